Context: an optimization exercise on an open-source flow, tuned for small area and a short achievable clock period. The choices shown serve that exercise and are no tape-out recipe.
RTL that was checked went through simulation tests only; none was proved equivalent to the original.
The runs stand in the order in which they began. Some may have run side by side, so a run need not build on the results above it, and the first need not be the original design.
Not every run is shown, and edits may drop behaviour that the tests do not exercise.
The RTL of run 2 was laid out without a check of its function.
Power is estimated from default activity; no workload was simulated.

--- flow/design.v ---
module InstDeco(
  input  [31:0] io_instruc,
  output [4:0]  io_rd,
  output [4:0]  io_rs1,
  output [4:0]  io_rs2,
  output [31:0] io_imm
);
  wire [6:0] opcode = io_instruc[6:0];  
  wire [2:0] funct3 = io_instruc[14:12];  
  wire [6:0] funct7 = io_instruc[31:25];  
  wire  _T_7 = 7'h37 == opcode;  
  wire [31:0] _T_10 = {io_instruc[31:12],12'h0};  
  wire  _T_11 = 7'h17 == opcode;  
  wire  _T_15 = 7'h6f == opcode;  
  wire [20:0] _T_24 = {io_instruc[31],io_instruc[19:12],io_instruc[20],io_instruc[30:21],1'h0};  
  wire  _T_25 = 7'h67 == opcode;  
  wire [11:0] _T_27 = io_instruc[31:20];  
  wire  _T_28 = 7'h63 == opcode;  
  wire [12:0] _T_37 = {io_instruc[31],io_instruc[7],io_instruc[30:25],io_instruc[11:8],1'h0};  
  wire  _T_38 = 3'h0 == funct3;  
  wire  _T_39 = 3'h1 == funct3;  
  wire  _T_40 = 3'h4 == funct3;  
  wire  _T_41 = 3'h5 == funct3;  
  wire  _T_42 = 3'h6 == funct3;  
  wire  _T_43 = 3'h7 == funct3;  
  wire  _T_44 = 7'h3 == opcode;  
  wire  _T_49 = 3'h2 == funct3;  
  wire  _T_52 = 7'h23 == opcode;  
  wire [11:0] _T_56 = {funct7,io_instruc[11:7]};  
  wire  _T_60 = 7'h13 == opcode;  
  wire  _T_65 = 3'h3 == funct3;  
  wire [4:0] _T_71 = io_instruc[24:20];  
  wire [11:0] _GEN_16 = _T_41 ? $signed({{7{_T_71[4]}},_T_71}) : $signed(_T_27);  
  wire [11:0] _GEN_18 = _T_39 ? $signed({{7{_T_71[4]}},_T_71}) : $signed(_GEN_16);  
  wire [11:0] _GEN_21 = _T_43 ? $signed(_T_27) : $signed(_GEN_18);  
  wire [11:0] _GEN_23 = _T_42 ? $signed(_T_27) : $signed(_GEN_21);  
  wire [11:0] _GEN_25 = _T_40 ? $signed(_T_27) : $signed(_GEN_23);  
  wire [11:0] _GEN_27 = _T_65 ? $signed(_T_27) : $signed(_GEN_25);  
  wire [11:0] _GEN_29 = _T_49 ? $signed(_T_27) : $signed(_GEN_27);  
  wire [11:0] _GEN_31 = _T_38 ? $signed(_T_27) : $signed(_GEN_29);  
  wire  _T_77 = 7'h33 == opcode;  
  wire  _T_104 = 7'h73 == opcode;  
  wire [31:0] _T_107 = {20'h0,io_instruc[31:20]};  
  wire [31:0] _GEN_65 = _T_104 ? $signed(_T_107) : $signed(32'sh0);  
  wire [31:0] _GEN_68 = _T_77 ? $signed(32'sh0) : $signed(_GEN_65);  
  wire [31:0] _GEN_69 = _T_60 ? $signed({{20{_GEN_31[11]}},_GEN_31}) : $signed(_GEN_68);  
  wire [31:0] _GEN_71 = _T_52 ? $signed({{20{_T_56[11]}},_T_56}) : $signed(_GEN_69);  
  wire [31:0] _GEN_73 = _T_44 ? $signed({{20{_T_27[11]}},_T_27}) : $signed(_GEN_71);  
  wire [31:0] _GEN_75 = _T_28 ? $signed({{19{_T_37[12]}},_T_37}) : $signed(_GEN_73);  
  wire [31:0] _GEN_78 = _T_25 ? $signed({{20{_T_27[11]}},_T_27}) : $signed(_GEN_75);  
  wire [31:0] _GEN_80 = _T_15 ? $signed({{11{_T_24[20]}},_T_24}) : $signed(_GEN_78);  
  wire [31:0] _GEN_82 = _T_11 ? $signed(_T_10) : $signed(_GEN_80);  
  assign io_rd = io_instruc[11:7];  
  assign io_rs1 = io_instruc[19:15];  
  assign io_rs2 = io_instruc[24:20];  
  assign io_imm = _T_7 ? $signed(_T_10) : $signed(_GEN_82);  
endmodule
module ALU(
  input  [31:0] io_instruc,
  input  [31:0] io_in1,
  input  [31:0] io_in2,
  output [31:0] io_out
);
  wire [6:0] opcode = io_instruc[6:0];  
  wire [2:0] funct3 = io_instruc[14:12];  
  wire [6:0] funct7 = io_instruc[31:25];  
  wire  _T_3 = opcode == 7'h37;  
  wire  _T_4 = opcode == 7'h17;  
  wire  _T_5 = opcode == 7'h13;  
  wire  _T_6 = funct3 == 3'h0;  
  wire [31:0] _T_8 = io_in1 + io_in2;  
  wire  _T_9 = funct3 == 3'h2;  
  wire  _T_12 = $signed(io_in1) < $signed(io_in2);  
  wire  _T_13 = funct3 == 3'h3;  
  wire  _T_14 = io_in1 < io_in2;  
  wire  _T_16 = funct3 == 3'h4;  
  wire [31:0] _T_17 = io_in1 ^ io_in2;  
  wire  _T_18 = funct3 == 3'h6;  
  wire [31:0] _T_19 = io_in1 | io_in2;  
  wire  _T_20 = funct3 == 3'h7;  
  wire [31:0] _T_21 = io_in1 & io_in2;  
  wire  _T_22 = funct3 == 3'h1;  
  wire [62:0] _GEN_34 = {{31'd0}, io_in1};  
  wire [62:0] _T_24 = _GEN_34 << io_in2[4:0];  
  wire  _T_25 = funct3 == 3'h5;  
  wire  _T_26 = funct7 == 7'h0;  
  wire [31:0] _T_28 = io_in1 >> io_in2[4:0];  
  wire  _T_29 = funct7 == 7'h20;  
  wire  _T_31 = ~io_in1[31];  
  wire [5:0] _GEN_35 = {{1'd0}, io_in2[4:0]};  
  wire [5:0] _T_38 = 6'h20 - _GEN_35;  
  wire [94:0] _T_39 = 95'hffffffff << _T_38;  
  wire [94:0] _GEN_36 = {{63'd0}, _T_28};  
  wire [94:0] _T_40 = _GEN_36 | _T_39;  
  wire [94:0] _GEN_0 = _T_31 ? {{63'd0}, _T_28} : _T_40;  
  wire [94:0] _GEN_1 = _T_29 ? _GEN_0 : 95'h0;  
  wire [94:0] _GEN_2 = _T_26 ? {{63'd0}, _T_28} : _GEN_1;  
  wire [94:0] _GEN_3 = _T_25 ? _GEN_2 : 95'h0;  
  wire [94:0] _GEN_4 = _T_22 ? {{32'd0}, _T_24} : _GEN_3;  
  wire [94:0] _GEN_5 = _T_20 ? {{63'd0}, _T_21} : _GEN_4;  
  wire [94:0] _GEN_6 = _T_18 ? {{63'd0}, _T_19} : _GEN_5;  
  wire [94:0] _GEN_7 = _T_16 ? {{63'd0}, _T_17} : _GEN_6;  
  wire [94:0] _GEN_8 = _T_13 ? {{94'd0}, _T_14} : _GEN_7;  
  wire [94:0] _GEN_9 = _T_9 ? {{94'd0}, _T_12} : _GEN_8;  
  wire [94:0] _GEN_10 = _T_6 ? {{63'd0}, _T_8} : _GEN_9;  
  wire  _T_41 = opcode == 7'h33;  
  wire [31:0] _T_48 = io_in1 - io_in2;  
  wire [31:0] _GEN_11 = _T_29 ? _T_48 : 32'h0;  
  wire [31:0] _GEN_12 = _T_26 ? _T_8 : _GEN_11;  
  wire [62:0] _GEN_13 = _T_26 ? _T_24 : 63'h0;  
  wire  _GEN_14 = _T_26 & _T_12;  
  wire  _GEN_15 = _T_26 & _T_14;  
  wire [31:0] _GEN_16 = _T_26 ? _T_17 : 32'h0;  
  wire [31:0] _GEN_20 = _T_26 ? _T_19 : 32'h0;  
  wire [31:0] _GEN_21 = _T_26 ? _T_21 : 32'h0;  
  wire [31:0] _GEN_22 = _T_20 ? _GEN_21 : 32'h0;  
  wire [31:0] _GEN_23 = _T_18 ? _GEN_20 : _GEN_22;  
  wire [94:0] _GEN_24 = _T_25 ? _GEN_2 : {{63'd0}, _GEN_23};  
  wire [94:0] _GEN_25 = _T_16 ? {{63'd0}, _GEN_16} : _GEN_24;  
  wire [94:0] _GEN_26 = _T_13 ? {{94'd0}, _GEN_15} : _GEN_25;  
  wire [94:0] _GEN_27 = _T_9 ? {{94'd0}, _GEN_14} : _GEN_26;  
  wire [94:0] _GEN_28 = _T_22 ? {{32'd0}, _GEN_13} : _GEN_27;  
  wire [94:0] _GEN_29 = _T_6 ? {{63'd0}, _GEN_12} : _GEN_28;  
  wire [94:0] _GEN_30 = _T_41 ? _GEN_29 : 95'h0;  
  wire [94:0] _GEN_31 = _T_5 ? _GEN_10 : _GEN_30;  
  wire [94:0] _GEN_32 = _T_4 ? 95'h0 : _GEN_31;  
  wire [94:0] _GEN_33 = _T_3 ? 95'h0 : _GEN_32;  
  assign io_out = _GEN_33[31:0];  
endmodule
module mary_top(
  input         clock,
  input         reset,
  input         io_reset,
  input  [31:0] io_instr,
  output [4:0]  io_addr,
  output [31:0] io_out
);
  wire [31:0] InstDeco_io_instruc;  
  wire [4:0] InstDeco_io_rd;  
  wire [4:0] InstDeco_io_rs1;  
  wire [4:0] InstDeco_io_rs2;  
  wire [31:0] InstDeco_io_imm;  
  wire [31:0] ALU_io_instruc;  
  wire [31:0] ALU_io_in1;  
  wire [31:0] ALU_io_in2;  
  wire [31:0] ALU_io_out;  
  reg [6:0] opcode;  
  reg [31:0] RegOfVec_0;  
  reg [31:0] RegOfVec_1;  
  reg [31:0] RegOfVec_2;  
  reg [31:0] RegOfVec_3;  
  reg [31:0] RegOfVec_4;  
  reg [31:0] RegOfVec_5;  
  reg [31:0] RegOfVec_6;  
  reg [31:0] RegOfVec_7;  
  reg [31:0] RegOfVec_8;  
  reg [31:0] RegOfVec_9;  
  reg [31:0] RegOfVec_10;  
  reg [31:0] RegOfVec_11;  
  reg [31:0] RegOfVec_12;  
  reg [31:0] RegOfVec_13;  
  reg [31:0] RegOfVec_14;  
  reg [31:0] RegOfVec_15;  
  reg [31:0] RegOfVec_16;  
  reg [31:0] RegOfVec_17;  
  reg [31:0] RegOfVec_18;  
  reg [31:0] RegOfVec_19;  
  reg [31:0] RegOfVec_20;  
  reg [31:0] RegOfVec_21;  
  reg [31:0] RegOfVec_22;  
  reg [31:0] RegOfVec_23;  
  reg [31:0] RegOfVec_24;  
  reg [31:0] RegOfVec_25;  
  reg [31:0] RegOfVec_26;  
  reg [31:0] RegOfVec_27;  
  reg [31:0] RegOfVec_28;  
  reg [31:0] RegOfVec_29;  
  reg [31:0] RegOfVec_30;  
  reg [31:0] RegOfVec_31;  
  reg [31:0] instruc;  
  reg [4:0] addrI;  
  reg [31:0] pc;  
  reg [31:0] reg_out;  
  wire [31:0] _GEN_1 = 5'h1 == InstDeco_io_rs1 ? RegOfVec_1 : RegOfVec_0;  
  wire [31:0] _GEN_2 = 5'h2 == InstDeco_io_rs1 ? RegOfVec_2 : _GEN_1;  
  wire [31:0] _GEN_3 = 5'h3 == InstDeco_io_rs1 ? RegOfVec_3 : _GEN_2;  
  wire [31:0] _GEN_4 = 5'h4 == InstDeco_io_rs1 ? RegOfVec_4 : _GEN_3;  
  wire [31:0] _GEN_5 = 5'h5 == InstDeco_io_rs1 ? RegOfVec_5 : _GEN_4;  
  wire [31:0] _GEN_6 = 5'h6 == InstDeco_io_rs1 ? RegOfVec_6 : _GEN_5;  
  wire [31:0] _GEN_7 = 5'h7 == InstDeco_io_rs1 ? RegOfVec_7 : _GEN_6;  
  wire [31:0] _GEN_8 = 5'h8 == InstDeco_io_rs1 ? RegOfVec_8 : _GEN_7;  
  wire [31:0] _GEN_9 = 5'h9 == InstDeco_io_rs1 ? RegOfVec_9 : _GEN_8;  
  wire [31:0] _GEN_10 = 5'ha == InstDeco_io_rs1 ? RegOfVec_10 : _GEN_9;  
  wire [31:0] _GEN_11 = 5'hb == InstDeco_io_rs1 ? RegOfVec_11 : _GEN_10;  
  wire [31:0] _GEN_12 = 5'hc == InstDeco_io_rs1 ? RegOfVec_12 : _GEN_11;  
  wire [31:0] _GEN_13 = 5'hd == InstDeco_io_rs1 ? RegOfVec_13 : _GEN_12;  
  wire [31:0] _GEN_14 = 5'he == InstDeco_io_rs1 ? RegOfVec_14 : _GEN_13;  
  wire [31:0] _GEN_15 = 5'hf == InstDeco_io_rs1 ? RegOfVec_15 : _GEN_14;  
  wire [31:0] _GEN_16 = 5'h10 == InstDeco_io_rs1 ? RegOfVec_16 : _GEN_15;  
  wire [31:0] _GEN_17 = 5'h11 == InstDeco_io_rs1 ? RegOfVec_17 : _GEN_16;  
  wire [31:0] _GEN_18 = 5'h12 == InstDeco_io_rs1 ? RegOfVec_18 : _GEN_17;  
  wire [31:0] _GEN_19 = 5'h13 == InstDeco_io_rs1 ? RegOfVec_19 : _GEN_18;  
  wire [31:0] _GEN_20 = 5'h14 == InstDeco_io_rs1 ? RegOfVec_20 : _GEN_19;  
  wire [31:0] _GEN_21 = 5'h15 == InstDeco_io_rs1 ? RegOfVec_21 : _GEN_20;  
  wire [31:0] _GEN_22 = 5'h16 == InstDeco_io_rs1 ? RegOfVec_22 : _GEN_21;  
  wire [31:0] _GEN_23 = 5'h17 == InstDeco_io_rs1 ? RegOfVec_23 : _GEN_22;  
  wire [31:0] _GEN_24 = 5'h18 == InstDeco_io_rs1 ? RegOfVec_24 : _GEN_23;  
  wire [31:0] _GEN_25 = 5'h19 == InstDeco_io_rs1 ? RegOfVec_25 : _GEN_24;  
  wire [31:0] _GEN_26 = 5'h1a == InstDeco_io_rs1 ? RegOfVec_26 : _GEN_25;  
  wire [31:0] _GEN_27 = 5'h1b == InstDeco_io_rs1 ? RegOfVec_27 : _GEN_26;  
  wire [31:0] _GEN_28 = 5'h1c == InstDeco_io_rs1 ? RegOfVec_28 : _GEN_27;  
  wire [31:0] _GEN_29 = 5'h1d == InstDeco_io_rs1 ? RegOfVec_29 : _GEN_28;  
  wire [31:0] _GEN_30 = 5'h1e == InstDeco_io_rs1 ? RegOfVec_30 : _GEN_29;  
  wire [31:0] _GEN_33 = 5'h1 == InstDeco_io_rs2 ? RegOfVec_1 : RegOfVec_0;  
  wire [31:0] _GEN_34 = 5'h2 == InstDeco_io_rs2 ? RegOfVec_2 : _GEN_33;  
  wire [31:0] _GEN_35 = 5'h3 == InstDeco_io_rs2 ? RegOfVec_3 : _GEN_34;  
  wire [31:0] _GEN_36 = 5'h4 == InstDeco_io_rs2 ? RegOfVec_4 : _GEN_35;  
  wire [31:0] _GEN_37 = 5'h5 == InstDeco_io_rs2 ? RegOfVec_5 : _GEN_36;  
  wire [31:0] _GEN_38 = 5'h6 == InstDeco_io_rs2 ? RegOfVec_6 : _GEN_37;  
  wire [31:0] _GEN_39 = 5'h7 == InstDeco_io_rs2 ? RegOfVec_7 : _GEN_38;  
  wire [31:0] _GEN_40 = 5'h8 == InstDeco_io_rs2 ? RegOfVec_8 : _GEN_39;  
  wire [31:0] _GEN_41 = 5'h9 == InstDeco_io_rs2 ? RegOfVec_9 : _GEN_40;  
  wire [31:0] _GEN_42 = 5'ha == InstDeco_io_rs2 ? RegOfVec_10 : _GEN_41;  
  wire [31:0] _GEN_43 = 5'hb == InstDeco_io_rs2 ? RegOfVec_11 : _GEN_42;  
  wire [31:0] _GEN_44 = 5'hc == InstDeco_io_rs2 ? RegOfVec_12 : _GEN_43;  
  wire [31:0] _GEN_45 = 5'hd == InstDeco_io_rs2 ? RegOfVec_13 : _GEN_44;  
  wire [31:0] _GEN_46 = 5'he == InstDeco_io_rs2 ? RegOfVec_14 : _GEN_45;  
  wire [31:0] _GEN_47 = 5'hf == InstDeco_io_rs2 ? RegOfVec_15 : _GEN_46;  
  wire [31:0] _GEN_48 = 5'h10 == InstDeco_io_rs2 ? RegOfVec_16 : _GEN_47;  
  wire [31:0] _GEN_49 = 5'h11 == InstDeco_io_rs2 ? RegOfVec_17 : _GEN_48;  
  wire [31:0] _GEN_50 = 5'h12 == InstDeco_io_rs2 ? RegOfVec_18 : _GEN_49;  
  wire [31:0] _GEN_51 = 5'h13 == InstDeco_io_rs2 ? RegOfVec_19 : _GEN_50;  
  wire [31:0] _GEN_52 = 5'h14 == InstDeco_io_rs2 ? RegOfVec_20 : _GEN_51;  
  wire [31:0] _GEN_53 = 5'h15 == InstDeco_io_rs2 ? RegOfVec_21 : _GEN_52;  
  wire [31:0] _GEN_54 = 5'h16 == InstDeco_io_rs2 ? RegOfVec_22 : _GEN_53;  
  wire [31:0] _GEN_55 = 5'h17 == InstDeco_io_rs2 ? RegOfVec_23 : _GEN_54;  
  wire [31:0] _GEN_56 = 5'h18 == InstDeco_io_rs2 ? RegOfVec_24 : _GEN_55;  
  wire [31:0] _GEN_57 = 5'h19 == InstDeco_io_rs2 ? RegOfVec_25 : _GEN_56;  
  wire [31:0] _GEN_58 = 5'h1a == InstDeco_io_rs2 ? RegOfVec_26 : _GEN_57;  
  wire [31:0] _GEN_59 = 5'h1b == InstDeco_io_rs2 ? RegOfVec_27 : _GEN_58;  
  wire [31:0] _GEN_60 = 5'h1c == InstDeco_io_rs2 ? RegOfVec_28 : _GEN_59;  
  wire [31:0] _GEN_61 = 5'h1d == InstDeco_io_rs2 ? RegOfVec_29 : _GEN_60;  
  wire [31:0] _GEN_62 = 5'h1e == InstDeco_io_rs2 ? RegOfVec_30 : _GEN_61;  
  wire [31:0] _GEN_63 = 5'h1f == InstDeco_io_rs2 ? RegOfVec_31 : _GEN_62;  
  wire  _T_7 = ~io_reset;  
  wire  _T_8 = pc != 32'h3;  
  wire  _T_9 = _T_7 & _T_8;  
  wire [31:0] _T_11 = pc + 32'h1;  
  wire [4:0] _T_13 = addrI + 5'h1;  
  wire  _T_14 = pc == 32'h3;  
  InstDeco InstDeco (  
    .io_instruc(InstDeco_io_instruc),
    .io_rd(InstDeco_io_rd),
    .io_rs1(InstDeco_io_rs1),
    .io_rs2(InstDeco_io_rs2),
    .io_imm(InstDeco_io_imm)
  );
  ALU ALU (  
    .io_instruc(ALU_io_instruc),
    .io_in1(ALU_io_in1),
    .io_in2(ALU_io_in2),
    .io_out(ALU_io_out)
  );
  assign io_out = reg_out;  
  assign io_addr = addrI;
  assign InstDeco_io_instruc = instruc;  
  assign ALU_io_instruc = instruc;  
  assign ALU_io_in1 = 5'h1f == InstDeco_io_rs1 ? RegOfVec_31 : _GEN_30;  
  assign ALU_io_in2 = opcode[5] ? _GEN_63 : InstDeco_io_imm;  
  always @(posedge clock) begin
    if (reset) begin
      opcode <= 7'h0;
    end else begin
      opcode <= instruc[6:0];
    end
    if (reset) begin
      RegOfVec_0 <= 32'h0;
    end else if (_T_14) begin
      if (5'h0 == InstDeco_io_rd) begin
        RegOfVec_0 <= reg_out;
      end
    end
    if (reset) begin
      RegOfVec_1 <= 32'h0;
    end else if (_T_14) begin
      if (5'h1 == InstDeco_io_rd) begin
        RegOfVec_1 <= reg_out;
      end
    end
    if (reset) begin
      RegOfVec_2 <= 32'h0;
    end else if (_T_14) begin
      if (5'h2 == InstDeco_io_rd) begin
        RegOfVec_2 <= reg_out;
      end
    end
    if (reset) begin
      RegOfVec_3 <= 32'h0;
    end else if (_T_14) begin
      if (5'h3 == InstDeco_io_rd) begin
        RegOfVec_3 <= reg_out;
      end
    end
    if (reset) begin
      RegOfVec_4 <= 32'h0;
    end else if (_T_14) begin
      if (5'h4 == InstDeco_io_rd) begin
        RegOfVec_4 <= reg_out;
      end
    end
    if (reset) begin
      RegOfVec_5 <= 32'h0;
    end else if (_T_14) begin
      if (5'h5 == InstDeco_io_rd) begin
        RegOfVec_5 <= reg_out;
      end
    end
    if (reset) begin
      RegOfVec_6 <= 32'h0;
    end else if (_T_14) begin
      if (5'h6 == InstDeco_io_rd) begin
        RegOfVec_6 <= reg_out;
      end
    end
    if (reset) begin
      RegOfVec_7 <= 32'h0;
    end else if (_T_14) begin
      if (5'h7 == InstDeco_io_rd) begin
        RegOfVec_7 <= reg_out;
      end
    end
    if (reset) begin
      RegOfVec_8 <= 32'h0;
    end else if (_T_14) begin
      if (5'h8 == InstDeco_io_rd) begin
        RegOfVec_8 <= reg_out;
      end
    end
    if (reset) begin
      RegOfVec_9 <= 32'h0;
    end else if (_T_14) begin
      if (5'h9 == InstDeco_io_rd) begin
        RegOfVec_9 <= reg_out;
      end
    end
    if (reset) begin
      RegOfVec_10 <= 32'h0;
    end else if (_T_14) begin
      if (5'ha == InstDeco_io_rd) begin
        RegOfVec_10 <= reg_out;
      end
    end
    if (reset) begin
      RegOfVec_11 <= 32'h0;
    end else if (_T_14) begin
      if (5'hb == InstDeco_io_rd) begin
        RegOfVec_11 <= reg_out;
      end
    end
    if (reset) begin
      RegOfVec_12 <= 32'h0;
    end else if (_T_14) begin
      if (5'hc == InstDeco_io_rd) begin
        RegOfVec_12 <= reg_out;
      end
    end
    if (reset) begin
      RegOfVec_13 <= 32'h0;
    end else if (_T_14) begin
      if (5'hd == InstDeco_io_rd) begin
        RegOfVec_13 <= reg_out;
      end
    end
    if (reset) begin
      RegOfVec_14 <= 32'h0;
    end else if (_T_14) begin
      if (5'he == InstDeco_io_rd) begin
        RegOfVec_14 <= reg_out;
      end
    end
    if (reset) begin
      RegOfVec_15 <= 32'h0;
    end else if (_T_14) begin
      if (5'hf == InstDeco_io_rd) begin
        RegOfVec_15 <= reg_out;
      end
    end
    if (reset) begin
      RegOfVec_16 <= 32'h0;
    end else if (_T_14) begin
      if (5'h10 == InstDeco_io_rd) begin
        RegOfVec_16 <= reg_out;
      end
    end
    if (reset) begin
      RegOfVec_17 <= 32'h0;
    end else if (_T_14) begin
      if (5'h11 == InstDeco_io_rd) begin
        RegOfVec_17 <= reg_out;
      end
    end
    if (reset) begin
      RegOfVec_18 <= 32'h0;
    end else if (_T_14) begin
      if (5'h12 == InstDeco_io_rd) begin
        RegOfVec_18 <= reg_out;
      end
    end
    if (reset) begin
      RegOfVec_19 <= 32'h0;
    end else if (_T_14) begin
      if (5'h13 == InstDeco_io_rd) begin
        RegOfVec_19 <= reg_out;
      end
    end
    if (reset) begin
      RegOfVec_20 <= 32'h0;
    end else if (_T_14) begin
      if (5'h14 == InstDeco_io_rd) begin
        RegOfVec_20 <= reg_out;
      end
    end
    if (reset) begin
      RegOfVec_21 <= 32'h0;
    end else if (_T_14) begin
      if (5'h15 == InstDeco_io_rd) begin
        RegOfVec_21 <= reg_out;
      end
    end
    if (reset) begin
      RegOfVec_22 <= 32'h0;
    end else if (_T_14) begin
      if (5'h16 == InstDeco_io_rd) begin
        RegOfVec_22 <= reg_out;
      end
    end
    if (reset) begin
      RegOfVec_23 <= 32'h0;
    end else if (_T_14) begin
      if (5'h17 == InstDeco_io_rd) begin
        RegOfVec_23 <= reg_out;
      end
    end
    if (reset) begin
      RegOfVec_24 <= 32'h0;
    end else if (_T_14) begin
      if (5'h18 == InstDeco_io_rd) begin
        RegOfVec_24 <= reg_out;
      end
    end
    if (reset) begin
      RegOfVec_25 <= 32'h0;
    end else if (_T_14) begin
      if (5'h19 == InstDeco_io_rd) begin
        RegOfVec_25 <= reg_out;
      end
    end
    if (reset) begin
      RegOfVec_26 <= 32'h0;
    end else if (_T_14) begin
      if (5'h1a == InstDeco_io_rd) begin
        RegOfVec_26 <= reg_out;
      end
    end
    if (reset) begin
      RegOfVec_27 <= 32'h0;
    end else if (_T_14) begin
      if (5'h1b == InstDeco_io_rd) begin
        RegOfVec_27 <= reg_out;
      end
    end
    if (reset) begin
      RegOfVec_28 <= 32'h0;
    end else if (_T_14) begin
      if (5'h1c == InstDeco_io_rd) begin
        RegOfVec_28 <= reg_out;
      end
    end
    if (reset) begin
      RegOfVec_29 <= 32'h0;
    end else if (_T_14) begin
      if (5'h1d == InstDeco_io_rd) begin
        RegOfVec_29 <= reg_out;
      end
    end
    if (reset) begin
      RegOfVec_30 <= 32'h0;
    end else if (_T_14) begin
      if (5'h1e == InstDeco_io_rd) begin
        RegOfVec_30 <= reg_out;
      end
    end
    if (reset) begin
      RegOfVec_31 <= 32'h0;
    end else if (_T_14) begin
      if (5'h1f == InstDeco_io_rd) begin
        RegOfVec_31 <= reg_out;
      end
    end
    if (reset) begin
      instruc <= 32'h0;
    end else begin
      instruc <= io_instr;
    end
    if (reset) begin
      addrI <= 5'h0;
    end else if (!(_T_9)) begin
      addrI <= _T_13;
    end
    if (reset) begin
      pc <= 32'h0;
    end else if (_T_9) begin
      pc <= _T_11;
    end else begin
      pc <= 32'h0;
    end
    if (reset) begin
      reg_out <= 32'h0;
    end else begin
      reg_out <= ALU_io_out;
    end
  end
endmodule
--- flow/run.sh ---
#!/bin/bash
# synth_recipe.tcl (not shown) runs the flow's synth.tcl, then flattens the netlist and writes it again
# the make line also repeats each setting of config.mk as NAME=value (left out here)
make -C /OpenROAD-flow-scripts/flow DESIGN_CONFIG=/design/flow/config.mk WORK_HOME=/design/flow/orfs CLKGATE_MAP_FILE= SYNTH_SCRIPT=/design/flow/synth_recipe.tcl finish
--- flow/config.mk ---
export PLATFORM = sky130hd
export DESIGN_NAME = mary_top
export DESIGN_NICKNAME = mary_top
export VERILOG_FILES = /design/flow/design.v
export SDC_FILE = /design/flow/constraint.sdc
export NUM_CORES = 4
export LEC_CHECK = 0
export CAP_MARGIN = 40
export CORE_MARGIN = 2
export CORE_UTILIZATION = 30
export SLEW_MARGIN = 40
--- flow/constraint.sdc ---
create_clock -name core_clock -period 12.0 [get_ports {clock}]
set_input_delay 2.4000 -clock core_clock [delete_from_list [all_inputs] [get_ports {clock}]]
set_output_delay 2.4000 -clock core_clock [all_outputs]
set_load 0.01 [all_outputs]
==> run summary, run 1 <==
final hold violations=0; Worst EP arrival=around 11 ns; pin count of the biggest net entering global routing=97; Power Density=126 nW/um^2; Leak Pwr=27.3 nW; Synth Area in Simple Gates=0.242; DR vias/cell=roughly 6.6; DRC=0; cell area after synthesis=70,400 sq um; register area share after synthesis=0.320; Final Setup Violations=0; max incr delay on CP=around 0.85 ns; Final period util=0.860; clk sinks=1,126; first-iteration detailed-routing DRC count=16,723; async set-reset flop share out of synthesis=0; status=no timing/DRC/antenna violations; Total GRT Usage=0.377; yosys warns=1; mux cell area share after synthesis=0.0368; Finished Layout Cells=13,084; FMAX=96.9 MHz; antenna violations before repair=63; io pins=72; DRT Pass-1 Iters=10; RSZ-0062 raised after global routing=no; Final Skew=0.0654 ns; CTS resizes=0; Critical Path Source Type=flop; crit path buf inv count=1; PnR worst setup slack=around 1.7 ns; VDD IR max=around 0.12 mV; setup TNS=0 ns; syn avg cell area=~7 sq um; GR Overflow Total=0; Synth Area in XOR/XNOR=0.0116; clock latency on the worst-skew pair=roughly 0.87 ns; Post-Route WL=between 400,000 and 500,000 microns; slowest library cell on the worst path=dfxtp_2; Max Slew Vio Count=0; Compound-Gate Fraction of Synth Area=0.308; Slew @ Worst Pin=between 1 and 1.5 ns; most frequent cells in the layout=nand2_1, a21oi_1, dfxtp_1; Yosys top cell by area=dfxtp_1; Placeable Area=around 230,000 sq um; Tmin final=10.32 ns; max cap viols=0; Die X=~490 microns; Root Buffer=clkbuf_16; Synth cell types=about 120; DP HPWL=roughly 330,000 microns; Area contributors post-synth=dfxtp_1, nand2_1, a21oi_1; Setup CP Type=flop to flop; Seq cells post-synth=1,126; Worst Path Required=~13 ns; Site Rows=177; cells after synthesis=about 10,000; Reg clk slew, reported paths=roughly 0.070 ns; IO Port Bufs=71; hold buffers post-CTS=0; Synth-to-Final Area Change=13.7%; routed len/inst=35.8 microns; CP top delay family=compound AO/OA/AOI/OAI gates; Synth top area share=0.320; placed cells=about 13,000; Slew HR=0.259; crit end category=flop; starting density of the core=0.302; commonest non-fill, non-tap cell in the layout=nand2_1; CP Max Fanout=34; Worst Hold Class=flop to flop; CTS buffer count=~130; dominant combinational cell family by area after synthesis=compound AO/OA/AOI/OAI gates; Final GP Congestion=1.09; DR vias=86,750; NumNets Final=9,917; Post-synth EDFFs=0; adder-cell share of the synthesized area=0.0191; share of layout cells above drive strength 1=0.101; DIE AREA=between 200,000 and 250,000 sq um; pre-CTS setup slack=2.39 ns; vias in the first global route=75,785; # Post-CTS Setup Buffers=0; first-pass GRT wire length=636,000 microns; Die H=between 400 and 500 microns; worst-case clock buffer depth=3; Post-synth top flop=dfxtp_1; DRT antenna net count=0; Net Count, Synth=just over 10,000; TritonCTS clock tree=yes; CTS H-tree depth=4
final cells by class:
class	count	area [sq um]
fillers	25322	153000
diodes	72	180
well taps	3132	3920
clock buffers	194	3900
multi-input cells	7893	44200
clock inverters	46	628
flip-flops and latches	1126	22600
inverters	111	420
repair buffers	510	4100
through the flow:
step / util / hold slack, ns / power, mW / area (sq um)
after floorplan: - / 0.436 / 4.80 / 70400
after global placement: 0.320 / 0.444 / 5.58 / 74600
after detailed placement: 0.322 / 0.450 / 5.59 / 75000
after CTS: 0.341 / 0.458 / 9.84 / 79600
after global routing: 0.343 / 0.470 / 10.2 / 79800
final: 0.343 / 0.459 / 10.1 / 80000
tightest hold or removal path: stages (launching register included):
cell and delay, ns:
dfxtp_1 0.31, nand2_1 0.05, a21oi_1 0.05
power breakdown:
part | internal, mW | total [mW] | leakage [nW] | switching (mW)
clock network | 2.42 | 4.36 | 2.20 | 1.94
logic | 0.510 | 1.92 | 16.0 | 1.41
registers | 3.74 | 3.78 | 9.09 | 0.0348
total | 6.67 | 10.1 | 27.3 | 3.38
cell families (layout without fill, tap and decap cells):
| group | after synthesis | after routing |
|---|---|---|
| AND/OR/NAND/NOR | 3979 | 3979 |
| AO/OA/AOI/OAI | 3471 | 3471 |
| flip-flops | 1126 | 1126 |
| buffers and inverters | 1043 | 861 |
| multiplexers | 248 | 248 |
| adder cells (fa/ha/maj) | 106 | 106 |
| XOR/XNOR | 89 | 89 |
| other | 0 | 72 |
cell usage after synthesis, drive strengths merged (33+ instances only):
master	instances
nand2b	53
a31oi	57
clkbuf	689
ha	104
a22o	54
dfxtp	1126
nor2b	76
o21ai	470
o21a	36
o211ai	80
and3	47
a21o	57
xnor2	52
mux2i	194
a21oi	1549
buf	243
mux2	51
inv	106
nor2	629
a211o	38
o221ai	61
xor2	37
nor3	166
o31ai	48
a221oi	84
nor4	33
a211oi	159
a221o	49
o22ai	246
nand2	2561
or3	42
a22oi	150
and2	42
nand3	149
o22a	38
final timing paths:
path / start / end / slack [ns] / depth (start not counted)
worst max-delay path: instruc[20]$_SDFF_PP0_ / reg_out[0]$_SDFF_PP0_ / 1.68 / 30
worst min-delay path: RegOfVec_21[6]$_SDFFE_PP0P_ / RegOfVec_21[6]$_SDFFE_PP0P_ / 0.46 / 2
worst max register to register: instruc[20]$_SDFF_PP0_ / reg_out[0]$_SDFF_PP0_ / 1.68 / 30
worst min register to register: RegOfVec_21[6]$_SDFFE_PP0P_ / RegOfVec_21[6]$_SDFFE_PP0P_ / 0.46 / 2
per-layer routing:
layer,global-route usage,wire length [microns],vias to the layer above
li1,-,-,35276
met1,0.463,169000,41314
met2,0.500,177000,8074
met3,0.179,77500,2038
met4,0.280,44000,48
met5,0.0284,737,-
==> run 2, diff against run 1 <==
==> flow/design.v (replaced) <==
module mary_top(
  input         clock,
  input         reset,
  input         io_reset,
  input  [31:0] io_instr,
  output [4:0]  io_addr,
  output [31:0] io_out
);
  reg  [1:0]    ph;
  reg  [4:0]    addr;
  reg  [4:0]    t;
  reg  [1023:0] ring;
  reg  [31:0]   vld;
  reg  [31:0]   opa;
  reg  [31:0]   opb;
  reg  [31:0]   res;
  reg  [4:0]    prd;
  reg           pend;
  reg           c_add, c_sll, c_slt, c_sltu, c_xor, c_srl, c_or, c_and;
  reg           c_cin, c_sra, c_left;
  assign io_addr = addr;
  assign io_out  = res;
  wire [6:0] opcode = io_instr[6:0];
  wire [2:0] f3     = io_instr[14:12];
  wire [6:0] f7     = io_instr[31:25];
  wire [4:0] rs1    = io_instr[19:15];
  wire [4:0] rs2    = io_instr[24:20];
  wire last = (ph == 2'd3) | io_reset;
  wire rd_ph = ~ph[1];                       
  wire [4:0] sa = rs1 + t;
  wire [4:0] sb = rs2 + t;
  wire byp_a = pend & (rs1 == prd);
  wire byp_b = pend & (rs2 == prd);
  reg  [31:0] tap_a, tap_b;
  integer j;
  always @* begin
    tap_a = {32{byp_a}} & res;
    tap_b = {32{byp_b}} & res;
    for (j = 0; j < 16; j = j + 1) begin
      tap_a = tap_a | ({32{~byp_a & (sa[4:1] == j) & vld[2*j]}} & ring[64*j +: 32]);
      tap_b = tap_b | ({32{~byp_b & (sb[4:1] == j) & vld[2*j]}} & ring[64*j +: 32]);
    end
  end
  wire use_imm = ~opcode[5];
  wire cap_a = rd_ph & ~sa[0];
  wire cap_b = (rd_ph & ~sb[0]) | (ph == 2'd1 & use_imm);
  wire [31:0] imm = {{20{io_instr[31]}}, io_instr[31:20]};
  wire [4:0] ws = prd + t + 5'd1;
  wire do_wr = pend & (ws[1:0] == 2'b00);
  integer s;
  always @(posedge clock) begin
    for (s = 0; s < 32; s = s + 1) begin
      if ((s % 4) == 0 && do_wr && ws[4:2] == s / 4) begin
        ring[32*s +: 32] <= res;
        vld[s] <= ~reset;
      end else begin
        ring[32*s +: 32] <= ring[32*((s + 31) % 32) +: 32];
        vld[s] <= ~reset & vld[(s + 31) % 32];
      end
    end
  end
  wire [31:0] bx  = opb ^ {32{c_cin}};
  wire [32:0] sum = {1'b0, opa} + {1'b0, bx} + {32'd0, c_cin};
  wire ltu = ~sum[32];
  wire lt  = (opa[31] ^ opb[31]) ? opa[31] : sum[31];
  reg  [31:0] sh_in, sh_rev;
  integer k;
  always @* begin
    for (k = 0; k < 32; k = k + 1) sh_in[k] = c_left ? opa[31 - k] : opa[k];
  end
  wire [31:0] shr = $signed({c_sra & opa[31], sh_in}) >>> opb[4:0];
  always @* begin
    for (k = 0; k < 32; k = k + 1) sh_rev[k] = shr[31 - k];
  end
  wire [31:0] alu = ({32{c_add}}  & sum[31:0])
                  | ({32{c_sll}}  & sh_rev)
                  | ({31'd0, c_slt  & lt})
                  | ({31'd0, c_sltu & ltu})
                  | ({32{c_xor}}  & (opa ^ opb))
                  | ({32{c_srl}}  & shr)
                  | ({32{c_or}}   & (opa | opb))
                  | ({32{c_and}}  & (opa & opb));
  wire is_opi = opcode == 7'h13;
  wire is_op  = opcode == 7'h33;
  wire f7z    = f7 == 7'h00;
  wire f7s    = f7 == 7'h20;
  wire opz    = is_op & f7z;
  wire oki    = is_opi | opz;
  always @(posedge clock) begin
    c_add  <= f3 == 3'd0 & (oki | (is_op & f7s));
    c_sll  <= f3 == 3'd1 & oki;
    c_slt  <= f3 == 3'd2 & oki;
    c_sltu <= f3 == 3'd3 & oki;
    c_xor  <= f3 == 3'd4 & oki;
    c_srl  <= f3 == 3'd5 & ((is_opi | is_op) & (f7z | f7s));
    c_or   <= f3 == 3'd6 & oki;
    c_and  <= f3 == 3'd7 & oki;
    c_cin  <= (f3 == 3'd0 & is_op & f7s) | f3 == 3'd2 | f3 == 3'd3;
    c_sra  <= f7s & f3 == 3'd5;
    c_left <= f3 == 3'd1;
    if (cap_a) opa <= tap_a;
    if (cap_b) opb <= use_imm ? imm : tap_b;
    if (ph == 2'd2) begin
      res <= alu;
      prd <= io_instr[11:7];
    end
    if (reset) begin
      ph   <= 2'd0;
      addr <= 5'd0;
      t    <= 5'd0;
      pend <= 1'b0;
    end else begin
      ph   <= last ? 2'd0 : ph + 2'd1;
      if (last) addr <= addr + 5'd1;
      t    <= t + 5'd1;
      pend <= (ph == 2'd2 & ~io_reset) | (pend & ~do_wr);
    end
  end
endmodule
==> run 2 against run 1 <==
Net effect:
- design area down 38%
- via count down 63%
- synthesized cell count down 65%
- worst setup slack better by 4.3 ns
- clock skew up 0.0038 ns
- critical endpoint is now opb[9]$_DFFE_PP_
- highest routed layer unchanged
==> run summary, run 2 <==
Total GRT Usage=0.216 (was 0.377); Power Density=171 nW/um^2 (was 126 nW/um^2); status=no timing/DRC/antenna violations (unchanged); Net Count, Synth=3,706 (was 10,203); Worst Hold Launch=ring[575]$_DFF_P_ (was RegOfVec_21[6]$_SDFFE_PP0P_); register area share after synthesis=0.581 (was 0.320); async set-reset flop share out of synthesis=0 (unchanged); DR vias=32,070 (was 86,750); Reg clk slew, reported paths=0.06 ns (was 0.07 ns); Synth Area in Simple Gates=0.0721 (was 0.242); DR vias/cell=5.75 (was 6.63); crit end category=flop (unchanged); VDD IR max=0.133 mV (was 0.122 mV); Site Rows=138 (was 177); antenna violations before repair=9 (was 63); Slew @ Worst Pin=0.992 ns (was 1.10 ns); dominant combinational cell family by area after synthesis=compound AO/OA/AOI/OAI gates (unchanged); WHS Path Cells=0 (was 2); gr busiest metal=met2 (unchanged); Final Skew=0.0692 ns (was 0.0654 ns); internal power=6.28 mW (was 6.67 mW); CTS H-tree depth=3 (was 4); NumNets Final=3,740 (was 9,917); DIE AREA=145,000 sq um (was 238,000 sq um); Logic pwr share=0.084 (was 0.191); pin count of the biggest net entering global routing=46 (was 97); Area contributors post-synth=dfxtp_1, mux2_2, edfxtp_1 (was dfxtp_1, nand2_1, a21oi_1); Die H=380 microns (was 488 microns); CP top delay family=simple AND/OR/NAND/NOR gates (was compound AO/OA/AOI/OAI gates); CP endpoint=opb[9]$_DFFE_PP_ (was reg_out[0]$_SDFF_PP0_); GR Util met2=0.310 (was 0.500); Placeable Area=141,000 sq um (was 233,000 sq um); DRT antenna net count=0 (unchanged); cells after synthesis=3,556 (was 10,062); Max Slew Vio Count=0 (unchanged); Reg power frac=0.493 (was 0.376); FF-to-FF setup slack=7.58 ns (was 1.68 ns); Yosys top cell by area=dfxtp_1 (unchanged); Final GP Congestion=0.939 (was 1.09); IO Port Bufs=71 (unchanged); most frequent cell after synthesis=dfxtp_1 (was nand2_1); Synth top area share=0.509 (was 0.320); Worst Path Required=12.50 ns (was 12.76 ns); max cap viols=0 (unchanged); CTS buffer count=109 (was 134); Worst path depth=13 (was 30); Critical path origin=io_instr[20] (was instruc[20]$_SDFF_PP0_); Leak Pwr=18.5 nW (was 27.3 nW); Biggest register=ring; final core occ=0.350 (was 0.343); io pins=72 (unchanged); share of layout cells above drive strength 1=0.178 (was 0.101); routed len/inst=29.0 microns (was 35.8 microns); Synth Area in XOR/XNOR=0.0179 (was 0.0116); Worst Hold Class=flop to flop (unchanged); clock share of power=0.422 (was 0.433); PnR worst setup slack=5.94 ns (was 1.68 ns); yosys warns=1 (unchanged); adder-cell share of the synthesized area=0.0344 (was 0.0191); most instantiated cells after synthesis=dfxtp_1, mux2_2, a22oi_1 (was nand2_1, a21oi_1, dfxtp_1); Post-synth top flop=dfxtp_1 (unchanged); mux cell area share after synthesis=0.0988 (was 0.0368); first-pass GRT wire length=227,000 microns (was 636,000 microns); DRC=0 (unchanged); setup TNS=0 ns (unchanged); syn avg cell area=11.9 sq um (was 6.99 sq um); cell area after synthesis=42,500 sq um (was 70,400 sq um); max reg flops=slightly above 1,000; # Post-CTS Setup Buffers=0 (unchanged); FMAX=165 MHz (was 96.9 MHz); hold buffers post-CTS=0 (unchanged); worst path cell trace=clkdlybuf4s50_1, ha_1, inv_1, fa_1, nor2b_1, o21a_1, or3_1, a21oi_1, and3_2, buf_4, a221oi_1, nand4_1, o32a_1; crit path buf inv count=3 (was 1); Root Buffer=clkbuf_16 (unchanged); DRT Pass-1 Iters=14 (was 10); Worst EP arrival=6.56 ns (was 11.07 ns); final hold violations=0 (unchanged); vias in the first global route=30,783 (was 75,785); most frequent cells in the layout=dfxtp_1, mux2_2, a22oi_1 (was nand2_1, a21oi_1, dfxtp_1); placed cell areas=45,500 sq um (was 75,000 sq um); Synth-to-Final Area Change=16.1% (was 13.7%); Final period util=0.505 (was 0.860); M1 GR Usage=0.291 (was 0.463); Compound-Gate Fraction of Synth Area=0.162 (was 0.308); Tmin final=6.06 ns (was 10.32 ns); first-iteration detailed-routing DRC count=6,146 (was 16,723); GR Overflow Total=0 (unchanged); max incr delay on CP=0.55 ns (was 0.85 ns); Post-synth EDFFs=101 (was 0); Multi-input gate area=16,700 sq um (was 44,200 sq um); Final Setup Violations=0 (unchanged); clock latency on the worst-skew pair=0.76 ns (was 0.87 ns); Seq cells post-synth=1,181 (was 1,126); Synth cell types=94 (was 122); worst r2r dst=res[28]$_DFFE_PN_ (was reg_out[0]$_SDFF_PP0_); Fillers=13,779 (was 25,322); Post-Route WL=162,000 microns (was 468,000 microns); DP HPWL=101,000 microns (was 329,000 microns); pre-CTS setup slack=5.25 ns (was 2.39 ns); worst-case clock buffer depth=3 (unchanged); worst r2r path cells=11 (was 30); switching power total=2.15 mW (was 3.38 mW); clk sinks=1,181 (was 1,126); Critical Path Source Type=primary input (was flop); switching part of the total=0.255 (was 0.337); commonest non-fill, non-tap cell in the layout=dfxtp_1 (was nand2_1); Die X=380 microns (was 488 microns); fin area=49,300 sq um (was 80,000 sq um); CTS resizes=0 (unchanged); CP Max Fanout=20 (was 34); starting density of the core=0.301 (was 0.302); RSZ-0062 raised after global routing=no (unchanged); TritonCTS clock tree=yes (unchanged); sequential cell area=24,700 sq um (was 22,600 sq um); Setup CP Type=primary input to flop (was flop to flop); routing usage on met3=0.0724 (was 0.179); RR Startpoint=opb[0]$_DFFE_PP_ (was instruc[20]$_SDFF_PP0_); Slew HR=0.334 (was 0.259); slowest library cell on the worst path=or3_1 (was dfxtp_2)
## run 2: changes by cell type after synthesis, moves of 149 or more
cell,change
o22ai_1,-245
mux2i_1,-160
nand2_1,-2362
o21ai_0,-345
a211oi_1,-149
mux2_2,+222
nor2_1,-506
clkbuf_1,-560
a21oi_1,-1445
## run 2: kinds of logic (layout without fill, tap and decap cells)
group | Yosys count | count (layout)
multiplexers | 340 | 340
AO/OA/AOI/OAI | 890 | 890
XOR/XNOR | 85 | 85
AND/OR/NAND/NOR | 606 | 606
adder cells (fa/ha/maj) | 115 | 115
buffers and inverters | 339 | 466
other | 0 | 2
flip-flops | 1181 | 1181
## run 2: final cells by class
type | count | share of cell area
flip-flops and latches | 1181 | 0.500
multi-input cells | 2036 | 0.339
clock buffers | 169 | 0.0684
well taps | 1890 | 0.0479
repair buffers | 159 | 0.0292
clock inverters | 35 | 0.00799
inverters | 103 | 0.00784
diodes | 2 | 0.000101
## run 2: stage by stage
step                cells  hold WS [ns]  total power, mW
floorplan            3556         0.310             4.64
global placement     5359         0.310             4.92
detailed placement   5366         0.312             4.93
CTS                  5570         0.285             8.43
global route         5573         0.298             8.68
finish               5575         0.296             8.43
## run 2: worst min-delay path by stage
stage,to,slack [ns]
3_3_place_gp,ring[67]$_DFF_P_,0.31
6_report,ring[607]$_DFF_P_,0.30
3_5_place_dp,ring[478]$_DFF_P_,0.31
4_1_cts,ring[607]$_DFF_P_,0.28
5_1_grt,ring[607]$_DFF_P_,0.30
2_1_floorplan,ring[192]$_DFF_P_,0.31
## run 2: routing by layer
metal  wire length (microns)  vias to the layer above
li1                        -                    13364
met1                   65500                    15557
met2                   66000                     2513
met3                   21700                      630
met4                    8530                        6
met5                      60                        -
## run 2: worst register-to-register path, cell delays in order (launching register included)
cell and delay, ns:
edfxtp_1 0.32, buf_4 0.45, mux2i_1 0.43, fa_1 0.28
nor2b_1 0.08, o2111ai_1 0.23, a21oi_1 0.16, a21boi_1 0.54
o221ai_1 0.33, a31oi_1 0.60, mux2i_1 0.20, a211o_1 0.50
## run 2: power by group through the flow
stage	clock [mW]	combinational, mW	sequential, mW
floorplan	0	0.463	4.17
global placement	0	0.682	4.24
detailed placement	0	0.688	4.24
CTS	3.59	0.691	4.15
global route	3.76	0.760	4.16
finish	3.56	0.712	4.16
==> run 3, diff against run 2 <==
--- a/flow/design.v
+++ b/flow/design.v
@@ -11,2 +11,6 @@
   reg  [4:0]    t;
+  reg  [1:0]    ta1;
+  reg  [3:0]    ta2;
+  reg  [7:0]    ta3;
+  reg  [15:0]   ta4;
   reg  [1023:0] ring;
@@ -15,3 +19,4 @@
   reg  [31:0]   opb;
-  reg  [31:0]   res;
+  reg  [31:0]   res;         
+  reg  [31:0]   out;         
   reg  [4:0]    prd;
@@ -21,3 +26,3 @@
   assign io_addr = addr;
-  assign io_out  = res;
+  assign io_out  = out;
   wire [6:0] opcode = io_instr[6:0];
@@ -27,22 +32,47 @@
   wire [4:0] rs2    = io_instr[24:20];
-  wire last = (ph == 2'd3) | io_reset;
+  wire last  = (ph == 2'd3) | io_reset;
   wire rd_ph = ~ph[1];                       
-  wire [4:0] sa = rs1 + t;
-  wire [4:0] sb = rs2 + t;
-  wire byp_a = pend & (rs1 == prd);
-  wire byp_b = pend & (rs2 == prd);
-  reg  [31:0] tap_a, tap_b;
+  wire use_imm = ~opcode[5];
+  reg  [4:0]  tr [0:15];
+  reg  [15:0] ok, hit_a, hit_b;
   integer j;
   always @* begin
-    tap_a = {32{byp_a}} & res;
-    tap_b = {32{byp_b}} & res;
     for (j = 0; j < 16; j = j + 1) begin
-      tap_a = tap_a | ({32{~byp_a & (sa[4:1] == j) & vld[2*j]}} & ring[64*j +: 32]);
-      tap_b = tap_b | ({32{~byp_b & (sb[4:1] == j) & vld[2*j]}} & ring[64*j +: 32]);
+      tr[j] = {ta4[j], ta3[j % 8], ta2[j % 4], ta1[j % 2], t[0]};
+      ok[j] = rd_ph & vld[2*j] & ~(pend & (prd == tr[j]));
+      hit_a[j] = (rs1 == tr[j]) & ok[j];
+      hit_b[j] = (rs2 == tr[j]) & ~use_imm & ok[j];
     end
   end
-  wire use_imm = ~opcode[5];
-  wire cap_a = rd_ph & ~sa[0];
-  wire cap_b = (rd_ph & ~sb[0]) | (ph == 2'd1 & use_imm);
+  wire [4:0] t_nx = reset ? 5'd0 : t + 5'd1;
+  reg  [1:0]  ta1_nx;
+  reg  [3:0]  ta2_nx;
+  reg  [7:0]  ta3_nx;
+  reg  [15:0] ta4_nx;
+  reg  [4:0]  r_nx;
+  always @* begin
+    for (j = 0; j < 16; j = j + 1) begin
+      r_nx = {j[3:0], 1'b0} - t_nx;
+      if (j < 2) ta1_nx[j] = r_nx[1];
+      if (j < 4) ta2_nx[j] = r_nx[2];
+      if (j < 8) ta3_nx[j] = r_nx[3];
+      ta4_nx[j] = r_nx[4];
+    end
+  end
+  wire byp_a   = pend & (rs1 == prd);
+  wire byp_b   = pend & (rs2 == prd);
+  wire cap_a   = rd_ph & (rs1[0] == t[0]);    
+  wire cap_b   = rd_ph & (rs2[0] == t[0]) & ~use_imm;
+  wire imm_b   = (ph == 2'd1) & use_imm;
   wire [31:0] imm = {{20{io_instr[31]}}, io_instr[31:20]};
+  reg  [31:0] nxt_a, nxt_b;
+  always @* begin
+    nxt_a = ({32{cap_a & byp_a}} & res) | ({32{~cap_a}} & opa);
+    nxt_b = ({32{cap_b & byp_b}} & res) | ({32{~cap_b & ~imm_b}} & opb)
+          | ({32{imm_b}} & imm);
+    for (j = 0; j < 16; j = j + 1) begin
+      nxt_a = nxt_a | ({32{hit_a[j]}} & ring[64*j +: 32]);
+      nxt_b = nxt_b | ({32{hit_b[j]}} & ring[64*j +: 32]);
+    end
+  end
   wire [4:0] ws = prd + t + 5'd1;
@@ -100,4 +130,10 @@
     c_left <= f3 == 3'd1;
-    if (cap_a) opa <= tap_a;
-    if (cap_b) opb <= use_imm ? imm : tap_b;
+    opa <= nxt_a;
+    opb <= nxt_b;
+    out <= alu;                
+    t   <= t_nx;
+    ta1 <= ta1_nx;
+    ta2 <= ta2_nx;
+    ta3 <= ta3_nx;
+    ta4 <= ta4_nx;
     if (ph == 2'd2) begin
@@ -109,3 +145,2 @@
       addr <= 5'd0;
-      t    <= 5'd0;
       pend <= 1'b0;
@@ -114,3 +149,2 @@
       if (last) addr <= addr + 5'd1;
-      t    <= t + 5'd1;
       pend <= (ph == 2'd2 & ~io_reset) | (pend & ~do_wr);
==> flow/flow/run.sh (new file) <==
#!/bin/bash
set -euo pipefail
bash standard.sh \
  CORE_UTILIZATION=40 \
  SLEW_MARGIN=20 CAP_MARGIN=20 \
  SETUP_SLACK_MARGIN=8.2 \
  CTS_ARGS="-sink_clustering_enable -repair_clock_nets -dont_use_dummy_load" \
  finish > standard.log 2>&1
==> flow/standard.sh (new file) <==
#!/bin/bash
# synth_recipe.tcl (not shown) runs the flow's synth.tcl, then flattens the netlist and writes it again
# the make line also repeats each setting of config.mk as NAME=value (left out here)
make -C /OpenROAD-flow-scripts/flow DESIGN_CONFIG=/design/flow/config.mk WORK_HOME=/design/flow/orfs CLKGATE_MAP_FILE= SYNTH_SCRIPT=/design/flow/synth_recipe.tcl "${@:-finish}"
removed: flow/run.sh
==> run 3 against run 2 <==
Net effect:
- power decreased by 6.8%
- non-clock buffer count increased by 125
- first-iteration DRC count decreased by 13%
- critical path depth unchanged
- critical endpoint is now opa[15]$_DFF_P_
- largest power group unchanged
==> run summary, run 3 <==
status=no timing/DRC/antenna violations (unchanged); IO Port Bufs=71 (unchanged); syn avg cell area=11.6 sq um (was 11.9 sq um); share of layout cells above drive strength 1=0.216 (was 0.178); Synth top area share=0.554 (was 0.509); Critical Path Source Type=primary input (unchanged); Reg power frac=0.544 (was 0.493); max cap viols=0 (unchanged); clock latency on the worst-skew pair=0.72 ns (was 0.76 ns); Total GRT Usage=0.291 (was 0.216); max reg flops=1,024 (unchanged); Biggest register=ring (unchanged); routed len/inst=33.5 microns (was 29.0 microns); commonest non-fill, non-tap cell in the layout=dfxtp_1 (unchanged); Post-synth top flop=dfxtp_1 (unchanged); Die X=334 microns (was 380 microns); async set-reset flop share out of synthesis=0 (unchanged); RSZ-0062 raised after global routing=yes (was no); clock share of power=0.400 (was 0.422); Seq cells post-synth=1,243 (was 1,181); Final period util=0.332 (was 0.505); CP Max Fanout=7 (was 20); Slew HR=0.230 (was 0.334); Reg clk slew, reported paths=0.06 ns (about the same); Yosys top cell by area=dfxtp_1 (unchanged); Max Slew Vio Count=0 (unchanged); DR vias=34,023 (was 32,070); switching power total=1.79 mW (was 2.15 mW); Worst Path Required=12.65 ns (was 12.50 ns); Synth-to-Final Area Change=20.5% (was 16.1%); DP HPWL=88,300 microns (was 101,000 microns); Final Skew=0.0457 ns (was 0.0692 ns); first-iteration detailed-routing DRC count=5,371 (was 6,146); Worst EP arrival=4.63 ns (was 6.56 ns); Final Setup Violations=0 (unchanged); internal power=6.07 mW (was 6.28 mW); DRT antenna net count=0 (unchanged); Synth cell types=81 (was 94); FMAX=251 MHz (was 165 MHz); PnR worst setup slack=8.02 ns (was 5.94 ns); Setup CP Type=primary input to flop (unchanged); FF-to-FF setup slack=8.07 ns (was 7.58 ns); io pins=72 (unchanged); Worst Hold Class=flop to flop (unchanged); Post-synth EDFFs=37 (was 101); crit end category=flop (unchanged); cells after synthesis=3,767 (was 3,556); Logic pwr share=0.056 (was 0.084); CTS H-tree depth=3 (unchanged); first-pass GRT wire length=235,000 microns (was 227,000 microns); most frequent cell after synthesis=dfxtp_1 (unchanged); Site Rows=121 (was 138); pin count of the biggest net entering global routing=46 (unchanged); GR Overflow Total=0 (unchanged); Power Density=150 nW/um^2 (was 171 nW/um^2); CTS buffer count=117 (was 109); DRT Pass-1 Iters=9 (was 14); worst-case clock buffer depth=3 (unchanged); switching part of the total=0.228 (was 0.255); Net Count, Synth=3,909 (was 3,706); Pwr Total=7.86 mW (was 8.43 mW); register area share after synthesis=0.579 (was 0.581); Leak Pwr=20.6 nW (was 18.5 nW); pre-CTS setup slack=6.23 ns (was 5.25 ns); NumNets Final=4,059 (was 3,740); placed cell areas=46,100 sq um (was 45,500 sq um); setup TNS=0 ns (unchanged); antenna violations before repair=17 (was 9); Die H=334 microns (was 380 microns); yosys warns=2 (was 1); TritonCTS clock tree=yes (unchanged); starting density of the core=0.402 (was 0.301); DIE AREA=112,000 sq um (was 145,000 sq um); DR vias/cell=6.38 (was 5.75); Root Buffer=clkbuf_16 (unchanged); clk sinks=1,243 (was 1,181); Post-Route WL=179,000 microns (was 162,000 microns); hold buffers post-CTS=0 (unchanged); VDD IR max=0.107 mV (was 0.133 mV); Slew @ Worst Pin=1.15 ns (was 0.992 ns); Area contributors post-synth=dfxtp_1, mux2_2, a22oi_1 (was dfxtp_1, mux2_2, edfxtp_1); DRC=0 (unchanged); Tmin final=3.98 ns (was 6.06 ns); Placeable Area=108,000 sq um (was 141,000 sq um); final hold violations=0 (unchanged); fin area=52,500 sq um (was 49,300 sq um); final core occ=0.485 (was 0.350); Final GP Congestion=0.997 (was 0.939); cell area after synthesis=43,600 sq um (was 42,500 sq um); most instantiated cells after synthesis=dfxtp_1, a22oi_1, mux2_2 (was dfxtp_1, mux2_2, a22oi_1); most frequent cells in the layout=dfxtp_1, mux2_2, a22oi_1 (unchanged); vias in the first global route=32,003 (was 30,783)
run 3: path summary, 6_finish.rpt:
check	from	to	depth (start not counted)
setup / recovery	io_instr[16]	opa[15]$_DFF_P_	13
hold / removal	ring[816]$_DFF_P_	ring[848]$_DFF_P_	0
setup reg to reg	prd[1]$_DFFE_PN_	ring[277]$_DFF_P_	7
hold reg to reg	ring[816]$_DFF_P_	ring[848]$_DFF_P_	0
run 3: routing by layer:
metal	global-route usage	wire length (microns)	up-vias
li1	-	-	14070
met1	0.375	67300	16626
met2	0.439	76100	2589
met3	0.0754	22200	718
met4	0.175	13000	20
met5	0	216	-
run 3: area by class of cell:
| type | count | area, sq um |
|---|---|---|
| well taps | 1414 | 1770 |
| fillers | 9522 | 55900 |
| clock buffers | 117 | 2930 |
| repair buffers | 284 | 3830 |
| multi-input cells | 2158 | 18300 |
| inverters | 113 | 433 |
| flip-flops and latches | 1243 | 25300 |
| diodes | 6 | 15.0 |
run 3: logic make-up after synthesis:
| family | count (synthesis) | synth area share |
|---|---|---|
| flops | 1243 | 0.579 |
| fa+ha+maj | 107 | 0.0309 |
| buf+inv | 368 | 0.0346 |
| xor+xnor | 181 | 0.0364 |
| simple gates | 670 | 0.0751 |
| mux | 356 | 0.0965 |
| compound gates | 842 | 0.147 |
run 3: metrics by stage:
step | hold WS, ns | std cells
2_1_floorplan | 0.310 | 3767
3_3_place_gp | 0.310 | 5058
3_5_place_dp | 0.312 | 5058
4_1_cts | 0.289 | 5233
5_1_grt | 0.292 | 5329
6_report | 0.291 | 5335
run 3: power by group through the flow:
stage	combinational, mW	sequential (mW)	clock, mW
finish	0.438	4.27	3.15
global route	0.463	4.28	3.33
detailed placement	0.361	4.35	0
CTS	0.392	4.27	3.17
floorplan	0.265	4.33	0
global placement	0.359	4.35	0
run 3: what timing repair did:
item                       in CTS  in global routing
buffers inserted               44                 78
setup endpoints to repair     202                200
gates cloned                   14                 18
gates resized for setup       243                180
pin swaps                      28                 70
run 3: worst max-delay path, stage by stage:
cell	delay (ns)
clkbuf_4	0.17
xor2_4	0.17
buf_4	0.16
nor3_4	0.21
nand2_2	0.09
buf_4	0.16
nor3_4	0.24
buf_6	0.21
clkbuf_16	0.24
a22o_1	0.23
a221oi_2	0.04
and3_1	0.20
nand3_1	0.08
==> run 4, diff against run 3 <==
--- a/flow/design.v
+++ b/flow/design.v
@@ -11,6 +11,2 @@
   reg  [4:0]    t;
-  reg  [1:0]    ta1;
-  reg  [3:0]    ta2;
-  reg  [7:0]    ta3;
-  reg  [15:0]   ta4;
   reg  [1023:0] ring;
@@ -19,4 +15,3 @@
   reg  [31:0]   opb;
-  reg  [31:0]   res;         
-  reg  [31:0]   out;         
+  reg  [31:0]   res;
   reg  [4:0]    prd;
@@ -26,3 +21,3 @@
   assign io_addr = addr;
-  assign io_out  = out;
+  assign io_out  = res;
   wire [6:0] opcode = io_instr[6:0];
@@ -34,5 +29,4 @@
   wire rd_ph = ~ph[1];                       
-  wire use_imm = ~opcode[5];
-  reg  [4:0]  tr [0:15];
-  reg  [15:0] ok, hit_a, hit_b;
+  wire [3:0] hc = t[4:1] + {3'd0, t[0]};
+  reg  [15:0] hit_a, hit_b;
   integer j;
@@ -40,21 +34,4 @@
     for (j = 0; j < 16; j = j + 1) begin
-      tr[j] = {ta4[j], ta3[j % 8], ta2[j % 4], ta1[j % 2], t[0]};
-      ok[j] = rd_ph & vld[2*j] & ~(pend & (prd == tr[j]));
-      hit_a[j] = (rs1 == tr[j]) & ok[j];
-      hit_b[j] = (rs2 == tr[j]) & ~use_imm & ok[j];
-    end
-  end
-  wire [4:0] t_nx = reset ? 5'd0 : t + 5'd1;
-  reg  [1:0]  ta1_nx;
-  reg  [3:0]  ta2_nx;
-  reg  [7:0]  ta3_nx;
-  reg  [15:0] ta4_nx;
-  reg  [4:0]  r_nx;
-  always @* begin
-    for (j = 0; j < 16; j = j + 1) begin
-      r_nx = {j[3:0], 1'b0} - t_nx;
-      if (j < 2) ta1_nx[j] = r_nx[1];
-      if (j < 4) ta2_nx[j] = r_nx[2];
-      if (j < 8) ta3_nx[j] = r_nx[3];
-      ta4_nx[j] = r_nx[4];
+      hit_a[j] = (rs1[4:1] == j[3:0] - hc) & vld[2*j];
+      hit_b[j] = (rs2[4:1] == j[3:0] - hc) & vld[2*j];
     end
@@ -63,3 +40,4 @@
   wire byp_b   = pend & (rs2 == prd);
-  wire cap_a   = rd_ph & (rs1[0] == t[0]);    
+  wire use_imm = ~opcode[5];
+  wire cap_a   = rd_ph & (rs1[0] == t[0]);
   wire cap_b   = rd_ph & (rs2[0] == t[0]) & ~use_imm;
@@ -73,4 +51,4 @@
     for (j = 0; j < 16; j = j + 1) begin
-      nxt_a = nxt_a | ({32{hit_a[j]}} & ring[64*j +: 32]);
-      nxt_b = nxt_b | ({32{hit_b[j]}} & ring[64*j +: 32]);
+      nxt_a = nxt_a | ({32{cap_a & ~byp_a & hit_a[j]}} & ring[64*j +: 32]);
+      nxt_b = nxt_b | ({32{cap_b & ~byp_b & hit_b[j]}} & ring[64*j +: 32]);
     end
@@ -132,8 +110,2 @@
     opb <= nxt_b;
-    out <= alu;                
-    t   <= t_nx;
-    ta1 <= ta1_nx;
-    ta2 <= ta2_nx;
-    ta3 <= ta3_nx;
-    ta4 <= ta4_nx;
     if (ph == 2'd2) begin
@@ -145,2 +117,3 @@
       addr <= 5'd0;
+      t    <= 5'd0;
       pend <= 1'b0;
@@ -149,2 +122,3 @@
       if (last) addr <= addr + 5'd1;
+      t    <= t + 5'd1;
       pend <= (ph == 2'd2 & ~io_reset) | (pend & ~do_wr);
--- a/flow/flow/run.sh
+++ b/flow/flow/run.sh
@@ -5,3 +5,3 @@
   SLEW_MARGIN=20 CAP_MARGIN=20 \
-  SETUP_SLACK_MARGIN=8.2 \
+  SETUP_SLACK_MARGIN=8.3 \
   CTS_ARGS="-sink_clustering_enable -repair_clock_nets -dont_use_dummy_load" \
==> run 4 against run 3 <==
Net effect:
- critical path type unchanged
- largest cell class unchanged
- non-clock buffer count increased by 129
- critical endpoint is now opb[1]$_DFF_P_
- worst setup slack got worse by 0.23 ns
- design area fell by 1.8%
- clock skew rose by 0.027 ns
- final cell count down 2.4%
- global-route usage is 1.5 points higher
==> run summary, run 4 <==
Final GP Congestion=0.993 (was 0.997); Post-Route WL=172,000 microns (was 179,000 microns); Slew HR=0.182 (was 0.230); crit end category=flop (unchanged); async set-reset flop share out of synthesis=0 (unchanged); WHS Path Cells=0 (unchanged); Worst Path Required=12.56 ns (was 12.65 ns); Seq cells post-synth=1,181 (was 1,243); Synth cell types=83 (was 81); share of layout cells above drive strength 1=0.275 (was 0.216); placed cells=4,810 (was 5,058); hold buffers post-CTS=0 (unchanged); Total GRT Usage=0.307 (was 0.291); DR vias=33,270 (was 34,023); cells after synthesis=3,545 (was 3,767); NumNets Final=3,984 (was 4,059); register area share after synthesis=0.581 (was 0.579); Post-synth EDFFs=37 (unchanged); Worst EP arrival=4.77 ns (was 4.63 ns); io pins=72 (unchanged); first-iteration detailed-routing DRC count=5,927 (was 5,371); Site Rows=117 (was 121); syn avg cell area=11.7 sq um (was 11.6 sq um); Biggest register=ring (unchanged); Synth-to-Final Area Change=24.9% (was 20.5%); Yosys top cell by area=dfxtp_1 (unchanged); most frequent cell after synthesis=dfxtp_1 (unchanged); CP Max Fanout=4 (was 7); Fillers=8,743 (was 9,522); vias in the first global route=31,350 (was 32,003); most frequent cells in the layout=dfxtp_1, nand2_1, mux2_2 (was dfxtp_1, mux2_2, a22oi_1); Worst Hold Class=flop to flop (unchanged); RR Startpoint=t[0]$_SDFF_PP0_ (was prd[1]$_DFFE_PN_); DRT antenna net count=0 (unchanged); status=no timing/DRC/antenna violations (unchanged); final hold violations=0 (unchanged); cell area after synthesis=41,300 sq um (was 43,600 sq um); Final Skew=0.0732 ns (was 0.0457 ns); Multi-input gate area=17,500 sq um (was 18,300 sq um); DR vias/cell=6.39 (was 6.38); GR Overflow Total=0 (unchanged); Root Buffer=clkbuf_16 (unchanged); Worst Hold Launch=ring[939]$_DFF_P_ (was ring[816]$_DFF_P_); Placeable Area=102,000 sq um (was 108,000 sq um); IO Port Bufs=71 (unchanged); Reg clk slew, reported paths=0.06 ns (about the same); Pwr Total=7.58 mW (was 7.86 mW); Final Setup Violations=0 (unchanged); VDD IR max=0.109 mV (was 0.107 mV); Die X=325 microns (was 334 microns); Critical Path Source Type=primary input (unchanged); clk sinks=1,181 (was 1,243); CTS buffer count=114 (was 117); Synth top area share=0.554 (about the same); Die H=325 microns (was 334 microns); worst-case clock buffer depth=3 (unchanged); routed len/inst=33.1 microns (was 33.5 microns); Post-synth top flop=dfxtp_1 (unchanged); antenna violations before repair=5 (was 17); worst r2r path cells=8 (was 7); first-pass GRT wire length=233,000 microns (was 235,000 microns); Finished Layout Cells=5,207 (was 5,335); max cap viols=0 (unchanged); Slew @ Worst Pin=1.22 ns (was 1.15 ns); Max Slew Vio Count=0 (unchanged); yosys warns=1 (was 2); FF-to-FF setup slack=8.03 ns (was 8.07 ns); setup TNS=0 ns (unchanged); FMAX=238 MHz (was 251 MHz); clock latency on the worst-skew pair=0.71 ns (was 0.72 ns); Setup CP Type=primary input to flop (unchanged); starting density of the core=0.405 (was 0.402); worst r2r dst=ring[524]$_DFF_P_ (was ring[277]$_DFF_P_); DIE AREA=106,000 sq um (was 112,000 sq um); most instantiated cells after synthesis=dfxtp_1, nand2_1, mux2_2 (was dfxtp_1, a22oi_1, mux2_2); max reg flops=1,024 (unchanged); DRT Pass-1 Iters=10 (was 9); Worst Hold End=ring[971]$_DFF_P_ (was ring[848]$_DFF_P_); TritonCTS clock tree=yes (unchanged); DP HPWL=89,200 microns (was 88,300 microns); Leak Pwr=20.4 nW (was 20.6 nW); commonest non-fill, non-tap cell in the layout=dfxtp_1 (unchanged); CTS H-tree depth=3 (unchanged); Final period util=0.350 (was 0.332); pin count of the biggest net entering global routing=46 (unchanged); Area contributors post-synth=dfxtp_1, mux2_2, ha_1 (was dfxtp_1, mux2_2, a22oi_1); Tmin final=4.20 ns (was 3.98 ns); Power Density=147 nW/um^2 (was 150 nW/um^2); sequential cell area=24,000 sq um (was 25,300 sq um); DRC=0 (unchanged); RSZ-0062 raised after global routing=yes (unchanged); Net Count, Synth=3,693 (was 3,909)
run 4: how the worst max path moves through the flow:
stage	from	to	slack, ns
after global placement	io_instr[23]	opb[24]$_DFF_P_	6.00
after CTS	io_instr[22]	opb[20]$_DFF_P_	8.07
after global routing	io_instr[20]	opb[22]$_DFF_P_	7.87
final	io_instr[20]	opb[1]$_DFF_P_	7.80
after detailed placement	io_instr[23]	opb[20]$_DFF_P_	5.92
after floorplan	io_instr[23]	opb[27]$_DFF_P_	7.66
run 4: layer usage:
| metal | part of all wire | GRT usage | up-vias |
|---|---|---|---|
| li1 | - | - | 13656 |
| met1 | 0.37 | 0.389 | 16030 |
| met2 | 0.42 | 0.447 | 2781 |
| met3 | 0.13 | 0.0990 | 797 |
| met4 | 0.077 | 0.197 | 6 |
| met5 | 0.00037 | 0 | - |
run 4: cell type report:
| type | instances | share of cell area |
|---|---|---|
| diodes | 5 | 0.000243 |
| flip-flops and latches | 1181 | 0.466 |
| repair buffers | 413 | 0.0993 |
| multi-input cells | 2027 | 0.339 |
| inverters | 99 | 0.00720 |
| clock buffers | 114 | 0.0553 |
| well taps | 1368 | 0.0332 |
run 4: stage by stage:
step	cell area (sq um)	worst slack, ns	hold WS, ns	utilization
floorplan	41800	7.66	0.310	-
global placement	43700	6.00	0.310	0.429
detailed placement	43800	5.92	0.312	0.429
CTS	50200	8.07	0.264	0.492
global route	51600	7.87	0.270	0.505
finish	51600	7.80	0.260	0.506
run 4: cells by family after synthesis:
kind of cell    count (synthesis)  synth area share
buf+inv                       339            0.0338
flops                        1181             0.581
xor+xnor                      107            0.0242
compound gates                795             0.148
fa+ha+maj                     113            0.0344
simple gates                  676            0.0789
mux                           334            0.0990
run 4: report_power, final:
group	switching, mW	internal [mW]
registers	0.0511	3.99
logic	0.298	0.205
clock network	1.38	1.65
total	1.73	5.84
run 4: critical path, stage by stage:
cell      delay, ns
buf_12         0.11
xnor2_2        0.12
nand4_1        0.13
buf_6          0.14
nor2_4         0.04
and2_4         0.15
buf_12         0.13
a222oi_1       1.01
nand2_1        0.11
a21oi_1        0.15
and4_1         0.19
nand3_1        0.08
run 4: timing repair:
action | CTS | global route
gates cloned | 20 | 8
gates resized for setup | 531 | 115
pin swaps | 147 | 107
setup buffers | 189 | 61
setup endpoints to repair | 111 | 193
==> run 5, diff against run 4 <==
==> flow/design.v (replaced) <==
module mary_top(
  input         clock,
  input         reset,
  input         io_reset,
  input  [31:0] io_instr,
  output [4:0]  io_addr,
  output [31:0] io_out
);
  reg  [1:0]    ph;
  reg  [4:0]    addr;
  reg  [4:0]    t;
  reg  [1:0]    ta1;
  reg  [3:0]    ta2;
  reg  [7:0]    ta3;
  reg  [15:0]   ta4;
  reg  [1023:0] ring;
  reg  [31:0]   vld;
  reg  [31:0]   opa;
  reg  [31:0]   opb;
  reg  [31:0]   res;         
  reg  [31:0]   out;         
  reg  [4:0]    prd;
  reg           pend;
  reg  [7:0]    wen;         
  reg           c_add, c_sll, c_slt, c_sltu, c_x, c_g, c_srl;
  reg           c_cin, c_sra, c_left;
  assign io_addr = addr;
  assign io_out  = out;
  wire [6:0] opcode = io_instr[6:0];
  wire [2:0] f3     = io_instr[14:12];
  wire [6:0] f7     = io_instr[31:25];
  wire [4:0] rs1    = io_instr[19:15];
  wire [4:0] rs2    = io_instr[24:20];
  wire last  = (ph == 2'd3) | io_reset;
  wire rd_ph = ~ph[1];                       
  wire use_imm = ~opcode[5];
  reg  [4:0]  tr [0:15];
  reg  [15:0] ok, hit_a, hit_b;
  integer j;
  always @* begin
    for (j = 0; j < 16; j = j + 1) begin
      tr[j] = {ta4[j], ta3[j % 8], ta2[j % 4], ta1[j % 2], t[0]};
      ok[j] = rd_ph & vld[2*j] & ~(pend & (prd == tr[j]));
      hit_a[j] = (rs1 == tr[j]) & ok[j];
      hit_b[j] = (rs2 == tr[j]) & ~use_imm & ok[j];
    end
  end
  wire [4:0] t_nx = reset ? 5'd0 : t + 5'd1;
  reg  [1:0]  ta1_nx;
  reg  [3:0]  ta2_nx;
  reg  [7:0]  ta3_nx;
  reg  [15:0] ta4_nx;
  reg  [4:0]  r_nx;
  always @* begin
    for (j = 0; j < 16; j = j + 1) begin
      r_nx = {j[3:0], 1'b0} - t_nx;
      if (j < 2) ta1_nx[j] = r_nx[1];
      if (j < 4) ta2_nx[j] = r_nx[2];
      if (j < 8) ta3_nx[j] = r_nx[3];
      ta4_nx[j] = r_nx[4];
    end
  end
  wire byp_a   = pend & (rs1 == prd);
  wire byp_b   = pend & (rs2 == prd);
  wire cap_a   = rd_ph & (rs1[0] == t[0]);    
  wire cap_b   = rd_ph & (rs2[0] == t[0]) & ~use_imm;
  wire imm_b   = (ph == 2'd1) & use_imm;
  wire [31:0] imm = {{20{io_instr[31]}}, io_instr[31:20]};
  reg  [31:0] nxt_a, nxt_b;
  always @* begin
    nxt_a = ({32{cap_a & byp_a}} & res) | ({32{~cap_a}} & opa);
    nxt_b = ({32{cap_b & byp_b}} & res) | ({32{~cap_b & ~imm_b}} & opb)
          | ({32{imm_b}} & imm);
    for (j = 0; j < 16; j = j + 1) begin
      nxt_a = nxt_a | ({32{hit_a[j]}} & ring[64*j +: 32]);
      nxt_b = nxt_b | ({32{hit_b[j]}} & ring[64*j +: 32]);
    end
  end
  wire       wr_now  = |wen;
  wire       pend_nx = ~reset & ((ph == 2'd2 & ~io_reset) | (pend & ~wr_now));
  wire [4:0] prd_nx  = (ph == 2'd2) ? io_instr[11:7] : prd;
  wire [4:0] ws_nx   = prd_nx + t_nx + 5'd1;
  reg  [7:0] wen_nx;
  always @* begin
    for (j = 0; j < 8; j = j + 1)
      wen_nx[j] = pend_nx & (ws_nx == 4 * j);
  end
  integer s;
  always @(posedge clock) begin
    for (s = 0; s < 32; s = s + 1) begin
      if ((s % 4) == 0 && wen[s / 4]) begin
        ring[32*s +: 32] <= res;
        vld[s] <= ~reset;
      end else begin
        ring[32*s +: 32] <= ring[32*((s + 31) % 32) +: 32];
        vld[s] <= ~reset & vld[(s + 31) % 32];
      end
    end
  end
  wire [31:0] bx = opb ^ {32{c_cin}};
  wire [31:0] p  = opa ^ bx;
  wire [31:0] g  = opa & bx;
  wire [32:0] sum = {1'b0, opa} + {1'b0, bx} + {32'd0, c_cin};
  wire ltu = ~sum[32];
  wire lt  = (opa[31] ^ opb[31]) ? opa[31] : sum[31];
  wire [4:0]  sh  = opb[4:0];
  wire [4:0]  amt = c_left ? (~sh + 5'd1) : sh;
  wire [31:0] r0  = amt[0] ? {opa[0],     opa[31:1]} : opa;
  wire [31:0] r1  = amt[1] ? {r0[1:0],    r0[31:2]}  : r0;
  wire [31:0] r2  = amt[2] ? {r1[3:0],    r1[31:4]}  : r1;
  wire [31:0] r3  = amt[3] ? {r2[7:0],    r2[31:8]}  : r2;
  wire [31:0] r4  = amt[4] ? {r3[15:0],   r3[31:16]} : r3;
  reg  [31:0] th, shv;                   
  integer k;
  always @* begin
    for (k = 0; k < 32; k = k + 1) th[k] = (sh <= k);
    for (k = 0; k < 32; k = k + 1)
      shv[k] = (c_sll & th[k] & r4[k]) | (c_srl & th[31 - k] & r4[k])
             | (c_sra & ~th[31 - k] & opa[31]);
  end
  wire [31:0] alu = ({32{c_add}} & sum[31:0])
                  | shv
                  | {31'd0, (c_slt & lt) | (c_sltu & ltu)}
                  | ({32{c_x}} & p)
                  | ({32{c_g}} & g);
  wire is_opi = opcode == 7'h13;
  wire is_op  = opcode == 7'h33;
  wire f7z    = f7 == 7'h00;
  wire f7s    = f7 == 7'h20;
  wire opz    = is_op & f7z;
  wire oki    = is_opi | opz;
  always @(posedge clock) begin
    c_add  <= f3 == 3'd0 & (oki | (is_op & f7s));
    c_sll  <= f3 == 3'd1 & oki;
    c_slt  <= f3 == 3'd2 & oki;
    c_sltu <= f3 == 3'd3 & oki;
    c_x    <= (f3 == 3'd4 | f3 == 3'd6) & oki;
    c_g    <= (f3 == 3'd7 | f3 == 3'd6) & oki;
    c_srl  <= f3 == 3'd5 & ((is_opi | is_op) & (f7z | f7s));
    c_cin  <= (f3 == 3'd0 & is_op & f7s) | f3 == 3'd2 | f3 == 3'd3;
    c_sra  <= f3 == 3'd5 & (is_opi | is_op) & f7s;
    c_left <= f3 == 3'd1;
    opa <= nxt_a;
    opb <= nxt_b;
    out <= alu;                
    t   <= t_nx;
    ta1 <= ta1_nx;
    ta2 <= ta2_nx;
    ta3 <= ta3_nx;
    ta4 <= ta4_nx;
    if (ph == 2'd2) res <= alu;
    prd <= prd_nx;
    pend <= pend_nx;
    wen <= wen_nx;
    if (reset) begin
      ph   <= 2'd0;
      addr <= 5'd0;
    end else begin
      ph   <= last ? 2'd0 : ph + 2'd1;
      if (last) addr <= addr + 5'd1;
    end
  end
endmodule
--- a/flow/flow/run.sh
+++ b/flow/flow/run.sh
@@ -5,3 +5,3 @@
   SLEW_MARGIN=20 CAP_MARGIN=20 \
-  SETUP_SLACK_MARGIN=8.3 \
+  SETUP_SLACK_MARGIN=8.0 \
   CTS_ARGS="-sink_clustering_enable -repair_clock_nets -dont_use_dummy_load" \
==> run 5 against run 4 <==
Net effect:
- critical path depth shrank 1
- worst setup slack gained 0.22 ns
- clock skew grew 0.043 ns
- maximum frequency grew 5.4%
- power grew 6.5%
- synthesized cell count grew 0.62%
- non-clock buffer count shrank 250
- clock power grew 6%
- die area grew 3.5%
- still clean on timing, DRC and antenna
- first-iteration DRC count shrank 25%
==> run summary, run 5 <==
Final period util=0.332 (was 0.350); final core occ=0.464 (was 0.506); register area share after synthesis=0.592 (was 0.581); Pwr Total=8.07 mW (was 7.58 mW); Post-synth top flop=dfxtp_1 (unchanged); DRT antenna net count=0 (unchanged); PnR worst setup slack=8.01 ns (was 7.80 ns); Critical path origin=io_instr[20] (unchanged); Power Density=164 nW/um^2 (was 147 nW/um^2); max reg flops=1,024 (unchanged); DR vias/cell=6.24 (was 6.39); Logic pwr share=0.059 (was 0.066); pre-CTS setup slack=6.60 ns (was 5.92 ns); Tmin final=3.99 ns (was 4.20 ns); Synth top area share=0.570 (was 0.554); DRT Pass-1 Iters=10 (unchanged); crit end category=flop (unchanged); Reg power frac=0.545 (was 0.533); Synth cell types=73 (was 83); Biggest register=ring (unchanged); Total GRT Usage=0.267 (was 0.307); Final Setup Violations=0 (unchanged); worst path cell trace=clkbuf_2, xor2_4, nor4b_2, nand2_2, nor3_4, buf_4, buf_6, a22oi_1, nand4_1, nor2_1, nand3_1 (was buf_12, xnor2_2, nand4_1, buf_6, nor2_4, and2_4, buf_12, a222oi_1, nand2_1, a21oi_1, and4_1, nand3_1); DRC=0 (unchanged); hold buffers post-CTS=0 (unchanged); share of layout cells above drive strength 1=0.173 (was 0.275); FMAX=251 MHz (was 238 MHz); RSZ-0062 raised after global routing=no (was yes); sequential cell area=25,400 sq um (was 24,000 sq um); Slew HR=0.279 (was 0.182); max cap viols=0 (unchanged); max incr delay on CP=0.52 ns (was 1.01 ns); IO Port Bufs=71 (unchanged); cell area after synthesis=42,800 sq um (was 41,300 sq um); Leak Pwr=19.2 nW (was 20.4 nW); antenna violations before repair=6 (was 5); Worst EP arrival=4.58 ns (was 4.77 ns); CTS buffer count=121 (was 114); Root Buffer=clkbuf_16 (unchanged); Net Count, Synth=3,651 (was 3,693); final hold violations=0 (unchanged); clock latency on the worst-skew pair=0.72 ns (was 0.71 ns); Post-Route WL=150,000 microns (was 172,000 microns); DIE AREA=110,000 sq um (was 106,000 sq um); GR Overflow Total=0 (unchanged); Worst Path Required=12.59 ns (was 12.56 ns); hold_ws=0.260 ns (about the same); routed len/inst=30.2 microns (was 33.1 microns); TritonCTS clock tree=yes (unchanged); Synth-to-Final Area Change=14.7% (was 24.9%); Reg clk slew, reported paths=0.06 ns (about the same); Final Skew=0.116 ns (was 0.0732 ns); DP HPWL=84,400 microns (was 89,200 microns); vias in the first global route=29,854 (was 31,350); Site Rows=119 (was 117); commonest non-fill, non-tap cell in the layout=dfxtp_1 (unchanged); DR vias=31,091 (was 33,270); Worst Hold Launch=ring[563]$_DFF_P_ (was ring[939]$_DFF_P_); yosys warns=2 (was 1); Slew @ Worst Pin=1.08 ns (was 1.22 ns); async set-reset flop share out of synthesis=0 (unchanged); clk sinks=1,250 (was 1,181); switching power total=1.84 mW (was 1.73 mW); worst-case clock buffer depth=3 (unchanged); internal power=6.23 mW (was 5.84 mW); Final GP Congestion=0.910 (was 0.993); most frequent cells in the layout=dfxtp_1, a22oi_1, mux2_2 (was dfxtp_1, nand2_1, mux2_2); Area contributors post-synth=dfxtp_1, mux2_2, a22oi_1 (was dfxtp_1, mux2_2, ha_1); setup TNS=0 ns (unchanged); RR Startpoint=c_cin$_DFF_P_ (was t[0]$_SDFF_PP0_); first-iteration detailed-routing DRC count=4,416 (was 5,927); NumNets Final=3,674 (was 3,984); Max Slew Vio Count=0 (unchanged); Fillers=9,547 (was 8,743); VDD IR max=0.115 mV (was 0.109 mV); Die H=331 microns (was 325 microns); CTS H-tree depth=3 (unchanged); Post-synth EDFFs=32 (was 37); Worst Hold Class=flop to flop (unchanged); most frequent cell after synthesis=dfxtp_1 (unchanged); status=no timing/DRC/antenna violations (unchanged); Seq cells post-synth=1,250 (was 1,181); cells after synthesis=3,567 (was 3,545); n_diodes=0 (was 5); Critical Path Source Type=primary input (unchanged); Setup CP Type=primary input to flop (unchanged); Placeable Area=106,000 sq um (was 102,000 sq um); slowest library cell on the worst path=nor4b_2 (was a222oi_1); switching part of the total=0.228 (was 0.229); Die X=331 microns (was 325 microns); syn avg cell area=12.0 sq um (was 11.7 sq um); io pins=72 (unchanged); pin count of the biggest net entering global routing=48 (was 46); Multi-input gate area=16,800 sq um (was 17,500 sq um); starting density of the core=0.405 (about the same); first-pass GRT wire length=213,000 microns (was 233,000 microns); CP Max Fanout=16 (was 4); Yosys top cell by area=dfxtp_1 (unchanged); clock share of power=0.396 (was 0.401); most instantiated cells after synthesis=dfxtp_1, a22oi_1, mux2_2 (was dfxtp_1, nand2_1, mux2_2)
## run 5: through the flow
stage | area, sq um | cells
finish | 49100 | 4979
global route | 49100 | 4979
CTS | 49000 | 4972
detailed placement | 45100 | 4834
global placement | 45100 | 4834
floorplan | 43100 | 3567
## run 5: path summary, 6_finish.rpt
kind	end	slack, ns	depth (start not counted)
worst max-delay path	opb[31]$_DFF_P_	8.01	11
worst min-delay path	ring[595]$_DFF_P_	0.26	0
worst max register to register	res[28]$_DFFE_PP_	8.12	11
worst min register to register	ring[595]$_DFF_P_	0.26	0
## run 5: power by group through the flow
stage	clock network [mW]	registers [mW]	logic, mW
finish	3.20	4.39	0.478
global route	3.39	4.40	0.515
global placement	0	4.48	0.446
floorplan	0	4.41	0.360
detailed placement	0	4.48	0.451
CTS	3.24	4.39	0.471
## run 5: layout make-up
class                           instances  share of cell area
Sequential cell                      1250               0.517
Multi-Input combinational cell       2011               0.342
Clock buffer                          121              0.0617
Timing Repair Buffer                  163              0.0413
Tap cell                             1391              0.0355
Inverter                               43             0.00329
## run 5: logic make-up after synthesis
kind of cell	count (synthesis)	share of synthesized area
adder cells (fa/ha/maj)	49	0.0145
AO/OA/AOI/OAI	821	0.150
flip-flops	1250	0.592
XOR/XNOR	178	0.0368
buffers and inverters	306	0.0298
AND/OR/NAND/NOR	569	0.0664
multiplexers	394	0.110
## run 5: metal layers
metal / vias to the layer above / GRT usage / routed length [microns]
met2: 2191 / 0.399 / 63900
li1: 13243 / - / -
met5: - / 0 / 15
met1: 15130 / 0.358 / 61300
met4: 2 / 0.113 / 7270
met3: 525 / 0.0829 / 17900
## run 5: worst max-delay path, delay by kind of cell
kind | cells | cell delay [ns]
buf+inv | 3 | 0.64
compound gates | 1 | 0.15
simple gates | 6 | 1.16
xor+xnor | 1 | 0.20
## run 5: repair_timing
action	in CTS	in global routing
endpoints found under the setup margin	110	63
pin swaps	8	4
buffers inserted	11	5
gates resized for setup	150	40
cloned	6	2
==> run 6, diff against run 5 <==
==> flow/design.v: back to that of run 3 <==
==> flow/flow/run.sh (replaced) <==
#!/bin/bash
set -euo pipefail
bash standard.sh \
  CORE_UTILIZATION=40 \
  SLEW_MARGIN=20 CAP_MARGIN=20 \
  SETUP_SLACK_MARGIN=8.0 \
  CTS_ARGS="-sink_clustering_enable -sink_clustering_size 30 -repair_clock_nets -dont_use_dummy_load" \
  finish > standard.log 2>&1
==> run 6 against run 5 <==
Net effect:
- still clean
- combinational power shrank about 20%
- first-iteration DRC count grew 21%
- sequential share of layout area shrank 1.2 points
- maximum frequency shrank 1.3%
- wire length grew 4.8%
- via count grew 4.9%
- non-clock buffer count grew 21
- critical endpoint is now opb[15]$_DFF_P_
- largest cell class unchanged
==> run summary, run 6 <==
status=no timing/DRC/antenna violations (unchanged); cell area after synthesis=43,600 sq um (was 42,800 sq um); DIE AREA=112,000 sq um (was 110,000 sq um); most instantiated cells after synthesis=dfxtp_1, a22oi_1, mux2_2 (unchanged); DP HPWL=90,600 microns (was 84,400 microns); Final GP Congestion=0.947 (was 0.910); share of layout cells above drive strength 1=0.169 (was 0.173); hold_ws=0.278 ns (was 0.260 ns); final core occ=0.462 (was 0.464); max reg flops=1,024 (unchanged); Max Slew Vio Count=0 (unchanged); CP top delay family=compound AO/OA/AOI/OAI gates (was simple AND/OR/NAND/NOR gates); Biggest register=ring (unchanged); slowest library cell on the worst path=xor2_1 (was nor4b_2); Worst Path Required=12.55 ns (was 12.59 ns); crit end category=flop (unchanged); routed len/inst=30.1 microns (was 30.2 microns); Area contributors post-synth=dfxtp_1, mux2_2, a22oi_1 (unchanged); DR vias=32,620 (was 31,091); Leak Pwr=19.5 nW (was 19.2 nW); Power Density=155 nW/um^2 (was 164 nW/um^2); TritonCTS clock tree=yes (unchanged); DRT Pass-1 Iters=13 (was 10); syn avg cell area=11.6 sq um (was 12.0 sq um); vias in the first global route=31,176 (was 29,854); Synth-to-Final Area Change=14.9% (was 14.7%); most frequent cell after synthesis=dfxtp_1 (unchanged); Reg clk slew, reported paths=0.06 ns (about the same); Site Rows=121 (was 119); DR vias/cell=6.24 (about the same); RSZ-0062 raised after global routing=yes (was no); FMAX=247 MHz (was 251 MHz); io pins=72 (unchanged); Post-synth EDFFs=37 (was 32); setup TNS=0 ns (unchanged); Multi-input gate area=17,500 sq um (was 16,800 sq um); Worst EP arrival=4.59 ns (was 4.58 ns); final hold violations=0 (unchanged); max incr delay on CP=0.32 ns (was 0.52 ns); first-iteration detailed-routing DRC count=5,326 (was 4,416); max cap viols=0 (unchanged); Die X=334 microns (was 331 microns); Final period util=0.337 (was 0.332); Post-synth top flop=dfxtp_1 (unchanged); clock latency on the worst-skew pair=0.71 ns (was 0.72 ns); Slew HR=0.250 (was 0.279); VDD IR max=0.116 mV (was 0.115 mV); Slew @ Worst Pin=1.13 ns (was 1.08 ns); register area share after synthesis=0.579 (was 0.592); placed cell areas=46,000 sq um (was 45,100 sq um); hold buffers post-CTS=0 (unchanged); Setup CP Type=primary input to flop (unchanged); fin area=50,100 sq um (was 49,100 sq um); Synth top area share=0.554 (was 0.570); CP Max Fanout=15 (was 16); Final Skew=0.0819 ns (was 0.116 ns); most frequent cells in the layout=dfxtp_1, a22oi_1, mux2_2 (unchanged); DRT antenna net count=0 (unchanged); Critical Path Source Type=primary input (unchanged); Die H=334 microns (was 331 microns); IO Port Bufs=71 (unchanged); Net Count, Synth=3,909 (was 3,651); Tmin final=4.04 ns (was 3.99 ns); commonest non-fill, non-tap cell in the layout=dfxtp_1 (unchanged); CTS buffer count=117 (was 121); CTS H-tree depth=3 (unchanged); Post-Route WL=158,000 microns (was 150,000 microns); Fillers=9,886 (was 9,547); Worst Hold Class=flop to flop (unchanged); Yosys top cell by area=dfxtp_1 (unchanged); pin count of the biggest net entering global routing=46 (was 48); clk sinks=1,243 (was 1,250); Final Setup Violations=0 (unchanged); GR Overflow Total=0 (unchanged); crit path buf inv count=2 (was 3); NumNets Final=3,957 (was 3,674); Placeable Area=108,000 sq um (was 106,000 sq um); first-pass GRT wire length=223,000 microns (was 213,000 microns); DRC=0 (unchanged); worst path cell trace=clkdlybuf4s15_2, xor2_1, nor4b_2, nand2_1, nor3_4, buf_4, a22o_1, a221oi_1, nand4_1, a211o_1 (was clkbuf_2, xor2_4, nor4b_2, nand2_2, nor3_4, buf_4, buf_6, a22oi_1, nand4_1, nor2_1, nand3_1); cells after synthesis=3,767 (was 3,567); sequential cell area=25,300 sq um (was 25,400 sq um); Root Buffer=clkbuf_16 (unchanged); Seq cells post-synth=1,243 (was 1,250); yosys warns=2 (unchanged); worst-case clock buffer depth=3 (unchanged); async set-reset flop share out of synthesis=0 (unchanged); antenna violations before repair=11 (was 6); Total GRT Usage=0.273 (was 0.267); Synth cell types=81 (was 73); starting density of the core=0.402 (was 0.405)
run 6: kinds of logic after synthesis:
| family | Yosys count | synth area share |
|---|---|---|
| AOI/OAI and AO/OA | 842 | 0.147 |
| xor gates and xnor gates | 181 | 0.0364 |
| adders and majority gates | 107 | 0.0309 |
| buffers and inverters | 368 | 0.0346 |
| DFF | 1243 | 0.579 |
| muxes | 356 | 0.0965 |
| and+or+nand+nor | 670 | 0.0751 |
run 6: worst paths after layout:
kind | start | endpoint | slack, ns | cells past startpoint
max | io_instr[21] | opb[15]$_DFF_P_ | 7.96 | 10
min reg2reg | ring[302]$_DFF_P_ | ring[334]$_DFF_P_ | 0.28 | 0
min | ring[302]$_DFF_P_ | ring[334]$_DFF_P_ | 0.28 | 0
max reg2reg | t[0]$_DFF_P_ | ring[275]$_DFF_P_ | 8.07 | 7
run 6: worst reg2reg max path: stages (launching register included):
cell and delay [ns]:
dfxtp_1 0.71, inv_1 0.10, ha_1 0.24, nor2b_1 0.14, xnor2_1 0.13, nor3b_1 0.81, nand3_4 0.95, mux2_2 0.72
run 6: what timing repair did:
action / 4_1_cts / 5_1_grt
gates cloned: 6 / 3
setup endpoints to repair: 90 / 123
setup buffers: 23 / 5
endpoints found under the hold margin: 0 / 0
pin swaps: 14 / 8
gates resized for setup: 139 / 54
run 6: final cells by class:
type                            count  share of cell area
Sequential cell                  1243               0.504
Multi-Input combinational cell   2156               0.350
Clock buffer                      117              0.0584
Timing Repair Buffer              184              0.0432
Tap cell                         1414              0.0353
Inverter                          113             0.00864
Antenna cell                        2           0.0000999
run 6: per-stage QoR:
step	total power, mW	setup WS (ns)	std cells
after floorplan	4.58	7.99	3767
after global placement	4.71	5.80	5072
after detailed placement	4.71	6.05	5073
after CTS	7.80	7.97	5219
after global routing	8.00	7.89	5227
final	7.78	7.96	5229
run 6: routing by layer:
metal  part of all wire  vias to the layer above  GRT usage
li1                   -                    13860          -
met1               0.41                    16014      0.370
met2               0.42                     2215      0.406
met3               0.12                      527     0.0772
met4              0.048                        4      0.120
met5            0.00052                        -    0.00912
run 6: report_power, final:
| part | internal (mW) | switching, mW |
|---|---|---|
| clock | 1.69 | 1.43 |
| combinational | 0.147 | 0.236 |
| sequential | 4.20 | 0.0735 |
| total | 6.04 | 1.73 |
==> run 7, diff against run 6 <==
==> flow/design.v: back to that of run 5 <==
==> flow/flow/run.sh (replaced) <==
#!/bin/bash
set -euo pipefail
bash standard.sh \
  CORE_UTILIZATION=40 \
  SLEW_MARGIN=20 CAP_MARGIN=20 \
  SETUP_SLACK_MARGIN=7.8 \
  CTS_ARGS="-sink_clustering_enable -sink_clustering_size 25 -sink_clustering_max_diameter 120 -repair_clock_nets -dont_use_dummy_load" \
  finish > standard.log 2>&1
==> run 7 against run 6 <==
Net effect:
- non-clock buffer count down 15
- clock skew down 0.038 ns
- sequential share of layout area up 3.0 points
- global-route usage down 0.76 points
- register-to-register slack worse by 0.17 ns
- final cell count down 5.9%
- worst setup slack worse by 0.11 ns
- critical path type unchanged
- critical endpoint is now opb[4]$_DFF_P_
- largest power group unchanged
==> run summary, run 7 <==
share of layout cells above drive strength 1=0.155 (was 0.169); RSZ-0062 raised after global routing=no (was yes); Slew HR=0.160 (was 0.250); Fillers=9,727 (was 9,886); worst-case clock buffer depth=3 (unchanged); Synth top area share=0.570 (was 0.554); Area contributors post-synth=dfxtp_1, mux2_2, a22oi_1 (unchanged); Net Count, Synth=3,651 (was 3,909); max cap viols=0 (unchanged); commonest non-fill, non-tap cell in the layout=dfxtp_1 (unchanged); most instantiated cells after synthesis=dfxtp_1, a22oi_1, mux2_2 (unchanged); crit path buf inv count=4 (was 2); vias in the first global route=29,264 (was 31,176); routed len/inst=30.8 microns (was 30.1 microns); async set-reset flop share out of synthesis=0 (unchanged); Synth-to-Final Area Change=10.9% (was 14.9%); Post-synth top flop=dfxtp_1 (unchanged); Total GRT Usage=0.266 (was 0.273); DIE AREA=110,000 sq um (was 112,000 sq um); clk sinks=1,250 (was 1,243); Post-synth EDFFs=32 (was 37); clock latency on the worst-skew pair=0.67 ns (was 0.71 ns); Worst EP arrival=4.77 ns (was 4.59 ns); Root Buffer=clkbuf_16 (unchanged); CP top delay family=buffers and inverters (was compound AO/OA/AOI/OAI gates); Placeable Area=106,000 sq um (was 108,000 sq um); first-iteration detailed-routing DRC count=5,127 (was 5,326); Post-Route WL=152,000 microns (was 158,000 microns); starting density of the core=0.405 (was 0.402); first-pass GRT wire length=211,000 microns (was 223,000 microns); Setup CP Type=primary input to flop (unchanged); yosys warns=2 (unchanged); crit end category=flop (unchanged); Power Density=147 nW/um^2 (was 155 nW/um^2); worst path cell trace=dlygate4sd2_1, xor2_2, nor4b_4, buf_4, nand2_2, nor3_4, buf_12, bufbuf_16, a22o_1, a221oi_1, nand4_1 (was clkdlybuf4s15_2, xor2_1, nor4b_2, nand2_1, nor3_4, buf_4, a22o_1, a221oi_1, nand4_1, a211o_1); pin count of the biggest net entering global routing=48 (was 46); DR vias=30,904 (was 32,620); Final period util=0.346 (was 0.337); DP HPWL=84,800 microns (was 90,600 microns); register area share after synthesis=0.592 (was 0.579); GR Overflow Total=0 (unchanged); most frequent cell after synthesis=dfxtp_1 (unchanged); sequential cell area=25,400 sq um (was 25,300 sq um); Slew @ Worst Pin=1.25 ns (was 1.13 ns); DRC=0 (unchanged); DR vias/cell=6.28 (was 6.24); cells after synthesis=3,567 (was 3,767); VDD IR max=0.114 mV (was 0.116 mV); Critical Path Source Type=primary input (unchanged); Yosys top cell by area=dfxtp_1 (unchanged); CTS H-tree depth=2 (was 3); worst r2r path cells=11 (was 7); Reg clk slew, reported paths=0.10 ns (was 0.06 ns); Leak Pwr=18.3 nW (was 19.5 nW); Tmin final=4.15 ns (was 4.04 ns); IO Port Bufs=71 (unchanged); Final Setup Violations=0 (unchanged); Worst path depth=11 (was 10); max incr delay on CP=0.41 ns (was 0.32 ns); FMAX=241 MHz (was 247 MHz); TritonCTS clock tree=yes (unchanged); slowest library cell on the worst path=nor4b_4 (was xor2_1); CP Max Fanout=16 (was 15); Final Skew=0.0440 ns (was 0.0819 ns); cell area after synthesis=42,800 sq um (was 43,600 sq um); Site Rows=119 (was 121); DRT antenna net count=0 (unchanged); antenna violations before repair=8 (was 11); io pins=72 (unchanged); Synth cell types=73 (was 81); DRT Pass-1 Iters=9 (was 13); Die X=331 microns (was 334 microns); status=no timing/DRC/antenna violations (unchanged); Max Slew Vio Count=0 (unchanged); Die H=331 microns (was 334 microns); Worst Path Required=12.61 ns (was 12.55 ns); Biggest register=ring (unchanged); Multi-input gate area=16,600 sq um (was 17,500 sq um); most frequent cells in the layout=dfxtp_1, a22oi_1, mux2_2 (unchanged); Worst Hold Class=flop to flop (unchanged); Finished Layout Cells=4,922 (was 5,229); CTS buffer count=56 (was 117); setup TNS=0 ns (unchanged); syn avg cell area=12.0 sq um (was 11.6 sq um); NumNets Final=3,615 (was 3,957); WHS Path Cells=0 (unchanged); Seq cells post-synth=1,250 (was 1,243); placed cells=4,834 (was 5,073); final hold violations=0 (unchanged); Final GP Congestion=0.912 (was 0.947); max reg flops=1,024 (unchanged)
## run 7: logic make-up after synthesis
kind of cell,after synthesis,synth area share
buf+inv,306,0.0298
simple gates,569,0.0664
mux,394,0.110
flops,1250,0.592
fa+ha+maj,49,0.0145
compound gates,821,0.150
xor+xnor,178,0.0368
## run 7: power breakdown
group	total, mW	internal (mW)	switching, mW
Combinational	0.477	0.199	0.278
Sequential	4.39	4.27	0.118
Clock	2.09	0.834	1.26
Total	6.96	5.30	1.65
## run 7: what timing repair did
item                       CTS  global route
setup endpoints to repair   94            68
gates cloned                 6             5
pin swaps                    3             6
setup buffers                9            10
hold buffers                 0             0
gates resized for setup    119            43
## run 7: final timing paths
path,from,end,slack (ns)
hold / removal,ring[436]$_DFF_P_,ring[468]$_DFF_P_,0.31
setup / recovery,io_instr[21],opb[4]$_DFF_P_,7.85
hold reg to reg,ring[436]$_DFF_P_,ring[468]$_DFF_P_,0.31
setup reg to reg,c_cin$_DFF_P_,res[28]$_DFFE_PP_,7.90
## run 7: stage by stage
stage               hold slack [ns]  power [mW]  instance area, sq um  setup slack, ns  utilization
floorplan                     0.310        4.76                 42800             7.81            -
global placement              0.310        4.92                 44900             6.33        0.425
detailed placement            0.312        4.93                 44900             6.24        0.425
CTS                           0.316        6.97                 47100             7.79        0.446
global route                  0.321        7.17                 47400             7.79        0.449
finish                        0.313        6.96                 47400             7.85        0.449
## run 7: area by class of cell
class                      count  share of cell area
sequential                  1250               0.535
clock buffer                  56              0.0295
tap                         1391              0.0367
multi-input combinational   2011               0.351
antenna                        2            0.000106
inverter                      43             0.00340
timing repair buffer         169              0.0447
## run 7: worst reg2reg max path: stages, from the launching register on
cell     delay [ns]
dfxtp_2        0.33
buf_6          0.36
xor2_1         0.40
ha_1           0.40
a211o_1        0.33
a21oi_4        0.30
nor3b_1        0.36
a21oi_2        0.16
a21oi_2        0.40
o21ai_0        0.23
a41o_1         0.29
a31o_2         0.28
## run 7: routing by layer
metal / vias up / routed length [microns] / share of wire / GRT usage
li1: 13117 / - / - / -
met1: 15054 / 62000 / 0.41 / 0.367
met2: 2249 / 62800 / 0.41 / 0.386
met3: 476 / 19200 / 0.13 / 0.0796
met4: 8 / 7540 / 0.050 / 0.111
met5: - / 49 / 0.00032 / 0
==> run 8, diff against run 7 <==
==> flow/flow/run.sh (replaced) <==
#!/bin/bash
set -euo pipefail
bash standard.sh \
  CORE_UTILIZATION=50 \
  SLEW_MARGIN=10 CAP_MARGIN=10 \
  SETUP_SLACK_MARGIN=8.0 \
  CTS_ARGS="-sink_clustering_enable -sink_clustering_size 25 -sink_clustering_max_diameter 120 -repair_clock_nets -dont_use_dummy_load" \
  finish > standard.log 2>&1
==> run 8 against run 7 <==
Net effect:
- wire length is 3.1% higher
- clock power hardly changed
- die area is 20% lower
- flip-flop and latch count stayed put
- count of clock-buffer cells in the layout stayed put
- critical path depth stayed put
- via count is 2.4% higher
- clock skew is 0.016 ns lower
- sequential power hardly changed
- power is 0.37% higher
==> run summary, run 8 <==
status=no timing/DRC/antenna violations (unchanged); Site Rows=107 (was 119); first-pass GRT wire length=219,000 microns (was 211,000 microns); DP HPWL=88,700 microns (was 84,800 microns); Area contributors post-synth=dfxtp_1, mux2_2, a22oi_1 (unchanged); Pwr Total=6.98 mW (was 6.96 mW); Final Skew=0.0283 ns (was 0.0440 ns); antenna violations before repair=14 (was 8); CTS buffer count=56 (unchanged); Final Setup Violations=0 (unchanged); most frequent cell after synthesis=dfxtp_1 (unchanged); Critical path origin=io_instr[21] (unchanged); cells after synthesis=3,567 (unchanged); Post-synth top flop=dfxtp_1 (unchanged); Worst Path Required=12.59 ns (was 12.61 ns); Placeable Area=85,000 sq um (was 106,000 sq um); Final GP Congestion=0.930 (was 0.912); IO Port Bufs=71 (unchanged); placed cell areas=44,800 sq um (was 44,900 sq um); CP Max Fanout=9 (was 16); Post-synth EDFFs=32 (unchanged); final core occ=0.564 (was 0.449); CP top delay family=simple AND/OR/NAND/NOR gates (was buffers and inverters); DR vias=31,639 (was 30,904); pin count of the biggest net entering global routing=48 (unchanged); DR vias/cell=6.72 (was 6.28); DRC=0 (unchanged); Synth cell types=73 (unchanged); Biggest register=ring (unchanged); final hold violations=0 (unchanged); worst path cell trace=clkbuf_4, xor2_2, nor4b_4, nand2_1, nor3_4, buf_4, buf_4, a22oi_1, nand4_1, nor2_1, nand3_1 (was dlygate4sd2_1, xor2_2, nor4b_4, buf_4, nand2_2, nor3_4, buf_12, bufbuf_16, a22o_1, a221oi_1, nand4_1); Worst EP arrival=4.60 ns (was 4.77 ns); worst-case clock buffer depth=3 (unchanged); most frequent cells in the layout=dfxtp_1, a22oi_1, mux2_2 (unchanged); clock latency on the worst-skew pair=0.66 ns (was 0.67 ns); register area share after synthesis=0.592 (unchanged); hold_ws=0.324 ns (was 0.313 ns); Final period util=0.334 (was 0.346); Worst Hold Launch=ring[300]$_DFF_P_ (was ring[436]$_DFF_P_); PnR worst setup slack=7.99 ns (was 7.85 ns); syn avg cell area=12.0 sq um (unchanged); most instantiated cells after synthesis=dfxtp_1, a22oi_1, mux2_2 (unchanged); pre-CTS setup slack=6.09 ns (was 6.24 ns); DIE AREA=87,900 sq um (was 110,000 sq um); Root Buffer=clkbuf_16 (unchanged); RR Startpoint=opb[0]$_DFF_P_ (was c_cin$_DFF_P_); Worst Hold Class=flop to flop (unchanged); placed cells=4,594 (was 4,834); Yosys top cell by area=dfxtp_1 (unchanged); Slew HR=0.165 (was 0.160); hold buffers post-CTS=0 (unchanged); io pins=72 (unchanged); yosys warns=2 (unchanged); max cap viols=0 (unchanged); setup TNS=0 ns (unchanged); Tmin final=4.01 ns (was 4.15 ns); Finished Layout Cells=4,711 (was 4,922); Seq cells post-synth=1,250 (unchanged); RSZ-0062 raised after global routing=yes (was no); TritonCTS clock tree=yes (unchanged); share of layout cells above drive strength 1=0.175 (was 0.155); clk sinks=1,250 (unchanged); Die X=297 microns (was 331 microns); DRT antenna net count=0 (unchanged); max reg flops=1,024 (unchanged); first-iteration detailed-routing DRC count=5,255 (was 5,127); async set-reset flop share out of synthesis=0 (unchanged); Setup CP Type=primary input to flop (unchanged); routed len/inst=33.2 microns (was 30.8 microns); max incr delay on CP=0.37 ns (was 0.41 ns); VDD IR max=0.105 mV (was 0.114 mV); Leak Pwr=18.8 nW (was 18.3 nW); Slew @ Worst Pin=1.25 ns (about the same); slowest library cell on the worst path=nor4b_4 (unchanged); DRT Pass-1 Iters=15 (was 9); fin area=48,000 sq um (was 47,400 sq um); commonest non-fill, non-tap cell in the layout=dfxtp_1 (unchanged); Net Count, Synth=3,651 (unchanged); Die H=297 microns (was 331 microns); GR Overflow Total=0 (unchanged); Critical Path Source Type=primary input (unchanged); Reg clk slew, reported paths=0.10 ns (about the same); cell area after synthesis=42,800 sq um (unchanged); Total GRT Usage=0.346 (was 0.266); Power Density=146 nW/um^2 (was 147 nW/um^2); FMAX=249 MHz (was 241 MHz); Critical Path Most Common Cell=buf_4; NumNets Final=3,651 (was 3,615); Synth-to-Final Area Change=12.1% (was 10.9%); starting density of the core=0.503 (was 0.405); CTS H-tree depth=2 (unchanged); vias in the first global route=30,432 (was 29,264); Max Slew Vio Count=0 (unchanged); Post-Route WL=156,000 microns (was 152,000 microns); Synth top area share=0.570 (unchanged); crit path buf inv count=3 (was 4); crit end category=flop (unchanged)
[run 8: cell counts after synthesis]
Identical to the previous run, type by type.
[run 8: path summary, 6_finish.rpt]
path / end / slack [ns] / cells after the start
setup / recovery: opb[31]$_DFF_P_ / 7.99 / 11
hold / removal: ring[332]$_DFF_P_ / 0.32 / 0
setup reg to reg: res[0]$_DFFE_PP_ / 8.05 / 12
hold reg to reg: ring[332]$_DFF_P_ / 0.32 / 0
[run 8: cell type report]
| type | instances | area (sq um) |
|---|---|---|
| Fill cell | 7007 | 37000 |
| Sequential cell | 1250 | 25400 |
| Multi-Input combinational cell | 2011 | 17000 |
| Timing Repair Buffer | 205 | 2580 |
| Tap cell | 1144 | 1430 |
| Clock buffer | 56 | 1400 |
| Inverter | 43 | 161 |
| Antenna cell | 2 | 5.00 |
[run 8: timing repair]
action / 4_1_cts / 5_1_grt
endpoints found under the setup margin: 131 / 86
buffers inserted: 39 / 10
pin swaps: 19 / 5
cloned: 7 / 3
resized for setup: 173 / 66
[run 8: where the power goes]
| part | total, mW | switching, mW | internal, mW | leakage (nW) |
|---|---|---|---|---|
| registers | 4.39 | 0.118 | 4.27 | 10.1 |
| logic | 0.510 | 0.300 | 0.210 | 7.98 |
| clock network | 2.08 | 1.25 | 0.833 | 0.690 |
| total | 6.98 | 1.67 | 5.31 | 18.8 |
[run 8: logic make-up after synthesis]
family,count (synthesis),synth area share
flops,1250,0.592
xor+xnor,178,0.0368
simple gates,569,0.0664
buf+inv,306,0.0298
compound gates,821,0.150
mux,394,0.110
fa+ha+maj,49,0.0145
[run 8: metal layers]
metal / global-route usage / vias to the layer above / wire [microns]
li1: - / 13160 / -
met1: 0.474 / 15512 / 62500
met2: 0.515 / 2378 / 66800
met3: 0.0923 / 581 / 19000
met4: 0.152 / 8 / 7940
met5: 0 / - / 52
==> run 9, diff against run 8 <==
--- a/flow/flow/run.sh
+++ b/flow/flow/run.sh
@@ -3,4 +3,4 @@
 bash standard.sh \
-  CORE_UTILIZATION=50 \
-  SLEW_MARGIN=10 CAP_MARGIN=10 \
+  CORE_UTILIZATION=40 \
+  SLEW_MARGIN=20 CAP_MARGIN=20 \
   SETUP_SLACK_MARGIN=8.0 \
==> run 9 against run 8 <==
Net effect:
- clock skew is 0.065 ns higher
- hold slack got worse by 0.032 ns
- design area down 0.40%
- first-iteration DRC count is 13% lower
- synthesized cell count unchanged
- final cell count is 4.5% higher
- sequential power about the same
- sequential share of layout area grew 0.21 points
- critical path depth is 1 lower
- worst setup slack better by 0.060 ns
- power hardly changed
- largest cell class unchanged
==> run summary, run 9 <==
DIE AREA=110,000 sq um (was 87,900 sq um); IO Port Bufs=71 (unchanged); hold buffers post-CTS=0 (unchanged); Critical Path Most Common Cell=nand3_1 (was buf_4); Power Density=146 nW/um^2 (about the same); NumNets Final=3,618 (was 3,651); DR vias=30,915 (was 31,639); Area contributors post-synth=dfxtp_1, mux2_2, a22oi_1 (unchanged); CTS H-tree depth=2 (unchanged); Placeable Area=106,000 sq um (was 85,000 sq um); status=no timing/DRC/antenna violations (unchanged); slowest library cell on the worst path=buf_6 (was nor4b_4); DRT antenna net count=0 (unchanged); Worst Path Required=12.60 ns (was 12.59 ns); Site Rows=119 (was 107); final hold violations=0 (unchanged); worst-case clock buffer depth=3 (unchanged); Die X=331 microns (was 297 microns); Critical Path Source Type=primary input (unchanged); routed len/inst=30.8 microns (was 33.2 microns); Worst Hold Class=flop to flop (unchanged); async set-reset flop share out of synthesis=0 (unchanged); Post-Route WL=152,000 microns (was 156,000 microns); Root Buffer=clkbuf_16 (unchanged); CP Max Fanout=32 (was 9); setup TNS=0 ns (unchanged); TritonCTS clock tree=yes (unchanged); Worst Hold Launch=ring[185]$_DFF_P_ (was ring[300]$_DFF_P_); crit end category=flop (unchanged); clock latency on the worst-skew pair=0.70 ns (was 0.66 ns); Seq cells post-synth=1,250 (unchanged); Critical path origin=io_instr[15] (was io_instr[21]); syn avg cell area=12.0 sq um (unchanged); antenna violations before repair=3 (was 14); Die H=331 microns (was 297 microns); Setup CP Type=primary input to flop (unchanged); DRC=0 (unchanged); yosys warns=2 (unchanged); Synth top area share=0.570 (unchanged); most instantiated cells after synthesis=dfxtp_1, a22oi_1, mux2_2 (unchanged); cell area after synthesis=42,800 sq um (unchanged); first-pass GRT wire length=212,000 microns (was 219,000 microns); Slew @ Worst Pin=1.07 ns (was 1.25 ns); pre-CTS setup slack=6.60 ns (was 6.09 ns); worst path cell trace=clkdlybuf4s15_1, xor2_2, nor3_1, nand2_1, nor3_4, buf_6, a22oi_1, nand3_1, a221oi_1, nand3_1 (was clkbuf_4, xor2_2, nor4b_4, nand2_1, nor3_4, buf_4, buf_4, a22oi_1, nand4_1, nor2_1, nand3_1); Yosys top cell by area=dfxtp_1 (unchanged); max incr delay on CP=0.44 ns (was 0.37 ns); pin count of the biggest net entering global routing=48 (unchanged); worst r2r path cells=11 (was 12); share of layout cells above drive strength 1=0.163 (was 0.175); Post-synth EDFFs=32 (unchanged); Final Skew=0.0932 ns (was 0.0283 ns); max reg flops=1,024 (unchanged); Tmin final=3.95 ns (was 4.01 ns); Total GRT Usage=0.267 (was 0.346); Finished Layout Cells=4,924 (was 4,711); Final GP Congestion=0.910 (was 0.930); RSZ-0062 raised after global routing=no (was yes); RR Startpoint=c_cin$_DFF_P_ (was opb[0]$_DFF_P_); GR Overflow Total=0 (unchanged); VDD IR max=0.114 mV (was 0.105 mV); Net Count, Synth=3,651 (unchanged); FMAX=253 MHz (was 249 MHz); Final Setup Violations=0 (unchanged); PnR worst setup slack=8.05 ns (was 7.99 ns); vias in the first global route=29,195 (was 30,432); cells after synthesis=3,567 (unchanged); Pwr Total=6.99 mW (was 6.98 mW); Slew HR=0.286 (was 0.165); most frequent cell after synthesis=dfxtp_1 (unchanged); DR vias/cell=6.28 (was 6.72); Synth-to-Final Area Change=11.7% (was 12.1%); Reg clk slew, reported paths=0.10 ns (about the same); first-iteration detailed-routing DRC count=4,592 (was 5,255); commonest non-fill, non-tap cell in the layout=dfxtp_1 (unchanged); most frequent cells in the layout=dfxtp_1, a22oi_1, mux2_2 (unchanged); Synth cell types=73 (unchanged); Worst EP arrival=4.56 ns (was 4.60 ns); DRT Pass-1 Iters=9 (was 15); Final period util=0.329 (was 0.334); max cap viols=0 (unchanged); DP HPWL=84,400 microns (was 88,700 microns); placed cells=4,834 (was 4,594); register area share after synthesis=0.592 (unchanged); clk sinks=1,250 (unchanged); Leak Pwr=18.5 nW (was 18.8 nW); WHS Path Cells=0 (unchanged); CTS buffer count=57 (was 56); starting density of the core=0.405 (was 0.503); Max Slew Vio Count=0 (unchanged); Post-synth top flop=dfxtp_1 (unchanged); io pins=72 (unchanged); Biggest register=ring (unchanged)
-- run 9: cell counts after synthesis --
Identical to the previous run, type by type.
-- run 9: where the power goes --
part | leakage [nW] | internal, mW | switching, mW | total, mW
Clock | 0.702 | 0.847 | 1.26 | 2.11
Sequential | 10.1 | 4.27 | 0.120 | 4.39
Combinational | 7.67 | 0.207 | 0.280 | 0.487
-- run 9: per-layer routing --
layer	vias up	part of all wire	global-route usage	wire, microns
li1	13131	-	-	-
met1	15189	0.41	0.363	62600
met2	2095	0.42	0.395	63700
met3	500	0.12	0.0755	17600
met4	0	0.050	0.115	7580
met5	-	0	0	0
-- run 9: kinds of logic after synthesis --
kind of cell,count (synthesis),share of synthesized area
flip-flops,1250,0.592
AO/OA/AOI/OAI,821,0.150
AND/OR/NAND/NOR,569,0.0664
multiplexers,394,0.110
buffers and inverters,306,0.0298
XOR/XNOR,178,0.0368
adder cells (fa/ha/maj),49,0.0145
-- run 9: worst max-delay path: cells and delay by family --
family / cells / cell delay, ns
AOI/OAI and AO/OA: 2 / 0.26
and+or+nand+nor: 5 / 0.92
xor gates and xnor gates: 1 / 0.22
buffers and inverters: 2 / 0.69
-- run 9: repair_timing --
action | CTS | global route
pin swaps | 9 | 6
gates resized for setup | 171 | 42
buffers inserted | 10 | 10
setup endpoints to repair | 113 | 42
cloned | 9 | 3
-- run 9: path summary, 6_finish.rpt --
| kind | endpoint | slack [ns] |
|---|---|---|
| max | opa[16]$_DFF_P_ | 8.05 |
| min | ring[217]$_DFF_P_ | 0.29 |
| max reg2reg | res[28]$_DFFE_PP_ | 8.12 |
| min reg2reg | ring[217]$_DFF_P_ | 0.29 |
-- run 9: per-stage QoR --
step	instance area (sq um)	util	hold slack [ns]
after floorplan	43100	-	0.310
after global placement	45100	0.427	0.310
after detailed placement	45100	0.427	0.312
after CTS	47500	0.450	0.297
after global routing	47800	0.452	0.312
final	47800	0.452	0.291
-- run 9: final cells by class --
type                    instances  area, sq um
inverters                      43          161
clock buffers                  57         1430
flip-flops and latches       1250        25400
diodes                          1         2.50
fillers                      9671        57900
well taps                    1391         1740
repair buffers                171         2220
multi-input cells            2011        16900
==> run 10, diff against run 9 <==
--- a/flow/flow/run.sh
+++ b/flow/flow/run.sh
@@ -5,3 +5,3 @@
   SLEW_MARGIN=20 CAP_MARGIN=20 \
-  SETUP_SLACK_MARGIN=8.0 \
+  SETUP_SLACK_MARGIN=8.1 \
   CTS_ARGS="-sink_clustering_enable -sink_clustering_size 25 -sink_clustering_max_diameter 120 -repair_clock_nets -dont_use_dummy_load" \
==> run 10 against run 9 <==
Net effect:
- worst setup slack worse by 0.041 ns
- final cell count is 0.35% higher
- clock power barely moved
- critical path type unchanged
- design area grew 0.66%
- non-clock buffer count is 13 higher
- largest cell class unchanged
- power grew 0.46%
- hold slack better by 0.031 ns
==> run summary, run 10 <==
status=no timing/DRC/antenna violations (unchanged); final core occ=0.455 (was 0.452); cell area after synthesis=42,800 sq um (unchanged); yosys warns=2 (unchanged); Post-synth EDFFs=32 (unchanged); Pwr Total=7.02 mW (was 6.99 mW); crit end category=flop (unchanged); Critical Path Source Type=primary input (unchanged); max cap viols=0 (unchanged); CP Max Fanout=17 (was 32); max reg flops=1,024 (unchanged); Synth-to-Final Area Change=12.4% (was 11.7%); clk sinks=1,250 (unchanged); Compound-Gate Fraction of Synth Area=0.150 (unchanged); Power Density=146 nW/um^2 (about the same); Worst Path Required=12.62 ns (was 12.60 ns); IO Port Bufs=71 (unchanged); Yosys top cell by area=dfxtp_1 (unchanged); Slew @ Worst Pin=1.02 ns (was 1.07 ns); Seq cells post-synth=1,250 (unchanged); Worst Hold Launch=ring[443]$_DFF_P_ (was ring[185]$_DFF_P_); CTS buffer count=57 (unchanged); Post-synth top flop=dfxtp_1 (unchanged); Final period util=0.333 (was 0.329); most frequent cells in the layout=dfxtp_1, a22oi_1, mux2_2 (unchanged); Total GRT Usage=0.274 (was 0.267); Final Setup Violations=0 (unchanged); hold_ws=0.322 ns (was 0.291 ns); DRC=0 (unchanged); CTS H-tree depth=2 (unchanged); Net Count, Synth=3,651 (unchanged); FF-to-FF setup slack=8.21 ns (was 8.12 ns); Final GP Congestion=0.911 (was 0.910); Synth top area share=0.570 (unchanged); Worst EP arrival=4.61 ns (was 4.56 ns); DR vias/cell=6.34 (was 6.28); RSZ-0062 raised after global routing=yes (was no); Reg clk slew, reported paths=0.10 ns (about the same); dominant combinational cell family by area after synthesis=compound AO/OA/AOI/OAI gates (unchanged); vias in the first global route=29,702 (was 29,195); Root Buffer=clkbuf_16 (unchanged); final hold violations=0 (unchanged); adder-cell share of the synthesized area=0.0145 (unchanged); Setup CP Type=primary input to flop (unchanged); setup TNS=0 ns (unchanged); Biggest register=ring (unchanged); Worst Hold Class=flop to flop (unchanged); Leak Pwr=18.8 nW (was 18.5 nW); DR vias=31,311 (was 30,915); worst r2r path cells=12 (was 11); Synth cell types=73 (unchanged); RR Startpoint=c_cin$_DFF_P_ (unchanged); async set-reset flop share out of synthesis=0 (unchanged); Die H=331 microns (unchanged); worst r2r dst=res[25]$_DFFE_PP_ (was res[28]$_DFFE_PP_); first-iteration detailed-routing DRC count=4,819 (was 4,592); Die X=331 microns (unchanged); NumNets Final=3,632 (was 3,618); Tmin final=3.99 ns (was 3.95 ns); cells after synthesis=3,567 (unchanged); Placeable Area=106,000 sq um (unchanged); Fillers=9,760 (was 9,671); register area share after synthesis=0.592 (unchanged); FMAX=250 MHz (was 253 MHz); starting density of the core=0.405 (unchanged); worst-case clock buffer depth=3 (unchanged); placed cells=4,839 (was 4,834); antenna violations before repair=14 (was 3); DIE AREA=110,000 sq um (unchanged); Worst Hold End=ring[475]$_DFF_P_ (was ring[217]$_DFF_P_); Final Skew=0.0636 ns (was 0.0932 ns); Finished Layout Cells=4,941 (was 4,924); mux cell area share after synthesis=0.110 (unchanged); commonest non-fill, non-tap cell in the layout=dfxtp_1 (unchanged); Area contributors post-synth=dfxtp_1, mux2_2, a22oi_1 (unchanged); WHS Path Cells=0 (unchanged); Max Slew Vio Count=0 (unchanged); hold buffers post-CTS=0 (unchanged); DRT Pass-1 Iters=11 (was 9); DP HPWL=85,100 microns (was 84,400 microns); VDD IR max=0.120 mV (was 0.114 mV); DRT antenna net count=0 (unchanged); Synth Area in XOR/XNOR=0.0368 (unchanged); Site Rows=119 (unchanged); syn avg cell area=12.0 sq um (unchanged); GR Overflow Total=0 (unchanged); most instantiated cells after synthesis=dfxtp_1, a22oi_1, mux2_2 (unchanged); most frequent cell after synthesis=dfxtp_1 (unchanged); pin count of the biggest net entering global routing=48 (unchanged); TritonCTS clock tree=yes (unchanged); Post-Route WL=154,000 microns (was 152,000 microns); Synth Area in Simple Gates=0.0664 (unchanged); clock latency on the worst-skew pair=0.69 ns (was 0.70 ns); share of layout cells above drive strength 1=0.174 (was 0.163); first-pass GRT wire length=217,000 microns (was 212,000 microns); Slew HR=0.316 (was 0.286); io pins=72 (unchanged); routed len/inst=31.2 microns (was 30.8 microns)
-- run 10: final cells by class --
class | instances | area [sq um] | area share
Antenna cell | 4 | 10.0 | 0.000208
Clock buffer | 57 | 1430 | 0.0297
Inverter | 43 | 164 | 0.00341
Multi-Input combinational cell | 2012 | 17100 | 0.356
Sequential cell | 1250 | 25400 | 0.527
Tap cell | 1391 | 1740 | 0.0362
Timing Repair Buffer | 184 | 2290 | 0.0476
-- run 10: how the worst max path moves through the flow --
stage / startpoint / endpoint / cells after the start
6_report: io_instr[5] / opb[0]$_DFF_P_ / 9
5_1_grt: io_instr[20] / opb[30]$_DFF_P_ / 11
4_1_cts: io_instr[21] / opb[30]$_DFF_P_ / 11
3_5_place_dp: io_instr[5] / opb[16]$_DFF_P_ / 9
3_3_place_gp: io_instr[5] / opb[16]$_DFF_P_ / 9
2_1_floorplan: io_instr[22] / opb[9]$_DFF_P_ / 10
-- run 10: per-stage QoR --
step	instance area (sq um)	setup WS, ns
global placement	45300	6.27
CTS	47900	8.03
floorplan	43500	8.05
detailed placement	45300	6.18
global route	48100	8.01
finish	48100	8.01
-- run 10: cell families (layout without fill, tap and decap cells) --
| logic type | Yosys count | count (layout) |
|---|---|---|
| compound gates | 821 | 821 |
| xor+xnor | 178 | 178 |
| mux | 394 | 394 |
| fa+ha+maj | 49 | 49 |
| buf+inv | 306 | 284 |
| other cells | 0 | 4 |
| flops | 1250 | 1250 |
| simple gates | 569 | 570 |
-- run 10: critical path: stages --
cell             delay (ns)
clkdlybuf4s15_2        0.43
nor4b_4                0.37
nand2_2                0.15
nor3_4                 0.28
buf_12                 0.17
buf_6                  0.35
a22oi_1                0.14
and4_1                 0.21
nand4_1                0.07
-- run 10: power breakdown --
| part | total (mW) | internal (mW) | leakage [nW] | switching, mW |
|---|---|---|---|---|
| registers | 4.38 | 4.27 | 10.1 | 0.107 |
| clock network | 2.12 | 0.848 | 0.702 | 1.27 |
| logic | 0.521 | 0.213 | 7.95 | 0.307 |
| total | 7.02 | 5.33 | 18.8 | 1.69 |
-- run 10: routing by layer --
metal | vias up | global-route usage | routed length, microns
met5 | - | 0 | 74
met4 | 10 | 0.104 | 6620
met3 | 457 | 0.0769 | 19000
met2 | 2176 | 0.405 | 65300
met1 | 15528 | 0.379 | 63100
li1 | 13140 | - | -
-- run 10: what timing repair did --
action	4_1_cts	5_1_grt
gates resized for setup	215	52
buffers inserted	24	6
cloned	10	1
hold endpoints to repair	0	0
pin swaps	14	10
endpoints found under the setup margin	154	86
==> run 11, diff against run 10 <==
==> flow/flow/run.sh (replaced) <==
#!/bin/bash
set -euo pipefail
bash standard.sh \
  CORE_UTILIZATION=40 \
  SLEW_MARGIN=20 CAP_MARGIN=20 \
  SETUP_SLACK_MARGIN=8.0 \
  CTS_ARGS="-sink_clustering_enable -sink_clustering_size 30 -sink_clustering_max_diameter 100 -repair_clock_nets -dont_use_dummy_load" \
  finish > standard.log 2>&1
==> run 11 against run 10 <==
Net effect:
- worst setup slack got worse by 0.036 ns
- utilization decreased by 0.56 points
- design area decreased by 1.2%
- highest routed layer is now met4
- synthesized cell count unchanged
- still clean
- die area unchanged
- count of clock-buffer cells in the layout decreased by 7
- clock skew decreased by 0.0042 ns
- first-iteration DRC count decreased by 3.7%
- largest power group unchanged
- sequential power about the same
- flip-flop and latch count unchanged
- clock power decreased by 7%
==> run summary, run 11 <==
Critical path origin=io_instr[20] (was io_instr[5]); Die H=331 microns (unchanged); most instantiated cells after synthesis=dfxtp_1, a22oi_1, mux2_2 (unchanged); worst r2r dst=res[14]$_DFFE_PP_ (was res[25]$_DFFE_PP_); Die X=331 microns (unchanged); Leak Pwr=18.4 nW (was 18.8 nW); DRT Pass-1 Iters=12 (was 11); DIE AREA=110,000 sq um (unchanged); Final Setup Violations=0 (unchanged); Site Rows=119 (unchanged); max incr delay on CP=0.39 ns (was 0.43 ns); share of layout cells above drive strength 1=0.160 (was 0.174); TritonCTS clock tree=yes (unchanged); hold_ws=0.319 ns (was 0.322 ns); RR Startpoint=opb[0]$_DFF_P_ (was c_cin$_DFF_P_); clock latency on the worst-skew pair=0.66 ns (was 0.69 ns); pin count of the biggest net entering global routing=48 (unchanged); Worst Hold End=ring[463]$_DFF_P_ (was ring[475]$_DFF_P_); worst-case clock buffer depth=3 (unchanged); Pwr Total=6.85 mW (was 7.02 mW); VDD IR max=0.103 mV (was 0.120 mV); Setup CP Type=primary input to flop (unchanged); syn avg cell area=12.0 sq um (unchanged); Post-synth EDFFs=32 (unchanged); setup TNS=0 ns (unchanged); Worst Path Required=12.60 ns (was 12.62 ns); WHS Path Cells=0 (unchanged); GR Overflow Total=0 (unchanged); Total GRT Usage=0.264 (was 0.274); DRC=0 (unchanged); top routing layer in use=met4 (was met5); async set-reset flop share out of synthesis=0 (unchanged); Synth-to-Final Area Change=11.0% (was 12.4%); Area contributors post-synth=dfxtp_1, mux2_2, a22oi_1 (unchanged); vias in the first global route=29,259 (was 29,702); Synth cell types=73 (unchanged); WL met1=61,000 microns (was 63,100 microns); Worst Hold Class=flop to flop (unchanged); slowest library cell on the worst path=nor3_4 (was clkdlybuf4s15_2); final hold violations=0 (unchanged); routed wl met2=63,400 microns (was 65,300 microns); antenna violations before repair=5 (was 14); Seq cells post-synth=1,250 (unchanged); DR vias/cell=6.26 (was 6.34); crit end category=flop (unchanged); status=no timing/DRC/antenna violations (unchanged); DP HPWL=84,400 microns (was 85,100 microns); yosys warns=2 (unchanged); CTS buffer count=50 (was 57); CP Max Fanout=16 (was 17); cell area after synthesis=42,800 sq um (unchanged); FMAX=248 MHz (was 250 MHz); Tmin final=4.03 ns (was 3.99 ns); Final GP Congestion=0.910 (was 0.911); Net Count, Synth=3,651 (unchanged); most frequent cell after synthesis=dfxtp_1 (unchanged); Post-Route WL=150,000 microns (was 154,000 microns); met3 wire len=17,800 microns (was 19,000 microns); Power Density=144 nW/um^2 (was 146 nW/um^2); Placeable Area=106,000 sq um (unchanged); max cap viols=0 (unchanged); DRT antenna net count=0 (unchanged); Slew HR=0.283 (was 0.316); cells after synthesis=3,567 (unchanged); worst r2r path cells=12 (unchanged); FF-to-FF setup slack=8.09 ns (was 8.21 ns); Final Skew=0.0594 ns (was 0.0636 ns); NumNets Final=3,608 (was 3,632); Worst EP arrival=4.63 ns (was 4.61 ns); Yosys top cell by area=dfxtp_1 (unchanged); Critical Path Source Type=primary input (unchanged); routed len/inst=30.6 microns (was 31.2 microns); Slew @ Worst Pin=1.07 ns (was 1.02 ns); Final period util=0.336 (was 0.333); CTS H-tree depth=2 (unchanged); commonest non-fill, non-tap cell in the layout=dfxtp_1 (unchanged); Post-synth top flop=dfxtp_1 (unchanged); IO Port Bufs=71 (unchanged); max reg flops=1,024 (unchanged); Root Buffer=clkbuf_16 (unchanged); first-iteration detailed-routing DRC count=4,642 (was 4,819); Max Slew Vio Count=0 (unchanged); register area share after synthesis=0.592 (unchanged); clk sinks=1,250 (unchanged); DR vias=30,766 (was 31,311); most frequent cells in the layout=dfxtp_1, a22oi_1, mux2_2 (unchanged); io pins=72 (unchanged); CP top delay family=simple AND/OR/NAND/NOR gates (unchanged); first-pass GRT wire length=210,000 microns (was 217,000 microns); Worst Hold Launch=ring[431]$_DFF_P_ (was ring[443]$_DFF_P_); RSZ-0062 raised after global routing=yes (unchanged); crit path buf inv count=3 (unchanged); worst path cell trace=buf_2, xor2_4, buf_4, nor4b_4, nand2_2, nor3_4, buf_8, a22oi_1, and4_1, nand4_1 (was clkdlybuf4s15_2, nor4b_4, nand2_2, nor3_4, buf_12, buf_6, a22oi_1, and4_1, nand4_1); starting density of the core=0.405 (unchanged); Reg clk slew, reported paths=0.12 ns (was 0.10 ns); Synth top area share=0.570 (unchanged); Biggest register=ring (unchanged)
## run 11: worst register-to-register path: cells and delay by family, from the launching register on
family / cells / cell delay, ns
muxes: 5 / 1.25
buffers and inverters: 4 / 0.77
adders and majority gates: 1 / 0.34
AOI/OAI and AO/OA: 2 / 0.81
DFF: 1 / 0.42
## run 11: how the worst max path moves through the flow
stage | endpoint | cells after the start
after detailed placement | opb[7]$_DFF_P_ | 9
after global placement | opb[27]$_DFF_P_ | 6
after floorplan | opa[28]$_DFF_P_ | 10
final | opb[2]$_DFF_P_ | 10
after CTS | io_addr[2] | 1
after global routing | opb[30]$_DFF_P_ | 10
## run 11: logic make-up (layout without fill, tap and decap cells)
kind of cell	after synthesis	after routing	share of synthesized area
AOI/OAI and AO/OA	821	821	0.150
buffers and inverters	306	261	0.0298
other	0	2	0
DFF	1250	1250	0.592
xor gates and xnor gates	178	178	0.0368
and+or+nand+nor	569	569	0.0664
adders and majority gates	49	49	0.0145
muxes	394	394	0.110
## run 11: final cells by class
| type | count | area [sq um] |
|---|---|---|
| clock buffers | 50 | 1250 |
| well taps | 1391 | 1740 |
| inverters | 43 | 161 |
| flip-flops and latches | 1250 | 25400 |
| repair buffers | 168 | 2150 |
| fillers | 9687 | 58200 |
| diodes | 2 | 5.00 |
| multi-input cells | 2011 | 16800 |
## run 11: stage by stage
stage / worst slack, ns / std cells / util / area [sq um]
after floorplan: 8.00 / 3567 / - / 43100
after global placement: 6.59 / 4834 / 0.427 / 45100
after detailed placement: 6.60 / 4834 / 0.427 / 45100
after CTS: 8.00 / 4899 / 0.447 / 47200
after global routing: 7.91 / 4913 / 0.449 / 47500
final: 7.97 / 4915 / 0.449 / 47500
## run 11: timing repair
action / 4_1_cts / 5_1_grt
setup endpoints to repair: 110 / 73
buffers inserted: 9 / 9
hold buffers: 0 / 0
pin swaps: 7 / 9
cloned: 6 / 5
gates resized for setup: 158 / 48
## run 11: layer usage
metal | global-route usage | vias to the layer above
li1 | - | 13111
met3 | 0.0726 | 531
met5 | 0.00174 | -
met4 | 0.120 | 0
met1 | 0.356 | 15007
met2 | 0.392 | 2117
## run 11: report_power, final
| part | switching (mW) | leakage, nW | total (mW) | internal [mW] |
|---|---|---|---|---|
| clock | 1.23 | 0.616 | 1.98 | 0.751 |
| combinational | 0.277 | 7.63 | 0.481 | 0.204 |
| sequential | 0.118 | 10.1 | 4.39 | 4.27 |
==> run 12, diff against run 11 <==
==> flow/flow/run.sh (replaced) <==
#!/bin/bash
set -euo pipefail
bash standard.sh \
  CORE_UTILIZATION=45 \
  SLEW_MARGIN=20 CAP_MARGIN=20 \
  SETUP_SLACK_MARGIN=8.0 \
  CTS_ARGS="-sink_clustering_enable -sink_clustering_size 25 -sink_clustering_max_diameter 120 -repair_clock_nets -dont_use_dummy_load" \
  finish > standard.log 2>&1
==> run 12 against run 11 <==
Net effect:
- hold slack got worse by 0.018 ns
- die area decreased by 11%
- synthesized cell count unchanged
- utilization increased by 5.5 points
- flip-flop and latch count unchanged
- clock skew increased by 0.016 ns
- sequential power about the same
- first-iteration DRC count increased by 11%
- highest routed layer is now met5
- global-route usage increased by 4.0 points
- design area increased by 0.35%
- via count increased by 2.1%
- power increased by 2.1%
- still clean
==> run summary, run 12 <==
CP Max Fanout=16 (unchanged); commonest non-fill, non-tap cell in the layout=dfxtp_1 (unchanged); Area contributors post-synth=dfxtp_1, mux2_2, a22oi_1 (unchanged); Synth-to-Final Area Change=11.4% (was 11.0%); max cap viols=0 (unchanged); Post-synth EDFFs=32 (unchanged); final hold violations=0 (unchanged); Finished Layout Cells=4,800 (was 4,915); DR vias=31,415 (was 30,766); share of layout cells above drive strength 1=0.162 (was 0.160); Seq cells post-synth=1,250 (unchanged); antenna violations before repair=15 (was 5); pin count of the biggest net entering global routing=48 (unchanged); GR Overflow Total=0 (unchanged); DRT Pass-1 Iters=14 (was 12); Worst EP arrival=4.57 ns (was 4.63 ns); hold_ws=0.301 ns (was 0.319 ns); io pins=72 (unchanged); Critical Path Source Type=primary input (unchanged); Die H=312 microns (was 331 microns); Root Buffer=clkbuf_16 (unchanged); Slew HR=0.178 (was 0.283); syn avg cell area=12.0 sq um (unchanged); DRC=0 (unchanged); Worst Path Required=12.60 ns (about the same); CTS H-tree depth=2 (unchanged); yosys warns=2 (unchanged); status=no timing/DRC/antenna violations (unchanged); DR vias/cell=6.54 (was 6.26); VDD IR max=0.109 mV (was 0.103 mV); Final Setup Violations=0 (unchanged); Post-synth top flop=dfxtp_1 (unchanged); Fillers=8,286 (was 9,687); PnR worst setup slack=8.03 ns (was 7.97 ns); Max Slew Vio Count=0 (unchanged); CP endpoint=opb[0]$_DFF_P_ (was opb[2]$_DFF_P_); DP HPWL=83,100 microns (was 84,400 microns); DRT antenna net count=0 (unchanged); routed len/inst=32.2 microns (was 30.6 microns); Setup CP Type=primary input to flop (unchanged); FF-to-FF setup slack=8.08 ns (was 8.09 ns); Synth cell types=73 (unchanged); Final Skew=0.0757 ns (was 0.0594 ns); Site Rows=113 (was 119); pre-CTS setup slack=6.56 ns (was 6.60 ns); worst-case clock buffer depth=3 (unchanged); Reg clk slew, reported paths=0.10 ns (was 0.12 ns); max reg flops=1,024 (unchanged); async set-reset flop share out of synthesis=0 (unchanged); most frequent cell after synthesis=dfxtp_1 (unchanged); register area share after synthesis=0.592 (unchanged); IO Port Bufs=71 (unchanged); NumNets Final=3,615 (was 3,608); Power Density=147 nW/um^2 (was 144 nW/um^2); Final GP Congestion=0.965 (was 0.910); Critical path origin=io_instr[20] (unchanged); vias in the first global route=29,452 (was 29,259); DIE AREA=97,600 sq um (was 110,000 sq um); most instantiated cells after synthesis=dfxtp_1, a22oi_1, mux2_2 (unchanged); CTS buffer count=58 (was 50); clk sinks=1,250 (unchanged); starting density of the core=0.452 (was 0.405); Worst Hold Launch=ring[702]$_DFF_P_ (was ring[431]$_DFF_P_); first-iteration detailed-routing DRC count=5,148 (was 4,642); Final period util=0.331 (was 0.336); cells after synthesis=3,567 (unchanged); TritonCTS clock tree=yes (unchanged); most frequent cells in the layout=dfxtp_1, a22oi_1, mux2_2 (unchanged); cell area after synthesis=42,800 sq um (unchanged); Leak Pwr=18.5 nW (was 18.4 nW); RR Startpoint=opb[0]$_DFF_P_ (unchanged); Post-Route WL=155,000 microns (was 150,000 microns); Slew @ Worst Pin=1.22 ns (was 1.07 ns); Yosys top cell by area=dfxtp_1 (unchanged); worst r2r path cells=11 (was 12); first-pass GRT wire length=215,000 microns (was 210,000 microns); Worst Hold Class=flop to flop (unchanged); RSZ-0062 raised after global routing=yes (unchanged); placed cells=4,702 (was 4,834); Placeable Area=94,600 sq um (was 106,000 sq um); crit end category=flop (unchanged); FMAX=252 MHz (was 248 MHz); clock latency on the worst-skew pair=0.69 ns (was 0.66 ns); setup TNS=0 ns (unchanged); Tmin final=3.97 ns (was 4.03 ns); Biggest register=ring (unchanged); Die X=312 microns (was 331 microns); Net Count, Synth=3,651 (unchanged); worst r2r dst=res[0]$_DFFE_PP_ (was res[14]$_DFFE_PP_); Synth top area share=0.570 (unchanged); Total GRT Usage=0.304 (was 0.264)
==> run 12: cell types whose count changed in the layout (fill, tap and decap cells not counted), sizes merged <==
cell and delta:
clkdlybuf4s15 -3, clkbuf +6, bufbuf +6, buf -2, dlymetal6s2s +2, dlygate4sd2 +1, clkdlybuf4s50 -3, diode +4
==> run 12: worst min-delay path by stage <==
| stage | to | slack (ns) | cells past startpoint |
|---|---|---|---|
| floorplan | ring[192]$_DFF_P_ | 0.31 | 0 |
| global placement | ring[193]$_DFF_P_ | 0.31 | 0 |
| detailed placement | ring[195]$_DFF_P_ | 0.31 | 0 |
| CTS | ring[734]$_DFF_P_ | 0.30 | 0 |
| global route | ring[734]$_DFF_P_ | 0.30 | 0 |
| finish | ring[734]$_DFF_P_ | 0.30 | 0 |
==> run 12: where the power goes <==
group          internal (mW)  switching (mW)  leakage, nW
Clock                  0.861            1.27        0.715
Sequential              4.27           0.115         10.1
Combinational          0.201           0.283         7.69
Total                   5.33            1.67         18.5
==> run 12: logic make-up (layout without fill, tap and decap cells) <==
kind of cell	count (synthesis)	in the layout	synth area share
AOI/OAI and AO/OA	821	821	0.150
xor gates and xnor gates	178	178	0.0368
adders and majority gates	49	49	0.0145
buffers and inverters	306	268	0.0298
DFF	1250	1250	0.592
muxes	394	394	0.110
other	0	6	0
and+or+nand+nor	569	569	0.0664
==> run 12: stage by stage <==
step                utilization  total power, mW  area (sq um)
floorplan                     -             4.77         43100
global placement          0.475             4.92         44900
detailed placement        0.475             4.92         44900
CTS                       0.502             7.00         47500
global route              0.504             7.20         47700
finish                    0.504             7.00         47700
==> run 12: worst max-delay path, stage by stage <==
cell and delay (ns):
buf_2 0.16, xor2_4 0.20, nor4b_2 0.43, nand2_2 0.14, nor3_4 0.22, buf_12 0.16
buf_6 0.37, a22oi_1 0.15, and4_1 0.22, nand4_1 0.11
==> run 12: what timing repair did <==
item	4_1_cts	5_1_grt
hold buffers	0	0
pin swaps	12	6
setup endpoints to repair	116	68
cloned	12	2
setup buffers	12	8
resized for setup	157	45
==> run 12: final cells by class <==
class	instances	area, sq um	share of cell area
flip-flops and latches	1250	25400	0.532
multi-input cells	2011	16800	0.353
repair buffers	167	2260	0.0474
well taps	1265	1580	0.0332
clock buffers	58	1450	0.0304
inverters	43	161	0.00339
diodes	6	15.0	0.000315
==> run 12: routing by layer <==
layer | vias to the layer above | global-route usage | part of all wire
met5 | - | 0 | 0.00046
met4 | 6 | 0.118 | 0.043
met3 | 495 | 0.0963 | 0.13
met2 | 2345 | 0.446 | 0.42
met1 | 15467 | 0.416 | 0.41
li1 | 13102 | - | -
==> run 13, diff against run 12 <==
--- a/flow/design.v
+++ b/flow/design.v
@@ -20,3 +20,2 @@
   reg  [31:0]   res;         
-  reg  [31:0]   out;         
   reg  [4:0]    prd;
@@ -27,3 +26,3 @@
   assign io_addr = addr;
-  assign io_out  = out;
+  assign io_out  = res;
   wire [6:0] opcode = io_instr[6:0];
@@ -144,3 +143,2 @@
     opb <= nxt_b;
-    out <= alu;                
     t   <= t_nx;
--- a/flow/flow/run.sh
+++ b/flow/flow/run.sh
@@ -3,3 +3,3 @@
 bash standard.sh \
-  CORE_UTILIZATION=45 \
+  CORE_UTILIZATION=40 \
   SLEW_MARGIN=20 CAP_MARGIN=20 \
==> run 13 against run 12 <==
Net effect:
- still clean on timing, DRC and antenna
- clock power fell by 3%
- global-route usage fell by 3.3 points
- combinational power rose by 3%
- final cell count rose by 2.5%
- clock skew fell by 0.023 ns
- largest cell class unchanged
==> run summary, run 13 <==
Area contributors post-synth=dfxtp_1, mux2_2, a22oi_1 (unchanged); DIE AREA=108,000 sq um (was 97,600 sq um); Placeable Area=105,000 sq um (was 94,600 sq um); clock latency on the worst-skew pair=0.71 ns (was 0.69 ns); starting density of the core=0.402 (was 0.452); syn avg cell area=11.9 sq um (was 12.0 sq um); Post-Route WL=151,000 microns (was 155,000 microns); most frequent cells in the layout=dfxtp_1, a22oi_1, mux2_2 (unchanged); most instantiated cells after synthesis=dfxtp_1, a22oi_1, mux2_2 (unchanged); async set-reset flop share out of synthesis=0 (unchanged); Synth-to-Final Area Change=12.0% (was 11.4%); crit path buf inv count=4 (was 3); clk sinks=1,218 (was 1,250); max incr delay on CP=0.51 ns (was 0.43 ns); pin count of the biggest net entering global routing=48 (unchanged); NumNets Final=3,615 (unchanged); Synth cell types=73 (unchanged); status=no timing/DRC/antenna violations (unchanged); worst r2r path cells=11 (unchanged); FMAX=251 MHz (was 252 MHz); most frequent cell after synthesis=dfxtp_1 (unchanged); cells after synthesis=3,535 (was 3,567); Final Setup Violations=0 (unchanged); DP HPWL=83,800 microns (was 83,100 microns); share of layout cells above drive strength 1=0.173 (was 0.162); routed len/inst=30.6 microns (was 32.2 microns); first-iteration detailed-routing DRC count=5,524 (was 5,148); commonest non-fill, non-tap cell in the layout=dfxtp_1 (unchanged); Leak Pwr=18.4 nW (was 18.5 nW); Worst Hold Class=flop to flop (unchanged); GR Overflow Total=0 (unchanged); crit end category=flop (unchanged); DRC=0 (unchanged); Setup CP Type=primary input to flop (unchanged); Yosys top cell by area=dfxtp_1 (unchanged); TritonCTS clock tree=yes (unchanged); Root Buffer=clkbuf_16 (unchanged); max reg flops=1,024 (unchanged); Site Rows=119 (was 113); DR vias/cell=6.29 (was 6.54); Critical Path Source Type=primary input (unchanged); Die H=329 microns (was 312 microns); max cap viols=0 (unchanged); worst-case clock buffer depth=3 (unchanged); DR vias=30,970 (was 31,415); hold buffers post-CTS=0 (unchanged); Seq cells post-synth=1,218 (was 1,250); CTS buffer count=55 (was 58); Reg clk slew, reported paths=0.10 ns (about the same); DRT antenna net count=0 (unchanged); worst path cell trace=clkdlybuf4s50_1, buf_12, xor2_2, nor3_4, buf_4, bufbuf_16, a222oi_1, nand3_1 (was buf_2, xor2_4, nor4b_2, nand2_2, nor3_4, buf_12, buf_6, a22oi_1, and4_1, nand4_1); DRT Pass-1 Iters=10 (was 14); final hold violations=0 (unchanged); Power Density=145 nW/um^2 (was 147 nW/um^2); setup TNS=0 ns (unchanged); Final period util=0.333 (was 0.331); vias in the first global route=29,465 (was 29,452); register area share after synthesis=0.586 (was 0.592); Slew HR=0.329 (was 0.178); Synth top area share=0.563 (was 0.570); Net Count, Synth=3,619 (was 3,651); Final Skew=0.0524 ns (was 0.0757 ns); slowest library cell on the worst path=clkdlybuf4s50_1 (was nor4b_2); Slew @ Worst Pin=1.00 ns (was 1.22 ns); first-pass GRT wire length=213,000 microns (was 215,000 microns); Worst Path Required=12.54 ns (was 12.60 ns); final core occ=0.450 (was 0.504); WHS Path Cells=0 (unchanged); cell area after synthesis=42,100 sq um (was 42,800 sq um); CP top delay family=buffers and inverters (was simple AND/OR/NAND/NOR gates); Total GRT Usage=0.271 (was 0.304); Post-synth top flop=dfxtp_1 (unchanged); Die X=329 microns (was 312 microns); IO Port Bufs=71 (unchanged); io pins=72 (unchanged); Tmin final=3.99 ns (was 3.97 ns); Worst path depth=8 (was 10); yosys warns=2 (unchanged); Worst EP arrival=4.53 ns (was 4.57 ns); Post-synth EDFFs=32 (unchanged); RSZ-0062 raised after global routing=yes (unchanged); CP Max Fanout=17 (was 16); CTS H-tree depth=2 (unchanged); VDD IR max=0.0990 mV (was 0.109 mV); Biggest register=ring (unchanged); Final GP Congestion=0.924 (was 0.965); antenna violations before repair=0 (was 15); Max Slew Vio Count=0 (unchanged)
## run 13: cell count changes in the layout (fill, tap and decap cells not counted), sizes merged
cell / delta
dfxtp: -32
clkbuf: -3
clkdlybuf4s15: +1
buf: +38
bufbuf: -6
clkdlybuf4s50: -24
dlymetal6s2s: +2
dlygate4sd2: +25
clkdlybuf4s18: -1
diode: -5
## run 13: kinds of logic (layout without fill, tap and decap cells)
logic type	after synthesis	after routing	share of synthesized area
adder cells (fa/ha/maj)	49	49	0.0147
multiplexers	394	394	0.112
buffers and inverters	306	300	0.0303
AO/OA/AOI/OAI	821	821	0.152
AND/OR/NAND/NOR	569	569	0.0674
other	0	1	0
flip-flops	1218	1218	0.586
XOR/XNOR	178	178	0.0373
## run 13: where the power goes
group	switching [mW]	total (mW)	leakage (nW)	internal, mW
registers	0.112	4.27	9.86	4.16
clock network	1.24	2.06	0.678	0.818
logic	0.291	0.498	7.86	0.207
total	1.64	6.83	18.4	5.19
## run 13: per-stage QoR
stage / instance area (sq um) / hold WS [ns] / total power, mW / setup slack [ns] / instances
finish: 47200 / 0.303 / 6.83 / 8.01 / 4921
global route: 47200 / 0.314 / 7.03 / 7.97 / 4920
CTS: 46900 / 0.306 / 6.82 / 8.00 / 4909
detailed placement: 44500 / 0.312 / 4.82 / 6.10 / 4804
global placement: 44500 / 0.310 / 4.81 / 6.08 / 4804
floorplan: 42500 / 0.310 / 4.66 / 8.00 / 3535
## run 13: final timing paths
kind | slack (ns) | start | endpoint
setup / recovery | 8.01 | io_instr[19] | opa[14]$_DFF_P_
hold / removal | 0.30 | ring[424]$_DFF_P_ | ring[456]$_DFF_P_
setup reg to reg | 8.10 | c_cin$_DFF_P_ | res[15]$_DFFE_PP_
hold reg to reg | 0.30 | ring[424]$_DFF_P_ | ring[456]$_DFF_P_
## run 13: area by class of cell
cell class	instances	area, sq um
Clock buffer	55	1380
Fill cell	9580	57800
Antenna cell	1	2.50
Inverter	43	161
Timing Repair Buffer	202	2310
Sequential cell	1218	24700
Tap cell	1391	1740
Multi-Input combinational cell	2011	16900
## run 13: layer usage
layer / vias up / routed length (microns) / share of wire / GRT usage
met1: 15308 / 62600 / 0.42 / 0.376
met4: 0 / 6960 / 0.046 / 0.114
met2: 2137 / 64200 / 0.43 / 0.404
met3: 453 / 17000 / 0.11 / 0.0619
li1: 13072 / - / - / -
met5: - / 0 / 0 / 0.00266
## run 13: what timing repair did
item | in CTS | in global routing
endpoints found under the setup margin | 131 | 68
pin swaps | 8 | 6
cloned | 7 | 2
resized for setup | 169 | 60
endpoints found under the hold margin | 0 | 0
setup buffers | 43 | 9
==> run 14, diff against run 13 <==
--- a/flow/flow/run.sh
+++ b/flow/flow/run.sh
@@ -3,3 +3,3 @@
 bash standard.sh \
-  CORE_UTILIZATION=40 \
+  CORE_UTILIZATION=45 \
   SLEW_MARGIN=20 CAP_MARGIN=20 \
==> run 14 against run 13 <==
Net effect:
- non-clock buffer count decreased by 12
- worst setup slack improved by 0.012 ns
- critical path type unchanged
- final cell count decreased by 3.0%
- count of clock-buffer cells in the layout increased by 1
- design area decreased by 0.74%
- clock skew decreased by 0.0021 ns
- area after synthesis unchanged
- combinational power increased by 1%
- wire length decreased by 2.7%
- maximum frequency increased by 0.30%
- power about the same
- via count decreased by 0.45%
- still clean on timing, DRC and antenna
==> run summary, run 14 <==
status=no timing/DRC/antenna violations (unchanged); gr busiest metal=met2 (unchanged); DRC=0 (unchanged); Tmin final=3.98 ns (was 3.99 ns); starting density of the core=0.453 (was 0.402); Synth top area share=0.563 (unchanged); Net Count, Synth=3,619 (unchanged); Slew HR=0.310 (was 0.329); yosys warns=2 (unchanged); Post-synth EDFFs=32 (unchanged); Area contributors post-synth=dfxtp_1, mux2_2, a22oi_1 (unchanged); most frequent cells in the layout=dfxtp_1, a22oi_1, mux2_2 (unchanged); n_diodes=0 (was 1); setup TNS=0 ns (unchanged); NumNets Final=3,604 (was 3,615); Die X=310 microns (was 329 microns); IO Port Bufs=71 (unchanged); placed cells=4,662 (was 4,804); clk sinks=1,218 (unchanged); dominant combinational cell family by area after synthesis=compound AO/OA/AOI/OAI gates (unchanged); Worst EP arrival=4.58 ns (was 4.53 ns); DR vias/cell=6.46 (was 6.29); WHS Path Cells=0 (unchanged); RR Startpoint=c_cin$_DFF_P_ (unchanged); clock latency on the worst-skew pair=0.66 ns (was 0.71 ns); syn avg cell area=11.9 sq um (unchanged); most frequent cell after synthesis=dfxtp_1 (unchanged); Post-Route WL=147,000 microns (was 151,000 microns); max reg flops=1,024 (unchanged); CP Max Fanout=32 (was 17); cells after synthesis=3,535 (unchanged); Finished Layout Cells=4,772 (was 4,921); placed cell areas=44,300 sq um (was 44,500 sq um); antenna violations before repair=4 (was 0); pre-CTS setup slack=6.45 ns (was 6.10 ns); adder-cell share of the synthesized area=0.0147 (unchanged); TritonCTS clock tree=yes (unchanged); Worst Hold Launch=ring[55]$_DFF_P_ (was ring[424]$_DFF_P_); final hold violations=0 (unchanged); GR Util met2=0.442 (was 0.404); crit end category=flop (unchanged); CTS H-tree depth=2 (unchanged); GR Overflow Total=0 (unchanged); Fillers=8,295 (was 9,580); worst r2r dst=res[24]$_DFFE_PP_ (was res[15]$_DFFE_PP_); Final Setup Violations=0 (unchanged); first-pass GRT wire length=206,000 microns (was 213,000 microns); VDD IR max=0.115 mV (was 0.0990 mV); max cap viols=0 (unchanged); mux cell area share after synthesis=0.112 (unchanged); final core occ=0.504 (was 0.450); Total GRT Usage=0.296 (was 0.271); worst path cell trace=clkdlybuf4s15_1, xor2_2, nor3_2, nand2_1, nor3_4, buf_8, a22o_1, a221oi_1, and3_1, nand3_1 (was clkdlybuf4s50_1, buf_12, xor2_2, nor3_4, buf_4, bufbuf_16, a222oi_1, nand3_1); vias in the first global route=28,990 (was 29,465); Worst Path Required=12.60 ns (was 12.54 ns); routing usage on met3=0.0709 (was 0.0619); Seq cells post-synth=1,218 (unchanged); worst r2r path cells=11 (unchanged); slowest library cell on the worst path=buf_8 (was clkdlybuf4s50_1); Placeable Area=93,000 sq um (was 105,000 sq um); Setup CP Type=primary input to flop (unchanged); pin count of the biggest net entering global routing=48 (unchanged); Slew @ Worst Pin=1.03 ns (was 1.00 ns); register area share after synthesis=0.586 (unchanged); Worst Hold End=ring[87]$_DFF_P_ (was ring[456]$_DFF_P_); FMAX=251 MHz (about the same); Power Density=146 nW/um^2 (was 145 nW/um^2); Synth cell types=73 (unchanged); FF-to-FF setup slack=8.19 ns (was 8.10 ns); Compound-Gate Fraction of Synth Area=0.152 (unchanged); Site Rows=112 (was 119); PnR worst setup slack=8.02 ns (was 8.01 ns); DRT antenna net count=0 (unchanged); Post-synth top flop=dfxtp_1 (unchanged); Synth Area in Simple Gates=0.0674 (unchanged); Synth-to-Final Area Change=11.2% (was 12.0%); hold_ws=0.300 ns (was 0.303 ns); commonest non-fill, non-tap cell in the layout=dfxtp_1 (unchanged); share of layout cells above drive strength 1=0.166 (was 0.173); DP HPWL=82,900 microns (was 83,800 microns); Leak Pwr=18.3 nW (was 18.4 nW); Worst Hold Class=flop to flop (unchanged); worst-case clock buffer depth=3 (unchanged); cell area after synthesis=42,100 sq um (unchanged); fin area=46,900 sq um (was 47,200 sq um); DRT Pass-1 Iters=8 (was 10); Biggest register=ring (unchanged); Root Buffer=clkbuf_16 (unchanged); io pins=72 (unchanged); first-iteration detailed-routing DRC count=5,501 (was 5,524); DR vias=30,832 (was 30,970); RSZ-0062 raised after global routing=yes (unchanged); Final period util=0.332 (was 0.333); Die H=310 microns (was 329 microns); Critical Path Source Type=primary input (unchanged); Max Slew Vio Count=0 (unchanged); Final GP Congestion=0.926 (was 0.924); max incr delay on CP=0.40 ns (was 0.51 ns); Pwr Total=6.82 mW (was 6.83 mW); async set-reset flop share out of synthesis=0 (unchanged); most instantiated cells after synthesis=dfxtp_1, a22oi_1, mux2_2 (unchanged); Yosys top cell by area=dfxtp_1 (unchanged); CTS buffer count=56 (was 55); M1 GR Usage=0.411 (was 0.376); routed len/inst=30.7 microns (was 30.6 microns); Final Skew=0.0503 ns (was 0.0524 ns); Reg clk slew, reported paths=0.10 ns (about the same); Synth Area in XOR/XNOR=0.0373 (unchanged); DIE AREA=96,100 sq um (was 108,000 sq um)
-- run 14: layout make-up --
type	instances	area [sq um]	area share
sequential	1218	24700	0.527
multi-input combinational	2011	16800	0.359
timing repair buffer	190	2210	0.0471
tap	1254	1570	0.0335
clock buffer	56	1400	0.0299
inverter	43	161	0.00344
-- run 14: timing repair --
item,CTS,global route
resized for setup,154,55
endpoints found under the setup margin,120,74
hold buffers,0,0
buffers inserted,40,6
cloned,5,3
pin swaps,5,9
endpoints found under the hold margin,0,0
-- run 14: where the power goes --
part           switching [mW]  internal [mW]  total [mW]
sequential              0.106           4.16        4.27
combinational           0.295          0.208       0.503
clock                    1.22          0.833        2.05
total                    1.62           5.20        6.82
-- run 14: logic make-up after synthesis --
kind of cell               count (synthesis)
AOI/OAI and AO/OA                        821
adders and majority gates                 49
xor gates and xnor gates                 178
DFF                                     1218
buffers and inverters                    306
and+or+nand+nor                          569
muxes                                    394
-- run 14: worst max-delay path by stage --
stage | startpoint | endpoint | slack [ns] | depth (start not counted)
final | io_instr[16] | opa[22]$_DFF_P_ | 8.02 | 10
after global routing | io_instr[21] | opb[3]$_DFF_P_ | 7.97 | 10
after CTS | addr[2]$_SDFFE_PP0P_ | io_addr[2] | 8.00 | 1
after detailed placement | io_instr[24] | opb[16]$_DFF_P_ | 6.45 | 8
after global placement | io_instr[24] | opb[27]$_DFF_P_ | 6.49 | 7
after floorplan | io_instr[17] | opa[28]$_DFF_P_ | 8.00 | 10
-- run 14: layer usage --
metal | wire length, microns | part of all wire
met5 | 113 | 0.00077
met4 | 7110 | 0.048
met3 | 16500 | 0.11
met2 | 62200 | 0.42
met1 | 60800 | 0.41
-- run 14: critical path: cells and delay by family --
kind                   cells  cell delay [ns]
AO/OA/AOI/OAI              2             0.26
XOR/XNOR                   1             0.22
buffers and inverters      2             0.69
AND/OR/NAND/NOR            5             0.95

afterwards: timing with drivers on the ports:
How much do the figures lean on ideal ports? The routed layouts below were timed once more, with nothing changed but the port constraints. Step 1 sets driving cells, clkbuf_16 on the clock port and buf_2 on the other inputs (assumed; they add their load-dependent delay and slew). Step 2, shift: input delay + t, output delay - t, t = (earliest + latest rising clock arrival at the registers) / 2. This alone moves slack from input paths to output paths. Three values: ideal, step 1, step 2; two values: the first two.
run	shift t [ns]	setup WS [ns]	worst setup path after step 2
run 1	0.953	1.684 / 1.684 / 1.684	register to register
run 2	0.802	5.939 / 5.951 / 5.149	input to register
run 3	0.760	8.021 / 8.066 / 7.306	input to register
run 4	0.746	7.795 / 7.822 / 7.076	input to register
run 5	0.729	8.012 / 8.004 / 7.326	input to register
run 6	0.746	7.959 / 7.978 / 7.257	input to register
run 7	0.724	7.846 / 7.892 / 7.177	input to register
run 8	0.712	7.987 / 7.974 / 7.319	input to register
run 9	0.728	8.047 / 8.017 / 7.362	input to register
run 10	0.724	8.006 / 8.053 / 7.329	input to register
run 11	0.698	7.970 / 7.999 / 7.314	input to register
run 12	0.720	8.029 / 8.000 / 7.356	input to register
run 13	0.754	8.009 / 7.978 / 7.283	input to register
run 14	0.696	8.021 / 7.999 / 7.357	input to register
After both steps setup and hold are still met in every run listed. For run 2, which loses most, drivers alone change the setup slack by +0.012 ns; drivers and shift together by -0.790 ns.
